Background: an optimization exercise with open tools, aiming at small area. Do not read the settings as production practice.
RTL that was checked went through simulation tests only; none was proved equivalent to the original.
Order is by start time. A run may have started before the one above it ended, and the first run may already hold edits.
The series may have gaps, and a smaller design here may also do less where the tests do not look.
Function not checked in runs 13 to 15: the RTL went through the layout flow alone.
The clock port is modelled as an ideal driver, which makes a skipped or thinned clock tree look cheaper than it is; a real chip needs a root buffer or a tree.

==> flow/design.v <==
module prbs#(parameter N=14)(
    input logic clk,
    input logic rst,
    output logic [N-1:0] rnd
    );
    parameter START = {{(N-1){1'b0}}, 1'b1};
    logic [N-1:0]count;
    logic [N-1:0]ncount;
    logic feedback;
    always_ff @(posedge(clk), posedge(rst))
        if(rst)
            count <= START;
        else
            count <= ncount;
    assign feedback = count[13]^count[4]^count[2]^count[0];
    assign ncount = {count[N-2:0], feedback};
    assign rnd = count;
endmodule
module sseg (
    input logic clk, 
    input logic clear,
    input logic [15:0] display_data,
    output logic [7:0]  sseg,
    output logic [7:0]  an
);
    parameter N = 5;
    logic [N-1:0] count;
    always_ff @(posedge(clk), posedge(clear)) begin
        if (clear)
            count <= 0;
        else
            count <= count + 1;
    end
    logic [1:0] digit_sel;
    assign digit_sel = count[N-1 -: 2];
    logic [3:0] digit_data;
    always_comb begin
        case (digit_sel)
            2'd0: digit_data = display_data[3:0];
            2'd1: digit_data = display_data[7:4];
            2'd2: digit_data = display_data[11:8];
            2'd3: digit_data = display_data[15:12];
            default: digit_data = 4'hF;
        endcase
    end
    logic [7:0] seg_lut;
    always_comb begin
        case (digit_data)
            4'h0: seg_lut = 8'hC0;  
            4'h1: seg_lut = 8'hF9;  
            4'h2: seg_lut = 8'hA4;  
            4'h3: seg_lut = 8'hB0;  
            4'h4: seg_lut = 8'h99;  
            4'h5: seg_lut = 8'h92;  
            4'h6: seg_lut = 8'h82;  
            4'h7: seg_lut = 8'hF8;  
            4'h8: seg_lut = 8'h80;  
            4'h9: seg_lut = 8'h90;  
            4'hA: seg_lut = 8'h88;  
            4'hB: seg_lut = 8'hFF;  
            4'hC: seg_lut = 8'h89;  
            4'hD: seg_lut = 8'hFF;  
            4'hE: seg_lut = 8'hCF;  
            default: seg_lut = 8'hFF;  
        endcase
    end
    always_comb begin 
        sseg = seg_lut; 
        an = ~(8'b00000001 << digit_sel); 
    end
endmodule
module timer (
    input  logic clk,
    input  logic clear,
    input  logic start,
    input  logic stop,
    output logic led,
    output logic [7:0] sseg,
    output logic [7:0] an
);
    typedef enum{initialize, pause, random, reset_ms, led_on, thousands, nines, fin} state_type;
    state_type current_state, next_state;
    logic [16:0] elapsed_ms;
    logic [3:0] ms_count;
    logic [15:0] display_data;
    parameter N_random = 14;
    logic [N_random-1:0] random_ms, random_ms_new;
    prbs#(N_random) lfsr(
        .clk(clk),
        .rst(clear),
        .rnd(random_ms)
    );
    sseg ss(
        .clk(clk),
        .clear(clear),
        .display_data(display_data),
        .sseg(sseg),
        .an(an)
    );
    always_ff @(posedge(clk), posedge(clear)) begin
        if (clear) begin
            current_state <= initialize;
            elapsed_ms <= 0;
            ms_count <= 0;
            random_ms_new <= 0;
        end else begin
            current_state <= next_state;
            if (current_state != fin) begin
                if (ms_count == 9) begin
                    ms_count <= 0;
                    elapsed_ms <= elapsed_ms + 1;
                end else begin
                    ms_count <= ms_count + 1;
                end
            end
            case (current_state)
                random: begin
                    elapsed_ms <= 0;
                    random_ms_new <= 14'd2000 + (random_ms % 14'd13001);
                end
                reset_ms:
                    elapsed_ms <= 0;
                default: ;
            endcase
        end
    end
    always_comb begin
    next_state = current_state;
    led = 1'b0;
    display_data = 16'hBBBB;
    case (current_state)
        initialize: begin
            display_data = 16'hBCEB;
            if (start)
                next_state = random;
        end
        random: begin
            next_state = pause;
        end
        pause: begin
            if (elapsed_ms == random_ms_new)
                next_state = reset_ms;
            else if (stop)
                next_state = nines;
        end
        reset_ms: begin
            next_state = led_on;
        end
        led_on: begin
            led = 1'b1;
            display_data[3:0] = elapsed_ms % 10;
            display_data[7:4] = (elapsed_ms / 10) % 10;
            display_data[11:8] = (elapsed_ms / 100) % 10;
            display_data[15:12] = (elapsed_ms / 1000) % 10;
            if (stop)
                next_state = fin;
            else if (elapsed_ms >= 1000)
                next_state = thousands;
        end
        nines: begin
            display_data = 16'h9999;
        end
        thousands: begin
            display_data = 16'h1000;
        end
        fin: begin
            display_data[3:0] = elapsed_ms % 10;
            display_data[7:4] = (elapsed_ms / 10) % 10;
            display_data[11:8] = (elapsed_ms / 100) % 10;
            display_data[15:12] = (elapsed_ms / 1000) % 10;
        end
        default: begin
            next_state = initialize;
        end
    endcase
end
endmodule
==> flow/run.sh <==
#!/bin/bash
# synth_recipe.tcl (not shown) runs the flow's synth.tcl, then flattens the netlist and writes it again
# the make line also repeats each setting of config.mk as NAME=value (left out here)
make -C /OpenROAD-flow-scripts/flow DESIGN_CONFIG=/design/flow/config.mk WORK_HOME=/design/flow/orfs CLKGATE_MAP_FILE= SYNTH_SCRIPT=/design/flow/synth_recipe.tcl finish
==> flow/config.mk <==
export PLATFORM = sky130hd
export DESIGN_NAME = timer
export DESIGN_NICKNAME = timer
export VERILOG_FILES = /design/flow/design.v
export SDC_FILE = /design/flow/constraint.sdc
export NUM_CORES = 4
export LEC_CHECK = 0
export CAP_MARGIN = 20
export CORE_MARGIN = 2
export CORE_UTILIZATION = 40
export SLEW_MARGIN = 20
==> flow/constraint.sdc <==
create_clock -name core_clock -period 13.0 [get_ports {clk}]
set_input_delay 2.6000 -clock core_clock [delete_from_list [all_inputs] [get_ports {clk}]]
set_output_delay 2.6000 -clock core_clock [all_outputs]
set_load 0.01 [all_outputs]
==> results of run 1 <==
synthesized netlist by cell type (14+ instances only):
| library cell | instances |
|---|---|
| nor2_1 | 178 |
| a21o_1 | 24 |
| o22ai_1 | 25 |
| nand2b_1 | 25 |
| o21ai_0 | 116 |
| or3_1 | 16 |
| ha_1 | 24 |
| nor2b_1 | 20 |
| nand4_1 | 27 |
| or2_2 | 15 |
| and2_1 | 28 |
| buf_2 | 34 |
| nor4_1 | 15 |
| mux2i_1 | 36 |
| buf_6 | 14 |
| nor3_1 | 66 |
| a21oi_1 | 126 |
| nand3_1 | 71 |
| nand2_1 | 201 |
| xor2_1 | 25 |
| a31oi_1 | 33 |
| clkbuf_1 | 57 |
| a211oi_1 | 32 |
| inv_1 | 50 |
| xnor2_1 | 81 |
| o221ai_1 | 21 |
| a22oi_1 | 15 |
| o21ai_1 | 23 |
| buf_4 | 18 |
| o21a_1 | 34 |
| a211o_1 | 15 |
| and3_1 | 25 |
| o211ai_1 | 31 |
| o31ai_1 | 19 |
| dfrtp_1 | 56 |
through the flow:
stage	area (um^2)	setup TNS, ns	util	hold WS [ns]
2_1_floorplan	13380	0	-	0.3741
5_1_grt	14550	-0.09699	0.4451	0.4203
3_5_place_dp	13970	0	0.4272	0.3887
3_3_place_gp	13970	0	0.4272	0.3869
6_report	14550	0	0.4451	0.4051
4_1_cts	14310	0	0.4374	0.4021
layer usage:
metal,part of all wire,GRT usage,up-vias
met5,0,0,-
met1,0.45,0.3302,7247
li1,-,-,7298
met2,0.47,0.3992,630
met3,0.064,0.01599,54
met4,0.016,0.05983,0
repair_timing:
action                     in CTS  in global routing
setup endpoints to repair       3                  7
setup buffers                   0                 10
pin swaps                       0                  5
gates resized for setup         2                 42
flip-flops by register name, summed over array words and instances, names as in the netlist:
name and count:
current_state 3, ss.count 5, random_ms_new 14, lfsr.count 14
elapsed_ms 17, ms_count 4
kinds of logic (layout without fill, tap and decap cells):
group           Yosys count  in the layout
simple gates            760            760
compound gates          722            722
buf+inv                 188            177
xor+xnor                107            107
flops                    57             57
mux                      54             54
fa+ha+maj                32             32
other cells               1              5
cell type report:
| type | count | area share |
|---|---|---|
| inverters | 54 | 0.01410 |
| clock inverters | 7 | 0.007049 |
| multi-input cells | 1680 | 0.7690 |
| well taps | 442 | 0.03800 |
| flip-flops and latches | 57 | 0.09861 |
| clock buffers | 9 | 0.01547 |
| repair buffers | 107 | 0.05777 |
how the worst min path moves through the flow:
stage,start,end,slack [ns]
after floorplan,lfsr.count[1],lfsr.count[2],0.37
after global placement,lfsr.count[1],lfsr.count[2],0.39
after detailed placement,lfsr.count[1],lfsr.count[2],0.39
after CTS,lfsr.count[1],lfsr.count[2],0.40
after global routing,lfsr.count[1],lfsr.count[2],0.42
final,lfsr.count[1],lfsr.count[2],0.41
worst reg2reg max path, delay by kind of cell (launching register included):
kind	cells	cell delay, ns
AO/OA/AOI/OAI	6	1.08
XOR/XNOR	2	0.44
adder cells (fa/ha/maj)	1	0.23
buffers and inverters	2	0.30
flip-flops	1	0.56
AND/OR/NAND/NOR	6	0.80
==> flow_metrics.tcl, run 1 <==
set metrics [dict create \
    r2r_end "random_ms_new[13]" \
    synth_xor_area_frac 0.07067 \
    dieArea_mm2 0.03489 \
    diodes 0 \
    finalMaxSlewViolations 0 \
    synth_area_leaders "dfrtp_1, nand2_1, xnor2_1, nor2_1, a21oi_1" \
    critPathMaxFanout 25 \
    status "finished clean" \
    track_usage 0.2376 \
    synth_compound_area_frac 0.3946 \
    grt_pass1_vias 13751 \
    synth_seq_area_share 0.1068 \
    hold_path_depth 0 \
    yosysWarnings 3 \
    finClkSkew_ns 0.008230 \
    nets 1937 \
    critPathCaptureType "output pin" \
    syn-instance-count 1921 \
    layout-drive-gt1-share 0.1348 \
    synth_top_family_by_area "compound AO/OA/AOI/OAI gates" \
    fin_cells 2356 \
    clk_latency_ns 0.33 \
    multi_input_area_mm2 0.01119 \
    die_x_um 186.8 \
    htreeDepth 3 \
    ios 21 \
    cpLargestDelayFamily "compound AO/OA/AOI/OAI gates" \
    cp_data_required_time_ns 10.40 \
    initial_utilization 0.4087 \
    cts_made_buffers 9 \
    path_class "reg -> out" \
    cpMostUsedCell "buf_4" \
    cp.depth 43 \
    finalCritPeriodShare 0.9583 \
    areaGrowthSynthToFinish_pct 8.884 \
    postSynth.asyncResetShare 1.000 \
    drt_iter0_drc 1629 \
    port_buffers 15 \
    final_common_cell "nand2_1" \
    wl_per_cell_um 18.54 \
    setup_violations 0 \
    worstMarginPinSlew_ns 0.9650 \
    cp-start-kind "register" \
    num_rows 66 \
    dominantRegCellSynth "dfrtp_1" \
    grt_pass1_wl_um 70520 \
    gp_congestion 0.9641 \
    design.core.area_mm2 0.03270 \
    pre_cts_ws_ns 0.3063 \
    layout_common_cells "nand2_1, nor2_1, a21oi_1" \
    ant_nets 0 \
    cp_slowest_cell "dfrtp_4" \
    worst_hold_path_type "reg -> reg" \
    gr-total-overflow 0 \
    cts_hold_buf 0 \
    fill_cells 3381 \
    cts_tree "yes" \
    vias 15229 \
    synth_top_area_share 0.1048 \
    via_per_inst 6.464 \
    clockBufferDepth 2 \
    synth_edf_count 0 \
    grt_max_degree 58 \
    period_needed_ns 12.46 \
    ys_types 131 \
    synth-simple-area-share 0.2844 \
    route.detailed.drc 0 \
    slowest_delay_ns 0.59 \
    wirelength_um 43690 \
    rrSetupSlack_ns 9.47 \
    ff2ff_path_depth 17 \
    grt_antenna_before_repair 0 \
    clk_pin_slew_ns 0.06 \
    dp_cells 2330 \
    synth-adder-area-share 0.02855 \
    crit_start "elapsed_ms[14]" \
    ys_ff_latch 57 \
    hold_viol_final 0 \
    cts_root_buf "clkbuf_16" \
    rr_startpoint "lfsr.count[0]" \
    cts_sinks 57 \
    yosysTopAreaCell "dfrtp_1" \
    crit_buf_inv 9 \
    dpl.hpwl_um 32940 \
    fin_ws_ns 0.5417 \
    max_slew_margin 0.3485 \
    regArea_mm2 0.001435 \
    netlist_area_mm2 0.01337 \
    dr.pass1.iters 8 \
    cp.arrival_ns 9.86 \
    cap_violations 0 \
    endpoint "sseg[1]" \
    max_freq_ghz 0.08027 \
    synth.mux.area_fraction 0.04474 \
    syn_area_per_cell_um2 6.958 \
    die_y_um 186.8 \
]
Power of run 1 is not shown: the default activity estimate is doubtful for this run.
==> inputs of run 2 (changes only) <==
==> flow/design.v (replaced) <==
module prbs #(parameter N = 14) (
    input  logic [N-1:0] cur,
    output logic [N-1:0] nxt
);
    assign nxt = {cur[N-2:0], cur[13] ^ cur[4] ^ cur[2] ^ cur[0]};
endmodule
module sseg (
    input  logic        clk,
    input  logic        clear,
    input  logic [15:0] display_data,
    output logic        phase,
    output logic [7:0]  sseg,
    output logic [7:0]  an
);
    logic [4:0] count;
    always_ff @(posedge clk, posedge clear)
        if (clear) count <= 5'd0;
        else       count <= count + 5'd1;
    assign phase = count[0];
    logic [1:0] digit_sel;
    assign digit_sel = count[4:3];
    logic [3:0] code;
    always_comb
        case (digit_sel)
            2'd0: code = display_data[3:0];
            2'd1: code = display_data[7:4];
            2'd2: code = display_data[11:8];
            default: code = display_data[15:12];
        endcase
    always_comb
        case (code)
            4'd0:  sseg = 8'h90;  
            4'd1:  sseg = 8'h80;  
            4'd2:  sseg = 8'hF8;  
            4'd3:  sseg = 8'h82;  
            4'd4:  sseg = 8'h92;  
            4'd5:  sseg = 8'h99;  
            4'd6:  sseg = 8'hB0;  
            4'd7:  sseg = 8'hA4;  
            4'd8:  sseg = 8'hF9;  
            4'd9:  sseg = 8'hC0;  
            4'd13: sseg = 8'h89;  
            4'd14: sseg = 8'hCF;  
            default: sseg = 8'hFF;
        endcase
    assign an = ~(8'b00000001 << digit_sel);
endmodule
module timer (
    input  logic clk,
    input  logic clear,
    input  logic start,
    input  logic stop,
    output logic led,
    output logic [7:0] sseg,
    output logic [7:0] an
);
    localparam logic [2:0] S_INIT  = 3'd0,
                           S_RAND  = 3'd1,
                           S_PA    = 3'd2,
                           S_PB    = 3'd3,
                           S_RST   = 3'd4,
                           S_LED   = 3'd5,
                           S_FIN   = 3'd6,
                           S_NINE  = 3'd7;
    logic [2:0]  st, nst;
    logic [13:0] r, r_n, r_step;
    logic [2:0]  q;
    logic        phase, tick;
    logic [15:0] display_data;
    prbs #(14) lfsr (.cur(r), .nxt(r_step));
    sseg ss (
        .clk(clk), .clear(clear), .display_data(display_data),
        .phase(phase), .sseg(sseg), .an(an)
    );
    always_ff @(posedge clk, posedge clear)
        if (clear) q <= 3'b000;
        else       q <= {q[1] & ~q[0] & ~q[2], (q[0] | q[1]) & ~q[2], ~q[1]};
    assign tick = phase & q[2];
    logic [14:0] b;
    logic [13:0] dec;
    logic        bcd;
    assign bcd = (st == S_LED);
    always_comb begin
        b[0] = 1'b1;
        for (int i = 0; i < 14; i++) b[i+1] = b[i] & ~r[i];
        for (int i = 0; i < 14; i++) dec[i] = r[i] ^ b[i];
        for (int k = 0; k < 3; k++) begin
            dec[4*k+1] = dec[4*k+1] & ~(bcd & b[4*k+4]);
            dec[4*k+2] = dec[4*k+2] & ~(bcd & b[4*k+4]);
        end
    end
    logic done;
    assign done = (st == S_PA) ? (r == 14'd14384) : (r == 14'd11001);
    always_comb begin
        r_n = r;
        case (st)
            S_INIT:             r_n = r_step;
            S_PA, S_PB, S_LED:  if (tick) r_n = dec;
            S_RST:              r_n = 14'h1999;
            default: ;
        endcase
    end
    always_ff @(posedge clk, posedge clear)
        if (clear) r <= 14'd1;
        else       r <= r_n;
    always_comb begin
        nst = st;
        case (st)
            S_INIT: if (start) nst = S_RAND;
            S_RAND: nst = (r >= 14'd13001) ? S_PB : S_PA;
            S_PA, S_PB:
                if (done)      nst = S_RST;
                else if (stop) nst = S_NINE;
            S_RST:  nst = S_LED;
            S_LED:  if (stop || !r[12]) nst = S_FIN;
            default: ;
        endcase
    end
    always_ff @(posedge clk, posedge clear)
        if (clear) st <= S_INIT;
        else       st <= nst;
    assign led = (st == S_LED);
    always_comb
        case (st)
            S_INIT:       display_data = 16'hFDEF;
            S_LED, S_FIN: display_data = {3'b100, r[12], r[11:0]};
            S_NINE:       display_data = 16'h0000;
            default:      display_data = 16'hFFFF;
        endcase
endmodule
--- a/flow/config.mk
+++ b/flow/config.mk
@@ -6,4 +6,5 @@
 export NUM_CORES = 4
 export LEC_CHECK = 0
+export ABC_AREA = 1
 export CAP_MARGIN = 20
 export CORE_MARGIN = 2
==> flow_metrics.tcl, run 2 <==
set metrics [dict create \
    slowest_delay_ns 0.55 \
    synth_area_leaders "dfrtp_1, nand2_1, ha_1, inv_1, nand3_1" \
    clockBufferDepth 2 \
    grt_pass1_vias 1727 \
    worstMarginPinSlew_ns 0.5351 \
    rr_startpoint "r[0]" \
    gr-total-overflow 0 \
    die_x_um 75.56 \
    via_per_inst 4.995 \
    wl_per_cell_um 12.16 \
    dominantRegCellSynth "dfrtp_1" \
    gp_congestion 0.8597 \
    rrSetupSlack_ns 9.47 \
    num_rows 26 \
    syn-instance-count 291 \
    final_common_cell "nand2_1" \
    grt_setup_unrepaired "false" \
    cts_sinks 25 \
    diodes 0 \
    dr.pass1.iters 4 \
    wirelength_um 4525 \
    cts_made_buffers 3 \
    ant_nets 0 \
    cp-start-kind "register" \
    top_regs "r (14), ss.count (5)" \
    postSynth.asyncResetShare 1.000 \
    fin_tns_setup_ns 0 \
    cts_resized 0 \
    crit_start "st[1]" \
    ff2ff_path_depth 17 \
    regMostFlops "r" \
    ios 21 \
    hold_viol_final 0 \
    vias 1858 \
    worst_hold_path_type "reg -> reg" \
    grt_pass1_wl_um 8038 \
    clk_pin_slew_ns 0.10 \
    areaGrowthSynthToFinish_pct 10.32 \
    grt_antenna_before_repair 0 \
    dpl.hpwl_um 3505 \
    clk_latency_ns 0.29 \
    setup_violations 0 \
    path_class "reg -> out" \
    netlist_area_mm2 0.002048 \
    ys_types 33 \
    htreeDepth 1 \
    hold_path_end "q[2]" \
    synth_edf_count 0 \
    critPathMaxFanout 7 \
    finalCritPeriodShare 0.4180 \
    r2r_end "r[13]" \
    status "finished clean" \
    port_buffers 15 \
    route.detailed.drc 0 \
    largest_reg_flops 14 \
    yosysWarnings 2 \
    yosysTopAreaCell "dfrtp_1" \
    fin_util 0.4510 \
    design_area_mm2 0.002260 \
    syn_area_per_cell_um2 7.039 \
    crit_buf_inv 5 \
    cts_hold_buf 0 \
    period_needed_ns 5.433 \
    hp-start "q[0]" \
    cp_slowest_cell "dfrtp_1" \
    finClkSkew_ns 0.004247 \
    ys_ff_latch 25 \
    crit_chain "inv_1 > nand2_1 > nand2_1 > nor2_1 > inv_1 > a21oi_1 > o21bai_2 > inv_1 > ha_1 > inv_1 > nand3_1 > nand3_1 > nand3_1 > clkdlybuf4s50_1" \
    cp.arrival_ns 2.83 \
    max_slew_margin 0.6428 \
    layout_common_cells "nand2_1, inv_1, nand3_1" \
    track_usage 0.1856 \
    synth_common_cells "nand2_1, inv_1, nand3_1" \
    critPathCaptureType "output pin" \
    nets 325 \
    grt_max_degree 29 \
    layout-drive-gt1-share 0.07947 \
    synth_top_area_share 0.2932 \
    cts_tree "yes" \
    finalMaxSlewViolations 0 \
    post_cts_buffers 0 \
    design.core.area_mm2 0.005010 \
    cpLargestDelayFamily "buffers and inverters" \
    max_freq_ghz 0.1840 \
    dieArea_mm2 0.005709 \
    cpMostUsedCell "inv_1" \
    drt_iter0_drc 134 \
    synth.most_common_cell "nand2_1" \
    hold_path_depth 1 \
    initial_utilization 0.4088 \
    synth_seq_area_share 0.3060 \
    cp_data_required_time_ns 10.40 \
    cts_root_buf "clkbuf_8" \
    place_area_mm2 0.002211 \
    die_y_um 75.56 \
    cap_violations 0 \
]
[run 2: changes by cell type after synthesis, moves of 45 or more]
cell,previous run,this run
xnor2_1,81,2
o21ai_0,116,12
a21oi_1,126,5
nor3_1,66,4
nor2_1,178,23
nand3_1,71,26
nand2_1,201,75
clkbuf_1,57,0
[run 2: kinds of logic after synthesis]
| family | after synthesis | synth area share |
|---|---|---|
| other | 1 | 0.001831 |
| and+or+nand+nor | 144 | 0.3134 |
| DFF | 25 | 0.3061 |
| buffers and inverters | 57 | 0.1289 |
| AOI/OAI and AO/OA | 41 | 0.1185 |
| adders and majority gates | 18 | 0.1100 |
| xor gates and xnor gates | 5 | 0.02138 |
[run 2: area by class of cell]
class,count,area (um^2)
multi-input cells,213,1172
well taps,70,87.58
flip-flops and latches,25,626.9
inverters,45,173.9
repair buffers,15,150.1
clock buffers,3,41.29
fillers,540,2750
clock inverters,1,7.507
[run 2: worst max-delay path by stage]
| stage | end | cells past startpoint |
|---|---|---|
| 2_1_floorplan | sseg[5] | 12 |
| 3_3_place_gp | sseg[5] | 14 |
| 3_5_place_dp | sseg[5] | 14 |
| 4_1_cts | sseg[5] | 14 |
| 5_1_grt | sseg[4] | 14 |
| 6_report | sseg[5] | 14 |
[run 2: through the flow]
stage,worst slack (ns),cells,hold WS [ns]
floorplan,8.664,295,0.4072
global placement,8.008,368,0.4119
detailed placement,7.902,368,0.4181
CTS,7.559,372,0.4323
global route,7.286,372,0.4621
finish,7.567,372,0.4292
[run 2: metal layers]
layer  wire length [um]  vias up  GRT usage  share of wire
met3                148       10    0.01984          0.033
met5                  0        -          0              0
met1               2230      858     0.2494           0.49
li1                   -      949          -              -
met4                 93        0    0.08187          0.021
met2               2052       41     0.3024           0.45
[run 2: worst reg2reg max path, stage by stage, from the launching register on]
cell	delay, ns
dfstp_2	0.59
inv_1	0.13
ha_1	0.23
ha_1	0.18
ha_1	0.19
ha_1	0.19
ha_1	0.18
ha_1	0.18
ha_1	0.19
ha_1	0.18
ha_1	0.18
ha_1	0.19
ha_1	0.21
ha_1	0.21
xnor2_1	0.13
o22ai_1	0.16
nand2_1	0.06
o21ai_1	0.08
Power of run 2 is not shown: the default activity estimate is doubtful for this run.
==> inputs of run 3 (changes only) <==
==> flow/flow/run.sh (new file) <==
#!/bin/bash
# Own layout flow: the standard flow (standard.sh) with three changes:
#  * ABC maps the logic with an area-only script (flow/abc_area_only.script)
#    instead of ORFS's, which buffers and upsizes for delay;
#  * no half/full-adder extraction before ABC and no buffers on pass-through
#    wires (ADDER_MAP_FILE empty, SYNTH_INSBUF 0);
#  * the port buffers are buf_1 cells.
# Synthesis is otherwise the standard flow's own (synth_recipe.tcl: no fsm/share passes,
# flattened, same register names). Each tool's output goes to a log here.
set -euo pipefail
W=$(pwd)
{
  echo 'proc abc {args} {'
  echo '  set i [lsearch -exact $args -script]'
  echo '  if {$i >= 0} { lset args [expr {$i + 1}] $::env(OWN_ABC_SCRIPT) }'
  echo '  yosys abc {*}$args'
  echo '}'
  cat "$W/synth_recipe.tcl"
} > "$W/own_synth.tcl"
export OWN_ABC_SCRIPT="$W/flow/abc_area_only.script"
sed -e "s|SYNTH_SCRIPT=[^ ]*synth_recipe.tcl|SYNTH_SCRIPT=$W/own_synth.tcl ADDER_MAP_FILE= SYNTH_INSBUF=0 'BUFFER_PORTS_ARGS=-buffer_cell sky130_fd_sc_hd__buf_1'|" \
  "$W/standard.sh" > "$W/own_standard.sh"
grep -q own_synth.tcl "$W/own_standard.sh"
bash "$W/own_standard.sh" > "$W/orfs_make.log" 2>&1
test -s "$W/out/final.def"
==> flow/flow/abc_area_only.script (new file) <==
strash
dch
map -a
topo
==> flow/standard.sh (new file) <==
#!/bin/bash
# synth_recipe.tcl (not shown) runs the flow's synth.tcl, then flattens the netlist and writes it again
# the make line also repeats each setting of config.mk as NAME=value (left out here)
make -C /OpenROAD-flow-scripts/flow DESIGN_CONFIG=/design/flow/config.mk WORK_HOME=/design/flow/orfs CLKGATE_MAP_FILE= SYNTH_SCRIPT=/design/flow/synth_recipe.tcl "${@:-finish}"
removed: flow/run.sh
==> flow_metrics.tcl, run 3 <==
set metrics [dict create \
    top_regs "r (14), ss.count (5)" \
    die_x_um 69.27 \
    synth_xor_area_frac 0.01542 \
    synth_area_leaders "dfrtp_1, clkinv_1, nor2_1, nand2_1, a21oi_1" \
    dominantRegCellSynth "dfrtp_1" \
    critPathMaxFanout 9 \
    hold_path_end "q[2]" \
    layout-drive-gt1-share 0.03273 \
    cp.arrival_ns 3.05 \
    postSynth.asyncResetShare 1.000 \
    crit_buf_inv 5 \
    via_per_inst 5.351 \
    netlist_area_mm2 0.001704 \
    num_rows 23 \
    max_freq_ghz 0.1771 \
    hp-start "q[0]" \
    cts_sinks 25 \
    worstMarginPinSlew_ns 0.8785 \
    initial_utilization 0.4200 \
    synth_common_cells "clkinv_1, nor2_1, nand2_1" \
    synth_edf_count 0 \
    layout_common_cells "clkinv_1, nor2_1, nand2_1" \
    fin_tns_setup_ns 0 \
    clockBufferDepth 2 \
    gp_congestion 0.8865 \
    cts_resized 0 \
    cp-start-kind "register" \
    finalMaxSlewViolations 0 \
    cts_root_buf "clkbuf_8" \
    clk_latency_ns 0.27 \
    hold_path_depth 1 \
    post_cts_buffers 0 \
    wirelength_um 4266 \
    cp_slowest_cell "nor2_1" \
    status "finished clean" \
    synth.mux.area_fraction 0 \
    synth_compound_area_frac 0.2680 \
    grt_max_degree 26 \
    r2r_end "r[13]" \
    diodes 0 \
    ios 21 \
    yosysTopAreaCell "dfrtp_1" \
    grt_pass1_wl_um 7389 \
    synth_seq_area_share 0.3678 \
    slowest_delay_ns 0.50 \
    die_y_um 69.27 \
    grt_antenna_before_repair 0 \
    cpLargestDelayFamily "simple AND/OR/NAND/NOR gates" \
    finalCritPeriodShare 0.4343 \
    synth_top_family_by_area "compound AO/OA/AOI/OAI gates" \
    port_buffers 15 \
    cts_made_buffers 3 \
    synth-adder-area-share 0 \
    dpl.hpwl_um 3346 \
    ys_types 29 \
    finClkSkew_ns 0.004424 \
    grt_pass1_vias 1571 \
    vias 1739 \
    rrSetupSlack_ns 9.68 \
    period_needed_ns 5.646 \
    yosysWarnings 2 \
    crit_chain "clkinv_1 > nor2_1 > clkinv_1 > nand2_1 > nand2_1 > a221oi_1 > nand2_1 > nor2_1 > clkinv_1 > nor2_1 > nor2_1 > clkinv_1 > a21oi_1 > a31o_2 > buf_1" \
    gr-total-overflow 0 \
    cts_hold_buf 0 \
    route.detailed.drc 0 \
    grt_setup_unrepaired "false" \
    synth-simple-area-share 0.2430 \
    regMostFlops "r" \
    htreeDepth 1 \
    design.core.area_mm2 0.004058 \
    nets 280 \
    cp_data_required_time_ns 10.40 \
    dieArea_mm2 0.004798 \
    setup_violations 0 \
    rr_startpoint "r[2]" \
    path_class "reg -> out" \
    ant_nets 0 \
    track_usage 0.1850 \
    clk_pin_slew_ns 0.09 \
    drt_iter0_drc 139 \
    worst_hold_path_type "reg -> reg" \
    wl_per_cell_um 13.13 \
    cap_violations 0 \
    dr.pass1.iters 4 \
    syn-instance-count 252 \
    cts_tree "yes" \
    syn_area_per_cell_um2 6.762 \
    largest_reg_flops 14 \
    critPathCaptureType "output pin" \
    max_slew_margin 0.4107 \
    synth_top_area_share 0.3524 \
    ff2ff_path_depth 19 \
    ys_ff_latch 25 \
    hold_viol_final 0 \
    areaGrowthSynthToFinish_pct 10.57 \
]
[run 3: cell count changes after synthesis, moves of 20 or more]
cell      delta
clkinv_1    +47
nor2_1      +24
nand2_1     -40
a21oi_1     +20
inv_1       -41
nand3_1     -20
[run 3: metrics by stage]
step / instances / worst slack (ns) / utilization / hold slack, ns / cell area [um^2]
after global placement: 321 / 7.617 / 0.4530 / 0.4137 / 1838
after floorplan: 256 / 8.153 / - / 0.4064 / 1719
final: 325 / 7.354 / 0.4644 / 0.4294 / 1884
after global routing: 325 / 7.052 / 0.4644 / 0.4514 / 1884
after CTS: 325 / 7.388 / 0.4644 / 0.4311 / 1884
after detailed placement: 321 / 7.706 / 0.4530 / 0.4186 / 1838
[run 3: cell type report]
cell class                 instances  area (um^2)
clock buffer                       3        41.29
multi-input combinational        184        915.9
tap                               50        62.56
clock inverter                     1        5.005
fill                             422         2173
inverter                          47        176.4
sequential                        25        626.9
timing repair buffer              15        56.30
[run 3: worst max-delay path by stage]
| stage | startpoint | to | cells after the start |
|---|---|---|---|
| after floorplan | st[2] | sseg[2] | 14 |
| after CTS | st[2] | sseg[2] | 15 |
| after global routing | st[2] | sseg[2] | 15 |
| final | st[2] | sseg[2] | 15 |
| after detailed placement | st[2] | sseg[2] | 15 |
| after global placement | st[2] | sseg[2] | 15 |
[run 3: cell families after synthesis]
kind of cell	count (synthesis)
buf+inv	47
flops	25
compound gates	75
xor+xnor	3
other cells	1
simple gates	101
[run 3: worst register-to-register path: stages (launching register included)]
cell      delay, ns
dfrtp_1        0.46
nor2_1         0.16
nand2_1        0.10
nor2_1         0.23
clkinv_1       0.16
nor2_1         0.23
clkinv_1       0.10
nor2_1         0.14
clkinv_1       0.10
nor2_1         0.16
clkinv_1       0.11
nor2_1         0.11
clkinv_1       0.06
nor2_1         0.19
nand2_1        0.10
nor2_1         0.19
clkinv_1       0.11
nor2_1         0.18
a21oi_1        0.09
o22a_2         0.24
[run 3: routing by layer]
layer	up-vias	track usage	wire, um	part of all wire
li1	913	-	-	-
met1	764	0.2610	2012	0.47
met2	58	0.3066	1935	0.45
met3	4	0.02471	291	0.068
met4	0	0.03268	27	0.0063
met5	-	0	0	0
Power of run 3 is not shown: the default activity estimate is doubtful for this run.
==> inputs of run 4 (changes only) <==
==> flow/design.v (replaced) <==
module prbs #(parameter N = 14) (
    input  logic [N-1:0] cur,
    output logic [N-1:0] nxt
);
    assign nxt = {cur[N-2:0], cur[13] ^ cur[4] ^ cur[2] ^ cur[0]};
endmodule
module sseg (
    input  logic        clk,
    input  logic        clear,
    input  logic [12:0] r,
    input  logic        show_r,    
    input  logic        show_hi,   
    input  logic        show_9,    
    output logic        phase,
    output logic [7:0]  sseg,
    output logic [7:0]  an
);
    logic [4:0] count;
    always_ff @(posedge clk, posedge clear)
        if (clear) count <= 5'd0;
        else       count <= count + 5'd1;
    assign phase = count[0];
    logic [1:0] digit_sel;
    assign digit_sel = count[4:3];
    logic [3:0] code;
    always_comb
        case (digit_sel)
            2'd0: code = r[3:0];
            2'd1: code = r[7:4];
            2'd2: code = r[11:8];
            default: code = {3'b100, r[12]};
        endcase
    logic [6:0] seg7;
    always_comb
        case (code)
            4'd0:  seg7 = 7'h10;  
            4'd1:  seg7 = 7'h00;  
            4'd2:  seg7 = 7'h78;  
            4'd3:  seg7 = 7'h02;  
            4'd4:  seg7 = 7'h12;  
            4'd5:  seg7 = 7'h19;  
            4'd6:  seg7 = 7'h30;  
            4'd7:  seg7 = 7'h24;  
            4'd8:  seg7 = 7'h79;  
            4'd9:  seg7 = 7'h40;  
            4'd10: seg7 = 7'h78;
            4'd11: seg7 = 7'h02;
            4'd12: seg7 = 7'h3B;
            4'd13: seg7 = 7'h38;
            4'd14: seg7 = 7'h30;
            default: seg7 = 7'h24;
        endcase
    always_comb begin
        if (show_r)                        sseg = {1'b1, seg7};
        else if (show_9)                   sseg = 8'h90;
        else if (show_hi && digit_sel == 2'd1) sseg = 8'hCF;  
        else if (show_hi && digit_sel == 2'd2) sseg = 8'h89;  
        else                               sseg = 8'hFF;
    end
    assign an = ~(8'b00000001 << digit_sel);
endmodule
module timer (
    input  logic clk,
    input  logic clear,
    input  logic start,
    input  logic stop,
    output logic led,
    output logic [7:0] sseg,
    output logic [7:0] an
);
    localparam logic [2:0] S_INIT  = 3'd0,
                           S_RAND  = 3'd1,
                           S_PA    = 3'd2,
                           S_PB    = 3'd3,
                           S_RST   = 3'd4,
                           S_LED   = 3'd5,
                           S_FIN   = 3'd6,
                           S_NINE  = 3'd7;
    logic [2:0]  st, nst;
    logic [13:0] r, r_n, r_step;
    logic [2:0]  q;
    logic        phase, tick;
    prbs #(14) lfsr (.cur(r), .nxt(r_step));
    sseg ss (
        .clk(clk), .clear(clear), .r(r[12:0]),
        .show_r(st == S_LED || st == S_FIN), .show_hi(st == S_INIT),
        .show_9(st == S_NINE), .phase(phase), .sseg(sseg), .an(an)
    );
    always_ff @(posedge clk, posedge clear)
        if (clear) q <= 3'b000;
        else       q <= {q[1] & ~q[0] & ~q[2], (q[0] | q[1]) & ~q[2], ~q[1]};
    assign tick = phase & q[2];
    logic        en, bcd;
    logic [14:0] b;
    logic [13:0] dec;
    assign bcd = (st == S_LED);
    assign en  = tick & (st == S_PA || st == S_PB || st == S_LED);
    always_comb begin
        b[0] = en;
        for (int i = 0; i < 14; i++) b[i+1] = b[i] & ~r[i];
        for (int i = 0; i < 14; i++) dec[i] = r[i] ^ b[i];
        for (int k = 0; k < 3; k++) begin
            dec[4*k+1] = dec[4*k+1] & ~(bcd & b[4*k+4]);
            dec[4*k+2] = dec[4*k+2] & ~(bcd & b[4*k+4]);
        end
    end
    logic done;
    assign done = (st == S_PA) ? (r[13:11] == 3'b111 && r[10:6] == 5'd0 && r[3:0] == 4'd0)
                               : (!r[12] && !r[10] && !r[8] && !r[2] && !r[1]);
    always_comb
        if (st == S_INIT)     r_n = r_step;
        else if (st == S_RST) r_n = (r | 14'h1189) & ~14'h0260;
        else                  r_n = dec;
    always_ff @(posedge clk, posedge clear)
        if (clear) r <= 14'd1;
        else       r <= r_n;
    logic ge13001;
    assign ge13001 = r[13] & r[12] & (r[11] | r[10] | (r[9] & (r[8] | (r[7] & r[6] &
                     (r[5] | r[4] | (r[3] & (r[2] | r[1] | r[0])))))));
    always_comb begin
        nst = st;
        case (st)
            S_INIT: if (start) nst = S_RAND;
            S_RAND: nst = ge13001 ? S_PB : S_PA;
            S_PA, S_PB:
                if (done)      nst = S_RST;
                else if (stop) nst = S_NINE;
            S_RST:  nst = S_LED;
            S_LED:  if (stop || !r[12]) nst = S_FIN;
            default: ;
        endcase
    end
    always_ff @(posedge clk, posedge clear)
        if (clear) st <= S_INIT;
        else       st <= nst;
    assign led = (st == S_LED);
endmodule
==> flow_metrics.tcl, run 4 <==
set metrics [dict create \
    finalCritPeriodShare 0.4330 \
    cts_resized 0 \
    clk_latency_ns 0.27 \
    nets 234 \
    cts_root_buf "clkbuf_8" \
    regMostFlops "r" \
    drt_iter0_drc 108 \
    final_common_cell "clkinv_1" \
    critPathMaxFanout 11 \
    worst_hold_path_type "reg -> reg" \
    clockBufferDepth 2 \
    cp-start-kind "register" \
    design.core.area_mm2 0.003633 \
    finClkSkew_ns 0.005893 \
    postSynth.asyncResetShare 1.000 \
    dominantRegCellSynth "dfrtp_1" \
    finalMaxSlewViolations 0 \
    synth-adder-area-share 0 \
    cts_tree "yes" \
    path_class "reg -> out" \
    ys_ff_latch 25 \
    cp_data_required_time_ns 10.40 \
    clk_pin_slew_ns 0.09 \
    layout-drive-gt1-share 0.02620 \
    synth_xor_area_frac 0.03483 \
    port_buffers 15 \
    cp.arrival_ns 3.03 \
    yosysTopAreaCell "dfrtp_1" \
    post_cts_buffers 0 \
    cts_sinks 25 \
    num_rows 22 \
    ios 21 \
    fin_tns_setup_ns 0 \
    dr.pass1.iters 5 \
    grt_pass1_vias 1341 \
    initial_utilization 0.4153 \
    yosysWarnings 2 \
    htreeDepth 1 \
    layout_common_cells "clkinv_1, nor2_1, dfrtp_1" \
    gp_congestion 0.8784 \
    synth_seq_area_share 0.4154 \
    syn_area_per_cell_um2 7.325 \
    max_slew_margin 0.3959 \
    critPathCaptureType "output pin" \
    cts_hold_buf 0 \
    synth.most_common_cell "clkinv_1" \
    die_x_um 65.42 \
    syn-instance-count 206 \
    top_regs "r (14), ss.count (5)" \
    vias 1439 \
    areaGrowthSynthToFinish_pct 11.77 \
    synth-simple-area-share 0.1700 \
    wl_per_cell_um 13.15 \
    grt_pass1_wl_um 6092 \
    ant_nets 0 \
    cap_violations 0 \
    diodes 0 \
    netlist_area_mm2 0.001509 \
    dpl.hpwl_um 2827 \
    grt_antenna_before_repair 0 \
    via_per_inst 5.195 \
    synth.mux.area_fraction 0.006633 \
    synth_compound_area_frac 0.2612 \
    grt_max_degree 26 \
    synth_common_cells "clkinv_1, nor2_1, dfrtp_1" \
    die_y_um 65.42 \
    synth_top_area_share 0.3980 \
    hold_viol_final 0 \
    dieArea_mm2 0.004280 \
    synth_area_leaders "dfrtp_1, clkinv_1, nor2_1, o21ai_0, a21oi_1" \
    route.detailed.drc 0 \
    synth_top_family_by_area "compound AO/OA/AOI/OAI gates" \
    gr-total-overflow 0 \
    period_needed_ns 5.629 \
    grt_setup_unrepaired "false" \
    track_usage 0.1839 \
    setup_violations 0 \
    status "finished clean" \
    cts_made_buffers 3 \
    worstMarginPinSlew_ns 0.9005 \
    synth_edf_count 0 \
    ys_types 25 \
    wirelength_um 3642 \
    largest_reg_flops 14 \
    max_freq_ghz 0.1777 \
]
-- run 4: changes by cell type in the layout (fill, tap and decap cells not counted), moves of 2 or more --
| cell | previous run | this run |
|---|---|---|
| a21oi_1 | 25 | 18 |
| nor2_1 | 47 | 41 |
| o211ai_1 | 7 | 0 |
| a22oi_1 | 4 | 6 |
| a31oi_1 | 0 | 3 |
| o32ai_1 | 2 | 0 |
| nand2_1 | 35 | 13 |
| nand3_1 | 6 | 3 |
| clkinv_1 | 47 | 44 |
| nand4_1 | 5 | 0 |
| xnor2_1 | 1 | 4 |
-- run 4: layout make-up --
| class | instances | area, um^2 |
|---|---|---|
| tap | 48 | 60.06 |
| fill | 380 | 1947 |
| timing repair buffer | 15 | 56.30 |
| clock inverter | 1 | 5.005 |
| sequential | 25 | 626.9 |
| inverter | 44 | 165.2 |
| clock buffer | 3 | 41.29 |
| multi-input combinational | 141 | 732.0 |
-- run 4: kinds of logic after synthesis --
group | count (synthesis)
simple gates | 64
mux | 1
other cells | 1
xor+xnor | 6
buf+inv | 44
flops | 25
compound gates | 65
-- run 4: worst paths after layout --
path | start | end | slack, ns | depth (start not counted)
max reg2reg | st[2] | r[13] | 8.97 | 23
max | st[0] | sseg[6] | 7.37 | 7
max in group asynchronous | clear | r[1] | 10.20 | 2
min | q[0] | q[2] | 0.43 | 1
min reg2reg | q[0] | q[2] | 0.43 | 1
min in group asynchronous | clear | r[2] | 2.38 | 2
-- run 4: metal layers --
metal / wire length [um] / global-route usage / up-vias
li1: - / - / 755
met1: 1818 / 0.2639 / 638
met2: 1617 / 0.2921 / 41
met3: 165 / 0.02055 / 5
met4: 40 / 0.05469 / 0
met5: 0 / 0 / -
-- run 4: critical path: stages, from the launching register on --
cell      delay (ns)
dfrtp_1         0.45
nor2_1          0.40
clkinv_1        0.30
nor2_1          0.49
clkinv_1        0.46
o21ai_0         0.39
o31ai_1         0.12
buf_1           0.14
-- run 4: stage by stage --
stage	hold WS, ns	setup WS, ns	instances	utilization	instance area, um^2
after floorplan	0.4061	8.376	210	-	1524
after global placement	0.4139	7.864	273	0.4514	1640
after detailed placement	0.4170	7.716	273	0.4514	1640
after CTS	0.4288	7.416	277	0.4642	1687
after global routing	0.4565	7.135	277	0.4642	1687
final	0.4313	7.371	277	0.4642	1687
Power of run 4 is not shown: the default activity estimate is doubtful for this run.
==> inputs of run 5 (changes only) <==
==> flow/flow/abc_area_only.script (replaced) <==
strash
dch
amap
strash
dch
amap
topo
--- a/flow/config.mk
+++ b/flow/config.mk
@@ -10,3 +10,4 @@
 export CORE_MARGIN = 2
 export CORE_UTILIZATION = 40
+export CTS_BUF_LIST = sky130_fd_sc_hd__clkbuf_8
 export SLEW_MARGIN = 20
==> flow_metrics.tcl, run 5 <==
set metrics [dict create \
    layout-drive-gt1-share 0.02679 \
    ys_types 24 \
    critPathMaxFanout 13 \
    diodes 0 \
    synth-simple-area-share 0.1878 \
    cts_resized 0 \
    clockBufferDepth 2 \
    path_class "reg -> out" \
    synth_top_family_by_area "compound AO/OA/AOI/OAI gates" \
    dieArea_mm2 0.004146 \
    cp-start-kind "register" \
    track_usage 0.1929 \
    largest_reg_flops 14 \
    grt_setup_unrepaired "false" \
    grt_pass1_wl_um 6223 \
    synth_top_area_share 0.4117 \
    netlist_area_mm2 0.001459 \
    ys_ff_latch 25 \
    die_x_um 64.39 \
    grt_antenna_before_repair 0 \
    synth_seq_area_share 0.4297 \
    syn-instance-count 200 \
    port_buffers 15 \
    finalCritPeriodShare 0.4148 \
    vias 1472 \
    design.core.area_mm2 0.003416 \
    synth_xor_area_frac 0 \
    worst_hold_path_type "reg -> reg" \
    gr-total-overflow 0 \
    wl_per_cell_um 13.34 \
    clk_pin_slew_ns 0.09 \
    htreeDepth 1 \
    postSynth.asyncResetShare 1.000 \
    timing.hold.ws_ns 0.4505 \
    die_y_um 64.39 \
    hold_viol_final 0 \
    finClkSkew_ns 0.009972 \
    critPathCaptureType "output pin" \
    initial_utilization 0.4271 \
    layout_common_cells "clkinv_1, nor2_1, dfrtp_1" \
    dr_wl_met2_um 1651 \
    synth_compound_area_frac 0.2873 \
    synth.mux.area_fraction 0 \
    worstMarginPinSlew_ns 0.7341 \
    met1_length_um 1718 \
    cts_sinks 25 \
    max_slew_margin 0.5088 \
    fin_ws_ns 7.608 \
    synth_edf_count 0 \
    via_per_inst 5.452 \
    dr.pass1.iters 4 \
    num_rows 21 \
    cap_violations 0 \
    dpl.hpwl_um 2760 \
    clk_latency_ns 0.28 \
    cts_tree "yes" \
    top_layer "met4" \
    syn_area_per_cell_um2 7.294 \
    setup_violations 0 \
    cp.arrival_ns 2.79 \
    top_regs "r (14), ss.count (5)" \
    period_needed_ns 5.392 \
    yosysWarnings 2 \
    route.detailed.drc 0 \
    wl_met3_um 214 \
    drt_iter0_drc 122 \
    cts_root_buf "clkbuf_8" \
    status "finished clean" \
    pre_cts_ws_ns 7.971 \
    grt_pass1_vias 1387 \
    synth.most_common_cell "clkinv_1" \
    synth_area_leaders "dfrtp_1, clkinv_1, nor2_1, a21oi_1, o21ai_0" \
    dominantRegCellSynth "dfrtp_1" \
    post_cts_buffers 0 \
    cts_made_buffers 3 \
    ios 21 \
    finalMaxSlewViolations 0 \
    cts_hold_buf 0 \
    fin_tns_setup_ns 0 \
    wirelength_um 3602 \
    regMostFlops "r" \
    grt_max_degree 26 \
    nets 229 \
    synth_common_cells "clkinv_1, nor2_1, dfrtp_1" \
    ant_nets 0 \
    max_freq_ghz 0.1855 \
    gp_congestion 0.8882 \
    areaGrowthSynthToFinish_pct 12.44 \
    yosysTopAreaCell "dfrtp_1" \
    synth-adder-area-share 0 \
    cp_data_required_time_ns 10.40 \
]
==> run 5: cell types whose count changed in the layout (fill, tap and decap cells not counted), moves of 6 or more <==
cell / delta
clkinv_1: -9
a22oi_1: -6
nand2_1: +6
nor2_1: -6
==> run 5: final timing paths <==
| path | start | endpoint | slack [ns] | cells after the start |
|---|---|---|---|---|
| setup / recovery | st[1] | sseg[2] | 7.61 | 8 |
| hold / removal | q[2] | q[1] | 0.45 | 1 |
| setup reg to reg | st[0] | r[13] | 9.73 | 22 |
| hold reg to reg | q[2] | q[1] | 0.45 | 1 |
| max in group asynchronous | clear | r[6] | 10.27 | 2 |
| min in group asynchronous | clear | r[9] | 2.35 | 2 |
==> run 5: cell type report <==
class | instances | area [um^2]
clock buffers | 3 | 41.29
inverters | 36 | 135.1
clock inverters | 1 | 3.754
fillers | 350 | 1775
repair buffers | 16 | 63.81
well taps | 46 | 57.56
flip-flops and latches | 25 | 626.9
multi-input cells | 143 | 711.9
==> run 5: kinds of logic after synthesis <==
| kind of cell | count (synthesis) |
|---|---|
| buffers and inverters | 36 |
| AO/OA/AOI/OAI | 71 |
| AND/OR/NAND/NOR | 67 |
| other | 1 |
| flip-flops | 25 |
==> run 5: stage by stage <==
step,util,instance area [um^2],std cells
final,0.4802,1640,270
after global routing,0.4802,1640,270
after CTS,0.4802,1640,270
after detailed placement,0.4670,1595,266
after global placement,0.4670,1595,266
after floorplan,-,1474,204
==> run 5: routing by layer <==
| layer | track usage | vias up |
|---|---|---|
| met5 | 0 | - |
| met4 | 0.04521 | 0 |
| met3 | 0.04225 | 2 |
| met2 | 0.3138 | 58 |
| met1 | 0.2619 | 675 |
| li1 | - | 737 |
==> run 5: critical path: stages (launching register included) <==
cell,delay [ns]
dfrtp_1,0.44
nor2_1,0.10
buf_4,0.21
clkinv_1,0.15
nor2_1,0.59
clkinv_1,0.43
o22ai_1,0.31
o21ai_0,0.13
buf_1,0.16
Power of run 5 is not shown: the default activity estimate is doubtful for this run.
==> inputs of run 6 (changes only) <==
--- a/flow/config.mk
+++ b/flow/config.mk
@@ -10,4 +10,4 @@
 export CORE_MARGIN = 2
 export CORE_UTILIZATION = 40
-export CTS_BUF_LIST = sky130_fd_sc_hd__clkbuf_8
+export CTS_BUF_LIST = sky130_fd_sc_hd__clkbuf_16
 export SLEW_MARGIN = 20
==> flow_metrics.tcl, run 6 <==
set metrics [dict create \
    pre_cts_ws_ns 7.971 \
    design.core.area_mm2 0.003416 \
    grt_pass1_wl_um 6237 \
    busiest_layer "met2" \
    crit_chain "nor2_1 > buf_4 > clkinv_1 > nor2_1 > clkinv_1 > o22ai_1 > o21ai_0 > buf_1" \
    wirelength_um 3627 \
    gr-total-overflow 0 \
    cts_tree "yes" \
    initial_utilization 0.4271 \
    grt_antenna_before_repair 0 \
    clockBufferDepth 2 \
    yosysTopAreaCell "dfrtp_1" \
    layout_common_cells "clkinv_1, nor2_1, dfrtp_1" \
    cts_root_buf "clkbuf_16" \
    slowest_delay_ns 0.58 \
    grt_use_met3 0.04049 \
    regMostFlops "r" \
    clk_pin_slew_ns 0.06 \
    grt_max_degree 26 \
    cp_data_required_time_ns 10.40 \
    hp-start "q[2]" \
    clk_latency_ns 0.26 \
    route.detailed.drc 0 \
    synth_common_cells "clkinv_1, nor2_1, dfrtp_1" \
    critPathMaxFanout 13 \
    track_usage 0.1918 \
    ant_nets 0 \
    hold_viol_final 0 \
    fin_tns_setup_ns 0 \
    wl_per_cell_um 13.43 \
    path_class "reg -> out" \
    crit_start "st[1]" \
    yosysWarnings 2 \
    synth.most_common_cell "clkinv_1" \
    htreeDepth 1 \
    cp_slowest_cell "nor2_1" \
    finClkSkew_ns 0.005796 \
    dieArea_mm2 0.004146 \
    cp-start-kind "register" \
    finalCritPeriodShare 0.4129 \
    period_needed_ns 5.367 \
    setup_violations 0 \
    finalMaxSlewViolations 0 \
    cts_resized 0 \
    grt_setup_unrepaired "false" \
    synth_edf_count 0 \
    num_rows 21 \
    synth_seq_area_share 0.4297 \
    cts_sinks 25 \
    synth_top_area_share 0.4117 \
    fin_util 0.4901 \
    ios 21 \
    grt_pass1_vias 1399 \
    vias 1467 \
    cts_hold_buf 0 \
    gp_congestion 0.8882 \
    nets 229 \
    dpl.hpwl_um 2760 \
    worstMarginPinSlew_ns 0.7264 \
    rr_startpoint "st[0]" \
    netlist_area_mm2 0.001459 \
    diodes 0 \
    post_cts_buffers 0 \
    syn_area_per_cell_um2 7.294 \
    critPathCaptureType "output pin" \
    cp.arrival_ns 2.77 \
    layout-drive-gt1-share 0.02679 \
    grt_use_met2 0.3190 \
    status "finished clean" \
    dominantRegCellSynth "dfrtp_1" \
    top_regs "r (14), ss.count (5)" \
    largest_reg_flops 14 \
    synth_area_leaders "dfrtp_1, clkinv_1, nor2_1, a21oi_1, o21ai_0" \
    max_freq_ghz 0.1863 \
    areaGrowthSynthToFinish_pct 14.75 \
    postSynth.asyncResetShare 1.000 \
    ys_types 24 \
    dr.pass1.iters 4 \
    syn-instance-count 200 \
    max_slew_margin 0.5140 \
    die_x_um 64.39 \
    cts_made_buffers 3 \
    fin_ws_ns 7.633 \
    ys_ff_latch 25 \
    grt_use_met1 0.2608 \
    cap_violations 0 \
    die_y_um 64.39 \
    via_per_inst 5.433 \
    worst_hold_path_type "reg -> reg" \
    drt_iter0_drc 97 \
    port_buffers 15 \
]
run 6: cell count changes in the layout (fill, tap and decap cells not counted):
cell,previous run,this run
clkbuf_16,0,3
clkbuf_8,3,0
run 6: path summary, 6_finish.rpt:
kind                                end  slack [ns]  cells past startpoint
worst max-delay path            sseg[2]        7.63                      8
worst min-delay path               q[1]        0.45                      1
worst max register to register    r[13]        9.71                     22
worst min register to register     q[1]        0.45                      1
max in group asynchronous          r[6]       10.26                      2
min in group asynchronous          q[1]        2.37                      2
run 6: cell families after synthesis:
family,share of synthesized area
AO/OA/AOI/OAI,0.2873
buffers and inverters,0.09262
flip-flops,0.4297
other,0.002570
AND/OR/NAND/NOR,0.1878
run 6: cell type report:
type	instances	area, um^2
fillers	343	1742
well taps	46	57.56
inverters	36	135.1
flip-flops and latches	25	626.9
clock inverters	1	3.754
clock buffers	3	75.07
multi-input cells	143	711.9
repair buffers	16	63.81
run 6: stage by stage:
step | cell area (um^2) | hold WS (ns) | instances
floorplan | 1474 | 0.4099 | 204
global placement | 1595 | 0.4351 | 266
detailed placement | 1595 | 0.4307 | 266
CTS | 1674 | 0.4505 | 270
global route | 1674 | 0.4781 | 270
finish | 1674 | 0.4477 | 270
run 6: per-layer routing:
metal,part of all wire,vias to the layer above,wire [um]
met1,0.48,679,1725
met2,0.46,46,1667
met5,0,-,0
met3,0.061,2,220
met4,0.0036,0,13
li1,-,740,-
run 6: critical path, delay by kind of cell (launching register included):
kind / cells / cell delay, ns
buffers and inverters: 4 / 0.95
and+or+nand+nor: 2 / 0.68
AOI/OAI and AO/OA: 2 / 0.45
DFF: 1 / 0.43
Power of run 6 is not shown: the default activity estimate is doubtful for this run.
==> inputs of run 7 (changes only) <==
--- a/flow/config.mk
+++ b/flow/config.mk
@@ -11,3 +11,5 @@
 export CORE_UTILIZATION = 40
 export CTS_BUF_LIST = sky130_fd_sc_hd__clkbuf_16
+export CTS_CLUSTER_DIAMETER = 500
+export CTS_CLUSTER_SIZE = 30
 export SLEW_MARGIN = 20
==> flow_metrics.tcl, run 7 <==
set metrics [dict create \
    status "finished clean" \
    diodes 0 \
    synth_compound_area_frac 0.2873 \
    clockBufferDepth 2 \
    cts_root_buf "clkbuf_16" \
    cp.arrival_ns 2.77 \
    grt_pass1_vias 1399 \
    initial_utilization 0.4271 \
    fin_tns_setup_ns 0 \
    nets 229 \
    synth_edf_count 0 \
    synth_seq_area_share 0.4297 \
    clk_pin_slew_ns 0.06 \
    place_area_mm2 0.001595 \
    synth-simple-area-share 0.1878 \
    via_per_inst 5.433 \
    pre_cts_ws_ns 7.971 \
    layout_common_cells "clkinv_1, nor2_1, dfrtp_1" \
    finClkSkew_ns 0.005796 \
    ys_ff_latch 25 \
    synth_xor_area_frac 0 \
    syn_area_per_cell_um2 7.294 \
    num_rows 21 \
    port_buffers 15 \
    synth_top_family_by_area "compound AO/OA/AOI/OAI gates" \
    synth.most_common_cell "clkinv_1" \
    track_usage 0.1918 \
    cts_resized 0 \
    fin_util 0.4901 \
    cts_tree "yes" \
    post_cts_buffers 0 \
    grt_pass1_wl_um 6237 \
    cap_violations 0 \
    synth.mux.area_fraction 0 \
    rr_startpoint "st[0]" \
    fin_ws_ns 7.633 \
    yosysWarnings 2 \
    synth_common_cells "clkinv_1, nor2_1, dfrtp_1" \
    syn-instance-count 200 \
    vias 1467 \
    max_slew_margin 0.5140 \
    ff2ff_path_depth 22 \
    wl_per_cell_um 13.43 \
    hold_path_end "q[1]" \
    cts_sinks 25 \
    clk_latency_ns 0.26 \
    netlist_area_mm2 0.001459 \
    ys_types 24 \
    grt_antenna_before_repair 0 \
    finalMaxSlewViolations 0 \
    dominantRegCellSynth "dfrtp_1" \
    max_freq_ghz 0.1863 \
    gp_congestion 0.8882 \
    postSynth.asyncResetShare 1.000 \
    htreeDepth 1 \
    dr.pass1.iters 4 \
    gr-total-overflow 0 \
    r2r_end "r[13]" \
    regMostFlops "r" \
    top_regs "r (14), ss.count (5)" \
    synth-adder-area-share 0 \
    cp_data_required_time_ns 10.40 \
    path_class "reg -> out" \
    grt_max_degree 26 \
    finalCritPeriodShare 0.4129 \
    rrSetupSlack_ns 9.71 \
    worstMarginPinSlew_ns 0.7264 \
    critPathMaxFanout 13 \
    route.detailed.drc 0 \
    drt_iter0_drc 97 \
    dieArea_mm2 0.004146 \
    synth_area_leaders "dfrtp_1, clkinv_1, nor2_1, a21oi_1, o21ai_0" \
    synth_top_area_share 0.4117 \
    dpl.hpwl_um 2760 \
    cp-start-kind "register" \
    largest_reg_flops 14 \
    period_needed_ns 5.367 \
    ios 21 \
    wirelength_um 3627 \
    hold_path_depth 1 \
    fill_cells 343 \
    hp-start "q[2]" \
    hold_viol_final 0 \
    die_x_um 64.39 \
    layout-drive-gt1-share 0.02679 \
    cts_made_buffers 3 \
    setup_violations 0 \
    cts_hold_buf 0 \
    die_y_um 64.39 \
    worst_hold_path_type "reg -> reg" \
    yosysTopAreaCell "dfrtp_1" \
    design.core.area_mm2 0.003416 \
    grt_setup_unrepaired "false" \
    ant_nets 0 \
    critPathCaptureType "output pin" \
    design_area_mm2 0.001674 \
    areaGrowthSynthToFinish_pct 14.75 \
]
## run 7: critical path, cell delays in order, from the launching register on
cell	delay, ns
dfrtp_1	0.43
nor2_1	0.10
buf_4	0.21
clkinv_1	0.15
nor2_1	0.58
clkinv_1	0.43
o22ai_1	0.31
o21ai_0	0.14
buf_1	0.16
## run 7: cell type report
type | count | area (um^2) | share of cell area
clock buffers | 3 | 75.07 | 0.04484
well taps | 46 | 57.56 | 0.03438
flip-flops and latches | 25 | 626.9 | 0.3744
repair buffers | 16 | 63.81 | 0.03812
inverters | 36 | 135.1 | 0.08072
clock inverters | 1 | 3.754 | 0.002242
multi-input cells | 143 | 711.9 | 0.4253
## run 7: metrics by stage
stage,cells,hold WS [ns]
after detailed placement,266,0.4307
after global routing,270,0.4781
after CTS,270,0.4505
after global placement,266,0.4351
final,270,0.4477
after floorplan,204,0.4099
## run 7: worst max-delay path by stage
| stage | from | to | slack, ns | depth (start not counted) |
|---|---|---|---|---|
| floorplan | st[1] | sseg[2] | 8.23 | 6 |
| global placement | st[1] | sseg[6] | 8.10 | 8 |
| detailed placement | st[1] | sseg[2] | 7.97 | 8 |
| CTS | st[1] | sseg[2] | 7.71 | 8 |
| global route | st[1] | sseg[2] | 7.44 | 8 |
| finish | st[1] | sseg[2] | 7.63 | 8 |
## run 7: cells by family (layout without fill, tap and decap cells)
group / count (synthesis) / after routing
buffers and inverters: 36 / 56
other: 1 / 5
AND/OR/NAND/NOR: 67 / 67
AO/OA/AOI/OAI: 71 / 71
flip-flops: 25 / 25
## run 7: per-layer routing
layer / GRT usage / share of wire / vias up
met5: 0 / 0 / -
met4: 0.03191 / 0.0036 / 0
met3: 0.04049 / 0.061 / 2
met2: 0.3190 / 0.46 / 46
met1: 0.2608 / 0.48 / 679
li1: - / - / 740
Power of run 7 is not shown: the default activity estimate is doubtful for this run.
==> inputs of run 8 (changes only) <==
--- a/flow/config.mk
+++ b/flow/config.mk
@@ -10,5 +10,5 @@
 export CORE_MARGIN = 2
 export CORE_UTILIZATION = 40
-export CTS_BUF_LIST = sky130_fd_sc_hd__clkbuf_16
+export CTS_BUF_LIST = sky130_fd_sc_hd__clkbuf_8
 export CTS_CLUSTER_DIAMETER = 500
 export CTS_CLUSTER_SIZE = 30
==> flow_metrics.tcl, run 8 <==
set metrics [dict create \
    period_needed_ns 5.392 \
    layout-drive-gt1-share 0.02679 \
    fin_tns_setup_ns 0 \
    netlist_area_mm2 0.001459 \
    synth_area_leaders "dfrtp_1, clkinv_1, nor2_1, a21oi_1, o21ai_0" \
    design.core.area_mm2 0.003416 \
    top_regs "r (14), ss.count (5)" \
    critPathCaptureType "output pin" \
    htreeDepth 1 \
    wirelength_um 3602 \
    ys_types 24 \
    syn-instance-count 200 \
    dr_wl_met2_um 1651 \
    vias 1472 \
    drt_iter0_drc 122 \
    ys_ff_latch 25 \
    hold_viol_final 0 \
    finClkSkew_ns 0.009972 \
    path_class "reg -> out" \
    cp_data_required_time_ns 10.40 \
    route.detailed.drc 0 \
    worstMarginPinSlew_ns 0.7341 \
    cp-start-kind "register" \
    clk_pin_slew_ns 0.09 \
    gr-total-overflow 0 \
    post_cts_buffers 0 \
    port_buffers 15 \
    synth_edf_count 0 \
    finalCritPeriodShare 0.4148 \
    wl_per_cell_um 13.34 \
    ant_nets 0 \
    dpl.hpwl_um 2760 \
    nets 229 \
    synth_top_area_share 0.4117 \
    max_slew_margin 0.5088 \
    clk_latency_ns 0.28 \
    dominantRegCellSynth "dfrtp_1" \
    grt_antenna_before_repair 0 \
    worst_hold_path_type "reg -> reg" \
    num_rows 21 \
    cap_violations 0 \
    ios 21 \
    status "finished clean" \
    setup_violations 0 \
    cp.arrival_ns 2.79 \
    cts_made_buffers 3 \
    layout_common_cells "clkinv_1, nor2_1, dfrtp_1" \
    syn_area_per_cell_um2 7.294 \
    met1_length_um 1718 \
    cts_sinks 25 \
    gp_congestion 0.8882 \
    cts_root_buf "clkbuf_8" \
    die_y_um 64.39 \
    via_per_inst 5.452 \
    max_freq_ghz 0.1855 \
    initial_utilization 0.4271 \
    diodes 0 \
    yosysTopAreaCell "dfrtp_1" \
    clockBufferDepth 2 \
    areaGrowthSynthToFinish_pct 12.44 \
    yosysWarnings 2 \
    track_usage 0.1929 \
    cts_hold_buf 0 \
    finalMaxSlewViolations 0 \
    regMostFlops "r" \
    grt_pass1_wl_um 6223 \
    postSynth.asyncResetShare 1.000 \
    top_layer "met4" \
    fin_cells 270 \
    grt_setup_unrepaired "false" \
    cts_tree "yes" \
    cts_resized 0 \
    largest_reg_flops 14 \
    dieArea_mm2 0.004146 \
    dr.pass1.iters 4 \
    grt_max_degree 26 \
    dp_cells 266 \
    synth.most_common_cell "clkinv_1" \
    critPathMaxFanout 13 \
    die_x_um 64.39 \
    synth_seq_area_share 0.4297 \
    grt_pass1_vias 1387 \
    wl_met3_um 214 \
    synth_common_cells "clkinv_1, nor2_1, dfrtp_1" \
]
## run 8: cell count changes in the layout (fill, tap and decap cells not counted)
cell,delta
clkbuf_16,-3
clkbuf_8,+3
## run 8: logic make-up after synthesis
kind of cell	count (synthesis)	share of synthesized area
and+or+nand+nor	67	0.1878
other	1	0.002570
DFF	25	0.4297
buffers and inverters	36	0.09262
AOI/OAI and AO/OA	71	0.2873
## run 8: path summary, 6_finish.rpt
path                            start  endpoint  slack [ns]  cells after the start
worst min-delay path             q[2]      q[1]        0.45                      1
max in group asynchronous       clear      r[6]       10.27                      2
worst max-delay path            st[1]   sseg[2]        7.61                      8
worst max register to register  st[0]     r[13]        9.73                     22
min in group asynchronous       clear      r[9]        2.35                      2
worst min register to register   q[2]      q[1]        0.45                      1
## run 8: cell type report
cell class	count	area, um^2
well taps	46	57.56
fillers	350	1775
repair buffers	16	63.81
clock buffers	3	41.29
clock inverters	1	3.754
flip-flops and latches	25	626.9
multi-input cells	143	711.9
inverters	36	135.1
## run 8: routing by layer
metal  global-route usage  up-vias
li1                     -      737
met1               0.2619      675
met2               0.3138       58
met3              0.04225        2
met4              0.04521        0
met5                    0        -
## run 8: critical path, stage by stage, from the launching register on
cell and delay (ns):
dfrtp_1 0.44, nor2_1 0.10, buf_4 0.21, clkinv_1 0.15, nor2_1 0.59, clkinv_1 0.43, o22ai_1 0.31, o21ai_0 0.13
buf_1 0.16
## run 8: per-stage QoR
| stage | worst slack (ns) | util | cell area [um^2] | hold slack (ns) |
|---|---|---|---|---|
| after detailed placement | 7.971 | 0.4670 | 1595 | 0.4307 |
| after floorplan | 8.231 | - | 1474 | 0.4099 |
| after CTS | 7.673 | 0.4802 | 1640 | 0.4539 |
| final | 7.608 | 0.4802 | 1640 | 0.4505 |
| after global placement | 8.103 | 0.4670 | 1595 | 0.4351 |
| after global routing | 7.401 | 0.4802 | 1640 | 0.4822 |
Power of run 8 is not shown: the default activity estimate is doubtful for this run.
==> inputs of run 9 (changes only) <==
--- a/flow/flow/run.sh
+++ b/flow/flow/run.sh
@@ -1,5 +1,5 @@
 #!/bin/bash
 # Own layout flow: the standard flow (standard.sh) with three changes:
-#  * ABC maps the logic with an area-only script (flow/abc_area_only.script)
+#  * ABC maps the logic with an area-only script (flow/abc_area_only.script,
 #    instead of ORFS's, which buffers and upsizes for delay;
 #  * no half/full-adder extraction before ABC and no buffers on pass-through
--- a/flow/config.mk
+++ b/flow/config.mk
@@ -11,5 +11,3 @@
 export CORE_UTILIZATION = 40
 export CTS_BUF_LIST = sky130_fd_sc_hd__clkbuf_8
-export CTS_CLUSTER_DIAMETER = 500
-export CTS_CLUSTER_SIZE = 30
 export SLEW_MARGIN = 20
==> flow_metrics.tcl, run 9 <==
set metrics [dict create \
    slowest_delay_ns 0.59 \
    fin_tns_setup_ns 0 \
    top_regs "r (14), ss.count (5)" \
    clk_latency_ns 0.28 \
    synth_edf_count 0 \
    crit_chain "nor2_1 > buf_4 > clkinv_1 > nor2_1 > clkinv_1 > o22ai_1 > o21ai_0 > buf_1" \
    clk_pin_slew_ns 0.09 \
    finalMaxSlewViolations 0 \
    die_y_um 64.39 \
    pre_cts_ws_ns 7.971 \
    cts_resized 0 \
    top_layer "met4" \
    finClkSkew_ns 0.009972 \
    vias 1472 \
    path_class "reg -> out" \
    critPathCaptureType "output pin" \
    areaGrowthSynthToFinish_pct 12.44 \
    port_buffers 15 \
    grt_pass1_vias 1387 \
    hold_viol_final 0 \
    largest_reg_flops 14 \
    finalCritPeriodShare 0.4148 \
    wl_per_cell_um 13.34 \
    fin_util 0.4802 \
    yosysTopAreaCell "dfrtp_1" \
    grt_max_degree 26 \
    design.core.area_mm2 0.003416 \
    ios 21 \
    worst_hold_path_type "reg -> reg" \
    crit_buf_inv 4 \
    yosysWarnings 2 \
    met1_length_um 1718 \
    dominantRegCellSynth "dfrtp_1" \
    post_cts_buffers 0 \
    dr.pass1.iters 4 \
    clockBufferDepth 2 \
    wl_met3_um 214 \
    cpLargestDelayFamily "buffers and inverters" \
    track_usage 0.1929 \
    status "finished clean" \
    worstMarginPinSlew_ns 0.7341 \
    setup_violations 0 \
    dr_wl_met2_um 1651 \
    via_per_inst 5.452 \
    layout_common_cells "clkinv_1, nor2_1, dfrtp_1" \
    synth_top_area_share 0.4117 \
    netlist_area_mm2 0.001459 \
    grt_antenna_before_repair 0 \
    cp_data_required_time_ns 10.40 \
    initial_utilization 0.4271 \
    cp-start-kind "register" \
    cts_root_buf "clkbuf_8" \
    grt_setup_unrepaired "false" \
    nets 229 \
    cts_hold_buf 0 \
    gp_congestion 0.8882 \
    diodes 0 \
    synth.most_common_cell "clkinv_1" \
    fin_ws_ns 7.608 \
    layout-drive-gt1-share 0.02679 \
    ys_ff_latch 25 \
    dpl.hpwl_um 2760 \
    htreeDepth 1 \
    wirelength_um 3602 \
    dieArea_mm2 0.004146 \
    max_slew_margin 0.5088 \
    cap_violations 0 \
    period_needed_ns 5.392 \
    regMostFlops "r" \
    syn-instance-count 200 \
    cts_made_buffers 3 \
    cp.arrival_ns 2.79 \
    synth_common_cells "clkinv_1, nor2_1, dfrtp_1" \
    synth_seq_area_share 0.4297 \
    max_freq_ghz 0.1855 \
    num_rows 21 \
    cts_tree "yes" \
    drt_iter0_drc 122 \
    critPathMaxFanout 13 \
    grt_pass1_wl_um 6223 \
    synth_area_leaders "dfrtp_1, clkinv_1, nor2_1, a21oi_1, o21ai_0" \
    gr-total-overflow 0 \
    postSynth.asyncResetShare 1.000 \
    ant_nets 0 \
    cp_slowest_cell "nor2_1" \
    timing.hold.ws_ns 0.4505 \
    syn_area_per_cell_um2 7.294 \
    cts_sinks 25 \
    route.detailed.drc 0 \
    die_x_um 64.39 \
    ys_types 24 \
]
run 9: cell counts in the layout (fill, tap and decap cells not counted):
Identical to the previous run, type by type.
run 9: worst paths after layout:
check                           startpoint       to  slack, ns  cells after the start
worst max-delay path                 st[1]  sseg[2]       7.61                      8
worst min-delay path                  q[2]     q[1]       0.45                      1
worst max register to register       st[0]    r[13]       9.73                     22
worst min register to register        q[2]     q[1]       0.45                      1
max in group asynchronous            clear     r[6]      10.27                      2
min in group asynchronous            clear     r[9]       2.35                      2
run 9: final cells by class:
class,instances,area (um^2)
clock buffers,3,41.29
inverters,36,135.1
repair buffers,16,63.81
fillers,350,1775
well taps,46,57.56
multi-input cells,143,711.9
flip-flops and latches,25,626.9
clock inverters,1,3.754
run 9: kinds of logic after synthesis:
group	count (synthesis)	synth area share
compound gates	71	0.2873
buf+inv	36	0.09262
flops	25	0.4297
other cells	1	0.002570
simple gates	67	0.1878
run 9: stage by stage:
step / instances / area (um^2)
6_report: 270 / 1640
5_1_grt: 270 / 1640
4_1_cts: 270 / 1640
3_5_place_dp: 266 / 1595
3_3_place_gp: 266 / 1595
2_1_floorplan: 204 / 1474
run 9: per-layer routing:
| metal | track usage | up-vias |
|---|---|---|
| li1 | - | 737 |
| met1 | 0.2619 | 675 |
| met2 | 0.3138 | 58 |
| met3 | 0.04225 | 2 |
| met4 | 0.04521 | 0 |
| met5 | 0 | - |
Power of run 9 is not shown: the default activity estimate is doubtful for this run.
==> inputs of run 10 (changes only) <==
--- a/flow/flow/run.sh
+++ b/flow/flow/run.sh
@@ -19,5 +19,5 @@
 } > "$W/own_synth.tcl"
 export OWN_ABC_SCRIPT="$W/flow/abc_area_only.script"
-sed -e "s|SYNTH_SCRIPT=[^ ]*synth_recipe.tcl|SYNTH_SCRIPT=$W/own_synth.tcl ADDER_MAP_FILE= SYNTH_INSBUF=0 'BUFFER_PORTS_ARGS=-buffer_cell sky130_fd_sc_hd__buf_1'|" \
+sed -e "s|SYNTH_SCRIPT=[^ ]*synth_recipe.tcl|SYNTH_SCRIPT=$W/own_synth.tcl ADDER_MAP_FILE= SYNTH_INSBUF=0 SKIP_REPAIR_TIE_FANOUT=1 'BUFFER_PORTS_ARGS=-buffer_cell sky130_fd_sc_hd__buf_1'|" \
   "$W/standard.sh" > "$W/own_standard.sh"
 grep -q own_synth.tcl "$W/own_standard.sh"
==> flow_metrics.tcl, run 10 <==
set metrics [dict create \
    status "finished clean" \
    synth_common_cells "clkinv_1, nor2_1, dfrtp_1" \
    finalCritPeriodShare 0.4097 \
    cp.arrival_ns 2.73 \
    cts_tree "yes" \
    cts_root_buf "clkbuf_8" \
    syn_area_per_cell_um2 7.294 \
    largest_reg_flops 14 \
    cts_made_buffers 3 \
    ios 21 \
    cp-start-kind "register" \
    synth.most_common_cell "clkinv_1" \
    via_per_inst 5.530 \
    yosysTopAreaCell "dfrtp_1" \
    worst_hold_path_type "reg -> reg" \
    areaGrowthSynthToFinish_pct 11.75 \
    max_freq_ghz 0.1877 \
    track_usage 0.2015 \
    cts_hold_buf 0 \
    drt_iter0_drc 107 \
    layout_common_cells "clkinv_1, nor2_1, dfrtp_1" \
    top_regs "r (14), ss.count (5)" \
    diodes 0 \
    layout-drive-gt1-share 0.02727 \
    netlist_area_mm2 0.001459 \
    critPathMaxFanout 13 \
    cap_violations 0 \
    setup_violations 0 \
    cts_sinks 25 \
    clk_latency_ns 0.28 \
    grt_pass1_wl_um 6506 \
    cts_resized 0 \
    finalMaxSlewViolations 0 \
    htreeDepth 1 \
    synth_edf_count 0 \
    gp_congestion 0.9626 \
    syn-instance-count 200 \
    cp_data_required_time_ns 10.40 \
    dominantRegCellSynth "dfrtp_1" \
    post_cts_buffers 0 \
    synth_seq_area_share 0.4297 \
    yosysWarnings 2 \
    final_common_cell "clkinv_1" \
    ys_types 24 \
    clockBufferDepth 2 \
    route.detailed.drc 0 \
    fin_cells 266 \
    hold_viol_final 0 \
    grt_setup_unrepaired "false" \
    ys_ff_latch 25 \
    dieArea_mm2 0.004146 \
    initial_utilization 0.4271 \
    dpl.hpwl_um 2896 \
    postSynth.asyncResetShare 1.000 \
    grt_antenna_before_repair 0 \
    period_needed_ns 5.327 \
    max_slew_margin 0.3954 \
    design.core.area_mm2 0.003416 \
    vias 1471 \
    path_class "reg -> out" \
    regMostFlops "r" \
    synth_area_leaders "dfrtp_1, clkinv_1, nor2_1, a21oi_1, o21ai_0" \
    worstMarginPinSlew_ns 0.9014 \
    gr-total-overflow 0 \
    fill_cells 354 \
    grt_pass1_vias 1396 \
    nets 225 \
    synth_top_area_share 0.4117 \
    ant_nets 0 \
    die_x_um 64.39 \
    timing.hold.ws_ns 0.4446 \
    dr.pass1.iters 4 \
    finClkSkew_ns 0.008233 \
    wirelength_um 3742 \
    die_y_um 64.39 \
    clk_pin_slew_ns 0.10 \
    fin_util 0.4773 \
    num_rows 21 \
    grt_max_degree 26 \
    critPathCaptureType "output pin" \
    port_buffers 15 \
    dp_cells 262 \
    fin_tns_setup_ns 0 \
    wl_per_cell_um 14.07 \
]
-- run 10: per-layer routing --
metal	share of wire	up-vias	track usage
li1	-	733	-
met4	0.011	0	0.05053
met2	0.47	39	0.3346
met5	0	-	0
met3	0.049	6	0.02289
met1	0.47	693	0.2806
-- run 10: cell type report --
class	count	area, um^2	area share
Timing Repair Buffer	16	63.81	0.03914
Multi-Input combinational cell	139	696.9	0.4275
Inverter	36	135.1	0.08289
Clock buffer	3	41.29	0.02533
Tap cell	46	57.56	0.03530
Sequential cell	25	626.9	0.3845
Clock inverter	1	8.758	0.005372
-- run 10: final timing paths --
kind,start,depth (start not counted),slack (ns),endpoint
worst min-delay path,q[0],1,0.44,q[2]
worst max-delay path,st[1],8,7.67,sseg[2]
worst max register to register,st[0],22,9.63,r[13]
max in group asynchronous,clear,2,10.22,st[1]
min in group asynchronous,clear,2,2.36,q[1]
worst min register to register,q[0],1,0.44,q[2]
-- run 10: worst max-delay path, stage by stage, from the launching register on --
cell      delay [ns]
dfrtp_1         0.43
nor2_1          0.10
buf_4           0.20
clkinv_1        0.13
nor2_1          0.56
clkinv_1        0.44
o22ai_1         0.28
o21ai_0         0.13
buf_1           0.17
-- run 10: cell families after synthesis --
group                  count (synthesis)  share of synthesized area
other                                  1                   0.002570
buffers and inverters                 36                    0.09262
AND/OR/NAND/NOR                       67                     0.1878
flip-flops                            25                     0.4297
AO/OA/AOI/OAI                         71                     0.2873
-- run 10: metrics by stage --
stage	cell area, um^2	setup slack, ns
finish	1630	7.673
global route	1630	7.400
CTS	1630	7.734
detailed placement	1580	8.059
global placement	1580	8.155
floorplan	1459	8.231
Power of run 10 is not shown: the default activity estimate is doubtful for this run.
==> inputs of run 11 (changes only) <==
--- a/flow/flow/run.sh
+++ b/flow/flow/run.sh
@@ -1,8 +1,10 @@
 #!/bin/bash
-# Own layout flow: the standard flow (standard.sh) with three changes:
-#  * ABC maps the logic with an area-only script (flow/abc_area_only.script,
+# Own layout flow: the standard flow (standard.sh) with these changes:
+#  * ABC maps the logic with an area-only script (flow/abc_area_only.script)
 #    instead of ORFS's, which buffers and upsizes for delay;
 #  * no half/full-adder extraction before ABC and no buffers on pass-through
 #    wires (ADDER_MAP_FILE empty, SYNTH_INSBUF 0);
+#  * the constant outputs share synthesis's one tie cell
+#    (SKIP_REPAIR_TIE_FANOUT 1);
 #  * the port buffers are buf_1 cells.
 # Synthesis is otherwise the standard flow's own (synth_recipe.tcl: no fsm/share passes,
==> flow_metrics.tcl, run 11 <==
set metrics [dict create \
    synth_compound_area_frac 0.2873 \
    pre_cts_ws_ns 8.059 \
    status "finished clean" \
    grt_setup_unrepaired "false" \
    die_y_um 64.39 \
    yosysWarnings 2 \
    ant_nets 0 \
    route.detailed.drc 0 \
    vias 1471 \
    layout_common_cells "clkinv_1, nor2_1, dfrtp_1" \
    synth_top_area_share 0.4117 \
    cp-start-kind "register" \
    hp-start "q[0]" \
    clk_pin_slew_ns 0.10 \
    hold_path_end "q[2]" \
    regMostFlops "r" \
    ys_types 24 \
    fin_tns_setup_ns 0 \
    clk_latency_ns 0.28 \
    gp_congestion 0.9626 \
    worstMarginPinSlew_ns 0.9014 \
    busiest_layer "met2" \
    ff2ff_path_depth 22 \
    track_usage 0.2015 \
    port_buffers 15 \
    cts_resized 0 \
    gr-total-overflow 0 \
    crit_start "st[1]" \
    max_freq_ghz 0.1877 \
    rr_startpoint "st[0]" \
    die_x_um 64.39 \
    drt_iter0_drc 107 \
    cts_tree "yes" \
    cp.arrival_ns 2.73 \
    ios 21 \
    hold_viol_final 0 \
    path_class "reg -> out" \
    finalMaxSlewViolations 0 \
    grt_pass1_wl_um 6506 \
    cts_root_buf "clkbuf_8" \
    synth_edf_count 0 \
    fin_ws_ns 7.673 \
    synth_area_leaders "dfrtp_1, clkinv_1, nor2_1, a21oi_1, o21ai_0" \
    grt_max_degree 26 \
    cts_hold_buf 0 \
    fin_cells 266 \
    critPathCaptureType "output pin" \
    finalCritPeriodShare 0.4097 \
    synth.most_common_cell "clkinv_1" \
    design_area_mm2 0.001630 \
    grt_pass1_vias 1396 \
    layout-drive-gt1-share 0.02727 \
    dpl.hpwl_um 2896 \
    synth.mux.area_fraction 0 \
    grt_use_met1 0.2806 \
    diodes 0 \
    netlist_area_mm2 0.001459 \
    dp_cells 262 \
    areaGrowthSynthToFinish_pct 11.75 \
    wl_per_cell_um 14.07 \
    design.core.area_mm2 0.003416 \
    finClkSkew_ns 0.008233 \
    ys_ff_latch 25 \
    critPathMaxFanout 13 \
    initial_utilization 0.4271 \
    yosysTopAreaCell "dfrtp_1" \
    nets 225 \
    top_regs "r (14), ss.count (5)" \
    cap_violations 0 \
    htreeDepth 1 \
    cts_made_buffers 3 \
    largest_reg_flops 14 \
    worst_hold_path_type "reg -> reg" \
    max_slew_margin 0.3954 \
    synth_common_cells "clkinv_1, nor2_1, dfrtp_1" \
    postSynth.asyncResetShare 1.000 \
    cts_sinks 25 \
    grt_use_met2 0.3346 \
    place_area_mm2 0.001580 \
    setup_violations 0 \
    dieArea_mm2 0.004146 \
    dominantRegCellSynth "dfrtp_1" \
    period_needed_ns 5.327 \
    syn-instance-count 200 \
    synth-simple-area-share 0.1878 \
    wirelength_um 3742 \
    cp_data_required_time_ns 10.40 \
    synth_seq_area_share 0.4297 \
    syn_area_per_cell_um2 7.294 \
    final_common_cell "clkinv_1" \
    synth-adder-area-share 0 \
    rrSetupSlack_ns 9.63 \
    clockBufferDepth 2 \
    grt_use_met3 0.02289 \
    dr.pass1.iters 4 \
    grt_antenna_before_repair 0 \
    post_cts_buffers 0 \
    synth_top_family_by_area "compound AO/OA/AOI/OAI gates" \
    num_rows 21 \
    r2r_end "r[13]" \
    hold_path_depth 1 \
    via_per_inst 5.530 \
    synth_xor_area_frac 0 \
]
run 11: layout make-up:
class,instances,area (um^2)
fill,354,1785
sequential,25,626.9
clock buffer,3,41.29
timing repair buffer,16,63.81
tap,46,57.56
inverter,36,135.1
clock inverter,1,8.758
multi-input combinational,139,696.9
run 11: metrics by stage:
| stage | hold WS [ns] | utilization |
|---|---|---|
| 2_1_floorplan | 0.4099 | - |
| 3_3_place_gp | 0.4223 | 0.4626 |
| 6_report | 0.4446 | 0.4773 |
| 4_1_cts | 0.4417 | 0.4773 |
| 3_5_place_dp | 0.4262 | 0.4626 |
| 5_1_grt | 0.4750 | 0.4773 |
run 11: logic make-up (layout without fill, tap and decap cells):
logic type             Yosys count  count (layout)
AO/OA/AOI/OAI                   71              71
AND/OR/NAND/NOR                 67              67
buffers and inverters           36              56
flip-flops                      25              25
other                            1               1
run 11: metal layers:
layer  vias up  share of wire
met5         -              0
met4         0          0.011
met3         6          0.049
met2        39           0.47
met1       693           0.47
li1        733              -
run 11: worst max-delay path by stage:
stage                    to  slack, ns  cells past startpoint
floorplan           sseg[2]       8.23                      6
global placement    sseg[6]       8.16                      8
detailed placement  sseg[2]       8.06                      8
CTS                 sseg[2]       7.73                      8
global route        sseg[2]       7.40                      8
finish              sseg[2]       7.67                      8
run 11: worst max-delay path, stage by stage, from the launching register on:
cell and delay, ns:
dfrtp_1 0.43, nor2_1 0.10, buf_4 0.20, clkinv_1 0.13, nor2_1 0.56, clkinv_1 0.44, o22ai_1 0.28, o21ai_0 0.13
buf_1 0.17
Power of run 11 is not shown: the default activity estimate is doubtful for this run.
==> inputs of run 12 (changes only) <==
--- a/flow/design.v
+++ b/flow/design.v
@@ -73,5 +73,4 @@
                            S_PA    = 3'd2,
                            S_PB    = 3'd3,
-                           S_RST   = 3'd4,
                            S_LED   = 3'd5,
                            S_FIN   = 3'd6,
@@ -80,5 +79,5 @@
     logic [13:0] r, r_n, r_step;
     logic [2:0]  q;
-    logic        phase, tick;
+    logic        phase, tick, one;
     prbs #(14) lfsr (.cur(r), .nxt(r_step));
     sseg ss (
@@ -90,5 +89,6 @@
         if (clear) q <= 3'b000;
         else       q <= {q[1] & ~q[0] & ~q[2], (q[0] | q[1]) & ~q[2], ~q[1]};
-    assign tick = phase & q[2];
+    assign tick = phase & q[2];        
+    assign one  = phase & q[0] & ~q[1];  
     logic        en, bcd;
     logic [14:0] b;
@@ -108,7 +108,9 @@
     assign done = (st == S_PA) ? (r[13:11] == 3'b111 && r[10:6] == 5'd0 && r[3:0] == 4'd0)
                                : (!r[12] && !r[10] && !r[8] && !r[2] && !r[1]);
+    logic go_led;
+    assign go_led = (st == S_PA || st == S_PB) && done && one;
     always_comb
         if (st == S_INIT)     r_n = r_step;
-        else if (st == S_RST) r_n = (r | 14'h1189) & ~14'h0260;
+        else if (go_led)      r_n = (r | 14'h1189) & ~14'h0260;
         else                  r_n = dec;
     always_ff @(posedge clk, posedge clear)
@@ -124,7 +126,7 @@
             S_RAND: nst = ge13001 ? S_PB : S_PA;
             S_PA, S_PB:
-                if (done)      nst = S_RST;
-                else if (stop) nst = S_NINE;
-            S_RST:  nst = S_LED;
+                if (done) begin
+                    if (go_led) nst = S_LED;
+                end else if (stop) nst = S_NINE;
             S_LED:  if (stop || !r[12]) nst = S_FIN;
             default: ;
==> flow_metrics.tcl, run 12 <==
set metrics [dict create \
    status "finished clean" \
    die_x_um 64.47 \
    crit_start "st[2]" \
    synth.most_common_cell "nor2_1" \
    vias 1479 \
    ys_ff_latch 25 \
    syn_area_per_cell_um2 7.539 \
    cts_root_buf "clkbuf_8" \
    cp-start-kind "register" \
    cp_data_required_time_ns 10.40 \
    max_freq_ghz 0.1888 \
    grt_max_degree 26 \
    grt_pass1_vias 1405 \
    htreeDepth 1 \
    via_per_inst 5.710 \
    track_usage 0.1973 \
    synth_top_family_by_area "compound AO/OA/AOI/OAI gates" \
    synth.mux.area_fraction 0 \
    wl_per_cell_um 14.17 \
    syn-instance-count 194 \
    finClkSkew_ns 0.002429 \
    clk_pin_slew_ns 0.09 \
    initial_utilization 0.4282 \
    gp_congestion 0.8511 \
    cpMostUsedCell "o21ai_0" \
    fin_util 0.4758 \
    fin_tns_setup_ns 0 \
    cts_resized 0 \
    synth_seq_area_share 0.4286 \
    clockBufferDepth 2 \
    rrSetupSlack_ns 9.49 \
    nets 218 \
    dieArea_mm2 0.004156 \
    netlist_area_mm2 0.001463 \
    synth_area_leaders "dfrtp_1, nor2_1, o21ai_0, clkinv_1, nand2_1" \
    cts_tree "yes" \
    final_common_cell "nor2_1" \
    crit_chain "nor3_1 > clkinv_1 > o21ai_0 > o21ai_0 > buf_1" \
    synth_common_cells "nor2_1, clkinv_1, dfrtp_1" \
    gr-total-overflow 0 \
    cts_hold_buf 0 \
    post_cts_buffers 0 \
    critPathMaxFanout 12 \
    cap_violations 0 \
    grt_antenna_before_repair 0 \
    period_needed_ns 5.295 \
    clk_latency_ns 0.27 \
    dr.pass1.iters 4 \
    synth_xor_area_frac 0.005988 \
    layout-drive-gt1-share 0.02347 \
    design.core.area_mm2 0.003416 \
    ios 21 \
    synth_edf_count 0 \
    synth-simple-area-share 0.2010 \
    wirelength_um 3670 \
    ant_nets 0 \
    finalCritPeriodShare 0.4073 \
    num_rows 21 \
    synth-adder-area-share 0 \
    ys_types 27 \
    synth_top_area_share 0.4106 \
    regMostFlops "r" \
    dominantRegCellSynth "dfrtp_1" \
    critPathCaptureType "output pin" \
    cts_made_buffers 3 \
    yosysTopAreaCell "dfrtp_1" \
    largest_reg_flops 14 \
    layout_common_cells "nor2_1, clkinv_1, dfrtp_1" \
    postSynth.asyncResetShare 1.000 \
    worst_hold_path_type "reg -> reg" \
    grt_pass1_wl_um 6348 \
    ff2ff_path_depth 17 \
    path_class "reg -> out" \
    max_slew_margin 0.4184 \
    finalMaxSlewViolations 0 \
    rr_startpoint "st[1]" \
    drt_iter0_drc 81 \
    endpoint "sseg[2]" \
    port_buffers 15 \
    cts_sinks 25 \
    cp_slowest_cell "nor3_1" \
    grt_setup_unrepaired "false" \
    slowest_delay_ns 0.69 \
    route.detailed.drc 0 \
    die_y_um 64.47 \
    yosysWarnings 2 \
    dpl.hpwl_um 2945 \
    areaGrowthSynthToFinish_pct 11.12 \
    worstMarginPinSlew_ns 0.8670 \
    diodes 0 \
    synth_compound_area_frac 0.2874 \
    hold_viol_final 0 \
    top_regs "r (14), ss.count (5)" \
    setup_violations 0 \
    cp.arrival_ns 2.70 \
    r2r_end "r[13]" \
]
==> run 12: changes by cell type after synthesis, sizes merged, moves of 3 or more <==
cell	before	now
a21oi	22	15
clkinv	36	29
a22oi	0	4
a211oi	4	1
nor2	35	32
nor4	1	4
==> run 12: how the worst min path moves through the flow <==
| stage | from | endpoint | slack, ns | depth (start not counted) |
|---|---|---|---|---|
| 2_1_floorplan | q[0] | q[2] | 0.42 | 1 |
| 5_1_grt | q[0] | q[2] | 0.50 | 1 |
| 4_1_cts | q[0] | q[2] | 0.47 | 1 |
| 6_report | q[0] | q[2] | 0.46 | 1 |
| 3_5_place_dp | q[0] | q[2] | 0.45 | 1 |
| 3_3_place_gp | q[0] | q[2] | 0.44 | 1 |
==> run 12: cell families after synthesis <==
group                     Yosys count
and+or+nand+nor                    70
other                               1
xor gates and xnor gates            1
AOI/OAI and AO/OA                  68
buffers and inverters              29
DFF                                25
==> run 12: cell type report <==
type / instances / area [um^2]
clock inverters: 1 / 7.507
inverters: 29 / 108.9
well taps: 46 / 57.56
multi-input cells: 140 / 726.9
fillers: 359 / 1790
clock buffers: 3 / 41.29
repair buffers: 15 / 56.30
flip-flops and latches: 25 / 626.9
==> run 12: metal layers <==
layer	part of all wire	GRT usage	up-vias	wire length (um)
met5	0	0	-	0
met4	0.023	0.06915	0	86
met3	0.068	0.02083	9	251
met2	0.45	0.3190	56	1655
met1	0.46	0.2767	695	1677
li1	-	-	719	-
==> run 12: critical path: cells and delay by family (launching register included) <==
kind	cells	cell delay (ns)
flip-flops	1	0.47
AND/OR/NAND/NOR	1	0.69
buffers and inverters	2	0.73
AO/OA/AOI/OAI	2	0.53
==> run 12: metrics by stage <==
step	worst slack [ns]	cells	instance area (um^2)	hold slack, ns
detailed placement	8.030	255	1577	0.4523
global placement	8.227	255	1577	0.4376
floorplan	8.631	194	1463	0.4247
CTS	7.730	259	1625	0.4675
finish	7.705	259	1625	0.4584
global route	7.345	259	1625	0.4963
Power of run 12 is not shown: the default activity estimate is doubtful for this run.
==> inputs of run 13 (changes only) <==
--- a/flow/design.v
+++ b/flow/design.v
@@ -70,10 +70,10 @@
 );
     localparam logic [2:0] S_INIT  = 3'd0,
-                           S_RAND  = 3'd1,
-                           S_PA    = 3'd2,
-                           S_PB    = 3'd3,
-                           S_LED   = 3'd5,
-                           S_FIN   = 3'd6,
-                           S_NINE  = 3'd7;
+                           S_RAND  = 3'd2,
+                           S_PA    = 3'd6,
+                           S_PB    = 3'd7,
+                           S_LED   = 3'd4,
+                           S_FIN   = 3'd1,
+                           S_NINE  = 3'd5;
     logic [2:0]  st, nst;
     logic [13:0] r, r_n, r_step;
==> flow_metrics.tcl, run 13 <==
set metrics [dict create \
    status "finished clean" \
    crit_start "st[0]" \
    cap_violations 0 \
    post_cts_buffers 0 \
    initial_utilization 0.4080 \
    cts_root_buf "clkbuf_8" \
    crit_chain "nor2_1 > clkinv_1 > nor2_1 > clkinv_1 > a21oi_1 > o22ai_1 > buf_1" \
    critPathMaxFanout 13 \
    top_regs "r (14), ss.count (5)" \
    cp-start-kind "register" \
    track_usage 0.1803 \
    hp-start "q[2]" \
    synth-simple-area-share 0.2100 \
    final_common_cell "nor2_1" \
    cts_resized 0 \
    wirelength_um 3458 \
    layout-drive-gt1-share 0.01860 \
    drt_iter0_drc 99 \
    die_y_um 64.65 \
    nets 220 \
    clk_pin_slew_ns 0.09 \
    yosysTopAreaCell "dfrtp_1" \
    cts_made_buffers 3 \
    route.detailed.drc 0 \
    synth_xor_area_frac 0 \
    num_rows 22 \
    synth_edf_count 0 \
    dr.pass1.iters 4 \
    synth_compound_area_frac 0.2772 \
    via_per_inst 5.430 \
    syn_area_per_cell_um2 7.507 \
    dominantRegCellSynth "dfrtp_1" \
    diodes 0 \
    worst_hold_path_type "reg -> reg" \
    grt_max_degree 26 \
    netlist_area_mm2 0.001471 \
    cp_slowest_cell "clkinv_1" \
    design.core.area_mm2 0.003606 \
    postSynth.asyncResetShare 1.000 \
    clockBufferDepth 2 \
    ys_ff_latch 25 \
    fin_tns_setup_ns 0 \
    worstMarginPinSlew_ns 0.8844 \
    areaGrowthSynthToFinish_pct 10.97 \
    hold_path_depth 1 \
    vias 1428 \
    synth.mux.area_fraction 0 \
    synth_seq_area_share 0.4260 \
    finClkSkew_ns 0.006976 \
    grt_pass1_wl_um 5934 \
    cp.arrival_ns 2.31 \
    ff2ff_path_depth 20 \
    dpl.hpwl_um 2690 \
    clk_latency_ns 0.26 \
    die_x_um 64.65 \
    slowest_delay_ns 0.44 \
    finalMaxSlewViolations 0 \
    max_slew_margin 0.4067 \
    critPathCaptureType "output pin" \
    finalCritPeriodShare 0.3776 \
    port_buffers 15 \
    grt_pass1_vias 1287 \
    wl_per_cell_um 13.15 \
    layout_common_cells "nor2_1, clkinv_1, dfrtp_1" \
    cp_data_required_time_ns 10.40 \
    ys_types 28 \
    max_freq_ghz 0.2037 \
    cts_hold_buf 0 \
    cts_tree "yes" \
    rrSetupSlack_ns 9.64 \
    synth_top_family_by_area "compound AO/OA/AOI/OAI gates" \
    rr_startpoint "st[2]" \
    path_class "reg -> out" \
    yosysWarnings 2 \
    regMostFlops "r" \
    gr-total-overflow 0 \
    synth_area_leaders "dfrtp_1, nor2_1, clkinv_1, o21ai_0, a21oi_1" \
    largest_reg_flops 14 \
    cts_sinks 25 \
    setup_violations 0 \
    syn-instance-count 196 \
    htreeDepth 1 \
    ios 21 \
    grt_antenna_before_repair 0 \
    synth.most_common_cell "nor2_1" \
    synth_common_cells "nor2_1, clkinv_1, dfrtp_1" \
    ant_nets 0 \
    synth_top_area_share 0.4082 \
    gp_congestion 0.8269 \
    synth-adder-area-share 0 \
    period_needed_ns 4.909 \
    dieArea_mm2 0.004180 \
    grt_setup_unrepaired "false" \
    hold_viol_final 0 \
]
[run 13: kinds of logic after synthesis]
logic type / Yosys count
compound gates: 63
other cells: 1
flops: 25
simple gates: 74
buf+inv: 33
[run 13: metal layers]
metal | GRT usage | part of all wire | up-vias
met5 | 0 | 0 | -
met4 | 0.04787 | 0.0095 | 0
met3 | 0.02778 | 0.045 | 4
met2 | 0.2943 | 0.46 | 35
met1 | 0.2503 | 0.48 | 659
li1 | - | - | 730
[run 13: final timing paths]
kind                                 to
worst max register to register    r[13]
min in group asynchronous          q[2]
max in group asynchronous          r[8]
worst min register to register     q[1]
worst max-delay path            sseg[5]
worst min-delay path               q[1]
[run 13: per-stage QoR]
stage          setup WS (ns)    util  instances  area [um^2]  hold slack [ns]
2_1_floorplan          8.649       -        196         1471           0.4238
3_3_place_gp           8.340  0.4403        259         1588           0.4432
3_5_place_dp           8.398  0.4403        259         1588           0.4495
4_1_cts                8.090  0.4528        263         1633           0.4618
5_1_grt                7.792  0.4528        263         1633           0.4768
6_report               8.091  0.4528        263         1633           0.4581
[run 13: final cells by class]
cell class / count / area [um^2]
Clock buffer: 3 / 41.29
Clock inverter: 1 / 3.754
Fill cell: 386 / 1973
Inverter: 33 / 123.9
Multi-Input combinational cell: 138 / 720.7
Sequential cell: 25 / 626.9
Tap cell: 48 / 60.06
Timing Repair Buffer: 15 / 56.30
[run 13: critical path, delay by kind of cell, from the launching register on]
family	cells	cell delay, ns
buffers and inverters	3	0.68
AND/OR/NAND/NOR	2	0.51
flip-flops	1	0.43
AO/OA/AOI/OAI	2	0.42
Power of run 13 is not shown: the default activity estimate is doubtful for this run.
==> inputs of run 14 (changes only) <==
--- a/flow/design.v
+++ b/flow/design.v
@@ -71,9 +71,9 @@
     localparam logic [2:0] S_INIT  = 3'd0,
                            S_RAND  = 3'd2,
-                           S_PA    = 3'd6,
-                           S_PB    = 3'd7,
-                           S_LED   = 3'd4,
-                           S_FIN   = 3'd1,
-                           S_NINE  = 3'd5;
+                           S_PA    = 3'd7,
+                           S_PB    = 3'd6,
+                           S_LED   = 3'd1,
+                           S_FIN   = 3'd3,
+                           S_NINE  = 3'd4;
     logic [2:0]  st, nst;
     logic [13:0] r, r_n, r_step;
==> flow_metrics.tcl, run 14 <==
set metrics [dict create \
    finClkSkew_ns 0.004028 \
    regMostFlops "r" \
    crit_buf_inv 3 \
    period_needed_ns 5.181 \
    yosysTopAreaCell "dfrtp_1" \
    htreeDepth 1 \
    cts_made_buffers 3 \
    areaGrowthSynthToFinish_pct 11.05 \
    syn-instance-count 199 \
    grt_max_degree 26 \
    gr-total-overflow 0 \
    grt_use_met2 0.2878 \
    finalMaxSlewViolations 0 \
    dpl.hpwl_um 2877 \
    max_slew_margin 0.4091 \
    dieArea_mm2 0.004183 \
    synth.most_common_cell "nor2_1" \
    max_freq_ghz 0.1930 \
    syn_area_per_cell_um2 7.400 \
    cts_hold_buf 0 \
    worst_hold_path_type "reg -> reg" \
    finalCritPeriodShare 0.3985 \
    ys_ff_latch 25 \
    cp.arrival_ns 2.58 \
    grt_pass1_vias 1319 \
    fill_cells 376 \
    via_per_inst 5.383 \
    grt_use_met1 0.2846 \
    ys_types 26 \
    route.detailed.drc 0 \
    top_regs "r (14), ss.count (5)" \
    grt_setup_unrepaired "false" \
    cp_slowest_cell "clkinv_1" \
    die_y_um 64.68 \
    largest_reg_flops 14 \
    synth_area_leaders "dfrtp_1, nor2_1, clkinv_1, o21ai_0, a21oi_1" \
    cp-start-kind "register" \
    critPathCaptureType "output pin" \
    cts_sinks 25 \
    num_rows 22 \
    synth_seq_area_share 0.4257 \
    gp_congestion 0.9483 \
    grt_pass1_wl_um 6306 \
    hold_path_depth 1 \
    setup_violations 0 \
    layout_common_cells "nor2_1, clkinv_1, dfrtp_1" \
    grt_use_met3 0.02778 \
    dr.pass1.iters 4 \
    drt_iter0_drc 104 \
    cts_resized 0 \
    wirelength_um 3581 \
    synth_edf_count 0 \
    clk_latency_ns 0.27 \
    ant_nets 0 \
    status "finished clean" \
    die_x_um 64.68 \
    final_common_cell "nor2_1" \
    hold_viol_final 0 \
    netlist_area_mm2 0.001473 \
    synth_common_cells "nor2_1, clkinv_1, dfrtp_1" \
    postSynth.asyncResetShare 1.000 \
    vias 1432 \
    cts_tree "yes" \
    clk_pin_slew_ns 0.09 \
    cp_data_required_time_ns 10.40 \
    post_cts_buffers 0 \
    ff2ff_path_depth 24 \
    worstMarginPinSlew_ns 0.8809 \
    crit_chain "nor2_1 > clkinv_1 > nor2_1 > clkinv_1 > o21ai_0 > o31ai_1 > buf_1" \
    design.core.area_mm2 0.003606 \
    cap_violations 0 \
    slowest_delay_ns 0.48 \
    diodes 0 \
    wl_per_cell_um 13.46 \
    fin_tns_setup_ns 0 \
    layout-drive-gt1-share 0.02294 \
    critPathMaxFanout 11 \
    yosysWarnings 2 \
    clockBufferDepth 2 \
    busiest_layer "met2" \
    grt_antenna_before_repair 0 \
    path_class "reg -> out" \
    cts_root_buf "clkbuf_8" \
    track_usage 0.1944 \
    nets 223 \
    initial_utilization 0.4084 \
    port_buffers 15 \
    cpLargestDelayFamily "buffers and inverters" \
    synth_top_area_share 0.4078 \
    dominantRegCellSynth "dfrtp_1" \
    ios 21 \
    cp.depth 7 \
]
run 14: logic make-up (layout without fill, tap and decap cells):
kind of cell / Yosys count / in the layout / share of synthesized area
AOI/OAI and AO/OA: 67 / 67 / 0.2855
buffers and inverters: 38 / 57 / 0.09686
DFF: 25 / 25 / 0.4257
other: 1 / 1 / 0.002546
and+or+nand+nor: 68 / 68 / 0.1895
run 14: layer usage:
metal | part of all wire | up-vias
met5 | 0 | -
met2 | 0.44 | 32
met3 | 0.032 | 6
met4 | 0.020 | 0
met1 | 0.51 | 657
li1 | - | 737
run 14: final timing paths:
path	endpoint	from	slack, ns
max	sseg[2]	st[2]	7.82
min	q[2]	q[0]	0.47
max reg2reg	r[13]	st[0]	8.73
min reg2reg	q[2]	q[0]	0.47
max in group asynchronous	r[8]	clear	10.22
min in group asynchronous	ss.count[1]	clear	2.37
run 14: area by class of cell:
cell class              instances  area [um^2]  area share
inverters                      38        142.6     0.08722
repair buffers                 15        56.30     0.03443
clock buffers                   3        41.29     0.02525
flip-flops and latches         25        626.9      0.3833
clock inverters                 1        5.005    0.003060
well taps                      48        60.06     0.03673
multi-input cells             136        703.2      0.4300
run 14: metrics by stage:
stage / instance area (um^2) / util / std cells / hold slack [ns] / setup slack (ns)
2_1_floorplan: 1473 / - / 199 / 0.4238 / 8.591
3_3_place_gp: 1589 / 0.4407 / 262 / 0.4490 / 8.069
3_5_place_dp: 1589 / 0.4407 / 262 / 0.4484 / 8.147
4_1_cts: 1635 / 0.4535 / 266 / 0.4663 / 7.831
5_1_grt: 1635 / 0.4535 / 266 / 0.5053 / 7.539
6_report: 1635 / 0.4535 / 266 / 0.4677 / 7.819
run 14: worst register-to-register path, stage by stage (launching register included):
cell and delay [ns]:
dfrtp_1 0.36, clkinv_1 0.12, nor2_1 0.26, clkinv_1 0.18, nor2_1 0.35, o211ai_1 0.18
or2_0 0.27, nor2_1 0.15, clkinv_1 0.10, nor2_1 0.16, nand2_1 0.12, nor2_1 0.16
clkinv_1 0.10, nor2_1 0.14, clkinv_1 0.10, nor2_1 0.17, nand2_1 0.14, nor2_1 0.18
nand2_1 0.12, clkinv_1 0.07, nand2_1 0.10, nor2_1 0.18, a21oi_1 0.09, a222oi_1 0.26
clkinv_1 0.11
Power of run 14 is not shown: the default activity estimate is doubtful for this run.
==> inputs of run 15 (changes only) <==
--- a/flow/design.v
+++ b/flow/design.v
@@ -70,10 +70,10 @@
 );
     localparam logic [2:0] S_INIT  = 3'd0,
-                           S_RAND  = 3'd2,
-                           S_PA    = 3'd7,
-                           S_PB    = 3'd6,
-                           S_LED   = 3'd1,
-                           S_FIN   = 3'd3,
-                           S_NINE  = 3'd4;
+                           S_RAND  = 3'd1,
+                           S_PA    = 3'd2,
+                           S_PB    = 3'd3,
+                           S_LED   = 3'd5,
+                           S_FIN   = 3'd4,
+                           S_NINE  = 3'd7;
     logic [2:0]  st, nst;
     logic [13:0] r, r_n, r_step;
==> flow_metrics.tcl, run 15 <==
set metrics [dict create \
    cpMostUsedCell "o21ai_0" \
    ys_types 28 \
    vias 1438 \
    num_rows 22 \
    areaGrowthSynthToFinish_pct 10.96 \
    ys_ff_latch 25 \
    cp_slowest_cell "nor3_1" \
    crit_chain "nor3_1 > clkinv_1 > o21ai_0 > o21ai_0 > buf_1" \
    yosysWarnings 2 \
    regArea_um2 626.9 \
    cp-start-kind "register" \
    dr.pass1.iters 4 \
    initial_utilization 0.4084 \
    place_area_mm2 0.001589 \
    die_x_um 64.68 \
    multi_input_area_um2 725.7 \
    cts_hold_buf 0 \
    design_area_mm2 0.001634 \
    cts_root_buf "clkbuf_8" \
    htreeDepth 1 \
    slowest_delay_ns 0.56 \
    cp_data_required_time_ns 10.40 \
    regMostFlops "r" \
    ios 21 \
    crit_start "st[2]" \
    dieArea_mm2 0.004183 \
    netlist_area_mm2 0.001473 \
    synth_top_area_share 0.4078 \
    hold_viol_final 0 \
    dominantRegCellSynth "dfrtp_1" \
    synth_common_cells "nor2_1, clkinv_1, o21ai_0" \
    cp.depth 5 \
    clockBufferDepth 2 \
    wl_per_cell_um 13.30 \
    critPathCaptureType "output pin" \
    fin_tns_setup_ns 0 \
    status "finished clean" \
    hp-start "q[2]" \
    grt_pass1_vias 1329 \
    period_needed_ns 5.118 \
    synth_area_leaders "dfrtp_1, nor2_1, o21ai_0, clkinv_1, a21oi_1" \
    diodes 0 \
    max_freq_ghz 0.1954 \
    cts_tree "yes" \
    cap_violations 0 \
    track_usage 0.1846 \
    via_per_inst 5.426 \
    rr_startpoint "st[0]" \
    max_slew_margin 0.4164 \
    path_class "reg -> out" \
    grt_antenna_before_repair 0 \
    layout_common_cells "nor2_1, clkinv_1, o21ai_0" \
    largest_reg_flops 14 \
    wirelength_um 3525 \
    yosysTopAreaCell "dfrtp_1" \
    drt_iter0_drc 76 \
    top_regs "r (14), ss.count (5)" \
    final_common_cell "nor2_1" \
    grt_setup_unrepaired "false" \
    finalMaxSlewViolations 0 \
    ant_nets 0 \
    cts_resized 0 \
    dpl.hpwl_um 2815 \
    setup_violations 0 \
    design.core.area_mm2 0.003606 \
    fill_cells 385 \
    clk_latency_ns 0.27 \
    hold_path_depth 1 \
    synth_seq_area_share 0.4257 \
    finalCritPeriodShare 0.3937 \
    post_cts_buffers 0 \
    nets 222 \
    cts_made_buffers 3 \
    clk_pin_slew_ns 0.08 \
    route.detailed.drc 0 \
    cp.arrival_ns 2.52 \
    finClkSkew_ns 0.005618 \
    port_buffers 15 \
    grt_pass1_wl_um 6065 \
    worst_hold_path_type "reg -> reg" \
    ff2ff_path_depth 25 \
    layout-drive-gt1-share 0.01843 \
    grt_max_degree 26 \
    gr-total-overflow 0 \
    synth.most_common_cell "nor2_1" \
    crit_buf_inv 2 \
    cts_sinks 25 \
    critPathMaxFanout 12 \
    worstMarginPinSlew_ns 0.8701 \
    postSynth.asyncResetShare 1.000 \
    synth_edf_count 0 \
    gp_congestion 0.8140 \
    die_y_um 64.68 \
    syn_area_per_cell_um2 7.438 \
    cpLargestDelayFamily "buffers and inverters" \
    syn-instance-count 198 \
]
## run 15: cell families after synthesis
| group | count (synthesis) | share of synthesized area |
|---|---|---|
| compound gates | 70 | 0.2940 |
| other cells | 1 | 0.002546 |
| buf+inv | 32 | 0.08157 |
| simple gates | 70 | 0.1963 |
| flops | 25 | 0.4257 |
## run 15: layout make-up
cell class	count	share of cell area
multi-input combinational	141	0.4441
tap	48	0.03675
inverter	32	0.07351
clock buffer	3	0.02527
timing repair buffer	15	0.03446
sequential	25	0.3836
clock inverter	1	0.002297
## run 15: stage by stage
step / util / hold slack [ns] / setup WS (ns) / instances
after floorplan: - / 0.4247 / 8.462 / 198
after global placement: 0.4407 / 0.4412 / 8.203 / 261
after detailed placement: 0.4407 / 0.4440 / 8.158 / 261
after CTS: 0.4532 / 0.4545 / 7.849 / 265
after global routing: 0.4532 / 0.4787 / 7.605 / 265
final: 0.4532 / 0.4474 / 7.882 / 265
## run 15: worst paths after layout
path	endpoint	slack, ns
min in group asynchronous	r[4]	2.37
min reg2reg	q[1]	0.45
min	q[1]	0.45
max	sseg[6]	7.88
max in group asynchronous	r[12]	10.22
max reg2reg	r[13]	9.25
## run 15: per-layer routing
metal	up-vias	track usage	part of all wire
met2	28	0.2956	0.45
met5	-	0	0
met4	0	0.06915	0.026
li1	736	-	-
met1	665	0.2567	0.49
met3	9	0.02257	0.034
Power of run 15 is not shown: the default activity estimate is doubtful for this run.
==> inputs of run 16 (changes only) <==
--- a/flow/design.v
+++ b/flow/design.v
@@ -74,5 +74,5 @@
                            S_PB    = 3'd3,
                            S_LED   = 3'd5,
-                           S_FIN   = 3'd4,
+                           S_FIN   = 3'd6,
                            S_NINE  = 3'd7;
     logic [2:0]  st, nst;
--- a/flow/flow/run.sh
+++ b/flow/flow/run.sh
@@ -21,5 +21,5 @@
 } > "$W/own_synth.tcl"
 export OWN_ABC_SCRIPT="$W/flow/abc_area_only.script"
-sed -e "s|SYNTH_SCRIPT=[^ ]*synth_recipe.tcl|SYNTH_SCRIPT=$W/own_synth.tcl ADDER_MAP_FILE= SYNTH_INSBUF=0 SKIP_REPAIR_TIE_FANOUT=1 'BUFFER_PORTS_ARGS=-buffer_cell sky130_fd_sc_hd__buf_1'|" \
+sed -e "s|SYNTH_SCRIPT=[^ ]*synth_recipe.tcl|SYNTH_SCRIPT=$W/own_synth.tcl ADDER_MAP_FILE= SYNTH_INSBUF=0 SKIP_REPAIR_TIE_FANOUT=1 POST_CTS_TCL=/flow/post_cts.tcl 'BUFFER_PORTS_ARGS=-buffer_cell sky130_fd_sc_hd__buf_1'|" \
   "$W/standard.sh" > "$W/own_standard.sh"
 grep -q own_synth.tcl "$W/own_standard.sh"
==> flow/flow/post_cts.tcl (new file) <==
# Collapse the clock tree that CTS built into its root buffer: the design
# has only a few flip-flops, which the one buffer drives within the slew
# limit. Every flip-flop then gets its clock through the same buffer.
set block [ord::get_db_block]
set clk_net [[$block findBTerm clk] getNet]
set roots {}
foreach it [$clk_net getITerms] { lappend roots [$it getInst] }
if {[llength $roots] != 1} { error "expected one clock root buffer, found [llength $roots]" }
set root [lindex $roots 0]
set root_out [[$root findITerm X] getNet]
set moved 0
set removed 0
set again 1
while {$again} {
  set again 0
  foreach it [$root_out getITerms] {
    set inst [$it getInst]
    if {$inst == $root} { continue }
    set m [[$inst getMaster] getName]
    if {[string match "sky130_fd_sc_hd__clkbuf_*" $m] || [string match "sky130_fd_sc_hd__buf_*" $m]} {
      set out [[$inst findITerm X] getNet]
      foreach s [$out getITerms] {
        if {[$s getInst] != $inst} { $s disconnect; $s connect $root_out; incr moved }
      }
      odb::dbInst_destroy $inst
      odb::dbNet_destroy $out
      incr removed
      set again 1
      break
    }
  }
}
# dummy loads left on the clock net (inverters with no output load)
foreach it [$root_out getITerms] {
  set inst [$it getInst]
  set m [[$inst getMaster] getName]
  if {[string match "sky130_fd_sc_hd__clkinv*" $m]} {
    set y [$inst findITerm Y]
    if {[$y getNet] == "NULL" || [llength [[$y getNet] getITerms]] <= 1} {
      set yn [$y getNet]
      odb::dbInst_destroy $inst
      if {$yn != "NULL"} { odb::dbNet_destroy $yn }
      incr removed
    }
  }
}
puts "post_cts: removed $removed clock tree cells, moved $moved sinks to [$root getName] ([[$root getMaster] getName])"
detailed_placement
estimate_parasitics -placement
report_clock_min_period
report_check_types -max_slew -max_capacitance -violators
==> flow_metrics.tcl, run 16 <==
set metrics [dict create \
    yosysTopAreaCell "dfrtp_1" \
    yosysWarnings 2 \
    synth_common_cells "nor2_1, clkinv_1, dfrtp_1" \
    die_y_um 64.47 \
    port_buffers 15 \
    dominantRegCellSynth "dfrtp_1" \
    cts_sinks 25 \
    synth.most_common_cell "nor2_1" \
    syn-instance-count 194 \
    ys_ff_latch 25 \
    synth_area_leaders "dfrtp_1, nor2_1, o21ai_0, clkinv_1, nand2_1" \
    ys_types 27 \
    syn_area_per_cell_um2 7.539 \
    netlist_area_mm2 0.001463 \
    synth_seq_area_share 0.4286 \
    die_x_um 64.47 \
    initial_utilization 0.4282 \
    dpl.hpwl_um 2945 \
    failed_stage "clock tree synthesis" \
    status "did not finish" \
    synth_top_area_share 0.4106 \
    ios 21 \
    firstError "Error: cts.tcl, 90 couldn't read file \"/flow/post_cts.tcl\": no such file or directory" \
    synth_edf_count 0 \
    postSynth.asyncResetShare 1.000 \
    gp_congestion 0.8511 \
    num_rows 21 \
]
-- run 16: cell families after synthesis --
kind of cell | after synthesis | synth area share
other cells | 1 | 0.002564
buf+inv | 29 | 0.07442
compound gates | 68 | 0.2874
flops | 25 | 0.4286
xor+xnor | 1 | 0.005989
simple gates | 70 | 0.2010
-- run 16: how the worst max path moves through the flow --
stage	startpoint	end	depth (start not counted)	slack, ns
after detailed placement	st[2]	sseg[2]	5	8.03
after global placement	st[2]	sseg[1]	5	8.23
after floorplan	ss.count[3]	sseg[1]	8	8.63
-- run 16: through the flow --
| stage | area [um^2] | setup WS (ns) | hold slack (ns) | instances |
|---|---|---|---|---|
| after global placement | 1577 | 8.227 | 0.4376 | 255 |
| after floorplan | 1463 | 8.631 | 0.4247 | 194 |
| after detailed placement | 1577 | 8.030 | 0.4523 | 255 |
==> inputs of run 17 (changes only) <==
--- a/flow/flow/run.sh
+++ b/flow/flow/run.sh
@@ -21,5 +21,5 @@
 } > "$W/own_synth.tcl"
 export OWN_ABC_SCRIPT="$W/flow/abc_area_only.script"
-sed -e "s|SYNTH_SCRIPT=[^ ]*synth_recipe.tcl|SYNTH_SCRIPT=$W/own_synth.tcl ADDER_MAP_FILE= SYNTH_INSBUF=0 SKIP_REPAIR_TIE_FANOUT=1 POST_CTS_TCL=/flow/post_cts.tcl 'BUFFER_PORTS_ARGS=-buffer_cell sky130_fd_sc_hd__buf_1'|" \
+sed -e "s|SYNTH_SCRIPT=[^ ]*synth_recipe.tcl|SYNTH_SCRIPT=$W/own_synth.tcl ADDER_MAP_FILE= SYNTH_INSBUF=0 SKIP_REPAIR_TIE_FANOUT=1 POST_CTS_TCL=$W/flow/post_cts.tcl 'BUFFER_PORTS_ARGS=-buffer_cell sky130_fd_sc_hd__buf_1'|" \
   "$W/standard.sh" > "$W/own_standard.sh"
 grep -q own_synth.tcl "$W/own_standard.sh"
--- a/flow/flow/post_cts.tcl
+++ b/flow/flow/post_cts.tcl
@@ -45,4 +45,7 @@
   }
 }
+# a stronger root buffer keeps the flip-flops' clock slew low
+set strong [[ord::get_db] findMaster sky130_fd_sc_hd__clkbuf_16]
+$root swapMaster $strong
 puts "post_cts: removed $removed clock tree cells, moved $moved sinks to [$root getName] ([[$root getMaster] getName])"
 detailed_placement
==> flow_metrics.tcl, run 17 <==
set metrics [dict create \
    grt_antenna_before_repair 0 \
    r2r_end "r[13]" \
    nets 216 \
    grt_max_degree 26 \
    finalCritPeriodShare 0.3961 \
    synth_edf_count 0 \
    initial_utilization 0.4282 \
    status "finished clean" \
    postSynth.asyncResetShare 1.000 \
    synth_common_cells "nor2_1, clkinv_1, dfrtp_1" \
    grt_pass1_vias 1387 \
    synth_top_area_share 0.4106 \
    crit_start "st[2]" \
    finalMaxSlewViolations 0 \
    max_freq_ghz 0.1942 \
    syn-instance-count 194 \
    yosysTopAreaCell "dfrtp_1" \
    diodes 0 \
    period_needed_ns 5.150 \
    cpMostUsedCell "o21ai_0" \
    fin_cells 256 \
    hold_path_depth 1 \
    synth.most_common_cell "nor2_1" \
    design.core.area_mm2 0.003416 \
    track_usage 0.2130 \
    largest_reg_flops 14 \
    drt_iter0_drc 119 \
    fin_tns_setup_ns 0 \
    yosysWarnings 2 \
    gp_congestion 0.8511 \
    regMostFlops "r" \
    vias 1468 \
    max_slew_margin 0.4161 \
    gr-total-overflow 0 \
    synth_seq_area_share 0.4286 \
    ant_nets 0 \
    cp_data_required_time_ns 10.40 \
    clk_latency_ns 0.16 \
    rrSetupSlack_ns 9.48 \
    dpl.hpwl_um 2945 \
    num_rows 21 \
    route.detailed.drc 0 \
    ios 21 \
    ys_ff_latch 25 \
    finClkSkew_ns 0.004268 \
    netlist_area_mm2 0.001463 \
    layout_common_cells "nor2_1, clkinv_1, dfrtp_1" \
    cp.arrival_ns 2.55 \
    critPathCaptureType "output pin" \
    final_common_cell "nor2_1" \
    synth_area_leaders "dfrtp_1, nor2_1, o21ai_0, clkinv_1, nand2_1" \
    grt_pass1_wl_um 6265 \
    die_y_um 64.47 \
    multi_input_area_um2 726.9 \
    slowest_delay_ns 0.69 \
    cp-start-kind "register" \
    wirelength_um 3671 \
    rr_startpoint "st[1]" \
    grt_setup_unrepaired "false" \
    critPathMaxFanout 12 \
    dominantRegCellSynth "dfrtp_1" \
    worstMarginPinSlew_ns 0.8705 \
    endpoint "sseg[2]" \
    areaGrowthSynthToFinish_pct 9.496 \
    ys_types 27 \
    layout-drive-gt1-share 0.009524 \
    cts_sinks 25 \
    worst_hold_path_type "reg -> reg" \
    dr.pass1.iters 5 \
    via_per_inst 5.734 \
    path_class "reg -> out" \
    syn_area_per_cell_um2 7.539 \
    cpLargestDelayFamily "buffers and inverters" \
    cp_slowest_cell "nor3_1" \
    regArea_um2 626.9 \
    cp.depth 5 \
    clk_pin_slew_ns 0.10 \
    wl_per_cell_um 14.34 \
    top_regs "r (14), ss.count (5)" \
    ff2ff_path_depth 17 \
    setup_violations 0 \
    cap_violations 0 \
    hold_viol_final 0 \
    dp_cells 255 \
    port_buffers 15 \
    die_x_um 64.47 \
    crit_chain "nor3_1 > clkinv_1 > o21ai_0 > o21ai_0 > buf_1" \
    dieArea_mm2 0.004156 \
    crit_buf_inv 2 \
    fill_cells 357 \
]
-- run 17: cell counts after synthesis --
No cell type changed its count.
-- run 17: per-stage QoR --
step,utilization,cell area [um^2],setup WS [ns],hold slack [ns]
finish,0.4689,1602,7.850,0.4633
global route,0.4689,1602,7.449,0.4967
detailed placement,0.4615,1577,8.030,0.4523
global placement,0.4615,1577,8.227,0.4376
floorplan,-,1463,8.631,0.4247
-- run 17: cell families (layout without fill, tap and decap cells) --
group | Yosys count | count (layout) | share of synthesized area
buffers and inverters | 29 | 45 | 0.07442
and+or+nand+nor | 70 | 70 | 0.2010
AOI/OAI and AO/OA | 68 | 68 | 0.2874
other | 1 | 1 | 0.002564
DFF | 25 | 25 | 0.4286
xor gates and xnor gates | 1 | 1 | 0.005989
-- run 17: layer usage --
layer | global-route usage | up-vias | wire (um)
met5 | 0 | - | 0
met4 | 0.04255 | 0 | 73
li1 | - | 723 | -
met2 | 0.3594 | 56 | 1686
met3 | 0.01736 | 12 | 257
met1 | 0.3026 | 677 | 1653
-- run 17: worst min-delay path by stage --
stage                     startpoint   end  slack, ns
after floorplan                 q[0]  q[2]       0.42
after global placement          q[0]  q[2]       0.44
after detailed placement        q[0]  q[2]       0.45
after global routing            q[0]  q[2]       0.50
final                           q[0]  q[2]       0.46
-- run 17: final cells by class --
cell class,instances,share of cell area
Multi-Input combinational cell,140,0.4539
Inverter,29,0.06797
Sequential cell,25,0.3914
Clock buffer,1,0.01562
Tap cell,46,0.03594
Timing Repair Buffer,15,0.03516
Power of run 17 is not shown: the default activity estimate is doubtful for this run.
==> inputs of run 18 (changes only) <==
--- a/flow/flow/run.sh
+++ b/flow/flow/run.sh
@@ -7,5 +7,7 @@
 #  * the constant outputs share synthesis's one tie cell
 #    (SKIP_REPAIR_TIE_FANOUT 1);
-#  * the port buffers are buf_1 cells.
+#  * the port buffers are buf_1 cells;
+#  * after CTS, flow/post_cts.tcl (run by ORFS's cts step as POST_CTS_TCL)
+#    collapses the clock tree into one clkbuf_16 that drives every flip-flop.
 # Synthesis is otherwise the standard flow's own (synth_recipe.tcl: no fsm/share passes,
 # flattened, same register names). Each tool's output goes to a log here.
==> flow_metrics.tcl, run 18 <==
set metrics [dict create \
    num_rows 21 \
    via_per_inst 5.734 \
    setup_violations 0 \
    critPathMaxFanout 12 \
    synth_seq_area_share 0.4286 \
    period_needed_ns 5.150 \
    ys_types 27 \
    ant_nets 0 \
    areaGrowthSynthToFinish_pct 9.496 \
    port_buffers 15 \
    yosysWarnings 2 \
    grt_antenna_before_repair 0 \
    synth_area_leaders "dfrtp_1, nor2_1, o21ai_0, clkinv_1, nand2_1" \
    cap_violations 0 \
    cp-start-kind "register" \
    diodes 0 \
    route.detailed.drc 0 \
    fin_tns_setup_ns 0 \
    die_x_um 64.47 \
    wirelength_um 3671 \
    wl_per_cell_um 14.34 \
    regMostFlops "r" \
    ys_ff_latch 25 \
    dr.pass1.iters 5 \
    fin_cells 256 \
    drt_iter0_drc 119 \
    design_area_mm2 0.001602 \
    largest_reg_flops 14 \
    grt_pass1_vias 1387 \
    synth_top_area_share 0.4106 \
    worst_hold_path_type "reg -> reg" \
    grt_pass1_wl_um 6265 \
    max_slew_margin 0.4161 \
    clk_latency_ns 0.16 \
    grt_max_degree 26 \
    die_y_um 64.47 \
    dpl.hpwl_um 2945 \
    design.core.area_mm2 0.003416 \
    multi_input_area_um2 726.9 \
    layout-drive-gt1-share 0.009524 \
    dp_cells 255 \
    status "finished clean" \
    critPathCaptureType "output pin" \
    gp_congestion 0.8511 \
    synth.most_common_cell "nor2_1" \
    worstMarginPinSlew_ns 0.8705 \
    dieArea_mm2 0.004156 \
    yosysTopAreaCell "dfrtp_1" \
    timing.hold.ws_ns 0.4633 \
    finalMaxSlewViolations 0 \
    path_class "reg -> out" \
    cts_sinks 25 \
    netlist_area_mm2 0.001463 \
    gr-total-overflow 0 \
    syn_area_per_cell_um2 7.539 \
    grt_setup_unrepaired "false" \
    layout_common_cells "nor2_1, clkinv_1, dfrtp_1" \
    max_freq_ghz 0.1942 \
    cp_data_required_time_ns 10.40 \
    clk_pin_slew_ns 0.10 \
    regArea_um2 626.9 \
    fill_cells 357 \
    syn-instance-count 194 \
    ios 21 \
    synth_common_cells "nor2_1, clkinv_1, dfrtp_1" \
    initial_utilization 0.4282 \
    vias 1468 \
    place_area_mm2 0.001577 \
    cp.arrival_ns 2.55 \
    hold_viol_final 0 \
    top_regs "r (14), ss.count (5)" \
    synth_edf_count 0 \
    nets 216 \
    finalCritPeriodShare 0.3961 \
    track_usage 0.2130 \
    dominantRegCellSynth "dfrtp_1" \
    final_common_cell "nor2_1" \
    postSynth.asyncResetShare 1.000 \
    finClkSkew_ns 0.004268 \
]
## run 18: worst paths after layout
path | from | endpoint | slack, ns | cells past startpoint
setup reg to reg | st[1] | r[13] | 9.48 | 17
setup / recovery | st[2] | sseg[2] | 7.85 | 5
max in group asynchronous | clear | r[5] | 10.12 | 2
hold / removal | q[0] | q[2] | 0.46 | 1
hold reg to reg | q[0] | q[2] | 0.46 | 1
min in group asynchronous | clear | st[2] | 2.48 | 2
## run 18: cell families (layout without fill, tap and decap cells)
kind of cell | Yosys count | after routing | synth area share
other | 1 | 1 | 0.002564
flip-flops | 25 | 25 | 0.4286
AO/OA/AOI/OAI | 68 | 68 | 0.2874
buffers and inverters | 29 | 45 | 0.07442
XOR/XNOR | 1 | 1 | 0.005989
AND/OR/NAND/NOR | 70 | 70 | 0.2010
## run 18: layout make-up
type | instances | share of cell area
Tap cell | 46 | 0.03594
Inverter | 29 | 0.06797
Multi-Input combinational cell | 140 | 0.4539
Timing Repair Buffer | 15 | 0.03516
Clock buffer | 1 | 0.01562
Sequential cell | 25 | 0.3914
## run 18: through the flow
stage                     worst slack (ns)  utilization
after global placement               8.227       0.4615
final                                7.850       0.4689
after floorplan                      8.631            -
after global routing                 7.449       0.4689
after detailed placement             8.030       0.4615
## run 18: critical path, cell delays in order, from the launching register on
cell	delay, ns
dfrtp_1	0.48
nor3_1	0.69
clkinv_1	0.56
o21ai_0	0.37
o21ai_0	0.15
buf_1	0.15
## run 18: routing by layer
metal | vias up | GRT usage | wire, um
met5 | - | 0 | 0
met4 | 0 | 0.04255 | 73
met3 | 12 | 0.01736 | 257
met2 | 56 | 0.3594 | 1686
met1 | 677 | 0.3026 | 1653
li1 | 723 | - | -
Power of run 18 is not shown: the default activity estimate is doubtful for this run.
==> inputs of run 19 (changes only) <==
--- a/flow/flow/run.sh
+++ b/flow/flow/run.sh
@@ -1,6 +1,7 @@
 #!/bin/bash
 # Own layout flow: the standard flow (standard.sh) with these changes:
-#  * ABC maps the logic with an area-only script (flow/abc_area_only.script)
-#    instead of ORFS's, which buffers and upsizes for delay;
+#  * ABC maps the logic with an area-only script (flow/abc_area_only.script:
+#    20 s of &deepsyn, then two rounds of dch + amap) instead of ORFS's,
+#    which buffers and upsizes for delay;
 #  * no half/full-adder extraction before ABC and no buffers on pass-through
 #    wires (ADDER_MAP_FILE empty, SYNTH_INSBUF 0);
==> flow/flow/abc_area_only.script (replaced) <==
strash
&get -n
&deepsyn -T 20
&put
dch
amap
strash
dch
amap
topo
==> flow_metrics.tcl, run 19 <==
set metrics [dict create \
    synth_top_area_share 0.4163 \
    route.detailed.drc 0 \
    design.core.area_mm2 0.003390 \
    dp_cells 256 \
    final_common_cell "nor2_1" \
    largest_reg_flops 14 \
    wl_per_cell_um 13.98 \
    path_class "reg -> out" \
    vias 1400 \
    ys_types 29 \
    grt_pass1_vias 1235 \
    max_slew_margin 0.4184 \
    ant_nets 0 \
    num_rows 21 \
    nets 217 \
    cp-start-kind "register" \
    via_per_inst 5.447 \
    cp_data_required_time_ns 10.40 \
    setup_violations 0 \
    cts_sinks 25 \
    netlist_area_mm2 0.001443 \
    fin_ws_ns 7.681 \
    port_buffers 15 \
    wirelength_um 3594 \
    die_y_um 64.06 \
    ios 21 \
    synth_edf_count 0 \
    synth_seq_area_share 0.4345 \
    regMostFlops "r" \
    yosysWarnings 2 \
    layout-drive-gt1-share 0.009479 \
    clk_pin_slew_ns 0.10 \
    syn-instance-count 195 \
    yosysTopAreaCell "dfrtp_1" \
    critPathMaxFanout 11 \
    gp_congestion 0.8920 \
    finalCritPeriodShare 0.4092 \
    worst_hold_path_type "reg -> reg" \
    worstMarginPinSlew_ns 0.8670 \
    top_regs "r (14), ss.count (5)" \
    die_x_um 64.06 \
    critPathCaptureType "output pin" \
    finClkSkew_ns 0.004714 \
    dieArea_mm2 0.004103 \
    dpl.hpwl_um 2796 \
    track_usage 0.2135 \
    slowest_delay_ns 0.54 \
    ys_ff_latch 25 \
    syn_area_per_cell_um2 7.398 \
    period_needed_ns 5.319 \
    fin_cells 257 \
    areaGrowthSynthToFinish_pct 9.627 \
    synth_area_leaders "dfrtp_1, nor2_1, clkinv_1, o21ai_0, a21oi_1" \
    gr-total-overflow 0 \
    diodes 0 \
    crit_chain "nor2_1 > clkinv_1 > nor2_1 > clkinv_1 > o21ai_0 > o21ai_0 > buf_1" \
    max_freq_ghz 0.1880 \
    grt_setup_unrepaired "false" \
    hold_viol_final 0 \
    initial_utilization 0.4256 \
    grt_antenna_before_repair 0 \
    grt_pass1_wl_um 6134 \
    dominantRegCellSynth "dfrtp_1" \
    cap_violations 0 \
    status "finished clean" \
    finalMaxSlewViolations 0 \
    postSynth.asyncResetShare 1.000 \
    synth_common_cells "nor2_1, clkinv_1, dfrtp_1" \
    layout_common_cells "nor2_1, clkinv_1, dfrtp_1" \
    synth.most_common_cell "nor2_1" \
    grt_max_degree 26 \
    fin_tns_setup_ns 0 \
    cp_slowest_cell "nor2_1" \
    clk_latency_ns 0.16 \
    cp.arrival_ns 2.72 \
    dr.pass1.iters 6 \
    drt_iter0_drc 184 \
    pre_cts_ws_ns 7.936 \
]
[run 19: cell types whose count changed after synthesis, moves of 4 or more]
cell | before | now
nor2_1 | 32 | 41
o21ai_0 | 22 | 18
nand2_1 | 21 | 14
clkinv_1 | 29 | 35
[run 19: final timing paths]
path / end / depth (start not counted) / slack [ns] / startpoint
min in group asynchronous: q[0] / 2 / 2.47 / clear
setup reg to reg: r[13] / 17 / 9.78 / st[1]
max in group asynchronous: r[1] / 2 / 10.12 / clear
hold / removal: q[2] / 1 / 0.48 / q[0]
setup / recovery: sseg[1] / 7 / 7.68 / st[1]
hold reg to reg: q[2] / 1 / 0.48 / q[0]
[run 19: layout make-up]
class / instances / area, um^2
fill: 344 / 1808
multi-input combinational: 135 / 684.4
sequential: 25 / 626.9
inverter: 35 / 131.4
tap: 46 / 57.56
timing repair buffer: 15 / 56.30
clock buffer: 1 / 25.02
[run 19: worst max-delay path: cells and delay by family, from the launching register on]
kind            cells  cell delay (ns)
simple gates        2             0.77
flops               1             0.45
buf+inv             3             0.78
compound gates      2             0.55
[run 19: cells by family after synthesis]
kind of cell           synth area share
AOI/OAI and AO/OA                0.2420
and+or+nand+nor                  0.2298
buffers and inverters           0.09107
DFF                              0.4345
other                          0.002599
[run 19: per-layer routing]
layer	GRT usage	up-vias	part of all wire	wire length, um
li1	-	695	-	-
met1	0.3345	635	0.47	1684
met2	0.3190	62	0.45	1613
met3	0.02289	8	0.067	241
met4	0.03804	0	0.015	54
met5	0	-	0	0
[run 19: through the flow]
stage          hold slack, ns    util  cell area, um^2
5_1_grt                0.4897  0.4666             1582
3_5_place_dp           0.4563  0.4592             1556
6_report               0.4757  0.4666             1582
3_3_place_gp           0.4551  0.4592             1556
2_1_floorplan          0.4234       -             1443
Power of run 19 is not shown: the default activity estimate is doubtful for this run.
==> inputs of run 20 (changes only) <==
--- a/flow/design.v
+++ b/flow/design.v
@@ -79,5 +79,5 @@
     logic [13:0] r, r_n, r_step;
     logic [2:0]  q;
-    logic        phase, tick, one;
+    logic        phase, tick;
     prbs #(14) lfsr (.cur(r), .nxt(r_step));
     sseg ss (
@@ -89,6 +89,5 @@
         if (clear) q <= 3'b000;
         else       q <= {q[1] & ~q[0] & ~q[2], (q[0] | q[1]) & ~q[2], ~q[1]};
-    assign tick = phase & q[2];        
-    assign one  = phase & q[0] & ~q[1];  
+    assign tick = phase & q[2];   
     logic        en, bcd;
     logic [14:0] b;
@@ -109,5 +108,5 @@
                                : (!r[12] && !r[10] && !r[8] && !r[2] && !r[1]);
     logic go_led;
-    assign go_led = (st == S_PA || st == S_PB) && done && one;
+    assign go_led = (st == S_PA || st == S_PB) && done && phase;
     always_comb
         if (st == S_INIT)     r_n = r_step;
==> flow_metrics.tcl, run 20 <==
set metrics [dict create \
    grt_pass1_vias 1369 \
    crit_chain "clkinv_1 > nand2_1 > nor2_1 > a221oi_1 > clkinv_1 > o21ai_0 > a21oi_1 > o21ai_0 > nand2_1 > o21a_1 > buf_1" \
    route.detailed.drc 0 \
    vias 1458 \
    period_needed_ns 5.207 \
    dominantRegCellSynth "dfrtp_1" \
    yosysTopAreaCell "dfrtp_1" \
    clk_latency_ns 0.16 \
    gp_congestion 0.9409 \
    synth_common_cells "nor2_1, clkinv_1, dfrtp_1" \
    syn-instance-count 194 \
    yosysWarnings 2 \
    wirelength_um 3631 \
    grt_use_met2 0.3320 \
    setup_violations 0 \
    final_common_cell "nor2_1" \
    top_regs "r (14), ss.count (5)" \
    grt_setup_unrepaired "false" \
    drt_iter0_drc 132 \
    hold_viol_final 0 \
    synth_edf_count 0 \
    timing.hold.ws_ns 0.4316 \
    cp-start-kind "register" \
    critPathMaxFanout 5 \
    grt_max_degree 26 \
    status "finished clean" \
    postSynth.asyncResetShare 1.000 \
    areaGrowthSynthToFinish_pct 9.695 \
    cts_sinks 25 \
    port_buffers 15 \
    ios 21 \
    regMostFlops "r" \
    critPathCaptureType "output pin" \
    diodes 0 \
    layout_common_cells "nor2_1, clkinv_1, dfrtp_1" \
    cp.arrival_ns 2.61 \
    track_usage 0.2205 \
    grt_antenna_before_repair 0 \
    synth_top_area_share 0.4192 \
    design.core.area_mm2 0.003390 \
    worstMarginPinSlew_ns 0.8950 \
    dr.pass1.iters 4 \
    dieArea_mm2 0.004076 \
    ys_ff_latch 25 \
    clk_pin_slew_ns 0.10 \
    syn_area_per_cell_um2 7.385 \
    via_per_inst 5.695 \
    slowest_delay_ns 0.43 \
    netlist_area_mm2 0.001433 \
    gr-total-overflow 0 \
    finClkSkew_ns 0.002588 \
    synth_area_leaders "dfrtp_1, nor2_1, clkinv_1, o22ai_1, o21ai_0" \
    die_x_um 63.85 \
    grt_pass1_wl_um 6430 \
    max_slew_margin 0.3997 \
    finalMaxSlewViolations 0 \
    grt_use_met1 0.3386 \
    num_rows 21 \
    grt_use_met3 0.02289 \
    synth_seq_area_share 0.4376 \
    max_freq_ghz 0.1920 \
    layout-drive-gt1-share 0.009524 \
    fin_tns_setup_ns 0 \
    worst_hold_path_type "reg -> reg" \
    dpl.hpwl_um 2832 \
    cp_data_required_time_ns 10.40 \
    nets 216 \
    die_y_um 63.85 \
    path_class "reg -> out" \
    wl_per_cell_um 14.18 \
    ys_types 27 \
    cap_violations 0 \
    largest_reg_flops 14 \
    synth.most_common_cell "nor2_1" \
    finalCritPeriodShare 0.4006 \
    busiest_layer "met1" \
    cp_slowest_cell "o21ai_0" \
    ant_nets 0 \
    initial_utilization 0.4227 \
]
-- run 20: cell types whose count changed in the layout (fill, tap and decap cells not counted), moves of 4 or more --
cell     change
o22ai_1      +4
a21oi_1      -4
nor2_1       +6
o21ai_0      -4
-- run 20: cells by family (layout without fill, tap and decap cells) --
family | Yosys count | in the layout | share of synthesized area
xor+xnor | 1 | 1 | 0.006115
simple gates | 80 | 80 | 0.2323
other cells | 1 | 1 | 0.002618
flops | 25 | 25 | 0.4376
buf+inv | 33 | 49 | 0.08646
compound gates | 54 | 54 | 0.2349
-- run 20: final timing paths --
kind	start	to	slack (ns)	depth (start not counted)
max in group asynchronous	clear	r[8]	10.10	2
setup reg to reg	st[0]	r[11]	9.46	13
min in group asynchronous	clear	r[12]	2.48	2
setup / recovery	ss.count[3]	sseg[0]	7.79	11
hold / removal	q[0]	q[2]	0.43	1
hold reg to reg	q[0]	q[2]	0.43	1
-- run 20: critical path, delay by kind of cell, from the launching register on --
kind / cells / cell delay (ns)
flip-flops: 1 / 0.40
AO/OA/AOI/OAI: 5 / 1.21
buffers and inverters: 3 / 0.49
AND/OR/NAND/NOR: 3 / 0.36
-- run 20: per-layer routing --
metal | wire (um) | up-vias
met5 | 0 | -
met4 | 68 | 0
met3 | 300 | 10
met2 | 1620 | 70
met1 | 1641 | 680
li1 | - | 698
-- run 20: layout make-up --
class,count,area (um^2)
timing repair buffer,15,56.30
clock buffer,1,25.02
sequential,25,626.9
tap,46,57.56
fill,336,1818
multi-input combinational,136,681.9
inverter,33,123.9
-- run 20: per-stage QoR --
stage          setup slack (ns)  area [um^2]    util  instances
6_report                  7.793         1572  0.4636        256
3_3_place_gp              8.179         1546  0.4563        255
2_1_floorplan             8.385         1433       -        194
3_5_place_dp              8.054         1546  0.4563        255
5_1_grt                   7.551         1572  0.4636        256
Power of run 20 is not shown: the default activity estimate is doubtful for this run.
==> inputs of run 21 (changes only) <==
--- a/flow/design.v
+++ b/flow/design.v
@@ -80,9 +80,13 @@
     logic [2:0]  q;
     logic        phase, tick;
+    logic        show_r, show_9, show_hi;
+    assign show_r  = st[2] & ~(st[1] & st[0]);
+    assign show_9  = st[2];
+    assign show_hi = ~st[1] & ~st[0];
     prbs #(14) lfsr (.cur(r), .nxt(r_step));
     sseg ss (
         .clk(clk), .clear(clear), .r(r[12:0]),
-        .show_r(st == S_LED || st == S_FIN), .show_hi(st == S_INIT),
-        .show_9(st == S_NINE), .phase(phase), .sseg(sseg), .an(an)
+        .show_r(show_r), .show_hi(show_hi), .show_9(show_9),
+        .phase(phase), .sseg(sseg), .an(an)
     );
     always_ff @(posedge clk, posedge clear)
@@ -93,6 +97,6 @@
     logic [14:0] b;
     logic [13:0] dec;
-    assign bcd = (st == S_LED);
-    assign en  = tick & (st == S_PA || st == S_PB || st == S_LED);
+    assign bcd = st[2];
+    assign en  = tick & (st[2] ? st[0] : st[1]);
     always_comb begin
         b[0] = en;
@@ -105,10 +109,10 @@
     end
     logic done;
-    assign done = (st == S_PA) ? (r[13:11] == 3'b111 && r[10:6] == 5'd0 && r[3:0] == 4'd0)
-                               : (!r[12] && !r[10] && !r[8] && !r[2] && !r[1]);
+    assign done = st[0] ? (!r[12] && !r[10] && !r[8] && !r[2] && !r[1])
+                        : (r[13:11] == 3'b111 && r[10:6] == 5'd0 && r[3:0] == 4'd0);
     logic go_led;
-    assign go_led = (st == S_PA || st == S_PB) && done && phase;
+    assign go_led = st[1] & ~st[2] & done & phase;   
     always_comb
-        if (st == S_INIT)     r_n = r_step;
+        if (~st[1] & ~st[0])  r_n = r_step;   
         else if (go_led)      r_n = (r | 14'h1189) & ~14'h0260;
         else                  r_n = dec;
@@ -119,20 +123,14 @@
     assign ge13001 = r[13] & r[12] & (r[11] | r[10] | (r[9] & (r[8] | (r[7] & r[6] &
                      (r[5] | r[4] | (r[3] & (r[2] | r[1] | r[0])))))));
-    always_comb begin
-        nst = st;
-        case (st)
-            S_INIT: if (start) nst = S_RAND;
-            S_RAND: nst = ge13001 ? S_PB : S_PA;
-            S_PA, S_PB:
-                if (done) begin
-                    if (go_led) nst = S_LED;
-                end else if (stop) nst = S_NINE;
-            S_LED:  if (stop || !r[12]) nst = S_FIN;
-            default: ;
-        endcase
-    end
+    logic go, leave;
+    assign go    = done & phase;
+    assign leave = stop | ~r[12];
+    assign nst[2] = st[2] | (st[1] & (go | (~done & stop)));
+    assign nst[1] = st[2] ? (st[1] | leave) : (st[1] ? ~go : st[0]);
+    assign nst[0] = st[2] ? (st[1] ? st[0] : ~leave)
+                          : (st[1] ? (go | (~done & stop) | st[0]) : (st[0] ? ge13001 : start));
     always_ff @(posedge clk, posedge clear)
         if (clear) st <= S_INIT;
         else       st <= nst;
-    assign led = (st == S_LED);
+    assign led = st[2] & ~st[1];   
 endmodule
==> flow_metrics.tcl, run 21 <==
set metrics [dict create \
    status "finished clean" \
    hold_viol_final 0 \
    cp.arrival_ns 2.53 \
    ys_ff_latch 25 \
    hold_path_end "q[2]" \
    critPathMaxFanout 11 \
    finalCritPeriodShare 0.3945 \
    rrSetupSlack_ns 10.21 \
    syn-instance-count 190 \
    dieArea_mm2 0.004056 \
    layout-drive-gt1-share 0.009709 \
    grt_antenna_before_repair 0 \
    synth_area_leaders "dfrtp_1, nor2_1, o21ai_0, clkinv_1, nand2_1" \
    synth_top_area_share 0.4214 \
    rr_startpoint "st[2]" \
    ys_types 25 \
    areaGrowthSynthToFinish_pct 9.745 \
    finalMaxSlewViolations 0 \
    path_class "reg -> out" \
    track_usage 0.2170 \
    design.core.area_mm2 0.003390 \
    diodes 0 \
    setup_violations 0 \
    clk_latency_ns 0.16 \
    ios 21 \
    synth_seq_area_share 0.4399 \
    grt_pass1_vias 1290 \
    r2r_end "r[13]" \
    fin_cells 252 \
    ant_nets 0 \
    syn_area_per_cell_um2 7.501 \
    hold_path_depth 1 \
    crit_chain "nor2_1 > clkinv_1 > o21ai_0 > o21bai_1 > o21ai_0 > buf_1" \
    multi_input_area_um2 715.7 \
    worst_hold_path_type "reg -> reg" \
    gr-total-overflow 0 \
    grt_max_degree 26 \
    postSynth.asyncResetShare 1.000 \
    clk_pin_slew_ns 0.10 \
    initial_utilization 0.4205 \
    netlist_area_mm2 0.001425 \
    max_freq_ghz 0.1950 \
    yosysWarnings 2 \
    layout_common_cells "nor2_1, dfrtp_1, clkinv_1" \
    dominantRegCellSynth "dfrtp_1" \
    synth_edf_count 0 \
    finClkSkew_ns 0.002673 \
    cap_violations 0 \
    ff2ff_path_depth 12 \
    grt_pass1_wl_um 6168 \
    max_slew_margin 0.4009 \
    yosysTopAreaCell "dfrtp_1" \
    wirelength_um 3728 \
    hp-start "q[0]" \
    dpl.hpwl_um 2860 \
    cp-start-kind "register" \
    dp_cells 251 \
    drt_iter0_drc 228 \
    via_per_inst 5.647 \
    critPathCaptureType "output pin" \
    cts_sinks 25 \
    dr.pass1.iters 5 \
    port_buffers 15 \
    nets 212 \
    final_common_cell "nor2_1" \
    die_y_um 63.69 \
    synth.most_common_cell "nor2_1" \
    largest_reg_flops 14 \
    cp_slowest_cell "nor2_1" \
    regMostFlops "r" \
    gp_congestion 0.8795 \
    fin_tns_setup_ns 0 \
    cp_data_required_time_ns 10.40 \
    regArea_um2 626.9 \
    slowest_delay_ns 0.52 \
    worstMarginPinSlew_ns 0.8931 \
    wl_per_cell_um 14.79 \
    cpMostUsedCell "o21ai_0" \
    num_rows 21 \
    period_needed_ns 5.129 \
    synth_common_cells "nor2_1, dfrtp_1, clkinv_1" \
    place_area_mm2 0.001539 \
    vias 1423 \
    grt_setup_unrepaired "false" \
    die_x_um 63.69 \
    pre_cts_ws_ns 8.056 \
    top_regs "r (14), ss.count (5)" \
    fill_cells 358 \
    fin_ws_ns 7.871 \
    route.detailed.drc 0 \
    design_area_mm2 0.001564 \
]
-- run 21: cell type report --
type | instances | share of cell area
Multi-Input combinational cell | 143 | 0.4576
Clock buffer | 1 | 0.01600
Timing Repair Buffer | 15 | 0.03600
Sequential cell | 25 | 0.4008
Tap cell | 46 | 0.03680
Inverter | 22 | 0.05280
-- run 21: cell families (layout without fill, tap and decap cells) --
| family | after synthesis | after routing | synth area share |
|---|---|---|---|
| flops | 25 | 25 | 0.4399 |
| other cells | 1 | 1 | 0.002631 |
| buf+inv | 22 | 38 | 0.05795 |
| compound gates | 56 | 56 | 0.2423 |
| simple gates | 86 | 86 | 0.2572 |
-- run 21: worst max path at each step --
stage / from / to / slack (ns) / depth (start not counted)
final: st[1] / sseg[4] / 7.87 / 6
after detailed placement: st[1] / sseg[4] / 8.06 / 6
after global routing: st[1] / sseg[4] / 7.49 / 6
after floorplan: ss.count[4] / sseg[0] / 8.50 / 10
after global placement: st[1] / sseg[4] / 8.15 / 6
-- run 21: worst max-delay path: cells and delay by family (launching register included) --
kind	cells	cell delay [ns]
and+or+nand+nor	1	0.52
DFF	1	0.43
AOI/OAI and AO/OA	3	0.80
buffers and inverters	2	0.60
-- run 21: metrics by stage --
| step | hold WS [ns] | utilization |
|---|---|---|
| 2_1_floorplan | 0.4061 | - |
| 3_3_place_gp | 0.4111 | 0.4540 |
| 3_5_place_dp | 0.4333 | 0.4540 |
| 5_1_grt | 0.4571 | 0.4614 |
| 6_report | 0.4359 | 0.4614 |
-- run 21: routing by layer --
layer | global-route usage | up-vias | routed length [um]
met1 | 0.3180 | 640 | 1603
li1 | - | 701 | -
met3 | 0.01786 | 10 | 332
met5 | 0 | - | 0
met2 | 0.3500 | 72 | 1703
met4 | 0.04348 | 0 | 89
Power of run 21 is not shown: the default activity estimate is doubtful for this run.
==> inputs of run 22 (changes only) <==
--- a/flow/flow/run.sh
+++ b/flow/flow/run.sh
@@ -2,5 +2,5 @@
 # Own layout flow: the standard flow (standard.sh) with these changes:
 #  * ABC maps the logic with an area-only script (flow/abc_area_only.script:
-#    20 s of &deepsyn, then two rounds of dch + amap) instead of ORFS's,
+#    60 s of &deepsyn, then two rounds of dch + amap) instead of ORFS's,
 #    which buffers and upsizes for delay;
 #  * no half/full-adder extraction before ABC and no buffers on pass-through
==> flow/flow/abc_area_only.script (replaced) <==
strash
&get -n
&deepsyn -T 60
&put
dch
amap
strash
dch
amap
topo
==> flow_metrics.tcl, run 22 <==
set metrics [dict create \
    cap_violations 0 \
    grt_pass1_wl_um 6320 \
    synth_area_leaders "dfrtp_1, nor2_1, clkinv_1, o21ai_0, o22ai_1" \
    layout_common_cells "nor2_1, clkinv_1, dfrtp_1" \
    synth.most_common_cell "nor2_1" \
    final_common_cell "nor2_1" \
    max_slew_margin 0.4114 \
    wl_per_cell_um 14.29 \
    track_usage 0.2163 \
    cp-start-kind "register" \
    design.core.area_mm2 0.003363 \
    path_class "reg -> out" \
    grt_setup_unrepaired "false" \
    via_per_inst 5.656 \
    synth_top_area_share 0.4255 \
    hp-start "q[0]" \
    wirelength_um 3572 \
    hold_viol_final 0 \
    cts_sinks 25 \
    route.detailed.drc 0 \
    die_x_um 63.40 \
    yosysWarnings 2 \
    grt_pass1_vias 1351 \
    grt_antenna_before_repair 0 \
    finalCritPeriodShare 0.3969 \
    grt_max_degree 26 \
    setup_violations 0 \
    dieArea_mm2 0.004020 \
    die_y_um 63.40 \
    ant_nets 0 \
    worstMarginPinSlew_ns 0.8775 \
    netlist_area_mm2 0.001411 \
    worst_hold_path_type "reg -> reg" \
    dpl.hpwl_um 2733 \
    critPathCaptureType "output pin" \
    synth_edf_count 0 \
    largest_reg_flops 14 \
    ys_ff_latch 25 \
    ios 21 \
    num_rows 21 \
    yosysTopAreaCell "dfrtp_1" \
    layout-drive-gt1-share 0.009804 \
    synth_common_cells "nor2_1, clkinv_1, dfrtp_1" \
    dr.pass1.iters 8 \
    crit_start "st[0]" \
    drt_iter0_drc 155 \
    finalMaxSlewViolations 0 \
    critPathMaxFanout 14 \
    period_needed_ns 5.160 \
    clk_pin_slew_ns 0.10 \
    areaGrowthSynthToFinish_pct 9.841 \
    syn_area_per_cell_um2 7.507 \
    clk_latency_ns 0.16 \
    ys_types 27 \
    regMostFlops "r" \
    cp.arrival_ns 2.56 \
    status "finished clean" \
    synth_seq_area_share 0.4441 \
    max_freq_ghz 0.1938 \
    rr_startpoint "st[0]" \
    top_regs "r (14), ss.count (5)" \
    nets 210 \
    port_buffers 15 \
    syn-instance-count 188 \
    dominantRegCellSynth "dfrtp_1" \
    gr-total-overflow 0 \
    vias 1414 \
    fin_tns_setup_ns 0 \
    initial_utilization 0.4196 \
    postSynth.asyncResetShare 1.000 \
    finClkSkew_ns 0.006153 \
    cp_data_required_time_ns 10.40 \
    gp_congestion 0.8860 \
    diodes 0 \
    fill_cells 374 \
]
-- run 22: cell type report --
cell class	instances	area, um^2	area share
Multi-Input combinational cell	138	690.7	0.4455
Tap cell	46	57.56	0.03713
Inverter	25	93.84	0.06053
Clock buffer	1	25.02	0.01614
Sequential cell	25	626.9	0.4044
Timing Repair Buffer	15	56.30	0.03632
-- run 22: logic make-up (layout without fill, tap and decap cells) --
family,Yosys count,after routing,synth area share
simple gates,79,79,0.2367
flops,25,25,0.4442
compound gates,58,58,0.2500
other cells,1,1,0.002657
buf+inv,25,41,0.06649
-- run 22: worst max-delay path, stage by stage, from the launching register on --
cell and delay (ns):
dfrtp_1 0.44, nor2_1 0.69, clkinv_1 0.42, o21ai_0 0.41, o21bai_1 0.18, o21ai_0 0.10, buf_1 0.13
-- run 22: worst paths after layout --
path                            to  slack [ns]  cells after the start
max in group asynchronous    r[11]       10.12                      2
hold / removal                q[2]        0.43                      1
hold reg to reg               q[2]        0.43                      1
min in group asynchronous     q[1]        2.47                      2
setup / recovery           sseg[5]        7.84                      6
setup reg to reg             r[12]        9.75                     11
-- run 22: routing by layer --
layer  vias up  GRT usage  wire length [um]
li1        687          -                 -
met3         4    0.03036               233
met5         -          0                 0
met1       665     0.3091              1578
met2        58     0.3474              1709
met4         0    0.04891                51
-- run 22: metrics by stage --
stage	utilization	setup slack [ns]	instances	hold WS [ns]	cell area [um^2]
floorplan	-	8.578	188	0.4061	1411
finish	0.4609	7.840	250	0.4338	1550
detailed placement	0.4535	8.056	249	0.4253	1525
global placement	0.4535	8.205	249	0.4109	1525
global route	0.4609	7.556	250	0.4590	1550
Power of run 22 is not shown: the default activity estimate is doubtful for this run.
==> inputs of run 23 (changes only) <==
--- a/flow/flow/post_cts.tcl
+++ b/flow/flow/post_cts.tcl
@@ -46,5 +46,5 @@
 }
 # a stronger root buffer keeps the flip-flops' clock slew low
-set strong [[ord::get_db] findMaster sky130_fd_sc_hd__clkbuf_16]
+set strong [[ord::get_db] findMaster sky130_fd_sc_hd__buf_12]
 $root swapMaster $strong
 puts "post_cts: removed $removed clock tree cells, moved $moved sinks to [$root getName] ([[$root getMaster] getName])"
==> flow_metrics.tcl, run 23 <==
set metrics [dict create \
    via_per_inst 5.672 \
    gr-total-overflow 0 \
    vias 1418 \
    cp-start-kind "register" \
    synth_top_area_share 0.4255 \
    track_usage 0.2178 \
    grt_setup_unrepaired "false" \
    synth_seq_area_share 0.4441 \
    gp_congestion 0.8860 \
    status "finished clean" \
    ios 21 \
    diodes 0 \
    hold_viol_final 0 \
    grt_max_degree 26 \
    layout-drive-gt1-share 0.009804 \
    fin_cells 250 \
    design.core.area_mm2 0.003363 \
    dr.pass1.iters 6 \
    synth_area_leaders "dfrtp_1, nor2_1, clkinv_1, o21ai_0, o22ai_1" \
    route.detailed.drc 0 \
    fin_tns_setup_ns 0 \
    grt_antenna_before_repair 0 \
    port_buffers 15 \
    ant_nets 0 \
    critPathCaptureType "output pin" \
    areaGrowthSynthToFinish_pct 9.486 \
    rrSetupSlack_ns 9.74 \
    cpLargestDelayFamily "simple AND/OR/NAND/NOR gates" \
    netlist_area_mm2 0.001411 \
    dominantRegCellSynth "dfrtp_1" \
    clk_pin_slew_ns 0.10 \
    layout_common_cells "nor2_1, clkinv_1, dfrtp_1" \
    synth_common_cells "nor2_1, clkinv_1, dfrtp_1" \
    dpl.hpwl_um 2733 \
    period_needed_ns 5.141 \
    crit_buf_inv 2 \
    syn-instance-count 188 \
    largest_reg_flops 14 \
    setup_violations 0 \
    cp.arrival_ns 2.54 \
    finClkSkew_ns 0.003790 \
    ys_ff_latch 25 \
    cp_data_required_time_ns 10.40 \
    worst_hold_path_type "reg -> reg" \
    dp_cells 249 \
    cap_violations 0 \
    cts_sinks 25 \
    clk_latency_ns 0.14 \
    max_slew_margin 0.3956 \
    crit_chain "nor2_1 > clkinv_1 > o21ai_0 > o21bai_1 > o21ai_0 > buf_1" \
    initial_utilization 0.4196 \
    synth.most_common_cell "nor2_1" \
    syn_area_per_cell_um2 7.507 \
    critPathMaxFanout 14 \
    slowest_delay_ns 0.71 \
    die_x_um 63.40 \
    die_y_um 63.40 \
    final_common_cell "nor2_1" \
    cpMostUsedCell "o21ai_0" \
    pre_cts_ws_ns 8.056 \
    regMostFlops "r" \
    finalCritPeriodShare 0.3955 \
    wirelength_um 3602 \
    worstMarginPinSlew_ns 0.9010 \
    num_rows 21 \
    fin_ws_ns 7.859 \
    max_freq_ghz 0.1945 \
    path_class "reg -> out" \
    grt_pass1_wl_um 6341 \
    grt_pass1_vias 1344 \
    synth_edf_count 0 \
    yosysTopAreaCell "dfrtp_1" \
    finalMaxSlewViolations 0 \
    postSynth.asyncResetShare 1.000 \
    drt_iter0_drc 159 \
    top_regs "r (14), ss.count (5)" \
    yosysWarnings 2 \
    ys_types 27 \
    nets 210 \
    cp_slowest_cell "nor2_1" \
    dieArea_mm2 0.004020 \
    wl_per_cell_um 14.41 \
]
## run 23: worst paths after layout
path	start	endpoint	cells past startpoint
max	st[0]	sseg[5]	6
min	q[0]	q[2]	1
min reg2reg	q[0]	q[2]	1
max in group asynchronous	clear	r[3]	2
min in group asynchronous	clear	ss.count[0]	2
max reg2reg	st[0]	r[12]	11
## run 23: per-layer routing
layer  global-route usage  part of all wire  routed length [um]
met5                    0                 0                   0
met4              0.04620             0.017                  62
met1               0.3136              0.46                1642
met3              0.03036             0.070                 253
met2               0.3487              0.46                1644
## run 23: layout make-up
class	count	area [um^2]
clock buffers	1	20.02
fillers	374	1818
multi-input cells	138	690.7
flip-flops and latches	25	626.9
well taps	46	57.56
repair buffers	15	56.30
inverters	25	93.84
## run 23: logic make-up (layout without fill, tap and decap cells)
logic type	after synthesis	in the layout	share of synthesized area
buffers and inverters	25	41	0.06649
other	1	1	0.002657
flip-flops	25	25	0.4442
AND/OR/NAND/NOR	79	79	0.2367
AO/OA/AOI/OAI	58	58	0.2500
## run 23: stage by stage
step / hold slack (ns) / util / instance area, um^2
after detailed placement: 0.4253 / 0.4535 / 1525
after floorplan: 0.4061 / - / 1411
final: 0.4339 / 0.4594 / 1545
after global placement: 0.4109 / 0.4535 / 1525
after global routing: 0.4598 / 0.4594 / 1545
Power of run 23 is not shown: the default activity estimate is doubtful for this run.
==> inputs of run 24 (changes only) <==
--- a/flow/flow/run.sh
+++ b/flow/flow/run.sh
@@ -10,5 +10,5 @@
 #  * the port buffers are buf_1 cells;
 #  * after CTS, flow/post_cts.tcl (run by ORFS's cts step as POST_CTS_TCL)
-#    collapses the clock tree into one clkbuf_16 that drives every flip-flop.
+#    collapses the clock tree into one buf_12 that drives every flip-flop.
 # Synthesis is otherwise the standard flow's own (synth_recipe.tcl: no fsm/share passes,
 # flattened, same register names). Each tool's output goes to a log here.
--- a/flow/flow/post_cts.tcl
+++ b/flow/flow/post_cts.tcl
@@ -45,5 +45,5 @@
   }
 }
-# a stronger root buffer keeps the flip-flops' clock slew low
+# a stronger root buffer (buf_12) keeps the flip-flops' clock slew low
 set strong [[ord::get_db] findMaster sky130_fd_sc_hd__buf_12]
 $root swapMaster $strong
==> flow_metrics.tcl, run 24 <==
set metrics [dict create \
    ys_ff_latch 25 \
    vias 1418 \
    die_x_um 63.40 \
    grt_use_met1 0.3136 \
    largest_reg_flops 14 \
    synth-adder-area-share 0 \
    synth_top_family_by_area "compound AO/OA/AOI/OAI gates" \
    cp_data_required_time_ns 10.40 \
    grt_setup_unrepaired "false" \
    grt_pass1_wl_um 6341 \
    busiest_layer "met2" \
    design.core.area_mm2 0.003363 \
    max_slew_margin 0.3956 \
    ios 21 \
    wirelength_um 3602 \
    hp-start "q[0]" \
    grt_use_met2 0.3487 \
    worst_hold_path_type "reg -> reg" \
    yosysWarnings 2 \
    initial_utilization 0.4196 \
    dominantRegCellSynth "dfrtp_1" \
    hold_path_end "q[2]" \
    max_freq_ghz 0.1945 \
    track_usage 0.2178 \
    finalMaxSlewViolations 0 \
    diodes 0 \
    ff2ff_path_depth 11 \
    cp-start-kind "register" \
    synth.most_common_cell "nor2_1" \
    areaGrowthSynthToFinish_pct 9.486 \
    synth-simple-area-share 0.2367 \
    pre_cts_ws_ns 8.056 \
    synth_seq_area_share 0.4441 \
    synth_area_leaders "dfrtp_1, nor2_1, clkinv_1, o21ai_0, o22ai_1" \
    setup_violations 0 \
    path_class "reg -> out" \
    hold_viol_final 0 \
    r2r_end "r[12]" \
    regMostFlops "r" \
    grt_use_met3 0.03036 \
    finClkSkew_ns 0.003790 \
    clk_latency_ns 0.14 \
    ys_types 27 \
    rrSetupSlack_ns 9.74 \
    synth_xor_area_frac 0 \
    synth_edf_count 0 \
    fin_ws_ns 7.859 \
    regArea_um2 626.9 \
    fill_cells 374 \
    synth.mux.area_fraction 0 \
    dpl.hpwl_um 2733 \
    top_regs "r (14), ss.count (5)" \
    clk_pin_slew_ns 0.10 \
    grt_max_degree 26 \
    critPathCaptureType "output pin" \
    yosysTopAreaCell "dfrtp_1" \
    via_per_inst 5.672 \
    synth_compound_area_frac 0.2500 \
    period_needed_ns 5.141 \
    route.detailed.drc 0 \
    status "finished clean" \
    layout-drive-gt1-share 0.009804 \
    cp.arrival_ns 2.54 \
    nets 210 \
    num_rows 21 \
    cap_violations 0 \
    cts_sinks 25 \
    grt_pass1_vias 1344 \
    gp_congestion 0.8860 \
    final_common_cell "nor2_1" \
    netlist_area_mm2 0.001411 \
    wl_per_cell_um 14.41 \
    grt_antenna_before_repair 0 \
    die_y_um 63.40 \
    rr_startpoint "st[0]" \
    synth_common_cells "nor2_1, clkinv_1, dfrtp_1" \
    layout_common_cells "nor2_1, clkinv_1, dfrtp_1" \
    port_buffers 15 \
    ant_nets 0 \
    crit_start "st[0]" \
    syn_area_per_cell_um2 7.507 \
    hold_path_depth 1 \
    dieArea_mm2 0.004020 \
    drt_iter0_drc 159 \
    gr-total-overflow 0 \
    postSynth.asyncResetShare 1.000 \
    dr.pass1.iters 6 \
    multi_input_area_um2 690.7 \
    worstMarginPinSlew_ns 0.9010 \
    syn-instance-count 188 \
    fin_tns_setup_ns 0 \
    critPathMaxFanout 14 \
    finalCritPeriodShare 0.3955 \
    synth_top_area_share 0.4255 \
]
[run 24: layout make-up]
cell class / count / area share
flip-flops and latches: 25 / 0.4057
well taps: 46 / 0.03725
inverters: 25 / 0.06073
clock buffers: 1 / 0.01296
multi-input cells: 138 / 0.4470
repair buffers: 15 / 0.03644
[run 24: kinds of logic (layout without fill, tap and decap cells)]
family	Yosys count	after routing
buffers and inverters	25	41
and+or+nand+nor	79	79
DFF	25	25
other	1	1
AOI/OAI and AO/OA	58	58
[run 24: metal layers]
| metal | vias up | wire length (um) | part of all wire |
|---|---|---|---|
| met5 | - | 0 | 0 |
| met4 | 0 | 62 | 0.017 |
| met3 | 4 | 253 | 0.070 |
| met2 | 60 | 1644 | 0.46 |
| met1 | 666 | 1642 | 0.46 |
| li1 | 688 | - | - |
[run 24: worst max-delay path by stage]
stage / cells after the start / end
3_3_place_gp: 6 / sseg[5]
5_1_grt: 6 / sseg[5]
2_1_floorplan: 5 / sseg[5]
6_report: 6 / sseg[5]
3_5_place_dp: 6 / sseg[5]
[run 24: critical path, cell delays in order (launching register included)]
cell	delay [ns]
dfrtp_1	0.44
nor2_1	0.71
clkinv_1	0.42
o21ai_0	0.41
o21bai_1	0.18
o21ai_0	0.11
buf_1	0.14
[run 24: stage by stage]
step | cell area, um^2 | instances | hold WS, ns | util
floorplan | 1411 | 188 | 0.4061 | -
global placement | 1525 | 249 | 0.4109 | 0.4535
detailed placement | 1525 | 249 | 0.4253 | 0.4535
global route | 1545 | 250 | 0.4598 | 0.4594
finish | 1545 | 250 | 0.4339 | 0.4594
Power of run 24 is not shown: the default activity estimate is doubtful for this run.
==> inputs of run 25 (changes only) <==
--- a/flow/design.v
+++ b/flow/design.v
@@ -44,10 +44,10 @@
             4'd8:  seg7 = 7'h79;  
             4'd9:  seg7 = 7'h40;  
-            4'd10: seg7 = 7'h78;
-            4'd11: seg7 = 7'h02;
-            4'd12: seg7 = 7'h3B;
-            4'd13: seg7 = 7'h38;
+            4'd10: seg7 = 7'h79;
+            4'd11: seg7 = 7'h40;
+            4'd12: seg7 = 7'h11;
+            4'd13: seg7 = 7'h00;
             4'd14: seg7 = 7'h30;
-            default: seg7 = 7'h24;
+            default: seg7 = 7'h20;
         endcase
     always_comb begin
==> flow_metrics.tcl, run 25 <==
set metrics [dict create \
    grt_use_met1 0.2945 \
    grt_pass1_wl_um 5940 \
    route.detailed.drc 0 \
    period_needed_ns 5.548 \
    max_slew_margin 0.3867 \
    syn_area_per_cell_um2 7.596 \
    worst_hold_path_type "reg -> reg" \
    ys_types 28 \
    cap_violations 0 \
    worstMarginPinSlew_ns 0.9143 \
    ys_ff_latch 25 \
    grt_antenna_before_repair 0 \
    ant_nets 0 \
    synth.mux.area_fraction 0 \
    num_rows 21 \
    grt_max_degree 27 \
    fin_tns_setup_ns 0 \
    netlist_area_mm2 0.001398 \
    fin_cells 248 \
    synth-adder-area-share 0 \
    clk_latency_ns 0.14 \
    vias 1401 \
    dp_cells 246 \
    finalCritPeriodShare 0.4268 \
    place_area_mm2 0.001519 \
    die_x_um 63.11 \
    synth_xor_area_frac 0 \
    synth.most_common_cell "nor2_1" \
    rrSetupSlack_ns 9.58 \
    synth_top_area_share 0.4297 \
    hold_viol_final 0 \
    critPathMaxFanout 5 \
    postSynth.asyncResetShare 1.000 \
    crit_start "ss.count[4]" \
    grt_setup_unrepaired "false" \
    cp.arrival_ns 2.95 \
    diodes 0 \
    cp-start-kind "register" \
    final_common_cell "nor2_1" \
    gr-total-overflow 0 \
    regArea_um2 626.9 \
    ff2ff_path_depth 15 \
    critPathCaptureType "output pin" \
    wl_per_cell_um 14.18 \
    areaGrowthSynthToFinish_pct 10.39 \
    regMostFlops "r" \
    finClkSkew_ns 0.002259 \
    rr_startpoint "st[2]" \
    synth-simple-area-share 0.2229 \
    dpl.hpwl_um 2671 \
    clk_pin_slew_ns 0.11 \
    wirelength_um 3516 \
    synth_area_leaders "dfrtp_1, nor2_1, clkinv_1, a21oi_1, o21ai_0" \
    via_per_inst 5.649 \
    yosysTopAreaCell "dfrtp_1" \
    cts_sinks 25 \
    fill_cells 344 \
    dr.pass1.iters 5 \
    synth_top_family_by_area "compound AO/OA/AOI/OAI gates" \
    port_buffers 15 \
    cp_data_required_time_ns 10.40 \
    synth_seq_area_share 0.4485 \
    synth_edf_count 0 \
    ios 21 \
    layout_common_cells "nor2_1, clkinv_1, dfrtp_1" \
    finalMaxSlewViolations 0 \
    r2r_end "r[12]" \
    top_regs "r (14), ss.count (5)" \
    gp_congestion 0.8960 \
    design_area_mm2 0.001543 \
    busiest_layer "met2" \
    initial_utilization 0.4188 \
    multi_input_area_um2 673.1 \
    yosysWarnings 2 \
    fin_util 0.4623 \
    track_usage 0.2065 \
    design.core.area_mm2 0.003337 \
    endpoint "sseg[6]" \
    synth_compound_area_frac 0.2560 \
    dieArea_mm2 0.003983 \
    nets 207 \
    largest_reg_flops 14 \
    synth_common_cells "nor2_1, clkinv_1, dfrtp_1" \
    grt_use_met2 0.3351 \
    grt_use_met3 0.02321 \
    path_class "reg -> out" \
    setup_violations 0 \
    die_y_um 63.11 \
    grt_pass1_vias 1314 \
    dominantRegCellSynth "dfrtp_1" \
    layout-drive-gt1-share 0.01485 \
    status "finished clean" \
    syn-instance-count 184 \
    drt_iter0_drc 121 \
    max_freq_ghz 0.1802 \
]
## run 25: cell types whose count changed in the layout (fill, tap and decap cells not counted), sizes merged, moves of 3 or more
cell	change
a221oi	+3
nand2	-3
a21oi	+3
a211oi	+4
o22ai	-3
## run 25: per-stage QoR
step	hold slack, ns	setup slack, ns
floorplan	0.4061	7.821
global placement	0.4138	7.861
detailed placement	0.4334	7.666
global route	0.4658	7.135
finish	0.4428	7.452
## run 25: worst min-delay path by stage
stage,startpoint,endpoint,slack (ns),depth (start not counted)
2_1_floorplan,q[0],q[2],0.41,1
3_3_place_gp,q[0],q[2],0.41,1
3_5_place_dp,q[0],q[2],0.43,1
5_1_grt,q[0],q[2],0.47,1
6_report,q[0],q[2],0.44,1
## run 25: cell families after synthesis
| logic type | count (synthesis) |
|---|---|
| AOI/OAI and AO/OA | 58 |
| DFF | 25 |
| buffers and inverters | 26 |
| other | 1 |
| and+or+nand+nor | 74 |
## run 25: final cells by class
class,count,area share
repair buffers,16,0.04136
clock buffers,1,0.01298
flip-flops and latches,25,0.4063
clock inverters,1,0.002433
well taps,46,0.03731
inverters,26,0.06326
multi-input cells,133,0.4363
## run 25: worst max-delay path, stage by stage, from the launching register on
cell and delay (ns):
dfrtp_1 0.41, clkinv_1 0.11, nor2_1 0.18, clkinv_1 0.18, o22ai_1 0.16, a21oi_1 0.09
nand2b_1 0.17, or3_1 0.40, o21ai_0 0.26, nor3_1 0.11, nor2_1 0.15, a21oi_1 0.07
nor2_1 0.15, clkinv_1 0.08, a21oi_1 0.13, buf_1 0.16
## run 25: routing by layer
metal	vias to the layer above	routed length, um
met3	4	222
met4	0	34
li1	684	-
met2	61	1641
met1	652	1618
met5	-	0
Power of run 25 is not shown: the default activity estimate is doubtful for this run.

## port drivers added, routing unchanged
The results above use ideal ports. As a check the final layouts listed here were re-extracted and re-timed, cells and wires unchanged. Step 1 sets driving cells, clkbuf_16 on the clock port and buf_2 on the other inputs (assumed; they add their load-dependent delay and slew). Step 2, shift: input delay + t, output delay - t, t = (earliest + latest rising clock arrival at the registers) / 2. This alone moves slack from input paths to output paths. Slacks: no drivers / after step 1 / after step 2; pairs: no drivers / after step 1.
| run | t (ns) | slack for setup (ns) | worst setup path after step 2 | slew at the worst register clock pin (ns) | pins driven straight from the clock port |
|---|---|---|---|---|---|
| run 1 | 0.364 | 0.542 / 0.506 / 0.870 | register to output | 0.06 / 0.06 | 1 |
| run 2 | 0.312 | 7.567 / 7.539 / 7.852 | register to output | 0.10 / 0.10 | 1 |
| run 3 | 0.289 | 7.354 / 7.331 / 7.620 | register to output | 0.09 / 0.09 | 1 |
| run 4 | 0.292 | 7.371 / 7.345 / 7.637 | register to output | 0.09 / 0.09 | 1 |
| run 5 | 0.294 | 7.608 / 7.586 / 7.880 | register to output | 0.09 / 0.09 | 1 |
| run 6 | 0.283 | 7.633 / 7.606 / 7.889 | register to output | 0.06 / 0.06 | 1 |
| run 7 | 0.283 | 7.633 / 7.606 / 7.889 | register to output | 0.06 / 0.06 | 1 |
| run 8 | 0.294 | 7.608 / 7.586 / 7.880 | register to output | 0.09 / 0.09 | 1 |
| run 9 | 0.294 | 7.608 / 7.586 / 7.880 | register to output | 0.09 / 0.09 | 1 |
| run 10 | 0.304 | 7.673 / 7.649 / 7.953 | register to output | 0.10 / 0.10 | 1 |
| run 11 | 0.304 | 7.673 / 7.649 / 7.953 | register to output | 0.10 / 0.10 | 1 |
| run 12 | 0.294 | 7.705 / 7.681 / 7.975 | register to output | 0.09 / 0.09 | 1 |
| run 13 | 0.281 | 8.091 / 8.067 / 8.349 | register to output | 0.09 / 0.09 | 1 |
| run 14 | 0.292 | 7.819 / 7.793 / 8.085 | register to output | 0.09 / 0.09 | 1 |
| run 15 | 0.288 | 7.882 / 7.859 / 8.147 | register to output | 0.08 / 0.08 | 1 |
| run 17 | 0.184 | 7.850 / 7.822 / 8.006 | register to output | 0.10 / 0.10 | 1 |
| run 18 | 0.184 | 7.850 / 7.822 / 8.006 | register to output | 0.10 / 0.10 | 1 |
| run 19 | 0.191 | 7.681 / 7.648 / 7.839 | register to output | 0.10 / 0.10 | 1 |
| run 20 | 0.185 | 7.793 / 7.762 / 7.948 | register to output | 0.10 / 0.10 | 1 |
| run 21 | 0.194 | 7.871 / 7.840 / 8.034 | register to output | 0.10 / 0.10 | 1 |
| run 22 | 0.188 | 7.840 / 7.810 / 7.998 | register to output | 0.10 / 0.10 | 1 |
| run 23 | 0.166 | 7.859 / 7.828 / 7.993 | register to output | 0.10 / 0.10 | 1 |
| run 24 | 0.166 | 7.859 / 7.828 / 7.993 | register to output | 0.10 / 0.10 | 1 |
| run 25 | 0.169 | 7.452 / 7.420 / 7.589 | register to output | 0.11 / 0.11 | 1 |
After both steps setup and hold are still met in every run listed.
